Context: an optimization exercise on an open-source flow, tuned for small area and a short achievable clock period. The choices shown serve that exercise and are no tape-out recipe. RTL that was checked went through simulation tests only; none was proved equivalent to the original. Order is by start time. A run may have started before the one above it ended, and the first run may already hold edits. Not every run is shown, and edits may drop behaviour that the tests do not exercise. For runs 7, 13 and 16, only the layout was checked, not whether the RTL still works. No activity file was given, so power comes from the tool's default toggle rates.

--- flow/config.mk ---
export PLATFORM = sky130hd
export DESIGN_NAME = unified_computing_system
export DESIGN_NICKNAME = unified_computing_system
export VERILOG_FILES = /design/flow/design.v
export SDC_FILE = /design/flow/constraint.sdc
export NUM_CORES = 4
export LEC_CHECK = 0
export CAP_MARGIN = 20
export CORE_MARGIN = 2
export CORE_UTILIZATION = 40
export SLEW_MARGIN = 20
--- flow/constraint.sdc ---
create_clock -name core_clock -period 26.0 [get_ports {clk}]
set_input_delay 5.2000 -clock core_clock [delete_from_list [all_inputs] [get_ports {clk}]]
set_output_delay 5.2000 -clock core_clock [all_outputs]
set_load 0.01 [all_outputs]
--- flow/design.v ---
module subtractor_16bits(
    input [15:0] a,
    input [15:0] b,
    input bin,
    output [15:0] diff,
    output bout
);
    assign {bout, diff} = a - b - bin;
endmodule
module adder_16bits(
    input [15:0] a,
    input [15:0] b,
    input cin,
    output [15:0] sum,
    output cout
);
    assign {cout, sum} = a + b + cin;
endmodule
module multiplier_16bits(
    input [15:0] a,
    input [15:0] b,
    output [31:0] product
);
    assign product = a * b;
endmodule
module divider_16bits(
    input [15:0] dividend,
    input [15:0] divisor,
    output [15:0] quotient,
    output [15:0] remainder
);
    assign quotient = dividend / divisor;
    assign remainder = dividend % divisor;
endmodule
module dff_16bit (
    input      [15:0] d,
    input             clk,
    input             rstn,
    input             en,
    output reg [15:0] q
);
    always @(posedge clk) begin
        if (!rstn)
            q <= 16'b0;
        else if (en)
            q <= d;
    end
endmodule
module unified_computing_system (
    input      [15:0] d_a,           
    input      [15:0] d_b,           
    input      [1:0]  op_code,       
    input             clk,
    input             rstn,
    input             en_a,           
    input             en_b,           
    input             en_result,      
    input             cin,            
    input             bin,            
    output reg [31:0] result,         
    output reg [15:0] remainder,      
    output reg        cout,           
    output reg        bout,           
    output reg        overflow_flag,  
    output reg        error_flag      
);
    wire [15:0] q_a;            
    wire [15:0] q_b;            
    wire [15:0] sum_result;
    wire        sum_cout;
    wire [15:0] diff_result;
    wire        diff_bout;
    wire [31:0] product_result;
    wire [15:0] quotient_result;
    wire [15:0] remainder_result;
    reg [31:0] temp_result;
    reg [15:0] temp_remainder;
    reg        temp_cout;
    reg        temp_bout;
    reg        temp_overflow;
    reg        temp_error;
    dff_16bit register_a_inst (
        .d   (d_a),
        .clk (clk),
        .rstn(rstn),
        .en  (en_a),
        .q   (q_a)
    );
    dff_16bit register_b_inst (
        .d   (d_b),
        .clk (clk),
        .rstn(rstn),
        .en  (en_b),
        .q   (q_b)
    );
    adder_16bits adder_inst (
        .a   (q_a),
        .b   (q_b),
        .cin (cin),
        .sum (sum_result),
        .cout(sum_cout)
    );
    subtractor_16bits subtractor_inst (
        .a    (q_a),
        .b    (q_b),
        .bin  (bin),
        .diff (diff_result),
        .bout (diff_bout)
    );
    multiplier_16bits multiplier_inst (
        .a      (q_a),
        .b      (q_b),
        .product(product_result)
    );
    divider_16bits divider_inst (
        .dividend (q_a),
        .divisor  (q_b),
        .quotient (quotient_result),
        .remainder(remainder_result)
    );
    always @(*) begin
        temp_result = 32'b0;
        temp_remainder = 16'b0;
        temp_cout = 1'b0;
        temp_bout = 1'b0;
        temp_overflow = 1'b0;
        temp_error = 1'b0;
        case(op_code)
            2'b00: begin  
                temp_result = {16'b0, sum_result};
                temp_cout = sum_cout;
                if ((q_a[15] == q_b[15]) && (sum_result[15] != q_a[15])) begin
                    temp_overflow = 1'b1;
                end
            end
            2'b01: begin  
                temp_result = {16'b0, diff_result};
                temp_bout = diff_bout;
                if ((q_a[15] != q_b[15]) && (diff_result[15] != q_a[15])) begin
                    temp_overflow = 1'b1;
                end
            end
            2'b10: begin  
                temp_result = product_result;
                if (product_result[31:16] != 16'b0 && 
                    product_result[31:16] != 16'hFFFF) begin
                    temp_overflow = 1'b1;
                end
            end
            2'b11: begin  
                if (q_b == 16'b0) begin  
                    temp_result = 32'b0;
                    temp_error = 1'b1;
                end else begin
                    temp_result = {16'b0, quotient_result};  
                    temp_remainder = remainder_result;
                end
            end
            default: begin
            end
        endcase
    end
    always @(posedge clk) begin
        if (!rstn) begin
            result <= 32'b0;
            remainder <= 16'b0;
            cout <= 1'b0;
            bout <= 1'b0;
            overflow_flag <= 1'b0;
            error_flag <= 1'b0;
        end
        else if (en_result) begin
            result <= temp_result;
            remainder <= temp_remainder;
            cout <= temp_cout;
            bout <= temp_bout;
            overflow_flag <= temp_overflow;
            error_flag <= temp_error;
        end
    end
endmodule
--- flow/run.sh ---
#!/bin/bash
# synth_recipe.tcl (not shown) runs the flow's synth.tcl, then flattens the netlist and writes it again
# the make line also repeats each setting of config.mk as NAME=value (left out here)
make -C /OpenROAD-flow-scripts/flow DESIGN_CONFIG=/design/flow/config.mk WORK_HOME=/design/flow/orfs CLKGATE_MAP_FILE= SYNTH_SCRIPT=/design/flow/synth_recipe.tcl finish
==> results of run 1 <==
==> state kept, by name, indices dropped and copies added, names as in the netlist <==
signal             cells
cout                   1
result                32
register_b_inst.q     16
bout                   1
remainder             16
overflow_flag          1
error_flag             1
register_a_inst.q     16
==> per-layer routing <==
metal	up-vias	share of wire	routed length [µm]	global-route usage
li1	9336	-	-	-
met1	10100	0.43	34100	0.392
met2	731	0.46	36100	0.482
met3	198	0.065	5100	0.0415
met4	0	0.047	3710	0.114
met5	-	0	0	0
==> layout make-up <==
cell class / count / area, µm²
tap: 672 / 841
clock inverter: 6 / 46.3
sequential: 84 / 1680
timing repair buffer: 366 / 3060
clock buffer: 10 / 239
fill: 4889 / 24900
inverter: 327 / 1230
multi-input combinational: 2060 / 18200
==> through the flow <==
step	setup TNS [ns]	area (µm²)	worst slack, ns	hold slack (ns)	instances
2_1_floorplan	0	20400	0.0291	0.484	2569
3_3_place_gp	-2.17	23200	-0.219	0.439	3425
3_5_place_dp	-10.97	23200	-0.730	0.443	3425
4_1_cts	0	23800	0.0241	0.462	3457
5_1_grt	-8.04	25300	-0.517	0.496	3525
6_report	0	25300	0.490	0.455	3525
==> timing repair <==
action                                  in CTS  in global routing
gates cloned                                 0                  3
endpoints found under the setup margin      17                 17
buffers inserted                            16                 66
pin swaps                                   18                111
resized for setup                           54                189
==> placed cells by master (no fill, tap or decap), types with 20 or more instances in the layout <==
cell type	count
nand2_1	280
a21oi_2	26
a21oi_1	89
o211ai_1	21
ha_4	20
o21a_1	63
inv_1	316
ha_1	267
fa_1	198
nand2b_1	20
nand3_1	34
clkdlybuf4s50_1	91
or3_1	21
nor3_1	66
dfxtp_1	83
o21ai_0	78
mux2i_1	39
xor2_1	42
nor2b_1	66
a21o_1	49
buf_4	255
nor2_1	217
xnor2_1	75
==> worst min path at each step <==
stage / start / end / depth (start not counted)
after global placement: remainder[15] / remainder[15] / 2
after global routing: remainder[1] / remainder[1] / 2
after floorplan: remainder[15] / remainder[15] / 2
final: remainder[1] / remainder[1] / 2
after detailed placement: remainder[1] / remainder[1] / 2
after CTS: remainder[1] / remainder[1] / 2
==> cell families (layout without fill, tap and decap cells) <==
family	count (synthesis)	in the layout	synth area share
AND/OR/NAND/NOR	812	812	0.185
buffers and inverters	425	709	0.0790
flip-flops	84	84	0.0828
adder cells (fa/ha/maj)	489	489	0.375
XOR/XNOR	118	118	0.0509
AO/OA/AOI/OAI	577	577	0.194
multiplexers	64	64	0.0332
==> worst max-delay path: cells and delay by family, from the launching register on <==
kind                     cells  cell delay, ns
multiplexers                 5            1.57
buffers and inverters       10            1.16
adder cells (fa/ha/maj)     15            3.54
AND/OR/NAND/NOR             25            5.62
AO/OA/AOI/OAI               72           13.17
flip-flops                   1            0.32
==> results_dict.tcl, run 1 <==
set metrics [dict create \
    rsz0062_at_grt "true" \
    ios 93 \
    worstPathArrival_ns 25.82 \
    antenna_found_initial 0 \
    critPathLaunch "register_b_inst.q[14]" \
    drive_gt1_frac 0.179 \
    routed_via_density 5.77 \
    synth_edf_count 0 \
    cts_tree "done" \
    synth_top_area_share 0.196 \
    cts_hold_buffers 0 \
    max_freq_mhz 39.2 \
    clock_path_buffers 2 \
    h-tree-depth 3 \
    synth.avg_cell_area_um2 7.90 \
    setup_viol 0 \
    place_congestion 1.01 \
    syn_nets 3099 \
    synth.area.top_cells "fa_1 20%, ha_1 18%, dfxtp_1 8.3%" \
    cp_max_fo 7 \
    crit_end "remainder[6]" \
    grt-ovfl-total 0 \
    rr_endpoint "remainder[6]" \
    critPathSlowestCell "or3b_4" \
    yosysTopAreaCell "fa_1" \
    areaGrowthSynthToFinish_pct 24.6 \
    core.rowCount 82 \
    async_reset_ff_frac 0 \
    r2r_start "register_b_inst.q[14]" \
    cts-root-buf "clkbuf_16" \
    reg2regPathDepth 127 \
    dieArea_mm2 0.0526 \
    grtUsageTotal 0.294 \
    clk_pin_slew_worst_paths_ns 0.08 \
    hold_viol 0 \
    synth_top_flop_cell "dfxtp_1" \
    synth-seq-cells 84 \
    routedWlPerCell_um 22.4 \
    core_area_mm2 0.0502 \
    critPathRequiredTime_ns 26.31 \
    clkLatencyLatePin_ns 0.42 \
    ys_warn_count 2 \
    fin_nets 3378 \
    min_path_type "reg2reg" \
    finalClockSkew_ns 0.0256 \
    seq_area_frac_synth 0.0828 \
    drtAntennaViolNets 0 \
    port_buffers 92 \
    start_util 0.405 \
    dieHeight_um 229 \
    route.detailed.drc 0 \
    endpoint_kind "flop" \
    fin_util 0.504 \
    drtIter0Drc 1690 \
    grt_pass1_vias 20000 \
    syn_area_mm2 0.0203 \
    grt_max_degree 69 \
    diodes 0 \
    slew_viol_final 0 \
    clock_sinks 84 \
    yosysMostFrequentCell "inv_1" \
    maxCapViolCount 0 \
    critPathMostFrequentCell "o21a_1" \
    outcome "no timing/DRC/antenna violations" \
    max_stage_delay_ns 0.42 \
    numCtsBuffers 9 \
    crit_type "reg2reg" \
    die_w_um 229 \
    tightest_slew_ns 1.15 \
    dp_hpwl_mm 60.3 \
    vias 20300 \
    finalCritPeriodShare 0.981 \
    start_kind "flop" \
    relSlewSlack 0.230 \
    dr.pass1.iters 8 \
    syn_inst 2569 \
    fin_crit_ns 25.51 \
    ys_top_cells_by_count "321 x inv_1, 290 x ha_1, 288 x nand2_1, 226 x nor2_1, 199 x fa_1" \
    r2r_slack_ns 0.49 \
    grt_pass1_wl_mm 118 \
    drt_wl_total_mm 79.0 \
    synth.distinct_cells 83 \
]
Power of run 1 is not shown: default switching activity piles up to over one toggle a cycle in this logic, so the estimate is an artifact.
## Run 2: large edit since run 1, in outline
flow/design.v: 181 -> 2330 lines; modules unchanged: 0
  unified_computing_system: edited, 133 -> 2330 lines, shown in part
  removed: subtractor_16bits, adder_16bits, multiplier_16bits, divider_16bits, dff_16bit
==> module unified_computing_system as of run 2, first 51 of 2330 lines <==
module unified_computing_system (
    input      [15:0] d_a, input [15:0] d_b, input [1:0] op_code,
    input clk, input rstn, input en_a, input en_b, input en_result,
    input cin, input bin,
    output reg [31:0] result, output reg [15:0] remainder,
    output reg cout, output reg bout, output reg overflow_flag, output reg error_flag);
  reg [15:0] qa, qb;
  always @(posedge clk) begin
    if (!rstn) begin qa <= 16'b0; qb <= 16'b0; end
    else begin if (en_a) qa <= d_a; if (en_b) qb <= d_b; end
  end
  wire sub = op_code[0];
  wire [15:0] bx = qb ^ {16{sub}};
  wire ci = sub ? ~bin : cin;
  wire [16:0] as_sum = {1'b0, qa} + {1'b0, bx} + {16'b0, ci};
  wire as_c = as_sum[16] ^ sub;
  wire as_ovf = (qa[15] == bx[15]) & (as_sum[15] != qa[15]);
  wire pp0_0 = qa[0] & qb[0];
  wire pp0_1 = qa[1] & qb[0];
  wire pp0_2 = qa[2] & qb[0];
  wire pp0_3 = qa[3] & qb[0];
  wire pp0_4 = qa[4] & qb[0];
  wire pp0_5 = qa[5] & qb[0];
  wire pp0_6 = qa[6] & qb[0];
  wire pp0_7 = qa[7] & qb[0];
  wire pp0_8 = qa[8] & qb[0];
  wire pp0_9 = qa[9] & qb[0];
  wire pp0_10 = qa[10] & qb[0];
  wire pp0_11 = qa[11] & qb[0];
  wire pp0_12 = qa[12] & qb[0];
  wire pp0_13 = qa[13] & qb[0];
  wire pp0_14 = qa[14] & qb[0];
  wire pp0_15 = qa[15] & qb[0];
  wire pp1_0 = qa[0] & qb[1];
  wire pp1_1 = qa[1] & qb[1];
  wire pp1_2 = qa[2] & qb[1];
  wire pp1_3 = qa[3] & qb[1];
  wire pp1_4 = qa[4] & qb[1];
  wire pp1_5 = qa[5] & qb[1];
  wire pp1_6 = qa[6] & qb[1];
  wire pp1_7 = qa[7] & qb[1];
  wire pp1_8 = qa[8] & qb[1];
  wire pp1_9 = qa[9] & qb[1];
  wire pp1_10 = qa[10] & qb[1];
  wire pp1_11 = qa[11] & qb[1];
  wire pp1_12 = qa[12] & qb[1];
  wire pp1_13 = qa[13] & qb[1];
  wire pp1_14 = qa[14] & qb[1];
  wire pp1_15 = qa[15] & qb[1];
  wire pp2_0 = qa[0] & qb[2];
  wire pp2_1 = qa[1] & qb[2];
==> results_dict.tcl, run 2 <==
set metrics [dict create \
    cts-root-buf "clkbuf_16" \
    die_w_um 237 \
    numCtsBuffers 9 \
    synth_compound_area_frac 0.167 \
    place_congestion 0.966 \
    setup_viol 0 \
    critPathTopFamily "compound AO/OA/AOI/OAI gates" \
    finalCritPeriodShare 0.866 \
    synth_top_area_share 0.287 \
    drive_gt1_frac 0.0460 \
    clkLatencyLatePin_ns 0.40 \
    relSlewSlack 0.231 \
    critPathMostFrequentCell "a21oi_1" \
    grtUsageTotal 0.288 \
    ctsResizeCount 0 \
    syn_inst 2559 \
    grt_max_degree 54 \
    dieHeight_um 237 \
    synth-seq-cells 84 \
    grt_pass1_vias 19900 \
    max_stage_delay_ns 0.85 \
    hold_viol 0 \
    route.detailed.drc 0 \
    start_util 0.404 \
    min_path_type "reg2reg" \
    ios 93 \
    fillers 5246 \
    grt-ovfl-total 0 \
    clock_path_buffers 2 \
    grt_most_used_layer "met2" \
    synth.distinct_cells 89 \
    ys_top_cells_by_count "329 x inv_1, 326 x nor2_1, 311 x fa_1, 262 x ha_1, 175 x nand2_1" \
    largest_register_ff_count 32 \
    maxCapViolCount 0 \
    routed_via_density 5.93 \
    synth_xor_area_frac 0.0509 \
    h-tree-depth 3 \
    yosysMostFrequentCell "inv_1" \
    postCtsSetupBuffers 0 \
    yosysTopAreaCell "fa_1" \
    clock_sinks 84 \
    core.rowCount 85 \
    final_cell_mix "326 x inv_1, 325 x nor2_1, 311 x fa_1" \
    grt_util_met2 0.449 \
    syn_area_mm2 0.0217 \
    drtIter0Drc 1853 \
    critPathRequiredTime_ns 26.28 \
    core_area_mm2 0.0537 \
    synthSimpleGateAreaFrac 0.149 \
    finalSetupTns_ns 0 \
    endpoint_kind "flop" \
    synth_edf_count 0 \
    crit_type "reg2reg" \
    clk_pin_slew_worst_paths_ns 0.08 \
    slew_viol_final 0 \
    top_register "result" \
    routedWlPerCell_um 24.2 \
    grtUsageMet1 0.401 \
    outcome "no timing/DRC/antenna violations" \
    start_kind "flop" \
    dr.pass1.iters 7 \
    final_common_cell "inv_1" \
    drtAntennaViolNets 0 \
    multi_input_area_mm2 0.0184 \
    critPathSlowestCell "a41o_1" \
    use_met3 0.0509 \
    fin_crit_ns 22.51 \
    seq_area_frac_synth 0.0775 \
    diodes 0 \
    synthAdderAreaFrac 0.438 \
    tightest_slew_ns 1.14 \
    synth.avg_cell_area_um2 8.48 \
    worstPathArrival_ns 22.79 \
    fin_nets 3241 \
    crit_buf_inv 8 \
    dieArea_mm2 0.0561 \
    syn_nets 3173 \
    areaGrowthSynthToFinish_pct 10.0 \
    synth_top_family_by_area "adder cells" \
    rsz0062_at_grt "false" \
    drt_wl_total_mm 80.5 \
    synthMuxAreaShare 0.0416 \
    finalClockSkew_ns 0.0174 \
    cp_max_fo 25 \
    max_freq_mhz 44.4 \
    grt_pass1_wl_mm 122 \
    vias 19700 \
    synth.area.top_cells "fa_1 29%, ha_1 15%, dfxtp_1 7.8%" \
    port_buffers 92 \
    dp_hpwl_mm 62.4 \
    synth_top_flop_cell "dfxtp_1" \
    cts_hold_buffers 0 \
    ys_warn_count 1 \
    regArea_mm2 0.00168 \
    async_reset_ff_frac 0 \
    cts_tree "done" \
    antenna_found_initial 1 \
]
[run 2: cell count changes in the layout (fill, tap and decap cells not counted), sizes merged, moves of 32 or more]
cell,previous run,this run
nor3,71,39
buf,274,60
nor2b,70,21
mux2i,43,75
fa,199,311
o21a,67,34
nor2,226,326
nand2,288,175
[run 2: area by class of cell]
cell class / instances / area share
multi-input cells: 2045 / 0.770
flip-flops and latches: 84 / 0.0706
repair buffers: 151 / 0.0573
inverters: 336 / 0.0529
well taps: 696 / 0.0365
clock buffers: 11 / 0.0102
clock inverters: 5 / 0.00252
[run 2: cells by family (layout without fill, tap and decap cells)]
group | count (synthesis) | in the layout
compound gates | 536 | 536
xor+xnor | 126 | 126
fa+ha+maj | 573 | 573
buf+inv | 430 | 503
flops | 84 | 84
mux | 87 | 87
simple gates | 723 | 723
[run 2: path summary, 6_finish.rpt]
path	startpoint	end	slack [ns]	cells after the start
max	qb[1]	remainder[14]	3.49	72
min	cout	cout	0.44	2
max reg2reg	qb[1]	remainder[14]	3.49	72
min reg2reg	cout	cout	0.44	2
[run 2: stage by stage]
step,std cells,instance area [µm²],hold WS [ns],setup WS [ns],utilization
floorplan,2559,21700,0.463,6.62,-
global placement,3311,23500,0.432,4.55,0.438
detailed placement,3311,23500,0.436,3.98,0.438
CTS,3327,23800,0.445,3.89,0.444
global route,3328,23900,0.481,1.88,0.444
finish,3328,23900,0.439,3.49,0.444
[run 2: worst reg2reg max path: cells and delay by family, from the launching register on]
kind,cells,cell delay [ns]
buffers and inverters,8,1.57
AND/OR/NAND/NOR,15,4.67
AO/OA/AOI/OAI,34,9.83
flip-flops,1,0.31
multiplexers,3,0.93
adder cells (fa/ha/maj),12,5.07
[run 2: layer usage]
metal	up-vias	share of wire
li1	8747	-
met1	9910	0.44
met2	928	0.44
met3	145	0.086
met4	2	0.039
met5	-	0.00016
Power of run 2 is left out for the same reason.
==> run 3: changes to the inputs <==
--- a/flow/config.mk
+++ b/flow/config.mk
@@ -7,5 +7,6 @@
 export LEC_CHECK = 0
 export CAP_MARGIN = 20
 export CORE_MARGIN = 2
-export CORE_UTILIZATION = 40
+export CORE_UTILIZATION = 60
+export SETUP_SLACK_MARGIN = 5
 export SLEW_MARGIN = 20
==> results_dict.tcl, run 3 <==
set metrics [dict create \
    critPathSlowestCell "or3_1" \
    crit_type "reg2reg" \
    grt_pass1_vias 19800 \
    final_cell_mix "325 x inv_1, 322 x nor2_1, 311 x fa_1" \
    drtIter0Drc 1842 \
    endpoint_kind "flop" \
    fin_crit_ns 19.95 \
    ys_top_cells_by_count "329 x inv_1, 326 x nor2_1, 311 x fa_1, 262 x ha_1, 175 x nand2_1" \
    grt_max_degree 54 \
    synth.avg_cell_area_um2 8.48 \
    hold_viol 0 \
    synth-seq-cells 84 \
    areaGrowthSynthToFinish_pct 10.0 \
    syn_inst 2559 \
    rr_endpoint "remainder[7]" \
    rsz0062_at_grt "false" \
    fin_ws_ns 6.05 \
    synth.area.top_cells "fa_1 29%, ha_1 15%, dfxtp_1 7.8%" \
    worstHoldPathCells 2 \
    port_buffers 92 \
    die_w_um 194 \
    yosysMostFrequentCell "inv_1" \
    cp_max_fo 25 \
    largest_register_ff_count 32 \
    clk_pin_slew_worst_paths_ns 0.09 \
    synth_top_flop_cell "dfxtp_1" \
    clock_path_buffers 2 \
    synth_edf_count 0 \
    maxCapViolCount 0 \
    start_util 0.610 \
    top_register "result" \
    core_area_mm2 0.0356 \
    syn_nets 3173 \
    vias 19900 \
    synth_top_area_share 0.287 \
    diodes 0 \
    r2r_slack_ns 6.05 \
    slew_viol_final 0 \
    drive_gt1_frac 0.0625 \
    cts-root-buf "clkbuf_16" \
    synth.distinct_cells 89 \
    ios 93 \
    drt_wl_total_mm 77.2 \
    max_stage_delay_ns 0.55 \
    yosysTopAreaCell "fa_1" \
    place_congestion 1.01 \
    fin_nets 3247 \
    min_path_type "reg2reg" \
    finalClockSkew_ns 0.0249 \
    clock_sinks 84 \
    grt-ovfl-total 0 \
    dp_hpwl_mm 59.5 \
    grtUsageTotal 0.410 \
    final_common_cell "inv_1" \
    finalCritPeriodShare 0.767 \
    place_ws_ns 4.47 \
    ys_warn_count 1 \
    tightest_slew_ns 1.00 \
    seq_area_frac_synth 0.0775 \
    dieHeight_um 194 \
    r2r_start "qb[7]" \
    core.rowCount 69 \
    drtAntennaViolNets 0 \
    start_kind "flop" \
    relSlewSlack 0.330 \
    max_freq_mhz 50.1 \
    hold_start "cout" \
    h-tree-depth 3 \
    outcome "no timing/DRC/antenna violations" \
    clkLatencyLatePin_ns 0.40 \
    setup_viol 0 \
    routedWlPerCell_um 24.9 \
    cts_hold_buffers 0 \
    cts_tree "done" \
    grt_pass1_wl_mm 118 \
    worstPathArrival_ns 20.22 \
    route.detailed.drc 0 \
    reg2regPathDepth 77 \
    numCtsBuffers 9 \
    syn_area_mm2 0.0217 \
    critPathRequiredTime_ns 26.27 \
    finalSetupTns_ns 0 \
    hold_end "cout" \
    dr.pass1.iters 8 \
    async_reset_ff_frac 0 \
    antenna_found_initial 2 \
    routed_via_density 6.42 \
    dieArea_mm2 0.0377 \
]
run 3: cell count changes in the layout (fill, tap and decap cells not counted), sizes merged:
| cell | previous run | this run |
|---|---|---|
| clkinvlp | 1 | 5 |
| clkbuf | 11 | 9 |
| clkinv | 11 | 8 |
| bufinv | 1 | 2 |
| buf | 60 | 66 |
run 3: logic make-up after synthesis:
family | synth area share
flip-flops | 0.0775
AND/OR/NAND/NOR | 0.149
buffers and inverters | 0.0758
multiplexers | 0.0416
XOR/XNOR | 0.0509
AO/OA/AOI/OAI | 0.167
adder cells (fa/ha/maj) | 0.438
run 3: metal layers:
metal / vias up / share of wire / track usage
met4: 2 / 0.051 / 0.177
met5: - / 0.00017 / 0
li1: 8747 / - / -
met3: 235 / 0.13 / 0.114
met1: 9654 / 0.41 / 0.572
met2: 1263 / 0.41 / 0.596
run 3: worst max-delay path by stage:
stage / from / endpoint / slack [ns] / cells after the start
finish: qb[7] / remainder[7] / 6.05 / 77
global route: qb[11] / remainder[7] / 5.02 / 76
CTS: qb[9] / remainder[4] / 5.07 / 80
detailed placement: qb[1] / remainder[14] / 4.47 / 74
global placement: qb[1] / remainder[4] / 4.86 / 72
floorplan: qb[1] / remainder[9] / 6.62 / 76
run 3: through the flow:
stage / cells / area (µm²) / utilization / hold slack [ns]
finish: 3099 / 23900 / 0.671 / 0.456
global route: 3099 / 23900 / 0.671 / 0.478
CTS: 3092 / 23600 / 0.664 / 0.461
detailed placement: 3076 / 23300 / 0.654 / 0.452
global placement: 3076 / 23200 / 0.654 / 0.432
floorplan: 2559 / 21700 / - / 0.463
run 3: repair_timing:
| action | in CTS | in global routing |
|---|---|---|
| setup endpoints to repair | 17 | 18 |
| gates resized for setup | 6 | 53 |
| pin swaps | 0 | 1 |
| hold endpoints to repair | 0 | 0 |
| gates cloned | 0 | 0 |
| buffers inserted | 0 | 6 |
run 3: worst max-delay path: cells and delay by family, from the launching register on:
kind	cells	cell delay, ns
flops	1	0.30
mux	6	2.20
compound gates	35	7.35
fa+ha+maj	11	4.07
simple gates	15	3.99
buf+inv	10	1.80
run 3: final cells by class:
| type | instances | area [µm²] |
|---|---|---|
| multi-input combinational | 2045 | 18600 |
| fill | 3060 | 11700 |
| sequential | 84 | 1690 |
| timing repair buffer | 157 | 1440 |
| inverter | 336 | 1280 |
| tap | 461 | 577 |
| clock buffer | 9 | 225 |
| clock inverter | 7 | 105 |
Power of run 3 is left out for the same reason.
==> run 4: changes to the inputs <==
--- a/flow/config.mk
+++ b/flow/config.mk
@@ -8,5 +8,4 @@
 export CAP_MARGIN = 20
 export CORE_MARGIN = 2
 export CORE_UTILIZATION = 60
-export SETUP_SLACK_MARGIN = 5
 export SLEW_MARGIN = 20
==> results_dict.tcl, run 4 <==
set metrics [dict create \
    seq_area_frac_synth 0.0775 \
    vias 19800 \
    die_w_um 194 \
    critPathRequiredTime_ns 26.27 \
    grt_max_degree 54 \
    clock_sinks 84 \
    r2r_start "qb[1]" \
    core_area_mm2 0.0356 \
    grt_pass1_vias 19800 \
    place_congestion 1.01 \
    crit_type "reg2reg" \
    hold_viol 0 \
    critPathMostFrequentCell "fa_1" \
    grt_pass1_wl_mm 118 \
    grt-ovfl-total 0 \
    routedWlPerCell_um 24.8 \
    worstPathArrival_ns 22.34 \
    max_freq_mhz 45.3 \
    critPathLaunch "qb[1]" \
    fillers 3079 \
    antenna_found_initial 1 \
    diodes 0 \
    ys_top_cells_by_count "329 x inv_1, 326 x nor2_1, 311 x fa_1, 262 x ha_1, 175 x nand2_1" \
    syn_nets 3173 \
    syn_inst 2559 \
    cp.depth 74 \
    synth.area.top_cells "fa_1 29%, ha_1 15%, dfxtp_1 7.8%" \
    top_register "result" \
    postCtsSetupBuffers 0 \
    critPathTopFamily "compound AO/OA/AOI/OAI gates" \
    numCtsBuffers 9 \
    endpoint_kind "flop" \
    start_util 0.610 \
    rsz0062_at_grt "false" \
    drtIter0Drc 1915 \
    h-tree-depth 3 \
    finalSetupTns_ns 0 \
    critPathSlowestCell "a211oi_2" \
    dieArea_mm2 0.0377 \
    clock_path_buffers 2 \
    slew_viol_final 0 \
    reg2regPathDepth 74 \
    finalCritPeriodShare 0.849 \
    dieHeight_um 194 \
    yosysMostFrequentCell "inv_1" \
    ys_warn_count 1 \
    fin_nets 3241 \
    fin_ws_ns 3.93 \
    drt_wl_total_mm 76.9 \
    core.rowCount 69 \
    port_buffers 92 \
    fin_crit_ns 22.07 \
    dp_hpwl_mm 59.5 \
    finalClockSkew_ns 0.0241 \
    cp_max_fo 25 \
    ctsResizeCount 0 \
    setup_viol 0 \
    synth_top_flop_cell "dfxtp_1" \
    relSlewSlack 0.236 \
    final_cell_mix "329 x inv_1, 326 x nor2_1, 311 x fa_1" \
    routed_via_density 6.42 \
    yosysTopAreaCell "fa_1" \
    multi_input_area_mm2 0.0184 \
    syn_area_mm2 0.0217 \
    dr.pass1.iters 6 \
    regArea_mm2 0.00168 \
    route.detailed.drc 0 \
    drive_gt1_frac 0.0464 \
    hold_start "cout" \
    drtAntennaViolNets 0 \
    place_ws_ns 4.47 \
    largest_register_ff_count 32 \
    worstHoldPathCells 2 \
    crit_buf_inv 10 \
    start_kind "flop" \
    ios 93 \
    async_reset_ff_frac 0 \
    areaGrowthSynthToFinish_pct 8.79 \
    final_common_cell "inv_1" \
    outcome "no timing/DRC/antenna violations" \
    cts_hold_buffers 0 \
    cts-root-buf "clkbuf_16" \
    synth_top_area_share 0.287 \
    max_stage_delay_ns 0.76 \
    synth.distinct_cells 89 \
    maxCapViolCount 0 \
    synth-seq-cells 84 \
    tightest_slew_ns 1.12 \
    min_path_type "reg2reg" \
    cts_tree "done" \
    synth.avg_cell_area_um2 8.48 \
    synth_edf_count 0 \
    clk_pin_slew_worst_paths_ns 0.07 \
    grtUsageTotal 0.410 \
    clkLatencyLatePin_ns 0.40 \
]
==> run 4: cell families after synthesis <==
logic type,share of synthesized area
multiplexers,0.0416
flip-flops,0.0775
AO/OA/AOI/OAI,0.167
buffers and inverters,0.0758
XOR/XNOR,0.0509
AND/OR/NAND/NOR,0.149
adder cells (fa/ha/maj),0.438
==> run 4: cell type report <==
| type | instances | area share |
|---|---|---|
| Tap cell | 461 | 0.0244 |
| Inverter | 336 | 0.0535 |
| Multi-Input combinational cell | 2045 | 0.779 |
| Timing Repair Buffer | 151 | 0.0579 |
| Clock inverter | 7 | 0.00445 |
| Clock buffer | 9 | 0.00954 |
| Sequential cell | 84 | 0.0714 |
==> run 4: path summary, 6_finish.rpt <==
path	slack [ns]	to
setup / recovery	3.93	remainder[4]
hold / removal	0.46	cout
setup reg to reg	3.93	remainder[4]
hold reg to reg	0.46	cout
==> run 4: worst reg2reg max path: cells and delay by family (launching register included) <==
kind	cells	cell delay (ns)
mux	3	1.00
buf+inv	10	2.04
simple gates	11	3.40
fa+ha+maj	12	4.86
flops	1	0.31
compound gates	38	10.37
==> run 4: per-layer routing <==
metal  part of all wire  track usage  routed length [µm]  up-vias
met3               0.13        0.114                9700      225
met2               0.41        0.597               31700     1212
met5                  0            0                   0        -
met4              0.050        0.176                3860        0
met1               0.41        0.573               31500     9658
li1                   -            -                   -     8749
==> run 4: per-stage QoR <==
| stage | area, µm² | util | cells | hold slack [ns] |
|---|---|---|---|---|
| 4_1_cts | 23600 | 0.663 | 3092 | 0.461 |
| 6_report | 23600 | 0.664 | 3093 | 0.457 |
| 3_5_place_dp | 23300 | 0.654 | 3076 | 0.452 |
| 2_1_floorplan | 21700 | - | 2559 | 0.463 |
| 5_1_grt | 23600 | 0.664 | 3093 | 0.478 |
| 3_3_place_gp | 23200 | 0.654 | 3076 | 0.432 |
Power of run 4 is left out for the same reason.
==> run 5: changes to the inputs <==
--- a/flow/design.v
+++ b/flow/design.v
@@ -828,37 +828,37 @@
   wire [1:0] s1_14_t;
   wire s1_14_co;
   wire s1_14_g0 = s1_14_x[0] & ~s1_14_y[0];
-  wire s1_14_p0 = ~(s1_14_x[0] ^ s1_14_y[0]);
+  wire s1_14_p0 = s1_14_x[0] | ~s1_14_y[0];
   wire s1_14_g1 = s1_14_x[1] & ~s1_14_y[1];
-  wire s1_14_p1 = ~(s1_14_x[1] ^ s1_14_y[1]);
+  wire s1_14_p1 = s1_14_x[1] | ~s1_14_y[1];
   wire pg481 = s1_14_g0 | s1_14_p0;
   wire g482 = s1_14_g1 | (s1_14_p1 & pg481);
   wire p483 = s1_14_p1 & s1_14_p0;
-  assign s1_14_t[0] = s1_14_p0 ^ 1;
-  assign s1_14_t[1] = s1_14_p1 ^ pg481;
+  assign s1_14_t[0] = s1_14_x[0] ^ (~s1_14_y[0] ^ 1);
+  assign s1_14_t[1] = s1_14_x[1] ^ (~s1_14_y[1] ^ pg481);
   assign s1_14_co = g482;
   wire [0:0] s2_14_x = r16[15:15];
   wire [0:0] s2_14_y = qb[0:0];
   wire [0:0] s2_14_t;
   wire s2_14_co;
   wire s2_14_g0 = s2_14_x[0] & ~s2_14_y[0];
-  wire s2_14_p0 = ~(s2_14_x[0] ^ s2_14_y[0]);
+  wire s2_14_p0 = s2_14_x[0] | ~s2_14_y[0];
   wire pg484 = s2_14_g0 | s2_14_p0;
-  assign s2_14_t[0] = s2_14_p0 ^ 1;
+  assign s2_14_t[0] = s2_14_x[0] ^ (~s2_14_y[0] ^ 1);
   assign s2_14_co = pg484;
   wire [1:0] s3_14_x = r16[15:14];
   wire [1:0] s3_14_y = b3[1:0];
   wire [1:0] s3_14_t;
   wire s3_14_co;
   wire s3_14_g0 = s3_14_x[0] & ~s3_14_y[0];
-  wire s3_14_p0 = ~(s3_14_x[0] ^ s3_14_y[0]);
+  wire s3_14_p0 = s3_14_x[0] | ~s3_14_y[0];
   wire s3_14_g1 = s3_14_x[1] & ~s3_14_y[1];
-  wire s3_14_p1 = ~(s3_14_x[1] ^ s3_14_y[1]);
+  wire s3_14_p1 = s3_14_x[1] | ~s3_14_y[1];
   wire pg485 = s3_14_g0 | s3_14_p0;
   wire g486 = s3_14_g1 | (s3_14_p1 & pg485);
   wire p487 = s3_14_p1 & s3_14_p0;
-  assign s3_14_t[0] = s3_14_p0 ^ 1;
-  assign s3_14_t[1] = s3_14_p1 ^ pg485;
+  assign s3_14_t[0] = s3_14_x[0] ^ (~s3_14_y[0] ^ 1);
+  assign s3_14_t[1] = s3_14_x[1] ^ (~s3_14_y[1] ^ pg485);
   assign s3_14_co = g486;
   wire c1_14 = ~(|qb[15:2]) & s1_14_co;
   wire c2_14 = ~(|qb[15:1]) & s2_14_co;
@@ -873,13 +873,13 @@
   wire [3:0] s1_12_t;
   wire s1_12_co;
   wire s1_12_g0 = s1_12_x[0] & ~s1_12_y[0];
-  wire s1_12_p0 = ~(s1_12_x[0] ^ s1_12_y[0]);
+  wire s1_12_p0 = s1_12_x[0] | ~s1_12_y[0];
   wire s1_12_g1 = s1_12_x[1] & ~s1_12_y[1];
-  wire s1_12_p1 = ~(s1_12_x[1] ^ s1_12_y[1]);
+  wire s1_12_p1 = s1_12_x[1] | ~s1_12_y[1];
   wire s1_12_g2 = s1_12_x[2] & ~s1_12_y[2];
-  wire s1_12_p2 = ~(s1_12_x[2] ^ s1_12_y[2]);
+  wire s1_12_p2 = s1_12_x[2] | ~s1_12_y[2];
   wire s1_12_g3 = s1_12_x[3] & ~s1_12_y[3];
-  wire s1_12_p3 = ~(s1_12_x[3] ^ s1_12_y[3]);
+  wire s1_12_p3 = s1_12_x[3] | ~s1_12_y[3];
   wire pg488 = s1_12_g0 | s1_12_p0;
   wire g489 = s1_12_g1 | (s1_12_p1 & pg488);
   wire p490 = s1_12_p1 & s1_12_p0;
@@ -889,42 +889,42 @@
   wire p494 = s1_12_p2 & p490;
   wire g495 = g491 | (p492 & g489);
   wire p496 = p492 & p490;
-  assign s1_12_t[0] = s1_12_p0 ^ 1;
-  assign s1_12_t[1] = s1_12_p1 ^ pg488;
-  assign s1_12_t[2] = s1_12_p2 ^ g489;
-  assign s1_12_t[3] = s1_12_p3 ^ g493;
+  assign s1_12_t[0] = s1_12_x[0] ^ (~s1_12_y[0] ^ 1);
+  assign s1_12_t[1] = s1_12_x[1] ^ (~s1_12_y[1] ^ pg488);
+  assign s1_12_t[2] = s1_12_x[2] ^ (~s1_12_y[2] ^ g489);
+  assign s1_12_t[3] = s1_12_x[3] ^ (~s1_12_y[3] ^ g493);
   assign s1_12_co = g495;
   wire [2:0] s2_12_x = r14[15:13];
   wire [2:0] s2_12_y = qb[2:0];
   wire [2:0] s2_12_t;
   wire s2_12_co;
   wire s2_12_g0 = s2_12_x[0] & ~s2_12_y[0];
-  wire s2_12_p0 = ~(s2_12_x[0] ^ s2_12_y[0]);
+  wire s2_12_p0 = s2_12_x[0] | ~s2_12_y[0];
   wire s2_12_g1 = s2_12_x[1] & ~s2_12_y[1];
-  wire s2_12_p1 = ~(s2_12_x[1] ^ s2_12_y[1]);
+  wire s2_12_p1 = s2_12_x[1] | ~s2_12_y[1];
   wire s2_12_g2 = s2_12_x[2] & ~s2_12_y[2];
-  wire s2_12_p2 = ~(s2_12_x[2] ^ s2_12_y[2]);
+  wire s2_12_p2 = s2_12_x[2] | ~s2_12_y[2];
   wire pg497 = s2_12_g0 | s2_12_p0;
   wire g498 = s2_12_g1 | (s2_12_p1 & pg497);
   wire p499 = s2_12_p1 & s2_12_p0;
   wire g500 = s2_12_g2 | (s2_12_p2 & g498);
   wire p501 = s2_12_p2 & p499;
-  assign s2_12_t[0] = s2_12_p0 ^ 1;
-  assign s2_12_t[1] = s2_12_p1 ^ pg497;
-  assign s2_12_t[2] = s2_12_p2 ^ g498;
+  assign s2_12_t[0] = s2_12_x[0] ^ (~s2_12_y[0] ^ 1);
+  assign s2_12_t[1] = s2_12_x[1] ^ (~s2_12_y[1] ^ pg497);
+  assign s2_12_t[2] = s2_12_x[2] ^ (~s2_12_y[2] ^ g498);
   assign s2_12_co = g500;
   wire [3:0] s3_12_x = r14[15:12];
   wire [3:0] s3_12_y = b3[3:0];
   wire [3:0] s3_12_t;
   wire s3_12_co;
   wire s3_12_g0 = s3_12_x[0] & ~s3_12_y[0];
-  wire s3_12_p0 = ~(s3_12_x[0] ^ s3_12_y[0]);
+  wire s3_12_p0 = s3_12_x[0] | ~s3_12_y[0];
   wire s3_12_g1 = s3_12_x[1] & ~s3_12_y[1];
-  wire s3_12_p1 = ~(s3_12_x[1] ^ s3_12_y[1]);
+  wire s3_12_p1 = s3_12_x[1] | ~s3_12_y[1];
   wire s3_12_g2 = s3_12_x[2] & ~s3_12_y[2];
-  wire s3_12_p2 = ~(s3_12_x[2] ^ s3_12_y[2]);
+  wire s3_12_p2 = s3_12_x[2] | ~s3_12_y[2];
   wire s3_12_g3 = s3_12_x[3] & ~s3_12_y[3];
-  wire s3_12_p3 = ~(s3_12_x[3] ^ s3_12_y[3]);
+  wire s3_12_p3 = s3_12_x[3] | ~s3_12_y[3];
   wire pg502 = s3_12_g0 | s3_12_p0;
   wire g503 = s3_12_g1 | (s3_12_p1 & pg502);
   wire p504 = s3_12_p1 & s3_12_p0;
@@ -934,10 +934,10 @@
   wire p508 = s3_12_p2 & p504;
   wire g509 = g505 | (p506 & g503);
   wire p510 = p506 & p504;
-  assign s3_12_t[0] = s3_12_p0 ^ 1;
-  assign s3_12_t[1] = s3_12_p1 ^ pg502;
-  assign s3_12_t[2] = s3_12_p2 ^ g503;
-  assign s3_12_t[3] = s3_12_p3 ^ g507;
+  assign s3_12_t[0] = s3_12_x[0] ^ (~s3_12_y[0] ^ 1);
+  assign s3_12_t[1] = s3_12_x[1] ^ (~s3_12_y[1] ^ pg502);
+  assign s3_12_t[2] = s3_12_x[2] ^ (~s3_12_y[2] ^ g503);
+  assign s3_12_t[3] = s3_12_x[3] ^ (~s3_12_y[3] ^ g507);
   assign s3_12_co = g509;
   wire c1_12 = ~(|qb[15:4]) & s1_12_co;
   wire c2_12 = ~(|qb[15:3]) & s2_12_co;
@@ -952,17 +952,17 @@
   wire [5:0] s1_10_t;
   wire s1_10_co;
   wire s1_10_g0 = s1_10_x[0] & ~s1_10_y[0];
-  wire s1_10_p0 = ~(s1_10_x[0] ^ s1_10_y[0]);
+  wire s1_10_p0 = s1_10_x[0] | ~s1_10_y[0];
   wire s1_10_g1 = s1_10_x[1] & ~s1_10_y[1];
-  wire s1_10_p1 = ~(s1_10_x[1] ^ s1_10_y[1]);
+  wire s1_10_p1 = s1_10_x[1] | ~s1_10_y[1];
   wire s1_10_g2 = s1_10_x[2] & ~s1_10_y[2];
-  wire s1_10_p2 = ~(s1_10_x[2] ^ s1_10_y[2]);
+  wire s1_10_p2 = s1_10_x[2] | ~s1_10_y[2];
   wire s1_10_g3 = s1_10_x[3] & ~s1_10_y[3];
-  wire s1_10_p3 = ~(s1_10_x[3] ^ s1_10_y[3]);
+  wire s1_10_p3 = s1_10_x[3] | ~s1_10_y[3];
   wire s1_10_g4 = s1_10_x[4] & ~s1_10_y[4];
-  wire s1_10_p4 = ~(s1_10_x[4] ^ s1_10_y[4]);
+  wire s1_10_p4 = s1_10_x[4] | ~s1_10_y[4];
   wire s1_10_g5 = s1_10_x[5] & ~s1_10_y[5];
-  wire s1_10_p5 = ~(s1_10_x[5] ^ s1_10_y[5]);
+  wire s1_10_p5 = s1_10_x[5] | ~s1_10_y[5];
   wire pg511 = s1_10_g0 | s1_10_p0;
   wire g512 = s1_10_g1 | (s1_10_p1 & pg511);
   wire p513 = s1_10_p1 & s1_10_p0;
@@ -978,27 +978,27 @@
   wire p523 = s1_10_p4 & p521;
   wire g524 = g516 | (p517 & g520);
   wire p525 = p517 & p521;
-  assign s1_10_t[0] = s1_10_p0 ^ 1;
-  assign s1_10_t[1] = s1_10_p1 ^ pg511;
-  assign s1_10_t[2] = s1_10_p2 ^ g512;
-  assign s1_10_t[3] = s1_10_p3 ^ g518;
-  assign s1_10_t[4] = s1_10_p4 ^ g520;
-  assign s1_10_t[5] = s1_10_p5 ^ g522;
+  assign s1_10_t[0] = s1_10_x[0] ^ (~s1_10_y[0] ^ 1);
+  assign s1_10_t[1] = s1_10_x[1] ^ (~s1_10_y[1] ^ pg511);
+  assign s1_10_t[2] = s1_10_x[2] ^ (~s1_10_y[2] ^ g512);
+  assign s1_10_t[3] = s1_10_x[3] ^ (~s1_10_y[3] ^ g518);
+  assign s1_10_t[4] = s1_10_x[4] ^ (~s1_10_y[4] ^ g520);
+  assign s1_10_t[5] = s1_10_x[5] ^ (~s1_10_y[5] ^ g522);
   assign s1_10_co = g524;
   wire [4:0] s2_10_x = r12[15:11];
   wire [4:0] s2_10_y = qb[4:0];
   wire [4:0] s2_10_t;
   wire s2_10_co;
   wire s2_10_g0 = s2_10_x[0] & ~s2_10_y[0];
-  wire s2_10_p0 = ~(s2_10_x[0] ^ s2_10_y[0]);
+  wire s2_10_p0 = s2_10_x[0] | ~s2_10_y[0];
   wire s2_10_g1 = s2_10_x[1] & ~s2_10_y[1];
-  wire s2_10_p1 = ~(s2_10_x[1] ^ s2_10_y[1]);
+  wire s2_10_p1 = s2_10_x[1] | ~s2_10_y[1];
   wire s2_10_g2 = s2_10_x[2] & ~s2_10_y[2];
-  wire s2_10_p2 = ~(s2_10_x[2] ^ s2_10_y[2]);
+  wire s2_10_p2 = s2_10_x[2] | ~s2_10_y[2];
   wire s2_10_g3 = s2_10_x[3] & ~s2_10_y[3];
-  wire s2_10_p3 = ~(s2_10_x[3] ^ s2_10_y[3]);
+  wire s2_10_p3 = s2_10_x[3] | ~s2_10_y[3];
   wire s2_10_g4 = s2_10_x[4] & ~s2_10_y[4];
-  wire s2_10_p4 = ~(s2_10_x[4] ^ s2_10_y[4]);
+  wire s2_10_p4 = s2_10_x[4] | ~s2_10_y[4];
   wire pg526 = s2_10_g0 | s2_10_p0;
   wire g527 = s2_10_g1 | (s2_10_p1 & pg526);
   wire p528 = s2_10_p1 & s2_10_p0;
@@ -1010,28 +1010,28 @@
   wire p534 = p530 & p528;
   wire g535 = s2_10_g4 | (s2_10_p4 & g533);
   wire p536 = s2_10_p4 & p534;
-  assign s2_10_t[0] = s2_10_p0 ^ 1;
-  assign s2_10_t[1] = s2_10_p1 ^ pg526;
-  assign s2_10_t[2] = s2_10_p2 ^ g527;
-  assign s2_10_t[3] = s2_10_p3 ^ g531;
-  assign s2_10_t[4] = s2_10_p4 ^ g533;
+  assign s2_10_t[0] = s2_10_x[0] ^ (~s2_10_y[0] ^ 1);
+  assign s2_10_t[1] = s2_10_x[1] ^ (~s2_10_y[1] ^ pg526);
+  assign s2_10_t[2] = s2_10_x[2] ^ (~s2_10_y[2] ^ g527);
+  assign s2_10_t[3] = s2_10_x[3] ^ (~s2_10_y[3] ^ g531);
+  assign s2_10_t[4] = s2_10_x[4] ^ (~s2_10_y[4] ^ g533);
   assign s2_10_co = g535;
   wire [5:0] s3_10_x = r12[15:10];
   wire [5:0] s3_10_y = b3[5:0];
   wire [5:0] s3_10_t;
   wire s3_10_co;
   wire s3_10_g0 = s3_10_x[0] & ~s3_10_y[0];
-  wire s3_10_p0 = ~(s3_10_x[0] ^ s3_10_y[0]);
+  wire s3_10_p0 = s3_10_x[0] | ~s3_10_y[0];
   wire s3_10_g1 = s3_10_x[1] & ~s3_10_y[1];
-  wire s3_10_p1 = ~(s3_10_x[1] ^ s3_10_y[1]);
+  wire s3_10_p1 = s3_10_x[1] | ~s3_10_y[1];
   wire s3_10_g2 = s3_10_x[2] & ~s3_10_y[2];
-  wire s3_10_p2 = ~(s3_10_x[2] ^ s3_10_y[2]);
+  wire s3_10_p2 = s3_10_x[2] | ~s3_10_y[2];
   wire s3_10_g3 = s3_10_x[3] & ~s3_10_y[3];
-  wire s3_10_p3 = ~(s3_10_x[3] ^ s3_10_y[3]);
+  wire s3_10_p3 = s3_10_x[3] | ~s3_10_y[3];
   wire s3_10_g4 = s3_10_x[4] & ~s3_10_y[4];
-  wire s3_10_p4 = ~(s3_10_x[4] ^ s3_10_y[4]);
+  wire s3_10_p4 = s3_10_x[4] | ~s3_10_y[4];
   wire s3_10_g5 = s3_10_x[5] & ~s3_10_y[5];
-  wire s3_10_p5 = ~(s3_10_x[5] ^ s3_10_y[5]);
+  wire s3_10_p5 = s3_10_x[5] | ~s3_10_y[5];
   wire pg537 = s3_10_g0 | s3_10_p0;
   wire g538 = s3_10_g1 | (s3_10_p1 & pg537);
   wire p539 = s3_10_p1 & s3_10_p0;
@@ -1047,12 +1047,12 @@
   wire p549 = s3_10_p4 & p547;
   wire g550 = g542 | (p543 & g546);
   wire p551 = p543 & p547;
-  assign s3_10_t[0] = s3_10_p0 ^ 1;
-  assign s3_10_t[1] = s3_10_p1 ^ pg537;
-  assign s3_10_t[2] = s3_10_p2 ^ g538;
-  assign s3_10_t[3] = s3_10_p3 ^ g544;
-  assign s3_10_t[4] = s3_10_p4 ^ g546;
-  assign s3_10_t[5] = s3_10_p5 ^ g548;
+  assign s3_10_t[0] = s3_10_x[0] ^ (~s3_10_y[0] ^ 1);
+  assign s3_10_t[1] = s3_10_x[1] ^ (~s3_10_y[1] ^ pg537);
+  assign s3_10_t[2] = s3_10_x[2] ^ (~s3_10_y[2] ^ g538);
+  assign s3_10_t[3] = s3_10_x[3] ^ (~s3_10_y[3] ^ g544);
+  assign s3_10_t[4] = s3_10_x[4] ^ (~s3_10_y[4] ^ g546);
+  assign s3_10_t[5] = s3_10_x[5] ^ (~s3_10_y[5] ^ g548);
   assign s3_10_co = g550;
   wire c1_10 = ~(|qb[15:6]) & s1_10_co;
   wire c2_10 = ~(|qb[15:5]) & s2_10_co;
@@ -1067,21 +1067,21 @@
   wire [7:0] s1_8_t;
   wire s1_8_co;
   wire s1_8_g0 = s1_8_x[0] & ~s1_8_y[0];
-  wire s1_8_p0 = ~(s1_8_x[0] ^ s1_8_y[0]);
+  wire s1_8_p0 = s1_8_x[0] | ~s1_8_y[0];
   wire s1_8_g1 = s1_8_x[1] & ~s1_8_y[1];
-  wire s1_8_p1 = ~(s1_8_x[1] ^ s1_8_y[1]);
+  wire s1_8_p1 = s1_8_x[1] | ~s1_8_y[1];
   wire s1_8_g2 = s1_8_x[2] & ~s1_8_y[2];
-  wire s1_8_p2 = ~(s1_8_x[2] ^ s1_8_y[2]);
+  wire s1_8_p2 = s1_8_x[2] | ~s1_8_y[2];
   wire s1_8_g3 = s1_8_x[3] & ~s1_8_y[3];
-  wire s1_8_p3 = ~(s1_8_x[3] ^ s1_8_y[3]);
+  wire s1_8_p3 = s1_8_x[3] | ~s1_8_y[3];
   wire s1_8_g4 = s1_8_x[4] & ~s1_8_y[4];
-  wire s1_8_p4 = ~(s1_8_x[4] ^ s1_8_y[4]);
+  wire s1_8_p4 = s1_8_x[4] | ~s1_8_y[4];
   wire s1_8_g5 = s1_8_x[5] & ~s1_8_y[5];
-  wire s1_8_p5 = ~(s1_8_x[5] ^ s1_8_y[5]);
+  wire s1_8_p5 = s1_8_x[5] | ~s1_8_y[5];
   wire s1_8_g6 = s1_8_x[6] & ~s1_8_y[6];
-  wire s1_8_p6 = ~(s1_8_x[6] ^ s1_8_y[6]);
+  wire s1_8_p6 = s1_8_x[6] | ~s1_8_y[6];
   wire s1_8_g7 = s1_8_x[7] & ~s1_8_y[7];
-  wire s1_8_p7 = ~(s1_8_x[7] ^ s1_8_y[7]);
+  wire s1_8_p7 = s1_8_x[7] | ~s1_8_y[7];
   wire pg552 = s1_8_g0 | s1_8_p0;
   wire g553 = s1_8_g1 | (s1_8_p1 & pg552);
   wire p554 = s1_8_p1 & s1_8_p0;
@@ -1107,33 +1107,33 @@
   wire p574 = p566 & p564;
   wire g575 = g567 | (p568 & g563);
   wire p576 = p568 & p564;
-  assign s1_8_t[0] = s1_8_p0 ^ 1;
-  assign s1_8_t[1] = s1_8_p1 ^ pg552;
-  assign s1_8_t[2] = s1_8_p2 ^ g553;
-  assign s1_8_t[3] = s1_8_p3 ^ g561;
-  assign s1_8_t[4] = s1_8_p4 ^ g563;
-  assign s1_8_t[5] = s1_8_p5 ^ g569;
-  assign s1_8_t[6] = s1_8_p6 ^ g571;
-  assign s1_8_t[7] = s1_8_p7 ^ g573;
+  assign s1_8_t[0] = s1_8_x[0] ^ (~s1_8_y[0] ^ 1);
+  assign s1_8_t[1] = s1_8_x[1] ^ (~s1_8_y[1] ^ pg552);
+  assign s1_8_t[2] = s1_8_x[2] ^ (~s1_8_y[2] ^ g553);
+  assign s1_8_t[3] = s1_8_x[3] ^ (~s1_8_y[3] ^ g561);
+  assign s1_8_t[4] = s1_8_x[4] ^ (~s1_8_y[4] ^ g563);
+  assign s1_8_t[5] = s1_8_x[5] ^ (~s1_8_y[5] ^ g569);
+  assign s1_8_t[6] = s1_8_x[6] ^ (~s1_8_y[6] ^ g571);
+  assign s1_8_t[7] = s1_8_x[7] ^ (~s1_8_y[7] ^ g573);
   assign s1_8_co = g575;
   wire [6:0] s2_8_x = r10[15:9];
   wire [6:0] s2_8_y = qb[6:0];
   wire [6:0] s2_8_t;
   wire s2_8_co;
   wire s2_8_g0 = s2_8_x[0] & ~s2_8_y[0];
-  wire s2_8_p0 = ~(s2_8_x[0] ^ s2_8_y[0]);
+  wire s2_8_p0 = s2_8_x[0] | ~s2_8_y[0];
   wire s2_8_g1 = s2_8_x[1] & ~s2_8_y[1];
-  wire s2_8_p1 = ~(s2_8_x[1] ^ s2_8_y[1]);
+  wire s2_8_p1 = s2_8_x[1] | ~s2_8_y[1];
   wire s2_8_g2 = s2_8_x[2] & ~s2_8_y[2];
-  wire s2_8_p2 = ~(s2_8_x[2] ^ s2_8_y[2]);
+  wire s2_8_p2 = s2_8_x[2] | ~s2_8_y[2];
   wire s2_8_g3 = s2_8_x[3] & ~s2_8_y[3];
-  wire s2_8_p3 = ~(s2_8_x[3] ^ s2_8_y[3]);
+  wire s2_8_p3 = s2_8_x[3] | ~s2_8_y[3];
   wire s2_8_g4 = s2_8_x[4] & ~s2_8_y[4];
-  wire s2_8_p4 = ~(s2_8_x[4] ^ s2_8_y[4]);
+  wire s2_8_p4 = s2_8_x[4] | ~s2_8_y[4];
   wire s2_8_g5 = s2_8_x[5] & ~s2_8_y[5];
-  wire s2_8_p5 = ~(s2_8_x[5] ^ s2_8_y[5]);
+  wire s2_8_p5 = s2_8_x[5] | ~s2_8_y[5];
   wire s2_8_g6 = s2_8_x[6] & ~s2_8_y[6];
-  wire s2_8_p6 = ~(s2_8_x[6] ^ s2_8_y[6]);
+  wire s2_8_p6 = s2_8_x[6] | ~s2_8_y[6];
   wire pg577 = s2_8_g0 | s2_8_p0;
   wire g578 = s2_8_g1 | (s2_8_p1 & pg577);
   wire p579 = s2_8_p1 & s2_8_p0;
@@ -1153,34 +1153,34 @@
   wire p593 = p583 & p587;
   wire g594 = g588 | (p589 & g586);
   wire p595 = p589 & p587;
-  assign s2_8_t[0] = s2_8_p0 ^ 1;
-  assign s2_8_t[1] = s2_8_p1 ^ pg577;
-  assign s2_8_t[2] = s2_8_p2 ^ g578;
-  assign s2_8_t[3] = s2_8_p3 ^ g584;
-  assign s2_8_t[4] = s2_8_p4 ^ g586;
-  assign s2_8_t[5] = s2_8_p5 ^ g590;
-  assign s2_8_t[6] = s2_8_p6 ^ g592;
+  assign s2_8_t[0] = s2_8_x[0] ^ (~s2_8_y[0] ^ 1);
+  assign s2_8_t[1] = s2_8_x[1] ^ (~s2_8_y[1] ^ pg577);
+  assign s2_8_t[2] = s2_8_x[2] ^ (~s2_8_y[2] ^ g578);
+  assign s2_8_t[3] = s2_8_x[3] ^ (~s2_8_y[3] ^ g584);
+  assign s2_8_t[4] = s2_8_x[4] ^ (~s2_8_y[4] ^ g586);
+  assign s2_8_t[5] = s2_8_x[5] ^ (~s2_8_y[5] ^ g590);
+  assign s2_8_t[6] = s2_8_x[6] ^ (~s2_8_y[6] ^ g592);
   assign s2_8_co = g594;
   wire [7:0] s3_8_x = r10[15:8];
   wire [7:0] s3_8_y = b3[7:0];
   wire [7:0] s3_8_t;
   wire s3_8_co;
   wire s3_8_g0 = s3_8_x[0] & ~s3_8_y[0];
-  wire s3_8_p0 = ~(s3_8_x[0] ^ s3_8_y[0]);
+  wire s3_8_p0 = s3_8_x[0] | ~s3_8_y[0];
   wire s3_8_g1 = s3_8_x[1] & ~s3_8_y[1];
-  wire s3_8_p1 = ~(s3_8_x[1] ^ s3_8_y[1]);
+  wire s3_8_p1 = s3_8_x[1] | ~s3_8_y[1];
   wire s3_8_g2 = s3_8_x[2] & ~s3_8_y[2];
-  wire s3_8_p2 = ~(s3_8_x[2] ^ s3_8_y[2]);
+  wire s3_8_p2 = s3_8_x[2] | ~s3_8_y[2];
   wire s3_8_g3 = s3_8_x[3] & ~s3_8_y[3];
-  wire s3_8_p3 = ~(s3_8_x[3] ^ s3_8_y[3]);
+  wire s3_8_p3 = s3_8_x[3] | ~s3_8_y[3];
   wire s3_8_g4 = s3_8_x[4] & ~s3_8_y[4];
-  wire s3_8_p4 = ~(s3_8_x[4] ^ s3_8_y[4]);
+  wire s3_8_p4 = s3_8_x[4] | ~s3_8_y[4];
   wire s3_8_g5 = s3_8_x[5] & ~s3_8_y[5];
-  wire s3_8_p5 = ~(s3_8_x[5] ^ s3_8_y[5]);
+  wire s3_8_p5 = s3_8_x[5] | ~s3_8_y[5];
   wire s3_8_g6 = s3_8_x[6] & ~s3_8_y[6];
-  wire s3_8_p6 = ~(s3_8_x[6] ^ s3_8_y[6]);
+  wire s3_8_p6 = s3_8_x[6] | ~s3_8_y[6];
   wire s3_8_g7 = s3_8_x[7] & ~s3_8_y[7];
-  wire s3_8_p7 = ~(s3_8_x[7] ^ s3_8_y[7]);
+  wire s3_8_p7 = s3_8_x[7] | ~s3_8_y[7];
   wire pg596 = s3_8_g0 | s3_8_p0;
   wire g597 = s3_8_g1 | (s3_8_p1 & pg596);
   wire p598 = s3_8_p1 & s3_8_p0;
@@ -1206,14 +1206,14 @@
   wire p618 = p610 & p608;
   wire g619 = g611 | (p612 & g607);
   wire p620 = p612 & p608;
-  assign s3_8_t[0] = s3_8_p0 ^ 1;
-  assign s3_8_t[1] = s3_8_p1 ^ pg596;
-  assign s3_8_t[2] = s3_8_p2 ^ g597;
-  assign s3_8_t[3] = s3_8_p3 ^ g605;
-  assign s3_8_t[4] = s3_8_p4 ^ g607;
-  assign s3_8_t[5] = s3_8_p5 ^ g613;
-  assign s3_8_t[6] = s3_8_p6 ^ g615;
-  assign s3_8_t[7] = s3_8_p7 ^ g617;
+  assign s3_8_t[0] = s3_8_x[0] ^ (~s3_8_y[0] ^ 1);
+  assign s3_8_t[1] = s3_8_x[1] ^ (~s3_8_y[1] ^ pg596);
+  assign s3_8_t[2] = s3_8_x[2] ^ (~s3_8_y[2] ^ g597);
+  assign s3_8_t[3] = s3_8_x[3] ^ (~s3_8_y[3] ^ g605);
+  assign s3_8_t[4] = s3_8_x[4] ^ (~s3_8_y[4] ^ g607);
+  assign s3_8_t[5] = s3_8_x[5] ^ (~s3_8_y[5] ^ g613);
+  assign s3_8_t[6] = s3_8_x[6] ^ (~s3_8_y[6] ^ g615);
+  assign s3_8_t[7] = s3_8_x[7] ^ (~s3_8_y[7] ^ g617);
   assign s3_8_co = g619;
   wire c1_8 = ~(|qb[15:8]) & s1_8_co;
   wire c2_8 = ~(|qb[15:7]) & s2_8_co;
@@ -1228,25 +1228,25 @@
   wire [9:0] s1_6_t;
   wire s1_6_co;
   wire s1_6_g0 = s1_6_x[0] & ~s1_6_y[0];
-  wire s1_6_p0 = ~(s1_6_x[0] ^ s1_6_y[0]);
+  wire s1_6_p0 = s1_6_x[0] | ~s1_6_y[0];
   wire s1_6_g1 = s1_6_x[1] & ~s1_6_y[1];
-  wire s1_6_p1 = ~(s1_6_x[1] ^ s1_6_y[1]);
+  wire s1_6_p1 = s1_6_x[1] | ~s1_6_y[1];
   wire s1_6_g2 = s1_6_x[2] & ~s1_6_y[2];
-  wire s1_6_p2 = ~(s1_6_x[2] ^ s1_6_y[2]);
+  wire s1_6_p2 = s1_6_x[2] | ~s1_6_y[2];
   wire s1_6_g3 = s1_6_x[3] & ~s1_6_y[3];
-  wire s1_6_p3 = ~(s1_6_x[3] ^ s1_6_y[3]);
+  wire s1_6_p3 = s1_6_x[3] | ~s1_6_y[3];
   wire s1_6_g4 = s1_6_x[4] & ~s1_6_y[4];
-  wire s1_6_p4 = ~(s1_6_x[4] ^ s1_6_y[4]);
+  wire s1_6_p4 = s1_6_x[4] | ~s1_6_y[4];
   wire s1_6_g5 = s1_6_x[5] & ~s1_6_y[5];
-  wire s1_6_p5 = ~(s1_6_x[5] ^ s1_6_y[5]);
+  wire s1_6_p5 = s1_6_x[5] | ~s1_6_y[5];
   wire s1_6_g6 = s1_6_x[6] & ~s1_6_y[6];
-  wire s1_6_p6 = ~(s1_6_x[6] ^ s1_6_y[6]);
+  wire s1_6_p6 = s1_6_x[6] | ~s1_6_y[6];
   wire s1_6_g7 = s1_6_x[7] & ~s1_6_y[7];
-  wire s1_6_p7 = ~(s1_6_x[7] ^ s1_6_y[7]);
+  wire s1_6_p7 = s1_6_x[7] | ~s1_6_y[7];
   wire s1_6_g8 = s1_6_x[8] & ~s1_6_y[8];
-  wire s1_6_p8 = ~(s1_6_x[8] ^ s1_6_y[8]);
+  wire s1_6_p8 = s1_6_x[8] | ~s1_6_y[8];
   wire s1_6_g9 = s1_6_x[9] & ~s1_6_y[9];
-  wire s1_6_p9 = ~(s1_6_x[9] ^ s1_6_y[9]);
+  wire s1_6_p9 = s1_6_x[9] | ~s1_6_y[9];
   wire pg621 = s1_6_g0 | s1_6_p0;
   wire g622 = s1_6_g1 | (s1_6_p1 & pg621);
   wire p623 = s1_6_p1 & s1_6_p0;
@@ -1278,39 +1278,39 @@
   wire p649 = s1_6_p8 & p647;
   wire g650 = g630 | (p631 & g646);
   wire p651 = p631 & p647;
-  assign s1_6_t[0] = s1_6_p0 ^ 1;
-  assign s1_6_t[1] = s1_6_p1 ^ pg621;
-  assign s1_6_t[2] = s1_6_p2 ^ g622;
-  assign s1_6_t[3] = s1_6_p3 ^ g632;
-  assign s1_6_t[4] = s1_6_p4 ^ g634;
-  assign s1_6_t[5] = s1_6_p5 ^ g640;
-  assign s1_6_t[6] = s1_6_p6 ^ g642;
-  assign s1_6_t[7] = s1_6_p7 ^ g644;
-  assign s1_6_t[8] = s1_6_p8 ^ g646;
-  assign s1_6_t[9] = s1_6_p9 ^ g648;
+  assign s1_6_t[0] = s1_6_x[0] ^ (~s1_6_y[0] ^ 1);
+  assign s1_6_t[1] = s1_6_x[1] ^ (~s1_6_y[1] ^ pg621);
+  assign s1_6_t[2] = s1_6_x[2] ^ (~s1_6_y[2] ^ g622);
+  assign s1_6_t[3] = s1_6_x[3] ^ (~s1_6_y[3] ^ g632);
+  assign s1_6_t[4] = s1_6_x[4] ^ (~s1_6_y[4] ^ g634);
+  assign s1_6_t[5] = s1_6_x[5] ^ (~s1_6_y[5] ^ g640);
+  assign s1_6_t[6] = s1_6_x[6] ^ (~s1_6_y[6] ^ g642);
+  assign s1_6_t[7] = s1_6_x[7] ^ (~s1_6_y[7] ^ g644);
+  assign s1_6_t[8] = s1_6_x[8] ^ (~s1_6_y[8] ^ g646);
+  assign s1_6_t[9] = s1_6_x[9] ^ (~s1_6_y[9] ^ g648);
   assign s1_6_co = g650;
   wire [8:0] s2_6_x = r8[15:7];
   wire [8:0] s2_6_y = qb[8:0];
   wire [8:0] s2_6_t;
   wire s2_6_co;
   wire s2_6_g0 = s2_6_x[0] & ~s2_6_y[0];
-  wire s2_6_p0 = ~(s2_6_x[0] ^ s2_6_y[0]);
+  wire s2_6_p0 = s2_6_x[0] | ~s2_6_y[0];
   wire s2_6_g1 = s2_6_x[1] & ~s2_6_y[1];
-  wire s2_6_p1 = ~(s2_6_x[1] ^ s2_6_y[1]);
+  wire s2_6_p1 = s2_6_x[1] | ~s2_6_y[1];
   wire s2_6_g2 = s2_6_x[2] & ~s2_6_y[2];
-  wire s2_6_p2 = ~(s2_6_x[2] ^ s2_6_y[2]);
+  wire s2_6_p2 = s2_6_x[2] | ~s2_6_y[2];
   wire s2_6_g3 = s2_6_x[3] & ~s2_6_y[3];
-  wire s2_6_p3 = ~(s2_6_x[3] ^ s2_6_y[3]);
+  wire s2_6_p3 = s2_6_x[3] | ~s2_6_y[3];
   wire s2_6_g4 = s2_6_x[4] & ~s2_6_y[4];
-  wire s2_6_p4 = ~(s2_6_x[4] ^ s2_6_y[4]);
+  wire s2_6_p4 = s2_6_x[4] | ~s2_6_y[4];
   wire s2_6_g5 = s2_6_x[5] & ~s2_6_y[5];
-  wire s2_6_p5 = ~(s2_6_x[5] ^ s2_6_y[5]);
+  wire s2_6_p5 = s2_6_x[5] | ~s2_6_y[5];
   wire s2_6_g6 = s2_6_x[6] & ~s2_6_y[6];
-  wire s2_6_p6 = ~(s2_6_x[6] ^ s2_6_y[6]);
+  wire s2_6_p6 = s2_6_x[6] | ~s2_6_y[6];
   wire s2_6_g7 = s2_6_x[7] & ~s2_6_y[7];
-  wire s2_6_p7 = ~(s2_6_x[7] ^ s2_6_y[7]);
+  wire s2_6_p7 = s2_6_x[7] | ~s2_6_y[7];
   wire s2_6_g8 = s2_6_x[8] & ~s2_6_y[8];
-  wire s2_6_p8 = ~(s2_6_x[8] ^ s2_6_y[8]);
+  wire s2_6_p8 = s2_6_x[8] | ~s2_6_y[8];
   wire pg652 = s2_6_g0 | s2_6_p0;
   wire g653 = s2_6_g1 | (s2_6_p1 & pg652);
   wire p654 = s2_6_p1 & s2_6_p0;
@@ -1338,40 +1338,40 @@
   wire p676 = p668 & p664;
   wire g677 = s2_6_g8 | (s2_6_p8 & g675);
   wire p678 = s2_6_p8 & p676;
-  assign s2_6_t[0] = s2_6_p0 ^ 1;
-  assign s2_6_t[1] = s2_6_p1 ^ pg652;
-  assign s2_6_t[2] = s2_6_p2 ^ g653;
-  assign s2_6_t[3] = s2_6_p3 ^ g661;
-  assign s2_6_t[4] = s2_6_p4 ^ g663;
-  assign s2_6_t[5] = s2_6_p5 ^ g669;
-  assign s2_6_t[6] = s2_6_p6 ^ g671;
-  assign s2_6_t[7] = s2_6_p7 ^ g673;
-  assign s2_6_t[8] = s2_6_p8 ^ g675;
+  assign s2_6_t[0] = s2_6_x[0] ^ (~s2_6_y[0] ^ 1);
+  assign s2_6_t[1] = s2_6_x[1] ^ (~s2_6_y[1] ^ pg652);
+  assign s2_6_t[2] = s2_6_x[2] ^ (~s2_6_y[2] ^ g653);
+  assign s2_6_t[3] = s2_6_x[3] ^ (~s2_6_y[3] ^ g661);
+  assign s2_6_t[4] = s2_6_x[4] ^ (~s2_6_y[4] ^ g663);
+  assign s2_6_t[5] = s2_6_x[5] ^ (~s2_6_y[5] ^ g669);
+  assign s2_6_t[6] = s2_6_x[6] ^ (~s2_6_y[6] ^ g671);
+  assign s2_6_t[7] = s2_6_x[7] ^ (~s2_6_y[7] ^ g673);
+  assign s2_6_t[8] = s2_6_x[8] ^ (~s2_6_y[8] ^ g675);
   assign s2_6_co = g677;
   wire [9:0] s3_6_x = r8[15:6];
   wire [9:0] s3_6_y = b3[9:0];
   wire [9:0] s3_6_t;
   wire s3_6_co;
   wire s3_6_g0 = s3_6_x[0] & ~s3_6_y[0];
-  wire s3_6_p0 = ~(s3_6_x[0] ^ s3_6_y[0]);
+  wire s3_6_p0 = s3_6_x[0] | ~s3_6_y[0];
   wire s3_6_g1 = s3_6_x[1] & ~s3_6_y[1];
-  wire s3_6_p1 = ~(s3_6_x[1] ^ s3_6_y[1]);
+  wire s3_6_p1 = s3_6_x[1] | ~s3_6_y[1];
   wire s3_6_g2 = s3_6_x[2] & ~s3_6_y[2];
-  wire s3_6_p2 = ~(s3_6_x[2] ^ s3_6_y[2]);
+  wire s3_6_p2 = s3_6_x[2] | ~s3_6_y[2];
   wire s3_6_g3 = s3_6_x[3] & ~s3_6_y[3];
-  wire s3_6_p3 = ~(s3_6_x[3] ^ s3_6_y[3]);
+  wire s3_6_p3 = s3_6_x[3] | ~s3_6_y[3];
   wire s3_6_g4 = s3_6_x[4] & ~s3_6_y[4];
-  wire s3_6_p4 = ~(s3_6_x[4] ^ s3_6_y[4]);
+  wire s3_6_p4 = s3_6_x[4] | ~s3_6_y[4];
   wire s3_6_g5 = s3_6_x[5] & ~s3_6_y[5];
-  wire s3_6_p5 = ~(s3_6_x[5] ^ s3_6_y[5]);
+  wire s3_6_p5 = s3_6_x[5] | ~s3_6_y[5];
   wire s3_6_g6 = s3_6_x[6] & ~s3_6_y[6];
-  wire s3_6_p6 = ~(s3_6_x[6] ^ s3_6_y[6]);
+  wire s3_6_p6 = s3_6_x[6] | ~s3_6_y[6];
   wire s3_6_g7 = s3_6_x[7] & ~s3_6_y[7];
-  wire s3_6_p7 = ~(s3_6_x[7] ^ s3_6_y[7]);
+  wire s3_6_p7 = s3_6_x[7] | ~s3_6_y[7];
   wire s3_6_g8 = s3_6_x[8] & ~s3_6_y[8];
-  wire s3_6_p8 = ~(s3_6_x[8] ^ s3_6_y[8]);
+  wire s3_6_p8 = s3_6_x[8] | ~s3_6_y[8];
   wire s3_6_g9 = s3_6_x[9] & ~s3_6_y[9];
-  wire s3_6_p9 = ~(s3_6_x[9] ^ s3_6_y[9]);
+  wire s3_6_p9 = s3_6_x[9] | ~s3_6_y[9];
   wire pg679 = s3_6_g0 | s3_6_p0;
   wire g680 = s3_6_g1 | (s3_6_p1 & pg679);
   wire p681 = s3_6_p1 & s3_6_p0;
@@ -1403,16 +1403,16 @@
   wire p707 = s3_6_p8 & p705;
   wire g708 = g688 | (p689 & g704);
   wire p709 = p689 & p705;
-  assign s3_6_t[0] = s3_6_p0 ^ 1;
-  assign s3_6_t[1] = s3_6_p1 ^ pg679;
-  assign s3_6_t[2] = s3_6_p2 ^ g680;
-  assign s3_6_t[3] = s3_6_p3 ^ g690;
-  assign s3_6_t[4] = s3_6_p4 ^ g692;
-  assign s3_6_t[5] = s3_6_p5 ^ g698;
-  assign s3_6_t[6] = s3_6_p6 ^ g700;
-  assign s3_6_t[7] = s3_6_p7 ^ g702;
-  assign s3_6_t[8] = s3_6_p8 ^ g704;
-  assign s3_6_t[9] = s3_6_p9 ^ g706;
+  assign s3_6_t[0] = s3_6_x[0] ^ (~s3_6_y[0] ^ 1);
+  assign s3_6_t[1] = s3_6_x[1] ^ (~s3_6_y[1] ^ pg679);
+  assign s3_6_t[2] = s3_6_x[2] ^ (~s3_6_y[2] ^ g680);
+  assign s3_6_t[3] = s3_6_x[3] ^ (~s3_6_y[3] ^ g690);
+  assign s3_6_t[4] = s3_6_x[4] ^ (~s3_6_y[4] ^ g692);
+  assign s3_6_t[5] = s3_6_x[5] ^ (~s3_6_y[5] ^ g698);
+  assign s3_6_t[6] = s3_6_x[6] ^ (~s3_6_y[6] ^ g700);
+  assign s3_6_t[7] = s3_6_x[7] ^ (~s3_6_y[7] ^ g702);
+  assign s3_6_t[8] = s3_6_x[8] ^ (~s3_6_y[8] ^ g704);
+  assign s3_6_t[9] = s3_6_x[9] ^ (~s3_6_y[9] ^ g706);
   assign s3_6_co = g708;
   wire c1_6 = ~(|qb[15:10]) & s1_6_co;
   wire c2_6 = ~(|qb[15:9]) & s2_6_co;
@@ -1427,29 +1427,29 @@
   wire [11:0] s1_4_t;
   wire s1_4_co;
   wire s1_4_g0 = s1_4_x[0] & ~s1_4_y[0];
-  wire s1_4_p0 = ~(s1_4_x[0] ^ s1_4_y[0]);
+  wire s1_4_p0 = s1_4_x[0] | ~s1_4_y[0];
   wire s1_4_g1 = s1_4_x[1] & ~s1_4_y[1];
-  wire s1_4_p1 = ~(s1_4_x[1] ^ s1_4_y[1]);
+  wire s1_4_p1 = s1_4_x[1] | ~s1_4_y[1];
   wire s1_4_g2 = s1_4_x[2] & ~s1_4_y[2];
-  wire s1_4_p2 = ~(s1_4_x[2] ^ s1_4_y[2]);
+  wire s1_4_p2 = s1_4_x[2] | ~s1_4_y[2];
   wire s1_4_g3 = s1_4_x[3] & ~s1_4_y[3];
-  wire s1_4_p3 = ~(s1_4_x[3] ^ s1_4_y[3]);
+  wire s1_4_p3 = s1_4_x[3] | ~s1_4_y[3];
   wire s1_4_g4 = s1_4_x[4] & ~s1_4_y[4];
-  wire s1_4_p4 = ~(s1_4_x[4] ^ s1_4_y[4]);
+  wire s1_4_p4 = s1_4_x[4] | ~s1_4_y[4];
   wire s1_4_g5 = s1_4_x[5] & ~s1_4_y[5];
-  wire s1_4_p5 = ~(s1_4_x[5] ^ s1_4_y[5]);
+  wire s1_4_p5 = s1_4_x[5] | ~s1_4_y[5];
   wire s1_4_g6 = s1_4_x[6] & ~s1_4_y[6];
-  wire s1_4_p6 = ~(s1_4_x[6] ^ s1_4_y[6]);
+  wire s1_4_p6 = s1_4_x[6] | ~s1_4_y[6];
   wire s1_4_g7 = s1_4_x[7] & ~s1_4_y[7];
-  wire s1_4_p7 = ~(s1_4_x[7] ^ s1_4_y[7]);
+  wire s1_4_p7 = s1_4_x[7] | ~s1_4_y[7];
   wire s1_4_g8 = s1_4_x[8] & ~s1_4_y[8];
-  wire s1_4_p8 = ~(s1_4_x[8] ^ s1_4_y[8]);
+  wire s1_4_p8 = s1_4_x[8] | ~s1_4_y[8];
   wire s1_4_g9 = s1_4_x[9] & ~s1_4_y[9];
-  wire s1_4_p9 = ~(s1_4_x[9] ^ s1_4_y[9]);
+  wire s1_4_p9 = s1_4_x[9] | ~s1_4_y[9];
   wire s1_4_g10 = s1_4_x[10] & ~s1_4_y[10];
-  wire s1_4_p10 = ~(s1_4_x[10] ^ s1_4_y[10]);
+  wire s1_4_p10 = s1_4_x[10] | ~s1_4_y[10];
   wire s1_4_g11 = s1_4_x[11] & ~s1_4_y[11];
-  wire s1_4_p11 = ~(s1_4_x[11] ^ s1_4_y[11]);
+  wire s1_4_p11 = s1_4_x[11] | ~s1_4_y[11];
   wire pg710 = s1_4_g0 | s1_4_p0;
   wire g711 = s1_4_g1 | (s1_4_p1 & pg710);
   wire p712 = s1_4_p1 & s1_4_p0;
@@ -1491,45 +1491,45 @@
   wire p748 = p732 & p742;
   wire g749 = g733 | (p734 & g741);
   wire p750 = p734 & p742;
-  assign s1_4_t[0] = s1_4_p0 ^ 1;
-  assign s1_4_t[1] = s1_4_p1 ^ pg710;
-  assign s1_4_t[2] = s1_4_p2 ^ g711;
-  assign s1_4_t[3] = s1_4_p3 ^ g723;
-  assign s1_4_t[4] = s1_4_p4 ^ g725;
-  assign s1_4_t[5] = s1_4_p5 ^ g735;
-  assign s1_4_t[6] = s1_4_p6 ^ g737;
-  assign s1_4_t[7] = s1_4_p7 ^ g739;
-  assign s1_4_t[8] = s1_4_p8 ^ g741;
-  assign s1_4_t[9] = s1_4_p9 ^ g743;
-  assign s1_4_t[10] = s1_4_p10 ^ g745;
-  assign s1_4_t[11] = s1_4_p11 ^ g747;
+  assign s1_4_t[0] = s1_4_x[0] ^ (~s1_4_y[0] ^ 1);
+  assign s1_4_t[1] = s1_4_x[1] ^ (~s1_4_y[1] ^ pg710);
+  assign s1_4_t[2] = s1_4_x[2] ^ (~s1_4_y[2] ^ g711);
+  assign s1_4_t[3] = s1_4_x[3] ^ (~s1_4_y[3] ^ g723);
+  assign s1_4_t[4] = s1_4_x[4] ^ (~s1_4_y[4] ^ g725);
+  assign s1_4_t[5] = s1_4_x[5] ^ (~s1_4_y[5] ^ g735);
+  assign s1_4_t[6] = s1_4_x[6] ^ (~s1_4_y[6] ^ g737);
+  assign s1_4_t[7] = s1_4_x[7] ^ (~s1_4_y[7] ^ g739);
+  assign s1_4_t[8] = s1_4_x[8] ^ (~s1_4_y[8] ^ g741);
+  assign s1_4_t[9] = s1_4_x[9] ^ (~s1_4_y[9] ^ g743);
+  assign s1_4_t[10] = s1_4_x[10] ^ (~s1_4_y[10] ^ g745);
+  assign s1_4_t[11] = s1_4_x[11] ^ (~s1_4_y[11] ^ g747);
   assign s1_4_co = g749;
   wire [10:0] s2_4_x = r6[15:5];
   wire [10:0] s2_4_y = qb[10:0];
   wire [10:0] s2_4_t;
   wire s2_4_co;
   wire s2_4_g0 = s2_4_x[0] & ~s2_4_y[0];
-  wire s2_4_p0 = ~(s2_4_x[0] ^ s2_4_y[0]);
+  wire s2_4_p0 = s2_4_x[0] | ~s2_4_y[0];
   wire s2_4_g1 = s2_4_x[1] & ~s2_4_y[1];
-  wire s2_4_p1 = ~(s2_4_x[1] ^ s2_4_y[1]);
+  wire s2_4_p1 = s2_4_x[1] | ~s2_4_y[1];
   wire s2_4_g2 = s2_4_x[2] & ~s2_4_y[2];
-  wire s2_4_p2 = ~(s2_4_x[2] ^ s2_4_y[2]);
+  wire s2_4_p2 = s2_4_x[2] | ~s2_4_y[2];
   wire s2_4_g3 = s2_4_x[3] & ~s2_4_y[3];
-  wire s2_4_p3 = ~(s2_4_x[3] ^ s2_4_y[3]);
+  wire s2_4_p3 = s2_4_x[3] | ~s2_4_y[3];
   wire s2_4_g4 = s2_4_x[4] & ~s2_4_y[4];
-  wire s2_4_p4 = ~(s2_4_x[4] ^ s2_4_y[4]);
+  wire s2_4_p4 = s2_4_x[4] | ~s2_4_y[4];
   wire s2_4_g5 = s2_4_x[5] & ~s2_4_y[5];
-  wire s2_4_p5 = ~(s2_4_x[5] ^ s2_4_y[5]);
+  wire s2_4_p5 = s2_4_x[5] | ~s2_4_y[5];
   wire s2_4_g6 = s2_4_x[6] & ~s2_4_y[6];
-  wire s2_4_p6 = ~(s2_4_x[6] ^ s2_4_y[6]);
+  wire s2_4_p6 = s2_4_x[6] | ~s2_4_y[6];
   wire s2_4_g7 = s2_4_x[7] & ~s2_4_y[7];
-  wire s2_4_p7 = ~(s2_4_x[7] ^ s2_4_y[7]);
+  wire s2_4_p7 = s2_4_x[7] | ~s2_4_y[7];
   wire s2_4_g8 = s2_4_x[8] & ~s2_4_y[8];
-  wire s2_4_p8 = ~(s2_4_x[8] ^ s2_4_y[8]);
+  wire s2_4_p8 = s2_4_x[8] | ~s2_4_y[8];
   wire s2_4_g9 = s2_4_x[9] & ~s2_4_y[9];
-  wire s2_4_p9 = ~(s2_4_x[9] ^ s2_4_y[9]);
+  wire s2_4_p9 = s2_4_x[9] | ~s2_4_y[9];
   wire s2_4_g10 = s2_4_x[10] & ~s2_4_y[10];
-  wire s2_4_p10 = ~(s2_4_x[10] ^ s2_4_y[10]);
+  wire s2_4_p10 = s2_4_x[10] | ~s2_4_y[10];
   wire pg751 = s2_4_g0 | s2_4_p0;
   wire g752 = s2_4_g1 | (s2_4_p1 & pg751);
   wire p753 = s2_4_p1 & s2_4_p0;
@@ -1565,46 +1565,46 @@
   wire p783 = p761 & p779;
   wire g784 = g770 | (p771 & g778);
   wire p785 = p771 & p779;
-  assign s2_4_t[0] = s2_4_p0 ^ 1;
-  assign s2_4_t[1] = s2_4_p1 ^ pg751;
-  assign s2_4_t[2] = s2_4_p2 ^ g752;
-  assign s2_4_t[3] = s2_4_p3 ^ g762;
-  assign s2_4_t[4] = s2_4_p4 ^ g764;
-  assign s2_4_t[5] = s2_4_p5 ^ g772;
-  assign s2_4_t[6] = s2_4_p6 ^ g774;
-  assign s2_4_t[7] = s2_4_p7 ^ g776;
-  assign s2_4_t[8] = s2_4_p8 ^ g778;
-  assign s2_4_t[9] = s2_4_p9 ^ g780;
-  assign s2_4_t[10] = s2_4_p10 ^ g782;
+  assign s2_4_t[0] = s2_4_x[0] ^ (~s2_4_y[0] ^ 1);
+  assign s2_4_t[1] = s2_4_x[1] ^ (~s2_4_y[1] ^ pg751);
+  assign s2_4_t[2] = s2_4_x[2] ^ (~s2_4_y[2] ^ g752);
+  assign s2_4_t[3] = s2_4_x[3] ^ (~s2_4_y[3] ^ g762);
+  assign s2_4_t[4] = s2_4_x[4] ^ (~s2_4_y[4] ^ g764);
+  assign s2_4_t[5] = s2_4_x[5] ^ (~s2_4_y[5] ^ g772);
+  assign s2_4_t[6] = s2_4_x[6] ^ (~s2_4_y[6] ^ g774);
+  assign s2_4_t[7] = s2_4_x[7] ^ (~s2_4_y[7] ^ g776);
+  assign s2_4_t[8] = s2_4_x[8] ^ (~s2_4_y[8] ^ g778);
+  assign s2_4_t[9] = s2_4_x[9] ^ (~s2_4_y[9] ^ g780);
+  assign s2_4_t[10] = s2_4_x[10] ^ (~s2_4_y[10] ^ g782);
   assign s2_4_co = g784;
   wire [11:0] s3_4_x = r6[15:4];
   wire [11:0] s3_4_y = b3[11:0];
   wire [11:0] s3_4_t;
   wire s3_4_co;
   wire s3_4_g0 = s3_4_x[0] & ~s3_4_y[0];
-  wire s3_4_p0 = ~(s3_4_x[0] ^ s3_4_y[0]);
+  wire s3_4_p0 = s3_4_x[0] | ~s3_4_y[0];
   wire s3_4_g1 = s3_4_x[1] & ~s3_4_y[1];
-  wire s3_4_p1 = ~(s3_4_x[1] ^ s3_4_y[1]);
+  wire s3_4_p1 = s3_4_x[1] | ~s3_4_y[1];
   wire s3_4_g2 = s3_4_x[2] & ~s3_4_y[2];
-  wire s3_4_p2 = ~(s3_4_x[2] ^ s3_4_y[2]);
+  wire s3_4_p2 = s3_4_x[2] | ~s3_4_y[2];
   wire s3_4_g3 = s3_4_x[3] & ~s3_4_y[3];
-  wire s3_4_p3 = ~(s3_4_x[3] ^ s3_4_y[3]);
+  wire s3_4_p3 = s3_4_x[3] | ~s3_4_y[3];
   wire s3_4_g4 = s3_4_x[4] & ~s3_4_y[4];
-  wire s3_4_p4 = ~(s3_4_x[4] ^ s3_4_y[4]);
+  wire s3_4_p4 = s3_4_x[4] | ~s3_4_y[4];
   wire s3_4_g5 = s3_4_x[5] & ~s3_4_y[5];
-  wire s3_4_p5 = ~(s3_4_x[5] ^ s3_4_y[5]);
+  wire s3_4_p5 = s3_4_x[5] | ~s3_4_y[5];
   wire s3_4_g6 = s3_4_x[6] & ~s3_4_y[6];
-  wire s3_4_p6 = ~(s3_4_x[6] ^ s3_4_y[6]);
+  wire s3_4_p6 = s3_4_x[6] | ~s3_4_y[6];
   wire s3_4_g7 = s3_4_x[7] & ~s3_4_y[7];
-  wire s3_4_p7 = ~(s3_4_x[7] ^ s3_4_y[7]);
+  wire s3_4_p7 = s3_4_x[7] | ~s3_4_y[7];
   wire s3_4_g8 = s3_4_x[8] & ~s3_4_y[8];
-  wire s3_4_p8 = ~(s3_4_x[8] ^ s3_4_y[8]);
+  wire s3_4_p8 = s3_4_x[8] | ~s3_4_y[8];
   wire s3_4_g9 = s3_4_x[9] & ~s3_4_y[9];
-  wire s3_4_p9 = ~(s3_4_x[9] ^ s3_4_y[9]);
+  wire s3_4_p9 = s3_4_x[9] | ~s3_4_y[9];
   wire s3_4_g10 = s3_4_x[10] & ~s3_4_y[10];
-  wire s3_4_p10 = ~(s3_4_x[10] ^ s3_4_y[10]);
+  wire s3_4_p10 = s3_4_x[10] | ~s3_4_y[10];
   wire s3_4_g11 = s3_4_x[11] & ~s3_4_y[11];
-  wire s3_4_p11 = ~(s3_4_x[11] ^ s3_4_y[11]);
+  wire s3_4_p11 = s3_4_x[11] | ~s3_4_y[11];
   wire pg786 = s3_4_g0 | s3_4_p0;
   wire g787 = s3_4_g1 | (s3_4_p1 & pg786);
   wire p788 = s3_4_p1 & s3_4_p0;
@@ -1646,18 +1646,18 @@
   wire p824 = p808 & p818;
   wire g825 = g809 | (p810 & g817);
   wire p826 = p810 & p818;
-  assign s3_4_t[0] = s3_4_p0 ^ 1;
-  assign s3_4_t[1] = s3_4_p1 ^ pg786;
-  assign s3_4_t[2] = s3_4_p2 ^ g787;
-  assign s3_4_t[3] = s3_4_p3 ^ g799;
-  assign s3_4_t[4] = s3_4_p4 ^ g801;
-  assign s3_4_t[5] = s3_4_p5 ^ g811;
-  assign s3_4_t[6] = s3_4_p6 ^ g813;
-  assign s3_4_t[7] = s3_4_p7 ^ g815;
-  assign s3_4_t[8] = s3_4_p8 ^ g817;
-  assign s3_4_t[9] = s3_4_p9 ^ g819;
-  assign s3_4_t[10] = s3_4_p10 ^ g821;
-  assign s3_4_t[11] = s3_4_p11 ^ g823;
+  assign s3_4_t[0] = s3_4_x[0] ^ (~s3_4_y[0] ^ 1);
+  assign s3_4_t[1] = s3_4_x[1] ^ (~s3_4_y[1] ^ pg786);
+  assign s3_4_t[2] = s3_4_x[2] ^ (~s3_4_y[2] ^ g787);
+  assign s3_4_t[3] = s3_4_x[3] ^ (~s3_4_y[3] ^ g799);
+  assign s3_4_t[4] = s3_4_x[4] ^ (~s3_4_y[4] ^ g801);
+  assign s3_4_t[5] = s3_4_x[5] ^ (~s3_4_y[5] ^ g811);
+  assign s3_4_t[6] = s3_4_x[6] ^ (~s3_4_y[6] ^ g813);
+  assign s3_4_t[7] = s3_4_x[7] ^ (~s3_4_y[7] ^ g815);
+  assign s3_4_t[8] = s3_4_x[8] ^ (~s3_4_y[8] ^ g817);
+  assign s3_4_t[9] = s3_4_x[9] ^ (~s3_4_y[9] ^ g819);
+  assign s3_4_t[10] = s3_4_x[10] ^ (~s3_4_y[10] ^ g821);
+  assign s3_4_t[11] = s3_4_x[11] ^ (~s3_4_y[11] ^ g823);
   assign s3_4_co = g825;
   wire c1_4 = ~(|qb[15:12]) & s1_4_co;
   wire c2_4 = ~(|qb[15:11]) & s2_4_co;
@@ -1672,33 +1672,33 @@
   wire [13:0] s1_2_t;
   wire s1_2_co;
   wire s1_2_g0 = s1_2_x[0] & ~s1_2_y[0];
-  wire s1_2_p0 = ~(s1_2_x[0] ^ s1_2_y[0]);
+  wire s1_2_p0 = s1_2_x[0] | ~s1_2_y[0];
   wire s1_2_g1 = s1_2_x[1] & ~s1_2_y[1];
-  wire s1_2_p1 = ~(s1_2_x[1] ^ s1_2_y[1]);
+  wire s1_2_p1 = s1_2_x[1] | ~s1_2_y[1];
   wire s1_2_g2 = s1_2_x[2] & ~s1_2_y[2];
-  wire s1_2_p2 = ~(s1_2_x[2] ^ s1_2_y[2]);
+  wire s1_2_p2 = s1_2_x[2] | ~s1_2_y[2];
   wire s1_2_g3 = s1_2_x[3] & ~s1_2_y[3];
-  wire s1_2_p3 = ~(s1_2_x[3] ^ s1_2_y[3]);
+  wire s1_2_p3 = s1_2_x[3] | ~s1_2_y[3];
   wire s1_2_g4 = s1_2_x[4] & ~s1_2_y[4];
-  wire s1_2_p4 = ~(s1_2_x[4] ^ s1_2_y[4]);
+  wire s1_2_p4 = s1_2_x[4] | ~s1_2_y[4];
   wire s1_2_g5 = s1_2_x[5] & ~s1_2_y[5];
-  wire s1_2_p5 = ~(s1_2_x[5] ^ s1_2_y[5]);
+  wire s1_2_p5 = s1_2_x[5] | ~s1_2_y[5];
   wire s1_2_g6 = s1_2_x[6] & ~s1_2_y[6];
-  wire s1_2_p6 = ~(s1_2_x[6] ^ s1_2_y[6]);
+  wire s1_2_p6 = s1_2_x[6] | ~s1_2_y[6];
   wire s1_2_g7 = s1_2_x[7] & ~s1_2_y[7];
-  wire s1_2_p7 = ~(s1_2_x[7] ^ s1_2_y[7]);
+  wire s1_2_p7 = s1_2_x[7] | ~s1_2_y[7];
   wire s1_2_g8 = s1_2_x[8] & ~s1_2_y[8];
-  wire s1_2_p8 = ~(s1_2_x[8] ^ s1_2_y[8]);
+  wire s1_2_p8 = s1_2_x[8] | ~s1_2_y[8];
   wire s1_2_g9 = s1_2_x[9] & ~s1_2_y[9];
-  wire s1_2_p9 = ~(s1_2_x[9] ^ s1_2_y[9]);
+  wire s1_2_p9 = s1_2_x[9] | ~s1_2_y[9];
   wire s1_2_g10 = s1_2_x[10] & ~s1_2_y[10];
-  wire s1_2_p10 = ~(s1_2_x[10] ^ s1_2_y[10]);
+  wire s1_2_p10 = s1_2_x[10] | ~s1_2_y[10];
   wire s1_2_g11 = s1_2_x[11] & ~s1_2_y[11];
-  wire s1_2_p11 = ~(s1_2_x[11] ^ s1_2_y[11]);
+  wire s1_2_p11 = s1_2_x[11] | ~s1_2_y[11];
   wire s1_2_g12 = s1_2_x[12] & ~s1_2_y[12];
-  wire s1_2_p12 = ~(s1_2_x[12] ^ s1_2_y[12]);
+  wire s1_2_p12 = s1_2_x[12] | ~s1_2_y[12];
   wire s1_2_g13 = s1_2_x[13] & ~s1_2_y[13];
-  wire s1_2_p13 = ~(s1_2_x[13] ^ s1_2_y[13]);
+  wire s1_2_p13 = s1_2_x[13] | ~s1_2_y[13];
   wire pg827 = s1_2_g0 | s1_2_p0;
   wire g828 = s1_2_g1 | (s1_2_p1 & pg827);
   wire p829 = s1_2_p1 & s1_2_p0;
@@ -1750,51 +1750,51 @@
   wire p875 = p863 & p861;
   wire g876 = g864 | (p865 & g860);
   wire p877 = p865 & p861;
-  assign s1_2_t[0] = s1_2_p0 ^ 1;
-  assign s1_2_t[1] = s1_2_p1 ^ pg827;
-  assign s1_2_t[2] = s1_2_p2 ^ g828;
-  assign s1_2_t[3] = s1_2_p3 ^ g842;
-  assign s1_2_t[4] = s1_2_p4 ^ g844;
-  assign s1_2_t[5] = s1_2_p5 ^ g854;
-  assign s1_2_t[6] = s1_2_p6 ^ g856;
-  assign s1_2_t[7] = s1_2_p7 ^ g858;
-  assign s1_2_t[8] = s1_2_p8 ^ g860;
-  assign s1_2_t[9] = s1_2_p9 ^ g866;
-  assign s1_2_t[10] = s1_2_p10 ^ g868;
-  assign s1_2_t[11] = s1_2_p11 ^ g870;
-  assign s1_2_t[12] = s1_2_p12 ^ g872;
-  assign s1_2_t[13] = s1_2_p13 ^ g874;
+  assign s1_2_t[0] = s1_2_x[0] ^ (~s1_2_y[0] ^ 1);
+  assign s1_2_t[1] = s1_2_x[1] ^ (~s1_2_y[1] ^ pg827);
+  assign s1_2_t[2] = s1_2_x[2] ^ (~s1_2_y[2] ^ g828);
+  assign s1_2_t[3] = s1_2_x[3] ^ (~s1_2_y[3] ^ g842);
+  assign s1_2_t[4] = s1_2_x[4] ^ (~s1_2_y[4] ^ g844);
+  assign s1_2_t[5] = s1_2_x[5] ^ (~s1_2_y[5] ^ g854);
+  assign s1_2_t[6] = s1_2_x[6] ^ (~s1_2_y[6] ^ g856);
+  assign s1_2_t[7] = s1_2_x[7] ^ (~s1_2_y[7] ^ g858);
+  assign s1_2_t[8] = s1_2_x[8] ^ (~s1_2_y[8] ^ g860);
+  assign s1_2_t[9] = s1_2_x[9] ^ (~s1_2_y[9] ^ g866);
+  assign s1_2_t[10] = s1_2_x[10] ^ (~s1_2_y[10] ^ g868);
+  assign s1_2_t[11] = s1_2_x[11] ^ (~s1_2_y[11] ^ g870);
+  assign s1_2_t[12] = s1_2_x[12] ^ (~s1_2_y[12] ^ g872);
+  assign s1_2_t[13] = s1_2_x[13] ^ (~s1_2_y[13] ^ g874);
   assign s1_2_co = g876;
   wire [12:0] s2_2_x = r4[15:3];
   wire [12:0] s2_2_y = qb[12:0];
   wire [12:0] s2_2_t;
   wire s2_2_co;
   wire s2_2_g0 = s2_2_x[0] & ~s2_2_y[0];
-  wire s2_2_p0 = ~(s2_2_x[0] ^ s2_2_y[0]);
+  wire s2_2_p0 = s2_2_x[0] | ~s2_2_y[0];
   wire s2_2_g1 = s2_2_x[1] & ~s2_2_y[1];
-  wire s2_2_p1 = ~(s2_2_x[1] ^ s2_2_y[1]);
+  wire s2_2_p1 = s2_2_x[1] | ~s2_2_y[1];
   wire s2_2_g2 = s2_2_x[2] & ~s2_2_y[2];
-  wire s2_2_p2 = ~(s2_2_x[2] ^ s2_2_y[2]);
+  wire s2_2_p2 = s2_2_x[2] | ~s2_2_y[2];
   wire s2_2_g3 = s2_2_x[3] & ~s2_2_y[3];
-  wire s2_2_p3 = ~(s2_2_x[3] ^ s2_2_y[3]);
+  wire s2_2_p3 = s2_2_x[3] | ~s2_2_y[3];
   wire s2_2_g4 = s2_2_x[4] & ~s2_2_y[4];
-  wire s2_2_p4 = ~(s2_2_x[4] ^ s2_2_y[4]);
+  wire s2_2_p4 = s2_2_x[4] | ~s2_2_y[4];
   wire s2_2_g5 = s2_2_x[5] & ~s2_2_y[5];
-  wire s2_2_p5 = ~(s2_2_x[5] ^ s2_2_y[5]);
+  wire s2_2_p5 = s2_2_x[5] | ~s2_2_y[5];
   wire s2_2_g6 = s2_2_x[6] & ~s2_2_y[6];
-  wire s2_2_p6 = ~(s2_2_x[6] ^ s2_2_y[6]);
+  wire s2_2_p6 = s2_2_x[6] | ~s2_2_y[6];
   wire s2_2_g7 = s2_2_x[7] & ~s2_2_y[7];
-  wire s2_2_p7 = ~(s2_2_x[7] ^ s2_2_y[7]);
+  wire s2_2_p7 = s2_2_x[7] | ~s2_2_y[7];
   wire s2_2_g8 = s2_2_x[8] & ~s2_2_y[8];
-  wire s2_2_p8 = ~(s2_2_x[8] ^ s2_2_y[8]);
+  wire s2_2_p8 = s2_2_x[8] | ~s2_2_y[8];
   wire s2_2_g9 = s2_2_x[9] & ~s2_2_y[9];
-  wire s2_2_p9 = ~(s2_2_x[9] ^ s2_2_y[9]);
+  wire s2_2_p9 = s2_2_x[9] | ~s2_2_y[9];
   wire s2_2_g10 = s2_2_x[10] & ~s2_2_y[10];
-  wire s2_2_p10 = ~(s2_2_x[10] ^ s2_2_y[10]);
+  wire s2_2_p10 = s2_2_x[10] | ~s2_2_y[10];
   wire s2_2_g11 = s2_2_x[11] & ~s2_2_y[11];
-  wire s2_2_p11 = ~(s2_2_x[11] ^ s2_2_y[11]);
+  wire s2_2_p11 = s2_2_x[11] | ~s2_2_y[11];
   wire s2_2_g12 = s2_2_x[12] & ~s2_2_y[12];
-  wire s2_2_p12 = ~(s2_2_x[12] ^ s2_2_y[12]);
+  wire s2_2_p12 = s2_2_x[12] | ~s2_2_y[12];
   wire pg878 = s2_2_g0 | s2_2_p0;
   wire g879 = s2_2_g1 | (s2_2_p1 & pg878);
   wire p880 = s2_2_p1 & s2_2_p0;
@@ -1840,52 +1840,52 @@
   wire p920 = p902 & p910;
   wire g921 = g911 | (p912 & g909);
   wire p922 = p912 & p910;
-  assign s2_2_t[0] = s2_2_p0 ^ 1;
-  assign s2_2_t[1] = s2_2_p1 ^ pg878;
-  assign s2_2_t[2] = s2_2_p2 ^ g879;
-  assign s2_2_t[3] = s2_2_p3 ^ g891;
-  assign s2_2_t[4] = s2_2_p4 ^ g893;
-  assign s2_2_t[5] = s2_2_p5 ^ g903;
-  assign s2_2_t[6] = s2_2_p6 ^ g905;
-  assign s2_2_t[7] = s2_2_p7 ^ g907;
-  assign s2_2_t[8] = s2_2_p8 ^ g909;
-  assign s2_2_t[9] = s2_2_p9 ^ g913;
-  assign s2_2_t[10] = s2_2_p10 ^ g915;
-  assign s2_2_t[11] = s2_2_p11 ^ g917;
-  assign s2_2_t[12] = s2_2_p12 ^ g919;
+  assign s2_2_t[0] = s2_2_x[0] ^ (~s2_2_y[0] ^ 1);
+  assign s2_2_t[1] = s2_2_x[1] ^ (~s2_2_y[1] ^ pg878);
+  assign s2_2_t[2] = s2_2_x[2] ^ (~s2_2_y[2] ^ g879);
+  assign s2_2_t[3] = s2_2_x[3] ^ (~s2_2_y[3] ^ g891);
+  assign s2_2_t[4] = s2_2_x[4] ^ (~s2_2_y[4] ^ g893);
+  assign s2_2_t[5] = s2_2_x[5] ^ (~s2_2_y[5] ^ g903);
+  assign s2_2_t[6] = s2_2_x[6] ^ (~s2_2_y[6] ^ g905);
+  assign s2_2_t[7] = s2_2_x[7] ^ (~s2_2_y[7] ^ g907);
+  assign s2_2_t[8] = s2_2_x[8] ^ (~s2_2_y[8] ^ g909);
+  assign s2_2_t[9] = s2_2_x[9] ^ (~s2_2_y[9] ^ g913);
+  assign s2_2_t[10] = s2_2_x[10] ^ (~s2_2_y[10] ^ g915);
+  assign s2_2_t[11] = s2_2_x[11] ^ (~s2_2_y[11] ^ g917);
+  assign s2_2_t[12] = s2_2_x[12] ^ (~s2_2_y[12] ^ g919);
   assign s2_2_co = g921;
   wire [13:0] s3_2_x = r4[15:2];
   wire [13:0] s3_2_y = b3[13:0];
   wire [13:0] s3_2_t;
   wire s3_2_co;
   wire s3_2_g0 = s3_2_x[0] & ~s3_2_y[0];
-  wire s3_2_p0 = ~(s3_2_x[0] ^ s3_2_y[0]);
+  wire s3_2_p0 = s3_2_x[0] | ~s3_2_y[0];
   wire s3_2_g1 = s3_2_x[1] & ~s3_2_y[1];
-  wire s3_2_p1 = ~(s3_2_x[1] ^ s3_2_y[1]);
+  wire s3_2_p1 = s3_2_x[1] | ~s3_2_y[1];
   wire s3_2_g2 = s3_2_x[2] & ~s3_2_y[2];
-  wire s3_2_p2 = ~(s3_2_x[2] ^ s3_2_y[2]);
+  wire s3_2_p2 = s3_2_x[2] | ~s3_2_y[2];
   wire s3_2_g3 = s3_2_x[3] & ~s3_2_y[3];
-  wire s3_2_p3 = ~(s3_2_x[3] ^ s3_2_y[3]);
+  wire s3_2_p3 = s3_2_x[3] | ~s3_2_y[3];
   wire s3_2_g4 = s3_2_x[4] & ~s3_2_y[4];
-  wire s3_2_p4 = ~(s3_2_x[4] ^ s3_2_y[4]);
+  wire s3_2_p4 = s3_2_x[4] | ~s3_2_y[4];
   wire s3_2_g5 = s3_2_x[5] & ~s3_2_y[5];
-  wire s3_2_p5 = ~(s3_2_x[5] ^ s3_2_y[5]);
+  wire s3_2_p5 = s3_2_x[5] | ~s3_2_y[5];
   wire s3_2_g6 = s3_2_x[6] & ~s3_2_y[6];
-  wire s3_2_p6 = ~(s3_2_x[6] ^ s3_2_y[6]);
+  wire s3_2_p6 = s3_2_x[6] | ~s3_2_y[6];
   wire s3_2_g7 = s3_2_x[7] & ~s3_2_y[7];
-  wire s3_2_p7 = ~(s3_2_x[7] ^ s3_2_y[7]);
+  wire s3_2_p7 = s3_2_x[7] | ~s3_2_y[7];
   wire s3_2_g8 = s3_2_x[8] & ~s3_2_y[8];
-  wire s3_2_p8 = ~(s3_2_x[8] ^ s3_2_y[8]);
+  wire s3_2_p8 = s3_2_x[8] | ~s3_2_y[8];
   wire s3_2_g9 = s3_2_x[9] & ~s3_2_y[9];
-  wire s3_2_p9 = ~(s3_2_x[9] ^ s3_2_y[9]);
+  wire s3_2_p9 = s3_2_x[9] | ~s3_2_y[9];
   wire s3_2_g10 = s3_2_x[10] & ~s3_2_y[10];
-  wire s3_2_p10 = ~(s3_2_x[10] ^ s3_2_y[10]);
+  wire s3_2_p10 = s3_2_x[10] | ~s3_2_y[10];
   wire s3_2_g11 = s3_2_x[11] & ~s3_2_y[11];
-  wire s3_2_p11 = ~(s3_2_x[11] ^ s3_2_y[11]);
+  wire s3_2_p11 = s3_2_x[11] | ~s3_2_y[11];
   wire s3_2_g12 = s3_2_x[12] & ~s3_2_y[12];
-  wire s3_2_p12 = ~(s3_2_x[12] ^ s3_2_y[12]);
+  wire s3_2_p12 = s3_2_x[12] | ~s3_2_y[12];
   wire s3_2_g13 = s3_2_x[13] & ~s3_2_y[13];
-  wire s3_2_p13 = ~(s3_2_x[13] ^ s3_2_y[13]);
+  wire s3_2_p13 = s3_2_x[13] | ~s3_2_y[13];
   wire pg923 = s3_2_g0 | s3_2_p0;
   wire g924 = s3_2_g1 | (s3_2_p1 & pg923);
   wire p925 = s3_2_p1 & s3_2_p0;
@@ -1937,20 +1937,20 @@
   wire p971 = p959 & p957;
   wire g972 = g960 | (p961 & g956);
   wire p973 = p961 & p957;
-  assign s3_2_t[0] = s3_2_p0 ^ 1;
-  assign s3_2_t[1] = s3_2_p1 ^ pg923;
-  assign s3_2_t[2] = s3_2_p2 ^ g924;
-  assign s3_2_t[3] = s3_2_p3 ^ g938;
-  assign s3_2_t[4] = s3_2_p4 ^ g940;
-  assign s3_2_t[5] = s3_2_p5 ^ g950;
-  assign s3_2_t[6] = s3_2_p6 ^ g952;
-  assign s3_2_t[7] = s3_2_p7 ^ g954;
-  assign s3_2_t[8] = s3_2_p8 ^ g956;
-  assign s3_2_t[9] = s3_2_p9 ^ g962;
-  assign s3_2_t[10] = s3_2_p10 ^ g964;
-  assign s3_2_t[11] = s3_2_p11 ^ g966;
-  assign s3_2_t[12] = s3_2_p12 ^ g968;
-  assign s3_2_t[13] = s3_2_p13 ^ g970;
+  assign s3_2_t[0] = s3_2_x[0] ^ (~s3_2_y[0] ^ 1);
+  assign s3_2_t[1] = s3_2_x[1] ^ (~s3_2_y[1] ^ pg923);
+  assign s3_2_t[2] = s3_2_x[2] ^ (~s3_2_y[2] ^ g924);
+  assign s3_2_t[3] = s3_2_x[3] ^ (~s3_2_y[3] ^ g938);
+  assign s3_2_t[4] = s3_2_x[4] ^ (~s3_2_y[4] ^ g940);
+  assign s3_2_t[5] = s3_2_x[5] ^ (~s3_2_y[5] ^ g950);
+  assign s3_2_t[6] = s3_2_x[6] ^ (~s3_2_y[6] ^ g952);
+  assign s3_2_t[7] = s3_2_x[7] ^ (~s3_2_y[7] ^ g954);
+  assign s3_2_t[8] = s3_2_x[8] ^ (~s3_2_y[8] ^ g956);
+  assign s3_2_t[9] = s3_2_x[9] ^ (~s3_2_y[9] ^ g962);
+  assign s3_2_t[10] = s3_2_x[10] ^ (~s3_2_y[10] ^ g964);
+  assign s3_2_t[11] = s3_2_x[11] ^ (~s3_2_y[11] ^ g966);
+  assign s3_2_t[12] = s3_2_x[12] ^ (~s3_2_y[12] ^ g968);
+  assign s3_2_t[13] = s3_2_x[13] ^ (~s3_2_y[13] ^ g970);
   assign s3_2_co = g972;
   wire c1_2 = ~(|qb[15:14]) & s1_2_co;
   wire c2_2 = ~(|qb[15:13]) & s2_2_co;
@@ -1965,37 +1965,37 @@
   wire [15:0] s1_0_t;
   wire s1_0_co;
   wire s1_0_g0 = s1_0_x[0] & ~s1_0_y[0];
-  wire s1_0_p0 = ~(s1_0_x[0] ^ s1_0_y[0]);
+  wire s1_0_p0 = s1_0_x[0] | ~s1_0_y[0];
   wire s1_0_g1 = s1_0_x[1] & ~s1_0_y[1];
-  wire s1_0_p1 = ~(s1_0_x[1] ^ s1_0_y[1]);
+  wire s1_0_p1 = s1_0_x[1] | ~s1_0_y[1];
   wire s1_0_g2 = s1_0_x[2] & ~s1_0_y[2];
-  wire s1_0_p2 = ~(s1_0_x[2] ^ s1_0_y[2]);
+  wire s1_0_p2 = s1_0_x[2] | ~s1_0_y[2];
   wire s1_0_g3 = s1_0_x[3] & ~s1_0_y[3];
-  wire s1_0_p3 = ~(s1_0_x[3] ^ s1_0_y[3]);
+  wire s1_0_p3 = s1_0_x[3] | ~s1_0_y[3];
   wire s1_0_g4 = s1_0_x[4] & ~s1_0_y[4];
-  wire s1_0_p4 = ~(s1_0_x[4] ^ s1_0_y[4]);
+  wire s1_0_p4 = s1_0_x[4] | ~s1_0_y[4];
   wire s1_0_g5 = s1_0_x[5] & ~s1_0_y[5];
-  wire s1_0_p5 = ~(s1_0_x[5] ^ s1_0_y[5]);
+  wire s1_0_p5 = s1_0_x[5] | ~s1_0_y[5];
   wire s1_0_g6 = s1_0_x[6] & ~s1_0_y[6];
-  wire s1_0_p6 = ~(s1_0_x[6] ^ s1_0_y[6]);
+  wire s1_0_p6 = s1_0_x[6] | ~s1_0_y[6];
   wire s1_0_g7 = s1_0_x[7] & ~s1_0_y[7];
-  wire s1_0_p7 = ~(s1_0_x[7] ^ s1_0_y[7]);
+  wire s1_0_p7 = s1_0_x[7] | ~s1_0_y[7];
   wire s1_0_g8 = s1_0_x[8] & ~s1_0_y[8];
-  wire s1_0_p8 = ~(s1_0_x[8] ^ s1_0_y[8]);
+  wire s1_0_p8 = s1_0_x[8] | ~s1_0_y[8];
   wire s1_0_g9 = s1_0_x[9] & ~s1_0_y[9];
-  wire s1_0_p9 = ~(s1_0_x[9] ^ s1_0_y[9]);
+  wire s1_0_p9 = s1_0_x[9] | ~s1_0_y[9];
   wire s1_0_g10 = s1_0_x[10] & ~s1_0_y[10];
-  wire s1_0_p10 = ~(s1_0_x[10] ^ s1_0_y[10]);
+  wire s1_0_p10 = s1_0_x[10] | ~s1_0_y[10];
   wire s1_0_g11 = s1_0_x[11] & ~s1_0_y[11];
-  wire s1_0_p11 = ~(s1_0_x[11] ^ s1_0_y[11]);
+  wire s1_0_p11 = s1_0_x[11] | ~s1_0_y[11];
   wire s1_0_g12 = s1_0_x[12] & ~s1_0_y[12];
-  wire s1_0_p12 = ~(s1_0_x[12] ^ s1_0_y[12]);
+  wire s1_0_p12 = s1_0_x[12] | ~s1_0_y[12];
   wire s1_0_g13 = s1_0_x[13] & ~s1_0_y[13];
-  wire s1_0_p13 = ~(s1_0_x[13] ^ s1_0_y[13]);
+  wire s1_0_p13 = s1_0_x[13] | ~s1_0_y[13];
   wire s1_0_g14 = s1_0_x[14] & ~s1_0_y[14];
-  wire s1_0_p14 = ~(s1_0_x[14] ^ s1_0_y[14]);
+  wire s1_0_p14 = s1_0_x[14] | ~s1_0_y[14];
   wire s1_0_g15 = s1_0_x[15] & ~s1_0_y[15];
-  wire s1_0_p15 = ~(s1_0_x[15] ^ s1_0_y[15]);
+  wire s1_0_p15 = s1_0_x[15] | ~s1_0_y[15];
   wire pg974 = s1_0_g0 | s1_0_p0;
   wire g975 = s1_0_g1 | (s1_0_p1 & pg974);
   wire p976 = s1_0_p1 & s1_0_p0;
@@ -2061,57 +2061,57 @@
   wire p1036 = p1020 & p1014;
   wire g1037 = g1021 | (p1022 & g1013);
   wire p1038 = p1022 & p1014;
-  assign s1_0_t[0] = s1_0_p0 ^ 1;
-  assign s1_0_t[1] = s1_0_p1 ^ pg974;
-  assign s1_0_t[2] = s1_0_p2 ^ g975;
-  assign s1_0_t[3] = s1_0_p3 ^ g991;
-  assign s1_0_t[4] = s1_0_p4 ^ g993;
-  assign s1_0_t[5] = s1_0_p5 ^ g1007;
-  assign s1_0_t[6] = s1_0_p6 ^ g1009;
-  assign s1_0_t[7] = s1_0_p7 ^ g1011;
-  assign s1_0_t[8] = s1_0_p8 ^ g1013;
-  assign s1_0_t[9] = s1_0_p9 ^ g1023;
-  assign s1_0_t[10] = s1_0_p10 ^ g1025;
-  assign s1_0_t[11] = s1_0_p11 ^ g1027;
-  assign s1_0_t[12] = s1_0_p12 ^ g1029;
-  assign s1_0_t[13] = s1_0_p13 ^ g1031;
-  assign s1_0_t[14] = s1_0_p14 ^ g1033;
-  assign s1_0_t[15] = s1_0_p15 ^ g1035;
+  assign s1_0_t[0] = s1_0_x[0] ^ (~s1_0_y[0] ^ 1);
+  assign s1_0_t[1] = s1_0_x[1] ^ (~s1_0_y[1] ^ pg974);
+  assign s1_0_t[2] = s1_0_x[2] ^ (~s1_0_y[2] ^ g975);
+  assign s1_0_t[3] = s1_0_x[3] ^ (~s1_0_y[3] ^ g991);
+  assign s1_0_t[4] = s1_0_x[4] ^ (~s1_0_y[4] ^ g993);
+  assign s1_0_t[5] = s1_0_x[5] ^ (~s1_0_y[5] ^ g1007);
+  assign s1_0_t[6] = s1_0_x[6] ^ (~s1_0_y[6] ^ g1009);
+  assign s1_0_t[7] = s1_0_x[7] ^ (~s1_0_y[7] ^ g1011);
+  assign s1_0_t[8] = s1_0_x[8] ^ (~s1_0_y[8] ^ g1013);
+  assign s1_0_t[9] = s1_0_x[9] ^ (~s1_0_y[9] ^ g1023);
+  assign s1_0_t[10] = s1_0_x[10] ^ (~s1_0_y[10] ^ g1025);
+  assign s1_0_t[11] = s1_0_x[11] ^ (~s1_0_y[11] ^ g1027);
+  assign s1_0_t[12] = s1_0_x[12] ^ (~s1_0_y[12] ^ g1029);
+  assign s1_0_t[13] = s1_0_x[13] ^ (~s1_0_y[13] ^ g1031);
+  assign s1_0_t[14] = s1_0_x[14] ^ (~s1_0_y[14] ^ g1033);
+  assign s1_0_t[15] = s1_0_x[15] ^ (~s1_0_y[15] ^ g1035);
   assign s1_0_co = g1037;
   wire [14:0] s2_0_x = r2[15:1];
   wire [14:0] s2_0_y = qb[14:0];
   wire [14:0] s2_0_t;
   wire s2_0_co;
   wire s2_0_g0 = s2_0_x[0] & ~s2_0_y[0];
-  wire s2_0_p0 = ~(s2_0_x[0] ^ s2_0_y[0]);
+  wire s2_0_p0 = s2_0_x[0] | ~s2_0_y[0];
   wire s2_0_g1 = s2_0_x[1] & ~s2_0_y[1];
-  wire s2_0_p1 = ~(s2_0_x[1] ^ s2_0_y[1]);
+  wire s2_0_p1 = s2_0_x[1] | ~s2_0_y[1];
   wire s2_0_g2 = s2_0_x[2] & ~s2_0_y[2];
-  wire s2_0_p2 = ~(s2_0_x[2] ^ s2_0_y[2]);
+  wire s2_0_p2 = s2_0_x[2] | ~s2_0_y[2];
   wire s2_0_g3 = s2_0_x[3] & ~s2_0_y[3];
-  wire s2_0_p3 = ~(s2_0_x[3] ^ s2_0_y[3]);
+  wire s2_0_p3 = s2_0_x[3] | ~s2_0_y[3];
   wire s2_0_g4 = s2_0_x[4] & ~s2_0_y[4];
-  wire s2_0_p4 = ~(s2_0_x[4] ^ s2_0_y[4]);
+  wire s2_0_p4 = s2_0_x[4] | ~s2_0_y[4];
   wire s2_0_g5 = s2_0_x[5] & ~s2_0_y[5];
-  wire s2_0_p5 = ~(s2_0_x[5] ^ s2_0_y[5]);
+  wire s2_0_p5 = s2_0_x[5] | ~s2_0_y[5];
   wire s2_0_g6 = s2_0_x[6] & ~s2_0_y[6];
-  wire s2_0_p6 = ~(s2_0_x[6] ^ s2_0_y[6]);
+  wire s2_0_p6 = s2_0_x[6] | ~s2_0_y[6];
   wire s2_0_g7 = s2_0_x[7] & ~s2_0_y[7];
-  wire s2_0_p7 = ~(s2_0_x[7] ^ s2_0_y[7]);
+  wire s2_0_p7 = s2_0_x[7] | ~s2_0_y[7];
   wire s2_0_g8 = s2_0_x[8] & ~s2_0_y[8];
-  wire s2_0_p8 = ~(s2_0_x[8] ^ s2_0_y[8]);
+  wire s2_0_p8 = s2_0_x[8] | ~s2_0_y[8];
   wire s2_0_g9 = s2_0_x[9] & ~s2_0_y[9];
-  wire s2_0_p9 = ~(s2_0_x[9] ^ s2_0_y[9]);
+  wire s2_0_p9 = s2_0_x[9] | ~s2_0_y[9];
   wire s2_0_g10 = s2_0_x[10] & ~s2_0_y[10];
-  wire s2_0_p10 = ~(s2_0_x[10] ^ s2_0_y[10]);
+  wire s2_0_p10 = s2_0_x[10] | ~s2_0_y[10];
   wire s2_0_g11 = s2_0_x[11] & ~s2_0_y[11];
-  wire s2_0_p11 = ~(s2_0_x[11] ^ s2_0_y[11]);
+  wire s2_0_p11 = s2_0_x[11] | ~s2_0_y[11];
   wire s2_0_g12 = s2_0_x[12] & ~s2_0_y[12];
-  wire s2_0_p12 = ~(s2_0_x[12] ^ s2_0_y[12]);
+  wire s2_0_p12 = s2_0_x[12] | ~s2_0_y[12];
   wire s2_0_g13 = s2_0_x[13] & ~s2_0_y[13];
-  wire s2_0_p13 = ~(s2_0_x[13] ^ s2_0_y[13]);
+  wire s2_0_p13 = s2_0_x[13] | ~s2_0_y[13];
   wire s2_0_g14 = s2_0_x[14] & ~s2_0_y[14];
-  wire s2_0_p14 = ~(s2_0_x[14] ^ s2_0_y[14]);
+  wire s2_0_p14 = s2_0_x[14] | ~s2_0_y[14];
   wire pg1039 = s2_0_g0 | s2_0_p0;
   wire g1040 = s2_0_g1 | (s2_0_p1 & pg1039);
   wire p1041 = s2_0_p1 & s2_0_p0;
@@ -2169,58 +2169,58 @@
   wire p1093 = p1079 & p1075;
   wire g1094 = g1080 | (p1081 & g1074);
   wire p1095 = p1081 & p1075;
-  assign s2_0_t[0] = s2_0_p0 ^ 1;
-  assign s2_0_t[1] = s2_0_p1 ^ pg1039;
-  assign s2_0_t[2] = s2_0_p2 ^ g1040;
-  assign s2_0_t[3] = s2_0_p3 ^ g1054;
-  assign s2_0_t[4] = s2_0_p4 ^ g1056;
-  assign s2_0_t[5] = s2_0_p5 ^ g1068;
-  assign s2_0_t[6] = s2_0_p6 ^ g1070;
-  assign s2_0_t[7] = s2_0_p7 ^ g1072;
-  assign s2_0_t[8] = s2_0_p8 ^ g1074;
-  assign s2_0_t[9] = s2_0_p9 ^ g1082;
-  assign s2_0_t[10] = s2_0_p10 ^ g1084;
-  assign s2_0_t[11] = s2_0_p11 ^ g1086;
-  assign s2_0_t[12] = s2_0_p12 ^ g1088;
-  assign s2_0_t[13] = s2_0_p13 ^ g1090;
-  assign s2_0_t[14] = s2_0_p14 ^ g1092;
+  assign s2_0_t[0] = s2_0_x[0] ^ (~s2_0_y[0] ^ 1);
+  assign s2_0_t[1] = s2_0_x[1] ^ (~s2_0_y[1] ^ pg1039);
+  assign s2_0_t[2] = s2_0_x[2] ^ (~s2_0_y[2] ^ g1040);
+  assign s2_0_t[3] = s2_0_x[3] ^ (~s2_0_y[3] ^ g1054);
+  assign s2_0_t[4] = s2_0_x[4] ^ (~s2_0_y[4] ^ g1056);
+  assign s2_0_t[5] = s2_0_x[5] ^ (~s2_0_y[5] ^ g1068);
+  assign s2_0_t[6] = s2_0_x[6] ^ (~s2_0_y[6] ^ g1070);
+  assign s2_0_t[7] = s2_0_x[7] ^ (~s2_0_y[7] ^ g1072);
+  assign s2_0_t[8] = s2_0_x[8] ^ (~s2_0_y[8] ^ g1074);
+  assign s2_0_t[9] = s2_0_x[9] ^ (~s2_0_y[9] ^ g1082);
+  assign s2_0_t[10] = s2_0_x[10] ^ (~s2_0_y[10] ^ g1084);
+  assign s2_0_t[11] = s2_0_x[11] ^ (~s2_0_y[11] ^ g1086);
+  assign s2_0_t[12] = s2_0_x[12] ^ (~s2_0_y[12] ^ g1088);
+  assign s2_0_t[13] = s2_0_x[13] ^ (~s2_0_y[13] ^ g1090);
+  assign s2_0_t[14] = s2_0_x[14] ^ (~s2_0_y[14] ^ g1092);
   assign s2_0_co = g1094;
   wire [15:0] s3_0_x = r2[15:0];
   wire [15:0] s3_0_y = b3[15:0];
   wire [15:0] s3_0_t;
   wire s3_0_co;
   wire s3_0_g0 = s3_0_x[0] & ~s3_0_y[0];
-  wire s3_0_p0 = ~(s3_0_x[0] ^ s3_0_y[0]);
+  wire s3_0_p0 = s3_0_x[0] | ~s3_0_y[0];
   wire s3_0_g1 = s3_0_x[1] & ~s3_0_y[1];
-  wire s3_0_p1 = ~(s3_0_x[1] ^ s3_0_y[1]);
+  wire s3_0_p1 = s3_0_x[1] | ~s3_0_y[1];
   wire s3_0_g2 = s3_0_x[2] & ~s3_0_y[2];
-  wire s3_0_p2 = ~(s3_0_x[2] ^ s3_0_y[2]);
+  wire s3_0_p2 = s3_0_x[2] | ~s3_0_y[2];
   wire s3_0_g3 = s3_0_x[3] & ~s3_0_y[3];
-  wire s3_0_p3 = ~(s3_0_x[3] ^ s3_0_y[3]);
+  wire s3_0_p3 = s3_0_x[3] | ~s3_0_y[3];
   wire s3_0_g4 = s3_0_x[4] & ~s3_0_y[4];
-  wire s3_0_p4 = ~(s3_0_x[4] ^ s3_0_y[4]);
+  wire s3_0_p4 = s3_0_x[4] | ~s3_0_y[4];
   wire s3_0_g5 = s3_0_x[5] & ~s3_0_y[5];
-  wire s3_0_p5 = ~(s3_0_x[5] ^ s3_0_y[5]);
+  wire s3_0_p5 = s3_0_x[5] | ~s3_0_y[5];
   wire s3_0_g6 = s3_0_x[6] & ~s3_0_y[6];
-  wire s3_0_p6 = ~(s3_0_x[6] ^ s3_0_y[6]);
+  wire s3_0_p6 = s3_0_x[6] | ~s3_0_y[6];
   wire s3_0_g7 = s3_0_x[7] & ~s3_0_y[7];
-  wire s3_0_p7 = ~(s3_0_x[7] ^ s3_0_y[7]);
+  wire s3_0_p7 = s3_0_x[7] | ~s3_0_y[7];
   wire s3_0_g8 = s3_0_x[8] & ~s3_0_y[8];
-  wire s3_0_p8 = ~(s3_0_x[8] ^ s3_0_y[8]);
+  wire s3_0_p8 = s3_0_x[8] | ~s3_0_y[8];
   wire s3_0_g9 = s3_0_x[9] & ~s3_0_y[9];
-  wire s3_0_p9 = ~(s3_0_x[9] ^ s3_0_y[9]);
+  wire s3_0_p9 = s3_0_x[9] | ~s3_0_y[9];
   wire s3_0_g10 = s3_0_x[10] & ~s3_0_y[10];
-  wire s3_0_p10 = ~(s3_0_x[10] ^ s3_0_y[10]);
+  wire s3_0_p10 = s3_0_x[10] | ~s3_0_y[10];
   wire s3_0_g11 = s3_0_x[11] & ~s3_0_y[11];
-  wire s3_0_p11 = ~(s3_0_x[11] ^ s3_0_y[11]);
+  wire s3_0_p11 = s3_0_x[11] | ~s3_0_y[11];
   wire s3_0_g12 = s3_0_x[12] & ~s3_0_y[12];
-  wire s3_0_p12 = ~(s3_0_x[12] ^ s3_0_y[12]);
+  wire s3_0_p12 = s3_0_x[12] | ~s3_0_y[12];
   wire s3_0_g13 = s3_0_x[13] & ~s3_0_y[13];
-  wire s3_0_p13 = ~(s3_0_x[13] ^ s3_0_y[13]);
+  wire s3_0_p13 = s3_0_x[13] | ~s3_0_y[13];
   wire s3_0_g14 = s3_0_x[14] & ~s3_0_y[14];
-  wire s3_0_p14 = ~(s3_0_x[14] ^ s3_0_y[14]);
+  wire s3_0_p14 = s3_0_x[14] | ~s3_0_y[14];
   wire s3_0_g15 = s3_0_x[15] & ~s3_0_y[15];
-  wire s3_0_p15 = ~(s3_0_x[15] ^ s3_0_y[15]);
+  wire s3_0_p15 = s3_0_x[15] | ~s3_0_y[15];
   wire pg1096 = s3_0_g0 | s3_0_p0;
   wire g1097 = s3_0_g1 | (s3_0_p1 & pg1096);
   wire p1098 = s3_0_p1 & s3_0_p0;
@@ -2286,22 +2286,22 @@
   wire p1158 = p1142 & p1136;
   wire g1159 = g1143 | (p1144 & g1135);
   wire p1160 = p1144 & p1136;
-  assign s3_0_t[0] = s3_0_p0 ^ 1;
-  assign s3_0_t[1] = s3_0_p1 ^ pg1096;
-  assign s3_0_t[2] = s3_0_p2 ^ g1097;
-  assign s3_0_t[3] = s3_0_p3 ^ g1113;
-  assign s3_0_t[4] = s3_0_p4 ^ g1115;
-  assign s3_0_t[5] = s3_0_p5 ^ g1129;
-  assign s3_0_t[6] = s3_0_p6 ^ g1131;
-  assign s3_0_t[7] = s3_0_p7 ^ g1133;
-  assign s3_0_t[8] = s3_0_p8 ^ g1135;
-  assign s3_0_t[9] = s3_0_p9 ^ g1145;
-  assign s3_0_t[10] = s3_0_p10 ^ g1147;
-  assign s3_0_t[11] = s3_0_p11 ^ g1149;
-  assign s3_0_t[12] = s3_0_p12 ^ g1151;
-  assign s3_0_t[13] = s3_0_p13 ^ g1153;
-  assign s3_0_t[14] = s3_0_p14 ^ g1155;
-  assign s3_0_t[15] = s3_0_p15 ^ g1157;
+  assign s3_0_t[0] = s3_0_x[0] ^ (~s3_0_y[0] ^ 1);
+  assign s3_0_t[1] = s3_0_x[1] ^ (~s3_0_y[1] ^ pg1096);
+  assign s3_0_t[2] = s3_0_x[2] ^ (~s3_0_y[2] ^ g1097);
+  assign s3_0_t[3] = s3_0_x[3] ^ (~s3_0_y[3] ^ g1113);
+  assign s3_0_t[4] = s3_0_x[4] ^ (~s3_0_y[4] ^ g1115);
+  assign s3_0_t[5] = s3_0_x[5] ^ (~s3_0_y[5] ^ g1129);
+  assign s3_0_t[6] = s3_0_x[6] ^ (~s3_0_y[6] ^ g1131);
+  assign s3_0_t[7] = s3_0_x[7] ^ (~s3_0_y[7] ^ g1133);
+  assign s3_0_t[8] = s3_0_x[8] ^ (~s3_0_y[8] ^ g1135);
+  assign s3_0_t[9] = s3_0_x[9] ^ (~s3_0_y[9] ^ g1145);
+  assign s3_0_t[10] = s3_0_x[10] ^ (~s3_0_y[10] ^ g1147);
+  assign s3_0_t[11] = s3_0_x[11] ^ (~s3_0_y[11] ^ g1149);
+  assign s3_0_t[12] = s3_0_x[12] ^ (~s3_0_y[12] ^ g1151);
+  assign s3_0_t[13] = s3_0_x[13] ^ (~s3_0_y[13] ^ g1153);
+  assign s3_0_t[14] = s3_0_x[14] ^ (~s3_0_y[14] ^ g1155);
+  assign s3_0_t[15] = s3_0_x[15] ^ (~s3_0_y[15] ^ g1157);
   assign s3_0_co = g1159;
   wire c1_0 = 1'b1 & s1_0_co;
   wire c2_0 = ~(|qb[15:15]) & s2_0_co;
==> flow/flow/run.sh (new file) <==
#!/bin/bash
# Standard ORFS layout, with a larger setup repair margin and minimum-size port buffers.
set -euo pipefail
bash standard.sh SETUP_SLACK_MARGIN=10 "BUFFER_PORTS_ARGS=-buffer_cell sky130_fd_sc_hd__buf_1" finish > standard_flow.log 2>&1
==> flow/standard.sh (new file) <==
#!/bin/bash
# synth_recipe.tcl (not shown) runs the flow's synth.tcl, then flattens the netlist and writes it again
# the make line also repeats each setting of config.mk as NAME=value (left out here)
make -C /OpenROAD-flow-scripts/flow DESIGN_CONFIG=/design/flow/config.mk WORK_HOME=/design/flow/orfs CLKGATE_MAP_FILE= SYNTH_SCRIPT=/design/flow/synth_recipe.tcl "${@:-finish}"
removed: flow/run.sh
==> results_dict.tcl, run 5 <==
set metrics [dict create \
    clkLatencyLatePin_ns 0.40 \
    die_w_um 201 \
    endpoint_kind "flop" \
    min_path_type "reg2reg" \
    drtAntennaViolNets 0 \
    critPathTopFamily "compound AO/OA/AOI/OAI gates" \
    clock_sinks 84 \
    grtUsageTotal 0.464 \
    syn_area_mm2 0.0233 \
    max_stage_delay_ns 0.60 \
    synth.distinct_cells 134 \
    drtIter0Drc 3230 \
    port_buffers 92 \
    yosysTopAreaCell "fa_1" \
    multi_input_area_mm2 0.0219 \
    cp_max_fo 11 \
    synth.avg_cell_area_um2 7.83 \
    fillers 2866 \
    cts-root-buf "clkbuf_16" \
    place_congestion 1.01 \
    grt_max_degree 62 \
    regArea_mm2 0.00172 \
    h-tree-depth 3 \
    start_util 0.605 \
    ios 93 \
    syn_nets 3347 \
    outcome "no timing/DRC/antenna violations" \
    critPathSlowestCell "or4_4" \
    core_area_mm2 0.0385 \
    clk_pin_slew_worst_paths_ns 0.08 \
    dp_hpwl_mm 65.4 \
    rsz0062_at_grt "false" \
    dr.pass1.iters 8 \
    start_kind "flop" \
    largest_register_ff_count 32 \
    worstPathArrival_ns 16.17 \
    synth_top_flop_cell "dfxtp_1" \
    async_reset_ff_frac 0 \
    synth_edf_count 0 \
    drt_wl_total_mm 101 \
    hold_viol 0 \
    synth_top_area_share 0.226 \
    seq_area_frac_synth 0.0723 \
    setup_viol 0 \
    dieArea_mm2 0.0404 \
    crit_buf_inv 4 \
    cts_tree "done" \
    numCtsBuffers 9 \
    fin_crit_ns 15.88 \
    tightest_slew_ns 1.18 \
    vias 25500 \
    dieHeight_um 201 \
    ys_top_cells_by_count "302 x nor2_1, 287 x inv_1, 263 x fa_1, 250 x nand2_1, 161 x xnor2_1" \
    critPathRequiredTime_ns 26.29 \
    core.rowCount 72 \
    ys_warn_count 1 \
    top_register "result" \
    cts_hold_buffers 0 \
    routed_via_density 6.90 \
    finalSetupTns_ns 0 \
    syn_inst 2971 \
    route.detailed.drc 0 \
    crit_type "reg2reg" \
    routedWlPerCell_um 27.3 \
    clock_path_buffers 2 \
    max_freq_mhz 63.0 \
    maxCapViolCount 0 \
    slew_viol_final 0 \
    relSlewSlack 0.209 \
    antenna_found_initial 3 \
    hold_slack_ns 0.451 \
    yosysMostFrequentCell "nor2_1" \
    synth.area.top_cells "fa_1 23%, dfxtp_1 7.2%, xnor2_1 6.1%" \
    final_cell_mix "290 x nor2_1, 274 x inv_1, 261 x fa_1" \
    grt_pass1_wl_mm 143 \
    fin_nets 3553 \
    finalClockSkew_ns 0.0137 \
    areaGrowthSynthToFinish_pct 24.4 \
    grt-ovfl-total 0 \
    grt_pass1_vias 24200 \
    synth-seq-cells 84 \
    drive_gt1_frac 0.232 \
    finalCritPeriodShare 0.611 \
    final_common_cell "nor2_1" \
]
## run 5: cell count changes after synthesis, sizes merged, moves of 59 or more
cell	before	now
ha	262	72
xnor2	65	166
and2	12	100
nand2	175	252
clkbuf	59	125
maj3	0	59
## run 5: final cells by class
| class | instances | area share |
|---|---|---|
| antenna | 2 | 0.000173 |
| sequential | 84 | 0.0595 |
| clock buffer | 9 | 0.00778 |
| timing repair buffer | 383 | 0.106 |
| tap | 518 | 0.0224 |
| inverter | 306 | 0.0419 |
| clock inverter | 7 | 0.00363 |
| timing repair inverter | 1 | 0.000303 |
| multi-input combinational | 2392 | 0.758 |
## run 5: metal layers
| metal | vias up | wire (µm) | GRT usage |
|---|---|---|---|
| met5 | - | 0 | 0 |
| met4 | 0 | 7900 | 0.296 |
| met3 | 574 | 14700 | 0.128 |
| li1 | 10800 | - | - |
| met2 | 1968 | 42900 | 0.702 |
| met1 | 12300 | 35700 | 0.587 |
## run 5: what timing repair did
action / CTS / global route
pin swaps: 44 / 128
endpoints found under the setup margin: 19 / 19
setup buffers: 74 / 153
resized for setup: 217 / 286
hold endpoints to repair: 0 / 0
cloned: 8 / 14
## run 5: final timing paths
check | startpoint | endpoint | slack (ns) | cells past startpoint
hold reg to reg | remainder[8] | remainder[8] | 0.45 | 2
setup / recovery | qb[12] | remainder[14] | 10.12 | 58
hold / removal | remainder[8] | remainder[8] | 0.45 | 2
setup reg to reg | qb[12] | remainder[14] | 10.12 | 58
## run 5: cells by family after synthesis
family,Yosys count,share of synthesized area
AOI/OAI and AO/OA,760,0.244
xor gates and xnor gates,198,0.0761
and+or+nand+nor,946,0.193
adders and majority gates,394,0.291
DFF,84,0.0723
buffers and inverters,503,0.0850
muxes,86,0.0376
## run 5: worst register-to-register path, delay by kind of cell (launching register included)
| family | cells | cell delay (ns) |
|---|---|---|
| AOI/OAI and AO/OA | 35 | 8.57 |
| adders and majority gates | 2 | 0.54 |
| buffers and inverters | 4 | 0.60 |
| DFF | 1 | 0.36 |
| muxes | 1 | 0.32 |
| and+or+nand+nor | 16 | 5.36 |
## run 5: metrics by stage
stage	instance area [µm²]	cells	worst slack, ns	util
5_1_grt	28900	3701	9.77	0.752
4_1_cts	26000	3533	9.96	0.677
3_5_place_dp	23900	3435	5.96	0.620
6_report	28900	3702	10.12	0.752
3_3_place_gp	23900	3435	6.45	0.620
2_1_floorplan	23300	2971	10.09	-
Power of run 5 is not shown: the default activity estimate is doubtful for this run.
==> run 6: changes to the inputs <==
==> flow/flow/run.sh (replaced) <==
#!/bin/bash
# Standard ORFS layout, with a larger setup repair margin and minimum-size port buffers.
set -euo pipefail
bash standard.sh SETUP_SLACK_MARGIN=14 "BUFFER_PORTS_ARGS=-buffer_cell sky130_fd_sc_hd__buf_1" finish > standard_flow.log 2>&1
==> results_dict.tcl, run 6 <==
set metrics [dict create \
    fin_util 0.786 \
    dieHeight_um 201 \
    seq_area_frac_synth 0.0723 \
    endpoint_kind "flop" \
    setup_viol 0 \
    routedWlPerCell_um 29.0 \
    syn_inst 2971 \
    hold_viol 0 \
    grt-ovfl-total 0 \
    core.rowCount 72 \
    drtIter0Drc 4022 \
    worstHoldPathCells 2 \
    async_reset_ff_frac 0 \
    drive_gt1_frac 0.293 \
    synth_top_flop_cell "dfxtp_1" \
    cts_tree "done" \
    finalCritPeriodShare 0.614 \
    worstPathArrival_ns 16.24 \
    numCtsBuffers 9 \
    fin_crit_ns 15.95 \
    max_freq_mhz 62.7 \
    yosysMostFrequentCell "nor2_1" \
    place_congestion 1.03 \
    synth-seq-cells 84 \
    h-tree-depth 3 \
    start_util 0.605 \
    ys_top_cells_by_count "302 x nor2_1, 287 x inv_1, 263 x fa_1, 250 x nand2_1, 161 x xnor2_1" \
    fillers 2609 \
    critPathMostFrequentCell "buf_4" \
    reg2regPathDepth 63 \
    synth.avg_cell_area_um2 7.83 \
    critPathRequiredTime_ns 26.28 \
    finalSetupTns_ns 0 \
    finalClockSkew_ns 0.0239 \
    crit_type "reg2reg" \
    cp_max_fo 49 \
    route.detailed.drc 0 \
    dr.pass1.iters 6 \
    synth.area.top_cells "fa_1 23%, dfxtp_1 7.2%, xnor2_1 6.1%" \
    largest_register_ff_count 32 \
    tightest_slew_ns 1.25 \
    cp.depth 63 \
    grtUsageTotal 0.512 \
    routed_via_density 7.23 \
    clk_pin_slew_worst_paths_ns 0.08 \
    dr_wl_met2_mm 45.9 \
    regArea_mm2 0.00173 \
    final_cell_mix "313 x buf_4, 283 x nor2_1, 270 x inv_1" \
    syn_nets 3347 \
    grt_max_degree 62 \
    antenna_found_initial 3 \
    m1WireLength_mm 36.3 \
    top_layer "met5" \
    yosysTopAreaCell "fa_1" \
    ys_warn_count 1 \
    min_path_type "reg2reg" \
    synth_top_area_share 0.226 \
    die_w_um 201 \
    clock_sinks 84 \
    grt_pass1_wl_mm 158 \
    syn_area_mm2 0.0233 \
    port_buffers 92 \
    maxCapViolCount 0 \
    vias 27300 \
    slew_viol_final 0 \
    areaGrowthSynthToFinish_pct 29.9 \
    max_stage_delay_ns 0.68 \
    dieArea_mm2 0.0404 \
    wl_met3_mm 16.7 \
    multi_input_area_mm2 0.0226 \
    final_common_cell "buf_4" \
    critPathSlowestCell "o211ai_1" \
    core_area_mm2 0.0385 \
    rsz0062_at_grt "true" \
    relSlewSlack 0.156 \
    dp_hpwl_mm 65.3 \
    critPathTopFamily "compound AO/OA/AOI/OAI gates" \
    ios 93 \
    fin_nets 3628 \
    drtAntennaViolNets 0 \
    crit_buf_inv 9 \
    clkLatencyLatePin_ns 0.42 \
    drt_wl_total_mm 110 \
    top_register "result" \
    grt_pass1_vias 27000 \
    start_kind "flop" \
    synth.distinct_cells 134 \
    synth_edf_count 0 \
    clock_path_buffers 2 \
    cts-root-buf "clkbuf_16" \
    outcome "no timing/DRC/antenna violations" \
]
-- run 6: final cells by class --
cell class / instances / area share
clock inverters: 7 / 0.00269
diodes: 4 / 0.000331
repair inverters: 4 / 0.00116
repair buffers: 457 / 0.119
clock buffers: 9 / 0.00745
multi-input cells: 2390 / 0.748
flip-flops and latches: 84 / 0.0574
inverters: 306 / 0.0427
well taps: 518 / 0.0214
-- run 6: worst paths after layout --
check | start | to | slack [ns]
setup / recovery | qb[2] | remainder[5] | 10.05
hold / removal | remainder[8] | remainder[8] | 0.46
setup reg to reg | qb[2] | remainder[5] | 10.05
hold reg to reg | remainder[8] | remainder[8] | 0.46
-- run 6: stage by stage --
step                area [µm²]  hold WS, ns  setup WS, ns  cells
floorplan                24100        0.467         11.40   2971
global placement         24300        0.434          7.00   3437
detailed placement       24300        0.440          6.17   3437
CTS                      28700        0.454         11.11   3694
global route             30200        0.481          9.89   3775
finish                   30200        0.456         10.05   3779
-- run 6: worst register-to-register path: cells and delay by family, from the launching register on --
family                     cells  cell delay [ns]
AOI/OAI and AO/OA             31             7.27
and+or+nand+nor               14             3.78
muxes                          4             0.96
xor gates and xnor gates       1             0.16
buffers and inverters          9             1.75
adders and majority gates      4             1.53
DFF                            1             0.38
-- run 6: cell families after synthesis --
family | Yosys count | synth area share
xor+xnor | 198 | 0.0761
simple gates | 946 | 0.193
flops | 84 | 0.0723
fa+ha+maj | 394 | 0.291
mux | 86 | 0.0376
compound gates | 760 | 0.244
buf+inv | 503 | 0.0850
-- run 6: routing by layer --
layer | track usage | vias to the layer above
li1 | - | 10900
met1 | 0.611 | 12900
met2 | 0.776 | 2587
met3 | 0.163 | 918
met4 | 0.380 | 6
met5 | 0 | -
-- run 6: repair_timing --
action / in CTS / in global routing
hold buffers: 0 / 0
gates cloned: 17 / 2
pin swaps: 155 / 161
setup buffers: 224 / 79
gates resized for setup: 409 / 188
endpoints found under the setup margin: 28 / 25
Power of run 6 is not shown: the default activity estimate is doubtful for this run.
==> run 7: changes to the inputs <==
--- a/flow/design.v
+++ b/flow/design.v
@@ -274,514 +274,514 @@
   wire hs1 = pp0_13 ^ pp1_12;
   wire hc2 = pp0_13 & pp1_12;
   wire fs3 = pp0_14 ^ pp1_13 ^ pp2_12;
-  wire fc4 = (pp0_14 & pp1_13) | (pp0_14 & pp2_12) | (pp1_13 & pp2_12);
+  wire fc4 = ~((~pp0_14 & ~pp1_13) | (~pp0_14 & ~pp2_12) | (~pp1_13 & ~pp2_12));
   wire hs5 = pp3_11 ^ pp4_10;
   wire hc6 = pp3_11 & pp4_10;
   wire fs7 = pp0_15 ^ pp1_14 ^ pp2_13;
-  wire fc8 = (pp0_15 & pp1_14) | (pp0_15 & pp2_13) | (pp1_14 & pp2_13);
+  wire fc8 = ~((~pp0_15 & ~pp1_14) | (~pp0_15 & ~pp2_13) | (~pp1_14 & ~pp2_13));
   wire fs9 = pp3_12 ^ pp4_11 ^ pp5_10;
-  wire fc10 = (pp3_12 & pp4_11) | (pp3_12 & pp5_10) | (pp4_11 & pp5_10);
+  wire fc10 = ~((~pp3_12 & ~pp4_11) | (~pp3_12 & ~pp5_10) | (~pp4_11 & ~pp5_10));
   wire hs11 = pp6_9 ^ pp7_8;
   wire hc12 = pp6_9 & pp7_8;
   wire fs13 = pp1_15 ^ pp2_14 ^ pp3_13;
-  wire fc14 = (pp1_15 & pp2_14) | (pp1_15 & pp3_13) | (pp2_14 & pp3_13);
+  wire fc14 = ~((~pp1_15 & ~pp2_14) | (~pp1_15 & ~pp3_13) | (~pp2_14 & ~pp3_13));
   wire fs15 = pp4_12 ^ pp5_11 ^ pp6_10;
-  wire fc16 = (pp4_12 & pp5_11) | (pp4_12 & pp6_10) | (pp5_11 & pp6_10);
+  wire fc16 = ~((~pp4_12 & ~pp5_11) | (~pp4_12 & ~pp6_10) | (~pp5_11 & ~pp6_10));
   wire hs17 = pp7_9 ^ pp8_8;
   wire hc18 = pp7_9 & pp8_8;
   wire fs19 = pp2_15 ^ pp3_14 ^ pp4_13;
-  wire fc20 = (pp2_15 & pp3_14) | (pp2_15 & pp4_13) | (pp3_14 & pp4_13);
+  wire fc20 = ~((~pp2_15 & ~pp3_14) | (~pp2_15 & ~pp4_13) | (~pp3_14 & ~pp4_13));
   wire fs21 = pp5_12 ^ pp6_11 ^ pp7_10;
-  wire fc22 = (pp5_12 & pp6_11) | (pp5_12 & pp7_10) | (pp6_11 & pp7_10);
+  wire fc22 = ~((~pp5_12 & ~pp6_11) | (~pp5_12 & ~pp7_10) | (~pp6_11 & ~pp7_10));
   wire fs23 = pp3_15 ^ pp4_14 ^ pp5_13;
-  wire fc24 = (pp3_15 & pp4_14) | (pp3_15 & pp5_13) | (pp4_14 & pp5_13);
+  wire fc24 = ~((~pp3_15 & ~pp4_14) | (~pp3_15 & ~pp5_13) | (~pp4_14 & ~pp5_13));
   wire hs25 = pp0_9 ^ pp1_8;
   wire hc26 = pp0_9 & pp1_8;
   wire fs27 = pp0_10 ^ pp1_9 ^ pp2_8;
-  wire fc28 = (pp0_10 & pp1_9) | (pp0_10 & pp2_8) | (pp1_9 & pp2_8);
+  wire fc28 = ~((~pp0_10 & ~pp1_9) | (~pp0_10 & ~pp2_8) | (~pp1_9 & ~pp2_8));
   wire hs29 = pp3_7 ^ pp4_6;
   wire hc30 = pp3_7 & pp4_6;
   wire fs31 = pp0_11 ^ pp1_10 ^ pp2_9;
-  wire fc32 = (pp0_11 & pp1_10) | (pp0_11 & pp2_9) | (pp1_10 & pp2_9);
+  wire fc32 = ~((~pp0_11 & ~pp1_10) | (~pp0_11 & ~pp2_9) | (~pp1_10 & ~pp2_9));
   wire fs33 = pp3_8 ^ pp4_7 ^ pp5_6;
-  wire fc34 = (pp3_8 & pp4_7) | (pp3_8 & pp5_6) | (pp4_7 & pp5_6);
+  wire fc34 = ~((~pp3_8 & ~pp4_7) | (~pp3_8 & ~pp5_6) | (~pp4_7 & ~pp5_6));
   wire hs35 = pp6_5 ^ pp7_4;
   wire hc36 = pp6_5 & pp7_4;
   wire fs37 = pp0_12 ^ pp1_11 ^ pp2_10;
-  wire fc38 = (pp0_12 & pp1_11) | (pp0_12 & pp2_10) | (pp1_11 & pp2_10);
+  wire fc38 = ~((~pp0_12 & ~pp1_11) | (~pp0_12 & ~pp2_10) | (~pp1_11 & ~pp2_10));
   wire fs39 = pp3_9 ^ pp4_8 ^ pp5_7;
-  wire fc40 = (pp3_9 & pp4_8) | (pp3_9 & pp5_7) | (pp4_8 & pp5_7);
+  wire fc40 = ~((~pp3_9 & ~pp4_8) | (~pp3_9 & ~pp5_7) | (~pp4_8 & ~pp5_7));
   wire fs41 = pp6_6 ^ pp7_5 ^ pp8_4;
-  wire fc42 = (pp6_6 & pp7_5) | (pp6_6 & pp8_4) | (pp7_5 & pp8_4);
+  wire fc42 = ~((~pp6_6 & ~pp7_5) | (~pp6_6 & ~pp8_4) | (~pp7_5 & ~pp8_4));
   wire hs43 = pp9_3 ^ pp10_2;
   wire hc44 = pp9_3 & pp10_2;
   wire fs45 = hs1 ^ pp2_11 ^ pp3_10;
-  wire fc46 = (hs1 & pp2_11) | (hs1 & pp3_10) | (pp2_11 & pp3_10);
+  wire fc46 = ~((~hs1 & ~pp2_11) | (~hs1 & ~pp3_10) | (~pp2_11 & ~pp3_10));
   wire fs47 = pp4_9 ^ pp5_8 ^ pp6_7;
-  wire fc48 = (pp4_9 & pp5_8) | (pp4_9 & pp6_7) | (pp5_8 & pp6_7);
+  wire fc48 = ~((~pp4_9 & ~pp5_8) | (~pp4_9 & ~pp6_7) | (~pp5_8 & ~pp6_7));
   wire fs49 = pp7_6 ^ pp8_5 ^ pp9_4;
-  wire fc50 = (pp7_6 & pp8_5) | (pp7_6 & pp9_4) | (pp8_5 & pp9_4);
+  wire fc50 = ~((~pp7_6 & ~pp8_5) | (~pp7_6 & ~pp9_4) | (~pp8_5 & ~pp9_4));
   wire fs51 = pp10_3 ^ pp11_2 ^ pp12_1;
-  wire fc52 = (pp10_3 & pp11_2) | (pp10_3 & pp12_1) | (pp11_2 & pp12_1);
+  wire fc52 = ~((~pp10_3 & ~pp11_2) | (~pp10_3 & ~pp12_1) | (~pp11_2 & ~pp12_1));
   wire fs53 = hc2 ^ fs3 ^ hs5;
-  wire fc54 = (hc2 & fs3) | (hc2 & hs5) | (fs3 & hs5);
+  wire fc54 = ~((~hc2 & ~fs3) | (~hc2 & ~hs5) | (~fs3 & ~hs5));
   wire fs55 = pp5_9 ^ pp6_8 ^ pp7_7;
-  wire fc56 = (pp5_9 & pp6_8) | (pp5_9 & pp7_7) | (pp6_8 & pp7_7);
+  wire fc56 = ~((~pp5_9 & ~pp6_8) | (~pp5_9 & ~pp7_7) | (~pp6_8 & ~pp7_7));
   wire fs57 = pp8_6 ^ pp9_5 ^ pp10_4;
-  wire fc58 = (pp8_6 & pp9_5) | (pp8_6 & pp10_4) | (pp9_5 & pp10_4);
+  wire fc58 = ~((~pp8_6 & ~pp9_5) | (~pp8_6 & ~pp10_4) | (~pp9_5 & ~pp10_4));
   wire fs59 = pp11_3 ^ pp12_2 ^ pp13_1;
-  wire fc60 = (pp11_3 & pp12_2) | (pp11_3 & pp13_1) | (pp12_2 & pp13_1);
+  wire fc60 = ~((~pp11_3 & ~pp12_2) | (~pp11_3 & ~pp13_1) | (~pp12_2 & ~pp13_1));
   wire fs61 = fc4 ^ hc6 ^ fs7;
-  wire fc62 = (fc4 & hc6) | (fc4 & fs7) | (hc6 & fs7);
+  wire fc62 = ~((~fc4 & ~hc6) | (~fc4 & ~fs7) | (~hc6 & ~fs7));
   wire fs63 = fs9 ^ hs11 ^ pp8_7;
-  wire fc64 = (fs9 & hs11) | (fs9 & pp8_7) | (hs11 & pp8_7);
+  wire fc64 = ~((~fs9 & ~hs11) | (~fs9 & ~pp8_7) | (~hs11 & ~pp8_7));
   wire fs65 = pp9_6 ^ pp10_5 ^ pp11_4;
-  wire fc66 = (pp9_6 & pp10_5) | (pp9_6 & pp11_4) | (pp10_5 & pp11_4);
+  wire fc66 = ~((~pp9_6 & ~pp10_5) | (~pp9_6 & ~pp11_4) | (~pp10_5 & ~pp11_4));
   wire fs67 = pp12_3 ^ pp13_2 ^ pp14_1;
-  wire fc68 = (pp12_3 & pp13_2) | (pp12_3 & pp14_1) | (pp13_2 & pp14_1);
+  wire fc68 = ~((~pp12_3 & ~pp13_2) | (~pp12_3 & ~pp14_1) | (~pp13_2 & ~pp14_1));
   wire fs69 = fc8 ^ fc10 ^ hc12;
-  wire fc70 = (fc8 & fc10) | (fc8 & hc12) | (fc10 & hc12);
+  wire fc70 = ~((~fc8 & ~fc10) | (~fc8 & ~hc12) | (~fc10 & ~hc12));
   wire fs71 = fs13 ^ fs15 ^ hs17;
-  wire fc72 = (fs13 & fs15) | (fs13 & hs17) | (fs15 & hs17);
+  wire fc72 = ~((~fs13 & ~fs15) | (~fs13 & ~hs17) | (~fs15 & ~hs17));
   wire fs73 = pp9_7 ^ pp10_6 ^ pp11_5;
-  wire fc74 = (pp9_7 & pp10_6) | (pp9_7 & pp11_5) | (pp10_6 & pp11_5);
+  wire fc74 = ~((~pp9_7 & ~pp10_6) | (~pp9_7 & ~pp11_5) | (~pp10_6 & ~pp11_5));
   wire fs75 = pp12_4 ^ pp13_3 ^ pp14_2;
-  wire fc76 = (pp12_4 & pp13_3) | (pp12_4 & pp14_2) | (pp13_3 & pp14_2);
+  wire fc76 = ~((~pp12_4 & ~pp13_3) | (~pp12_4 & ~pp14_2) | (~pp13_3 & ~pp14_2));
   wire fs77 = fc14 ^ fc16 ^ hc18;
-  wire fc78 = (fc14 & fc16) | (fc14 & hc18) | (fc16 & hc18);
+  wire fc78 = ~((~fc14 & ~fc16) | (~fc14 & ~hc18) | (~fc16 & ~hc18));
   wire fs79 = fs19 ^ fs21 ^ pp8_9;
-  wire fc80 = (fs19 & fs21) | (fs19 & pp8_9) | (fs21 & pp8_9);
+  wire fc80 = ~((~fs19 & ~fs21) | (~fs19 & ~pp8_9) | (~fs21 & ~pp8_9));
   wire fs81 = pp9_8 ^ pp10_7 ^ pp11_6;
-  wire fc82 = (pp9_8 & pp10_7) | (pp9_8 & pp11_6) | (pp10_7 & pp11_6);
+  wire fc82 = ~((~pp9_8 & ~pp10_7) | (~pp9_8 & ~pp11_6) | (~pp10_7 & ~pp11_6));
   wire fs83 = pp12_5 ^ pp13_4 ^ pp14_3;
-  wire fc84 = (pp12_5 & pp13_4) | (pp12_5 & pp14_3) | (pp13_4 & pp14_3);
+  wire fc84 = ~((~pp12_5 & ~pp13_4) | (~pp12_5 & ~pp14_3) | (~pp13_4 & ~pp14_3));
   wire fs85 = fc20 ^ fc22 ^ fs23;
-  wire fc86 = (fc20 & fc22) | (fc20 & fs23) | (fc22 & fs23);
+  wire fc86 = ~((~fc20 & ~fc22) | (~fc20 & ~fs23) | (~fc22 & ~fs23));
   wire fs87 = pp6_12 ^ pp7_11 ^ pp8_10;
-  wire fc88 = (pp6_12 & pp7_11) | (pp6_12 & pp8_10) | (pp7_11 & pp8_10);
+  wire fc88 = ~((~pp6_12 & ~pp7_11) | (~pp6_12 & ~pp8_10) | (~pp7_11 & ~pp8_10));
   wire fs89 = pp9_9 ^ pp10_8 ^ pp11_7;
-  wire fc90 = (pp9_9 & pp10_8) | (pp9_9 & pp11_7) | (pp10_8 & pp11_7);
+  wire fc90 = ~((~pp9_9 & ~pp10_8) | (~pp9_9 & ~pp11_7) | (~pp10_8 & ~pp11_7));
   wire fs91 = pp12_6 ^ pp13_5 ^ pp14_4;
-  wire fc92 = (pp12_6 & pp13_5) | (pp12_6 & pp14_4) | (pp13_5 & pp14_4);
+  wire fc92 = ~((~pp12_6 & ~pp13_5) | (~pp12_6 & ~pp14_4) | (~pp13_5 & ~pp14_4));
   wire fs93 = fc24 ^ pp4_15 ^ pp5_14;
-  wire fc94 = (fc24 & pp4_15) | (fc24 & pp5_14) | (pp4_15 & pp5_14);
+  wire fc94 = ~((~fc24 & ~pp4_15) | (~fc24 & ~pp5_14) | (~pp4_15 & ~pp5_14));
   wire fs95 = pp6_13 ^ pp7_12 ^ pp8_11;
-  wire fc96 = (pp6_13 & pp7_12) | (pp6_13 & pp8_11) | (pp7_12 & pp8_11);
+  wire fc96 = ~((~pp6_13 & ~pp7_12) | (~pp6_13 & ~pp8_11) | (~pp7_12 & ~pp8_11));
   wire fs97 = pp9_10 ^ pp10_9 ^ pp11_8;
-  wire fc98 = (pp9_10 & pp10_9) | (pp9_10 & pp11_8) | (pp10_9 & pp11_8);
+  wire fc98 = ~((~pp9_10 & ~pp10_9) | (~pp9_10 & ~pp11_8) | (~pp10_9 & ~pp11_8));
   wire fs99 = pp12_7 ^ pp13_6 ^ pp14_5;
-  wire fc100 = (pp12_7 & pp13_6) | (pp12_7 & pp14_5) | (pp13_6 & pp14_5);
+  wire fc100 = ~((~pp12_7 & ~pp13_6) | (~pp12_7 & ~pp14_5) | (~pp13_6 & ~pp14_5));
   wire fs101 = pp5_15 ^ pp6_14 ^ pp7_13;
-  wire fc102 = (pp5_15 & pp6_14) | (pp5_15 & pp7_13) | (pp6_14 & pp7_13);
+  wire fc102 = ~((~pp5_15 & ~pp6_14) | (~pp5_15 & ~pp7_13) | (~pp6_14 & ~pp7_13));
   wire fs103 = pp8_12 ^ pp9_11 ^ pp10_10;
-  wire fc104 = (pp8_12 & pp9_11) | (pp8_12 & pp10_10) | (pp9_11 & pp10_10);
+  wire fc104 = ~((~pp8_12 & ~pp9_11) | (~pp8_12 & ~pp10_10) | (~pp9_11 & ~pp10_10));
   wire fs105 = pp11_9 ^ pp12_8 ^ pp13_7;
-  wire fc106 = (pp11_9 & pp12_8) | (pp11_9 & pp13_7) | (pp12_8 & pp13_7);
+  wire fc106 = ~((~pp11_9 & ~pp12_8) | (~pp11_9 & ~pp13_7) | (~pp12_8 & ~pp13_7));
   wire fs107 = pp6_15 ^ pp7_14 ^ pp8_13;
-  wire fc108 = (pp6_15 & pp7_14) | (pp6_15 & pp8_13) | (pp7_14 & pp8_13);
+  wire fc108 = ~((~pp6_15 & ~pp7_14) | (~pp6_15 & ~pp8_13) | (~pp7_14 & ~pp8_13));
   wire fs109 = pp9_12 ^ pp10_11 ^ pp11_10;
-  wire fc110 = (pp9_12 & pp10_11) | (pp9_12 & pp11_10) | (pp10_11 & pp11_10);
+  wire fc110 = ~((~pp9_12 & ~pp10_11) | (~pp9_12 & ~pp11_10) | (~pp10_11 & ~pp11_10));
   wire fs111 = pp7_15 ^ pp8_14 ^ pp9_13;
-  wire fc112 = (pp7_15 & pp8_14) | (pp7_15 & pp9_13) | (pp8_14 & pp9_13);
+  wire fc112 = ~((~pp7_15 & ~pp8_14) | (~pp7_15 & ~pp9_13) | (~pp8_14 & ~pp9_13));
   wire hs113 = pp0_6 ^ pp1_5;
   wire hc114 = pp0_6 & pp1_5;
   wire fs115 = pp0_7 ^ pp1_6 ^ pp2_5;
-  wire fc116 = (pp0_7 & pp1_6) | (pp0_7 & pp2_5) | (pp1_6 & pp2_5);
+  wire fc116 = ~((~pp0_7 & ~pp1_6) | (~pp0_7 & ~pp2_5) | (~pp1_6 & ~pp2_5));
   wire hs117 = pp3_4 ^ pp4_3;
   wire hc118 = pp3_4 & pp4_3;
   wire fs119 = pp0_8 ^ pp1_7 ^ pp2_6;
-  wire fc120 = (pp0_8 & pp1_7) | (pp0_8 & pp2_6) | (pp1_7 & pp2_6);
+  wire fc120 = ~((~pp0_8 & ~pp1_7) | (~pp0_8 & ~pp2_6) | (~pp1_7 & ~pp2_6));
   wire fs121 = pp3_5 ^ pp4_4 ^ pp5_3;
-  wire fc122 = (pp3_5 & pp4_4) | (pp3_5 & pp5_3) | (pp4_4 & pp5_3);
+  wire fc122 = ~((~pp3_5 & ~pp4_4) | (~pp3_5 & ~pp5_3) | (~pp4_4 & ~pp5_3));
   wire hs123 = pp6_2 ^ pp7_1;
   wire hc124 = pp6_2 & pp7_1;
   wire fs125 = hs25 ^ pp2_7 ^ pp3_6;
-  wire fc126 = (hs25 & pp2_7) | (hs25 & pp3_6) | (pp2_7 & pp3_6);
+  wire fc126 = ~((~hs25 & ~pp2_7) | (~hs25 & ~pp3_6) | (~pp2_7 & ~pp3_6));
   wire fs127 = pp4_5 ^ pp5_4 ^ pp6_3;
-  wire fc128 = (pp4_5 & pp5_4) | (pp4_5 & pp6_3) | (pp5_4 & pp6_3);
+  wire fc128 = ~((~pp4_5 & ~pp5_4) | (~pp4_5 & ~pp6_3) | (~pp5_4 & ~pp6_3));
   wire fs129 = pp7_2 ^ pp8_1 ^ pp9_0;
-  wire fc130 = (pp7_2 & pp8_1) | (pp7_2 & pp9_0) | (pp8_1 & pp9_0);
+  wire fc130 = ~((~pp7_2 & ~pp8_1) | (~pp7_2 & ~pp9_0) | (~pp8_1 & ~pp9_0));
   wire fs131 = hc26 ^ fs27 ^ hs29;
-  wire fc132 = (hc26 & fs27) | (hc26 & hs29) | (fs27 & hs29);
+  wire fc132 = ~((~hc26 & ~fs27) | (~hc26 & ~hs29) | (~fs27 & ~hs29));
   wire fs133 = pp5_5 ^ pp6_4 ^ pp7_3;
-  wire fc134 = (pp5_5 & pp6_4) | (pp5_5 & pp7_3) | (pp6_4 & pp7_3);
+  wire fc134 = ~((~pp5_5 & ~pp6_4) | (~pp5_5 & ~pp7_3) | (~pp6_4 & ~pp7_3));
   wire fs135 = pp8_2 ^ pp9_1 ^ pp10_0;
-  wire fc136 = (pp8_2 & pp9_1) | (pp8_2 & pp10_0) | (pp9_1 & pp10_0);
+  wire fc136 = ~((~pp8_2 & ~pp9_1) | (~pp8_2 & ~pp10_0) | (~pp9_1 & ~pp10_0));
   wire fs137 = fc28 ^ hc30 ^ fs31;
-  wire fc138 = (fc28 & hc30) | (fc28 & fs31) | (hc30 & fs31);
+  wire fc138 = ~((~fc28 & ~hc30) | (~fc28 & ~fs31) | (~hc30 & ~fs31));
   wire fs139 = fs33 ^ hs35 ^ pp8_3;
-  wire fc140 = (fs33 & hs35) | (fs33 & pp8_3) | (hs35 & pp8_3);
+  wire fc140 = ~((~fs33 & ~hs35) | (~fs33 & ~pp8_3) | (~hs35 & ~pp8_3));
   wire fs141 = pp9_2 ^ pp10_1 ^ pp11_0;
-  wire fc142 = (pp9_2 & pp10_1) | (pp9_2 & pp11_0) | (pp10_1 & pp11_0);
+  wire fc142 = ~((~pp9_2 & ~pp10_1) | (~pp9_2 & ~pp11_0) | (~pp10_1 & ~pp11_0));
   wire fs143 = fc32 ^ fc34 ^ hc36;
-  wire fc144 = (fc32 & fc34) | (fc32 & hc36) | (fc34 & hc36);
+  wire fc144 = ~((~fc32 & ~fc34) | (~fc32 & ~hc36) | (~fc34 & ~hc36));
   wire fs145 = fs37 ^ fs39 ^ fs41;
-  wire fc146 = (fs37 & fs39) | (fs37 & fs41) | (fs39 & fs41);
+  wire fc146 = ~((~fs37 & ~fs39) | (~fs37 & ~fs41) | (~fs39 & ~fs41));
   wire fs147 = hs43 ^ pp11_1 ^ pp12_0;
-  wire fc148 = (hs43 & pp11_1) | (hs43 & pp12_0) | (pp11_1 & pp12_0);
+  wire fc148 = ~((~hs43 & ~pp11_1) | (~hs43 & ~pp12_0) | (~pp11_1 & ~pp12_0));
   wire fs149 = fc38 ^ fc40 ^ fc42;
-  wire fc150 = (fc38 & fc40) | (fc38 & fc42) | (fc40 & fc42);
+  wire fc150 = ~((~fc38 & ~fc40) | (~fc38 & ~fc42) | (~fc40 & ~fc42));
   wire fs151 = hc44 ^ fs45 ^ fs47;
-  wire fc152 = (hc44 & fs45) | (hc44 & fs47) | (fs45 & fs47);
+  wire fc152 = ~((~hc44 & ~fs45) | (~hc44 & ~fs47) | (~fs45 & ~fs47));
   wire fs153 = fs49 ^ fs51 ^ pp13_0;
-  wire fc154 = (fs49 & fs51) | (fs49 & pp13_0) | (fs51 & pp13_0);
+  wire fc154 = ~((~fs49 & ~fs51) | (~fs49 & ~pp13_0) | (~fs51 & ~pp13_0));
   wire fs155 = fc46 ^ fc48 ^ fc50;
-  wire fc156 = (fc46 & fc48) | (fc46 & fc50) | (fc48 & fc50);
+  wire fc156 = ~((~fc46 & ~fc48) | (~fc46 & ~fc50) | (~fc48 & ~fc50));
   wire fs157 = fc52 ^ fs53 ^ fs55;
-  wire fc158 = (fc52 & fs53) | (fc52 & fs55) | (fs53 & fs55);
+  wire fc158 = ~((~fc52 & ~fs53) | (~fc52 & ~fs55) | (~fs53 & ~fs55));
   wire fs159 = fs57 ^ fs59 ^ pp14_0;
-  wire fc160 = (fs57 & fs59) | (fs57 & pp14_0) | (fs59 & pp14_0);
+  wire fc160 = ~((~fs57 & ~fs59) | (~fs57 & ~pp14_0) | (~fs59 & ~pp14_0));
   wire fs161 = fc54 ^ fc56 ^ fc58;
-  wire fc162 = (fc54 & fc56) | (fc54 & fc58) | (fc56 & fc58);
+  wire fc162 = ~((~fc54 & ~fc56) | (~fc54 & ~fc58) | (~fc56 & ~fc58));
   wire fs163 = fc60 ^ fs61 ^ fs63;
-  wire fc164 = (fc60 & fs61) | (fc60 & fs63) | (fs61 & fs63);
+  wire fc164 = ~((~fc60 & ~fs61) | (~fc60 & ~fs63) | (~fs61 & ~fs63));
   wire fs165 = fs65 ^ fs67 ^ pp15_0;
-  wire fc166 = (fs65 & fs67) | (fs65 & pp15_0) | (fs67 & pp15_0);
+  wire fc166 = ~((~fs65 & ~fs67) | (~fs65 & ~pp15_0) | (~fs67 & ~pp15_0));
   wire fs167 = fc62 ^ fc64 ^ fc66;
-  wire fc168 = (fc62 & fc64) | (fc62 & fc66) | (fc64 & fc66);
+  wire fc168 = ~((~fc62 & ~fc64) | (~fc62 & ~fc66) | (~fc64 & ~fc66));
   wire fs169 = fc68 ^ fs69 ^ fs71;
-  wire fc170 = (fc68 & fs69) | (fc68 & fs71) | (fs69 & fs71);
+  wire fc170 = ~((~fc68 & ~fs69) | (~fc68 & ~fs71) | (~fs69 & ~fs71));
   wire fs171 = fs73 ^ fs75 ^ pp15_1;
-  wire fc172 = (fs73 & fs75) | (fs73 & pp15_1) | (fs75 & pp15_1);
+  wire fc172 = ~((~fs73 & ~fs75) | (~fs73 & ~pp15_1) | (~fs75 & ~pp15_1));
   wire fs173 = fc70 ^ fc72 ^ fc74;
-  wire fc174 = (fc70 & fc72) | (fc70 & fc74) | (fc72 & fc74);
+  wire fc174 = ~((~fc70 & ~fc72) | (~fc70 & ~fc74) | (~fc72 & ~fc74));
   wire fs175 = fc76 ^ fs77 ^ fs79;
-  wire fc176 = (fc76 & fs77) | (fc76 & fs79) | (fs77 & fs79);
+  wire fc176 = ~((~fc76 & ~fs77) | (~fc76 & ~fs79) | (~fs77 & ~fs79));
   wire fs177 = fs81 ^ fs83 ^ pp15_2;
-  wire fc178 = (fs81 & fs83) | (fs81 & pp15_2) | (fs83 & pp15_2);
+  wire fc178 = ~((~fs81 & ~fs83) | (~fs81 & ~pp15_2) | (~fs83 & ~pp15_2));
   wire fs179 = fc78 ^ fc80 ^ fc82;
-  wire fc180 = (fc78 & fc80) | (fc78 & fc82) | (fc80 & fc82);
+  wire fc180 = ~((~fc78 & ~fc80) | (~fc78 & ~fc82) | (~fc80 & ~fc82));
   wire fs181 = fc84 ^ fs85 ^ fs87;
-  wire fc182 = (fc84 & fs85) | (fc84 & fs87) | (fs85 & fs87);
+  wire fc182 = ~((~fc84 & ~fs85) | (~fc84 & ~fs87) | (~fs85 & ~fs87));
   wire fs183 = fs89 ^ fs91 ^ pp15_3;
-  wire fc184 = (fs89 & fs91) | (fs89 & pp15_3) | (fs91 & pp15_3);
+  wire fc184 = ~((~fs89 & ~fs91) | (~fs89 & ~pp15_3) | (~fs91 & ~pp15_3));
   wire fs185 = fc86 ^ fc88 ^ fc90;
-  wire fc186 = (fc86 & fc88) | (fc86 & fc90) | (fc88 & fc90);
+  wire fc186 = ~((~fc86 & ~fc88) | (~fc86 & ~fc90) | (~fc88 & ~fc90));
   wire fs187 = fc92 ^ fs93 ^ fs95;
-  wire fc188 = (fc92 & fs93) | (fc92 & fs95) | (fs93 & fs95);
+  wire fc188 = ~((~fc92 & ~fs93) | (~fc92 & ~fs95) | (~fs93 & ~fs95));
   wire fs189 = fs97 ^ fs99 ^ pp15_4;
-  wire fc190 = (fs97 & fs99) | (fs97 & pp15_4) | (fs99 & pp15_4);
+  wire fc190 = ~((~fs97 & ~fs99) | (~fs97 & ~pp15_4) | (~fs99 & ~pp15_4));
   wire fs191 = fc94 ^ fc96 ^ fc98;
-  wire fc192 = (fc94 & fc96) | (fc94 & fc98) | (fc96 & fc98);
+  wire fc192 = ~((~fc94 & ~fc96) | (~fc94 & ~fc98) | (~fc96 & ~fc98));
   wire fs193 = fc100 ^ fs101 ^ fs103;
-  wire fc194 = (fc100 & fs101) | (fc100 & fs103) | (fs101 & fs103);
+  wire fc194 = ~((~fc100 & ~fs101) | (~fc100 & ~fs103) | (~fs101 & ~fs103));
   wire fs195 = fs105 ^ pp14_6 ^ pp15_5;
-  wire fc196 = (fs105 & pp14_6) | (fs105 & pp15_5) | (pp14_6 & pp15_5);
+  wire fc196 = ~((~fs105 & ~pp14_6) | (~fs105 & ~pp15_5) | (~pp14_6 & ~pp15_5));
   wire fs197 = fc102 ^ fc104 ^ fc106;
-  wire fc198 = (fc102 & fc104) | (fc102 & fc106) | (fc104 & fc106);
+  wire fc198 = ~((~fc102 & ~fc104) | (~fc102 & ~fc106) | (~fc104 & ~fc106));
   wire fs199 = fs107 ^ fs109 ^ pp12_9;
-  wire fc200 = (fs107 & fs109) | (fs107 & pp12_9) | (fs109 & pp12_9);
+  wire fc200 = ~((~fs107 & ~fs109) | (~fs107 & ~pp12_9) | (~fs109 & ~pp12_9));
   wire fs201 = pp13_8 ^ pp14_7 ^ pp15_6;
-  wire fc202 = (pp13_8 & pp14_7) | (pp13_8 & pp15_6) | (pp14_7 & pp15_6);
+  wire fc202 = ~((~pp13_8 & ~pp14_7) | (~pp13_8 & ~pp15_6) | (~pp14_7 & ~pp15_6));
   wire fs203 = fc108 ^ fc110 ^ fs111;
-  wire fc204 = (fc108 & fc110) | (fc108 & fs111) | (fc110 & fs111);
+  wire fc204 = ~((~fc108 & ~fc110) | (~fc108 & ~fs111) | (~fc110 & ~fs111));
   wire fs205 = pp10_12 ^ pp11_11 ^ pp12_10;
-  wire fc206 = (pp10_12 & pp11_11) | (pp10_12 & pp12_10) | (pp11_11 & pp12_10);
+  wire fc206 = ~((~pp10_12 & ~pp11_11) | (~pp10_12 & ~pp12_10) | (~pp11_11 & ~pp12_10));
   wire fs207 = pp13_9 ^ pp14_8 ^ pp15_7;
-  wire fc208 = (pp13_9 & pp14_8) | (pp13_9 & pp15_7) | (pp14_8 & pp15_7);
+  wire fc208 = ~((~pp13_9 & ~pp14_8) | (~pp13_9 & ~pp15_7) | (~pp14_8 & ~pp15_7));
   wire fs209 = fc112 ^ pp8_15 ^ pp9_14;
-  wire fc210 = (fc112 & pp8_15) | (fc112 & pp9_14) | (pp8_15 & pp9_14);
+  wire fc210 = ~((~fc112 & ~pp8_15) | (~fc112 & ~pp9_14) | (~pp8_15 & ~pp9_14));
   wire fs211 = pp10_13 ^ pp11_12 ^ pp12_11;
-  wire fc212 = (pp10_13 & pp11_12) | (pp10_13 & pp12_11) | (pp11_12 & pp12_11);
+  wire fc212 = ~((~pp10_13 & ~pp11_12) | (~pp10_13 & ~pp12_11) | (~pp11_12 & ~pp12_11));
   wire fs213 = pp13_10 ^ pp14_9 ^ pp15_8;
-  wire fc214 = (pp13_10 & pp14_9) | (pp13_10 & pp15_8) | (pp14_9 & pp15_8);
+  wire fc214 = ~((~pp13_10 & ~pp14_9) | (~pp13_10 & ~pp15_8) | (~pp14_9 & ~pp15_8));
   wire fs215 = pp9_15 ^ pp10_14 ^ pp11_13;
-  wire fc216 = (pp9_15 & pp10_14) | (pp9_15 & pp11_13) | (pp10_14 & pp11_13);
+  wire fc216 = ~((~pp9_15 & ~pp10_14) | (~pp9_15 & ~pp11_13) | (~pp10_14 & ~pp11_13));
   wire fs217 = pp12_12 ^ pp13_11 ^ pp14_10;
-  wire fc218 = (pp12_12 & pp13_11) | (pp12_12 & pp14_10) | (pp13_11 & pp14_10);
+  wire fc218 = ~((~pp12_12 & ~pp13_11) | (~pp12_12 & ~pp14_10) | (~pp13_11 & ~pp14_10));
   wire fs219 = pp10_15 ^ pp11_14 ^ pp12_13;
-  wire fc220 = (pp10_15 & pp11_14) | (pp10_15 & pp12_13) | (pp11_14 & pp12_13);
+  wire fc220 = ~((~pp10_15 & ~pp11_14) | (~pp10_15 & ~pp12_13) | (~pp11_14 & ~pp12_13));
   wire hs221 = pp0_4 ^ pp1_3;
   wire hc222 = pp0_4 & pp1_3;
   wire fs223 = pp0_5 ^ pp1_4 ^ pp2_3;
-  wire fc224 = (pp0_5 & pp1_4) | (pp0_5 & pp2_3) | (pp1_4 & pp2_3);
+  wire fc224 = ~((~pp0_5 & ~pp1_4) | (~pp0_5 & ~pp2_3) | (~pp1_4 & ~pp2_3));
   wire hs225 = pp3_2 ^ pp4_1;
   wire hc226 = pp3_2 & pp4_1;
   wire fs227 = hs113 ^ pp2_4 ^ pp3_3;
-  wire fc228 = (hs113 & pp2_4) | (hs113 & pp3_3) | (pp2_4 & pp3_3);
+  wire fc228 = ~((~hs113 & ~pp2_4) | (~hs113 & ~pp3_3) | (~pp2_4 & ~pp3_3));
   wire fs229 = pp4_2 ^ pp5_1 ^ pp6_0;
-  wire fc230 = (pp4_2 & pp5_1) | (pp4_2 & pp6_0) | (pp5_1 & pp6_0);
+  wire fc230 = ~((~pp4_2 & ~pp5_1) | (~pp4_2 & ~pp6_0) | (~pp5_1 & ~pp6_0));
   wire fs231 = hc114 ^ fs115 ^ hs117;
-  wire fc232 = (hc114 & fs115) | (hc114 & hs117) | (fs115 & hs117);
+  wire fc232 = ~((~hc114 & ~fs115) | (~hc114 & ~hs117) | (~fs115 & ~hs117));
   wire fs233 = pp5_2 ^ pp6_1 ^ pp7_0;
-  wire fc234 = (pp5_2 & pp6_1) | (pp5_2 & pp7_0) | (pp6_1 & pp7_0);
+  wire fc234 = ~((~pp5_2 & ~pp6_1) | (~pp5_2 & ~pp7_0) | (~pp6_1 & ~pp7_0));
   wire fs235 = fc116 ^ hc118 ^ fs119;
-  wire fc236 = (fc116 & hc118) | (fc116 & fs119) | (hc118 & fs119);
+  wire fc236 = ~((~fc116 & ~hc118) | (~fc116 & ~fs119) | (~hc118 & ~fs119));
   wire fs237 = fs121 ^ hs123 ^ pp8_0;
-  wire fc238 = (fs121 & hs123) | (fs121 & pp8_0) | (hs123 & pp8_0);
+  wire fc238 = ~((~fs121 & ~hs123) | (~fs121 & ~pp8_0) | (~hs123 & ~pp8_0));
   wire fs239 = fc120 ^ fc122 ^ hc124;
-  wire fc240 = (fc120 & fc122) | (fc120 & hc124) | (fc122 & hc124);
+  wire fc240 = ~((~fc120 & ~fc122) | (~fc120 & ~hc124) | (~fc122 & ~hc124));
   wire fs241 = fs125 ^ fs127 ^ fs129;
-  wire fc242 = (fs125 & fs127) | (fs125 & fs129) | (fs127 & fs129);
+  wire fc242 = ~((~fs125 & ~fs127) | (~fs125 & ~fs129) | (~fs127 & ~fs129));
   wire fs243 = fc126 ^ fc128 ^ fc130;
-  wire fc244 = (fc126 & fc128) | (fc126 & fc130) | (fc128 & fc130);
+  wire fc244 = ~((~fc126 & ~fc128) | (~fc126 & ~fc130) | (~fc128 & ~fc130));
   wire fs245 = fs131 ^ fs133 ^ fs135;
-  wire fc246 = (fs131 & fs133) | (fs131 & fs135) | (fs133 & fs135);
+  wire fc246 = ~((~fs131 & ~fs133) | (~fs131 & ~fs135) | (~fs133 & ~fs135));
   wire fs247 = fc132 ^ fc134 ^ fc136;
-  wire fc248 = (fc132 & fc134) | (fc132 & fc136) | (fc134 & fc136);
+  wire fc248 = ~((~fc132 & ~fc134) | (~fc132 & ~fc136) | (~fc134 & ~fc136));
   wire fs249 = fs137 ^ fs139 ^ fs141;
-  wire fc250 = (fs137 & fs139) | (fs137 & fs141) | (fs139 & fs141);
+  wire fc250 = ~((~fs137 & ~fs139) | (~fs137 & ~fs141) | (~fs139 & ~fs141));
   wire fs251 = fc138 ^ fc140 ^ fc142;
-  wire fc252 = (fc138 & fc140) | (fc138 & fc142) | (fc140 & fc142);
+  wire fc252 = ~((~fc138 & ~fc140) | (~fc138 & ~fc142) | (~fc140 & ~fc142));
   wire fs253 = fs143 ^ fs145 ^ fs147;
-  wire fc254 = (fs143 & fs145) | (fs143 & fs147) | (fs145 & fs147);
+  wire fc254 = ~((~fs143 & ~fs145) | (~fs143 & ~fs147) | (~fs145 & ~fs147));
   wire fs255 = fc144 ^ fc146 ^ fc148;
-  wire fc256 = (fc144 & fc146) | (fc144 & fc148) | (fc146 & fc148);
+  wire fc256 = ~((~fc144 & ~fc146) | (~fc144 & ~fc148) | (~fc146 & ~fc148));
   wire fs257 = fs149 ^ fs151 ^ fs153;
-  wire fc258 = (fs149 & fs151) | (fs149 & fs153) | (fs151 & fs153);
+  wire fc258 = ~((~fs149 & ~fs151) | (~fs149 & ~fs153) | (~fs151 & ~fs153));
   wire fs259 = fc150 ^ fc152 ^ fc154;
-  wire fc260 = (fc150 & fc152) | (fc150 & fc154) | (fc152 & fc154);
+  wire fc260 = ~((~fc150 & ~fc152) | (~fc150 & ~fc154) | (~fc152 & ~fc154));
   wire fs261 = fs155 ^ fs157 ^ fs159;
-  wire fc262 = (fs155 & fs157) | (fs155 & fs159) | (fs157 & fs159);
+  wire fc262 = ~((~fs155 & ~fs157) | (~fs155 & ~fs159) | (~fs157 & ~fs159));
   wire fs263 = fc156 ^ fc158 ^ fc160;
-  wire fc264 = (fc156 & fc158) | (fc156 & fc160) | (fc158 & fc160);
+  wire fc264 = ~((~fc156 & ~fc158) | (~fc156 & ~fc160) | (~fc158 & ~fc160));
   wire fs265 = fs161 ^ fs163 ^ fs165;
-  wire fc266 = (fs161 & fs163) | (fs161 & fs165) | (fs163 & fs165);
+  wire fc266 = ~((~fs161 & ~fs163) | (~fs161 & ~fs165) | (~fs163 & ~fs165));
   wire fs267 = fc162 ^ fc164 ^ fc166;
-  wire fc268 = (fc162 & fc164) | (fc162 & fc166) | (fc164 & fc166);
+  wire fc268 = ~((~fc162 & ~fc164) | (~fc162 & ~fc166) | (~fc164 & ~fc166));
   wire fs269 = fs167 ^ fs169 ^ fs171;
-  wire fc270 = (fs167 & fs169) | (fs167 & fs171) | (fs169 & fs171);
+  wire fc270 = ~((~fs167 & ~fs169) | (~fs167 & ~fs171) | (~fs169 & ~fs171));
   wire fs271 = fc168 ^ fc170 ^ fc172;
-  wire fc272 = (fc168 & fc170) | (fc168 & fc172) | (fc170 & fc172);
+  wire fc272 = ~((~fc168 & ~fc170) | (~fc168 & ~fc172) | (~fc170 & ~fc172));
   wire fs273 = fs173 ^ fs175 ^ fs177;
-  wire fc274 = (fs173 & fs175) | (fs173 & fs177) | (fs175 & fs177);
+  wire fc274 = ~((~fs173 & ~fs175) | (~fs173 & ~fs177) | (~fs175 & ~fs177));
   wire fs275 = fc174 ^ fc176 ^ fc178;
-  wire fc276 = (fc174 & fc176) | (fc174 & fc178) | (fc176 & fc178);
+  wire fc276 = ~((~fc174 & ~fc176) | (~fc174 & ~fc178) | (~fc176 & ~fc178));
   wire fs277 = fs179 ^ fs181 ^ fs183;
-  wire fc278 = (fs179 & fs181) | (fs179 & fs183) | (fs181 & fs183);
+  wire fc278 = ~((~fs179 & ~fs181) | (~fs179 & ~fs183) | (~fs181 & ~fs183));
   wire fs279 = fc180 ^ fc182 ^ fc184;
-  wire fc280 = (fc180 & fc182) | (fc180 & fc184) | (fc182 & fc184);
+  wire fc280 = ~((~fc180 & ~fc182) | (~fc180 & ~fc184) | (~fc182 & ~fc184));
   wire fs281 = fs185 ^ fs187 ^ fs189;
-  wire fc282 = (fs185 & fs187) | (fs185 & fs189) | (fs187 & fs189);
+  wire fc282 = ~((~fs185 & ~fs187) | (~fs185 & ~fs189) | (~fs187 & ~fs189));
   wire fs283 = fc186 ^ fc188 ^ fc190;
-  wire fc284 = (fc186 & fc188) | (fc186 & fc190) | (fc188 & fc190);
+  wire fc284 = ~((~fc186 & ~fc188) | (~fc186 & ~fc190) | (~fc188 & ~fc190));
   wire fs285 = fs191 ^ fs193 ^ fs195;
-  wire fc286 = (fs191 & fs193) | (fs191 & fs195) | (fs193 & fs195);
+  wire fc286 = ~((~fs191 & ~fs193) | (~fs191 & ~fs195) | (~fs193 & ~fs195));
   wire fs287 = fc192 ^ fc194 ^ fc196;
-  wire fc288 = (fc192 & fc194) | (fc192 & fc196) | (fc194 & fc196);
+  wire fc288 = ~((~fc192 & ~fc194) | (~fc192 & ~fc196) | (~fc194 & ~fc196));
   wire fs289 = fs197 ^ fs199 ^ fs201;
-  wire fc290 = (fs197 & fs199) | (fs197 & fs201) | (fs199 & fs201);
+  wire fc290 = ~((~fs197 & ~fs199) | (~fs197 & ~fs201) | (~fs199 & ~fs201));
   wire fs291 = fc198 ^ fc200 ^ fc202;
-  wire fc292 = (fc198 & fc200) | (fc198 & fc202) | (fc200 & fc202);
+  wire fc292 = ~((~fc198 & ~fc200) | (~fc198 & ~fc202) | (~fc200 & ~fc202));
   wire fs293 = fs203 ^ fs205 ^ fs207;
-  wire fc294 = (fs203 & fs205) | (fs203 & fs207) | (fs205 & fs207);
+  wire fc294 = ~((~fs203 & ~fs205) | (~fs203 & ~fs207) | (~fs205 & ~fs207));
   wire fs295 = fc204 ^ fc206 ^ fc208;
-  wire fc296 = (fc204 & fc206) | (fc204 & fc208) | (fc206 & fc208);
+  wire fc296 = ~((~fc204 & ~fc206) | (~fc204 & ~fc208) | (~fc206 & ~fc208));
   wire fs297 = fs209 ^ fs211 ^ fs213;
-  wire fc298 = (fs209 & fs211) | (fs209 & fs213) | (fs211 & fs213);
+  wire fc298 = ~((~fs209 & ~fs211) | (~fs209 & ~fs213) | (~fs211 & ~fs213));
   wire fs299 = fc210 ^ fc212 ^ fc214;
-  wire fc300 = (fc210 & fc212) | (fc210 & fc214) | (fc212 & fc214);
+  wire fc300 = ~((~fc210 & ~fc212) | (~fc210 & ~fc214) | (~fc212 & ~fc214));
   wire fs301 = fs215 ^ fs217 ^ pp15_9;
-  wire fc302 = (fs215 & fs217) | (fs215 & pp15_9) | (fs217 & pp15_9);
+  wire fc302 = ~((~fs215 & ~fs217) | (~fs215 & ~pp15_9) | (~fs217 & ~pp15_9));
   wire fs303 = fc216 ^ fc218 ^ fs219;
-  wire fc304 = (fc216 & fc218) | (fc216 & fs219) | (fc218 & fs219);
+  wire fc304 = ~((~fc216 & ~fc218) | (~fc216 & ~fs219) | (~fc218 & ~fs219));
   wire fs305 = pp13_12 ^ pp14_11 ^ pp15_10;
-  wire fc306 = (pp13_12 & pp14_11) | (pp13_12 & pp15_10) | (pp14_11 & pp15_10);
+  wire fc306 = ~((~pp13_12 & ~pp14_11) | (~pp13_12 & ~pp15_10) | (~pp14_11 & ~pp15_10));
   wire fs307 = fc220 ^ pp11_15 ^ pp12_14;
-  wire fc308 = (fc220 & pp11_15) | (fc220 & pp12_14) | (pp11_15 & pp12_14);
+  wire fc308 = ~((~fc220 & ~pp11_15) | (~fc220 & ~pp12_14) | (~pp11_15 & ~pp12_14));
   wire fs309 = pp13_13 ^ pp14_12 ^ pp15_11;
-  wire fc310 = (pp13_13 & pp14_12) | (pp13_13 & pp15_11) | (pp14_12 & pp15_11);
+  wire fc310 = ~((~pp13_13 & ~pp14_12) | (~pp13_13 & ~pp15_11) | (~pp14_12 & ~pp15_11));
   wire fs311 = pp12_15 ^ pp13_14 ^ pp14_13;
-  wire fc312 = (pp12_15 & pp13_14) | (pp12_15 & pp14_13) | (pp13_14 & pp14_13);
+  wire fc312 = ~((~pp12_15 & ~pp13_14) | (~pp12_15 & ~pp14_13) | (~pp13_14 & ~pp14_13));
   wire hs313 = pp0_3 ^ pp1_2;
   wire hc314 = pp0_3 & pp1_2;
   wire fs315 = hs221 ^ pp2_2 ^ pp3_1;
-  wire fc316 = (hs221 & pp2_2) | (hs221 & pp3_1) | (pp2_2 & pp3_1);
+  wire fc316 = ~((~hs221 & ~pp2_2) | (~hs221 & ~pp3_1) | (~pp2_2 & ~pp3_1));
   wire fs317 = hc222 ^ fs223 ^ hs225;
-  wire fc318 = (hc222 & fs223) | (hc222 & hs225) | (fs223 & hs225);
+  wire fc318 = ~((~hc222 & ~fs223) | (~hc222 & ~hs225) | (~fs223 & ~hs225));
   wire fs319 = fc224 ^ hc226 ^ fs227;
-  wire fc320 = (fc224 & hc226) | (fc224 & fs227) | (hc226 & fs227);
+  wire fc320 = ~((~fc224 & ~hc226) | (~fc224 & ~fs227) | (~hc226 & ~fs227));
   wire fs321 = fc228 ^ fc230 ^ fs231;
-  wire fc322 = (fc228 & fc230) | (fc228 & fs231) | (fc230 & fs231);
+  wire fc322 = ~((~fc228 & ~fc230) | (~fc228 & ~fs231) | (~fc230 & ~fs231));
   wire fs323 = fc232 ^ fc234 ^ fs235;
-  wire fc324 = (fc232 & fc234) | (fc232 & fs235) | (fc234 & fs235);
+  wire fc324 = ~((~fc232 & ~fc234) | (~fc232 & ~fs235) | (~fc234 & ~fs235));
   wire fs325 = fc236 ^ fc238 ^ fs239;
-  wire fc326 = (fc236 & fc238) | (fc236 & fs239) | (fc238 & fs239);
+  wire fc326 = ~((~fc236 & ~fc238) | (~fc236 & ~fs239) | (~fc238 & ~fs239));
   wire fs327 = fc240 ^ fc242 ^ fs243;
-  wire fc328 = (fc240 & fc242) | (fc240 & fs243) | (fc242 & fs243);
+  wire fc328 = ~((~fc240 & ~fc242) | (~fc240 & ~fs243) | (~fc242 & ~fs243));
   wire fs329 = fc244 ^ fc246 ^ fs247;
-  wire fc330 = (fc244 & fc246) | (fc244 & fs247) | (fc246 & fs247);
+  wire fc330 = ~((~fc244 & ~fc246) | (~fc244 & ~fs247) | (~fc246 & ~fs247));
   wire fs331 = fc248 ^ fc250 ^ fs251;
-  wire fc332 = (fc248 & fc250) | (fc248 & fs251) | (fc250 & fs251);
+  wire fc332 = ~((~fc248 & ~fc250) | (~fc248 & ~fs251) | (~fc250 & ~fs251));
   wire fs333 = fc252 ^ fc254 ^ fs255;
-  wire fc334 = (fc252 & fc254) | (fc252 & fs255) | (fc254 & fs255);
+  wire fc334 = ~((~fc252 & ~fc254) | (~fc252 & ~fs255) | (~fc254 & ~fs255));
   wire fs335 = fc256 ^ fc258 ^ fs259;
-  wire fc336 = (fc256 & fc258) | (fc256 & fs259) | (fc258 & fs259);
+  wire fc336 = ~((~fc256 & ~fc258) | (~fc256 & ~fs259) | (~fc258 & ~fs259));
   wire fs337 = fc260 ^ fc262 ^ fs263;
-  wire fc338 = (fc260 & fc262) | (fc260 & fs263) | (fc262 & fs263);
+  wire fc338 = ~((~fc260 & ~fc262) | (~fc260 & ~fs263) | (~fc262 & ~fs263));
   wire fs339 = fc264 ^ fc266 ^ fs267;
-  wire fc340 = (fc264 & fc266) | (fc264 & fs267) | (fc266 & fs267);
+  wire fc340 = ~((~fc264 & ~fc266) | (~fc264 & ~fs267) | (~fc266 & ~fs267));
   wire fs341 = fc268 ^ fc270 ^ fs271;
-  wire fc342 = (fc268 & fc270) | (fc268 & fs271) | (fc270 & fs271);
+  wire fc342 = ~((~fc268 & ~fc270) | (~fc268 & ~fs271) | (~fc270 & ~fs271));
   wire fs343 = fc272 ^ fc274 ^ fs275;
-  wire fc344 = (fc272 & fc274) | (fc272 & fs275) | (fc274 & fs275);
+  wire fc344 = ~((~fc272 & ~fc274) | (~fc272 & ~fs275) | (~fc274 & ~fs275));
   wire fs345 = fc276 ^ fc278 ^ fs279;
-  wire fc346 = (fc276 & fc278) | (fc276 & fs279) | (fc278 & fs279);
+  wire fc346 = ~((~fc276 & ~fc278) | (~fc276 & ~fs279) | (~fc278 & ~fs279));
   wire fs347 = fc280 ^ fc282 ^ fs283;
-  wire fc348 = (fc280 & fc282) | (fc280 & fs283) | (fc282 & fs283);
+  wire fc348 = ~((~fc280 & ~fc282) | (~fc280 & ~fs283) | (~fc282 & ~fs283));
   wire fs349 = fc284 ^ fc286 ^ fs287;
-  wire fc350 = (fc284 & fc286) | (fc284 & fs287) | (fc286 & fs287);
+  wire fc350 = ~((~fc284 & ~fc286) | (~fc284 & ~fs287) | (~fc286 & ~fs287));
   wire fs351 = fc288 ^ fc290 ^ fs291;
-  wire fc352 = (fc288 & fc290) | (fc288 & fs291) | (fc290 & fs291);
+  wire fc352 = ~((~fc288 & ~fc290) | (~fc288 & ~fs291) | (~fc290 & ~fs291));
   wire fs353 = fc292 ^ fc294 ^ fs295;
-  wire fc354 = (fc292 & fc294) | (fc292 & fs295) | (fc294 & fs295);
+  wire fc354 = ~((~fc292 & ~fc294) | (~fc292 & ~fs295) | (~fc294 & ~fs295));
   wire fs355 = fc296 ^ fc298 ^ fs299;
-  wire fc356 = (fc296 & fc298) | (fc296 & fs299) | (fc298 & fs299);
+  wire fc356 = ~((~fc296 & ~fc298) | (~fc296 & ~fs299) | (~fc298 & ~fs299));
   wire fs357 = fc300 ^ fc302 ^ fs303;
-  wire fc358 = (fc300 & fc302) | (fc300 & fs303) | (fc302 & fs303);
+  wire fc358 = ~((~fc300 & ~fc302) | (~fc300 & ~fs303) | (~fc302 & ~fs303));
   wire fs359 = fc304 ^ fc306 ^ fs307;
-  wire fc360 = (fc304 & fc306) | (fc304 & fs307) | (fc306 & fs307);
+  wire fc360 = ~((~fc304 & ~fc306) | (~fc304 & ~fs307) | (~fc306 & ~fs307));
   wire fs361 = fc308 ^ fc310 ^ fs311;
-  wire fc362 = (fc308 & fc310) | (fc308 & fs311) | (fc310 & fs311);
+  wire fc362 = ~((~fc308 & ~fc310) | (~fc308 & ~fs311) | (~fc310 & ~fs311));
   wire fs363 = fc312 ^ pp13_15 ^ pp14_14;
-  wire fc364 = (fc312 & pp13_15) | (fc312 & pp14_14) | (pp13_15 & pp14_14);
+  wire fc364 = ~((~fc312 & ~pp13_15) | (~fc312 & ~pp14_14) | (~pp13_15 & ~pp14_14));
   wire hs365 = pp0_2 ^ pp1_1;
   wire hc366 = pp0_2 & pp1_1;
   wire fs367 = hs313 ^ pp2_1 ^ pp3_0;
-  wire fc368 = (hs313 & pp2_1) | (hs313 & pp3_0) | (pp2_1 & pp3_0);
+  wire fc368 = ~((~hs313 & ~pp2_1) | (~hs313 & ~pp3_0) | (~pp2_1 & ~pp3_0));
   wire fs369 = hc314 ^ fs315 ^ pp4_0;
-  wire fc370 = (hc314 & fs315) | (hc314 & pp4_0) | (fs315 & pp4_0);
+  wire fc370 = ~((~hc314 & ~fs315) | (~hc314 & ~pp4_0) | (~fs315 & ~pp4_0));
   wire fs371 = fc316 ^ fs317 ^ pp5_0;
-  wire fc372 = (fc316 & fs317) | (fc316 & pp5_0) | (fs317 & pp5_0);
+  wire fc372 = ~((~fc316 & ~fs317) | (~fc316 & ~pp5_0) | (~fs317 & ~pp5_0));
   wire fs373 = fc318 ^ fs319 ^ fs229;
-  wire fc374 = (fc318 & fs319) | (fc318 & fs229) | (fs319 & fs229);
+  wire fc374 = ~((~fc318 & ~fs319) | (~fc318 & ~fs229) | (~fs319 & ~fs229));
   wire fs375 = fc320 ^ fs321 ^ fs233;
-  wire fc376 = (fc320 & fs321) | (fc320 & fs233) | (fs321 & fs233);
+  wire fc376 = ~((~fc320 & ~fs321) | (~fc320 & ~fs233) | (~fs321 & ~fs233));
   wire fs377 = fc322 ^ fs323 ^ fs237;
-  wire fc378 = (fc322 & fs323) | (fc322 & fs237) | (fs323 & fs237);
+  wire fc378 = ~((~fc322 & ~fs323) | (~fc322 & ~fs237) | (~fs323 & ~fs237));
   wire fs379 = fc324 ^ fs325 ^ fs241;
-  wire fc380 = (fc324 & fs325) | (fc324 & fs241) | (fs325 & fs241);
+  wire fc380 = ~((~fc324 & ~fs325) | (~fc324 & ~fs241) | (~fs325 & ~fs241));
   wire fs381 = fc326 ^ fs327 ^ fs245;
-  wire fc382 = (fc326 & fs327) | (fc326 & fs245) | (fs327 & fs245);
+  wire fc382 = ~((~fc326 & ~fs327) | (~fc326 & ~fs245) | (~fs327 & ~fs245));
   wire fs383 = fc328 ^ fs329 ^ fs249;
-  wire fc384 = (fc328 & fs329) | (fc328 & fs249) | (fs329 & fs249);
+  wire fc384 = ~((~fc328 & ~fs329) | (~fc328 & ~fs249) | (~fs329 & ~fs249));
   wire fs385 = fc330 ^ fs331 ^ fs253;
-  wire fc386 = (fc330 & fs331) | (fc330 & fs253) | (fs331 & fs253);
+  wire fc386 = ~((~fc330 & ~fs331) | (~fc330 & ~fs253) | (~fs331 & ~fs253));
   wire fs387 = fc332 ^ fs333 ^ fs257;
-  wire fc388 = (fc332 & fs333) | (fc332 & fs257) | (fs333 & fs257);
+  wire fc388 = ~((~fc332 & ~fs333) | (~fc332 & ~fs257) | (~fs333 & ~fs257));
   wire fs389 = fc334 ^ fs335 ^ fs261;
-  wire fc390 = (fc334 & fs335) | (fc334 & fs261) | (fs335 & fs261);
+  wire fc390 = ~((~fc334 & ~fs335) | (~fc334 & ~fs261) | (~fs335 & ~fs261));
   wire fs391 = fc336 ^ fs337 ^ fs265;
-  wire fc392 = (fc336 & fs337) | (fc336 & fs265) | (fs337 & fs265);
+  wire fc392 = ~((~fc336 & ~fs337) | (~fc336 & ~fs265) | (~fs337 & ~fs265));
   wire fs393 = fc338 ^ fs339 ^ fs269;
-  wire fc394 = (fc338 & fs339) | (fc338 & fs269) | (fs339 & fs269);
+  wire fc394 = ~((~fc338 & ~fs339) | (~fc338 & ~fs269) | (~fs339 & ~fs269));
   wire fs395 = fc340 ^ fs341 ^ fs273;
-  wire fc396 = (fc340 & fs341) | (fc340 & fs273) | (fs341 & fs273);
+  wire fc396 = ~((~fc340 & ~fs341) | (~fc340 & ~fs273) | (~fs341 & ~fs273));
   wire fs397 = fc342 ^ fs343 ^ fs277;
-  wire fc398 = (fc342 & fs343) | (fc342 & fs277) | (fs343 & fs277);
+  wire fc398 = ~((~fc342 & ~fs343) | (~fc342 & ~fs277) | (~fs343 & ~fs277));
   wire fs399 = fc344 ^ fs345 ^ fs281;
-  wire fc400 = (fc344 & fs345) | (fc344 & fs281) | (fs345 & fs281);
+  wire fc400 = ~((~fc344 & ~fs345) | (~fc344 & ~fs281) | (~fs345 & ~fs281));
   wire fs401 = fc346 ^ fs347 ^ fs285;
-  wire fc402 = (fc346 & fs347) | (fc346 & fs285) | (fs347 & fs285);
+  wire fc402 = ~((~fc346 & ~fs347) | (~fc346 & ~fs285) | (~fs347 & ~fs285));
   wire fs403 = fc348 ^ fs349 ^ fs289;
-  wire fc404 = (fc348 & fs349) | (fc348 & fs289) | (fs349 & fs289);
+  wire fc404 = ~((~fc348 & ~fs349) | (~fc348 & ~fs289) | (~fs349 & ~fs289));
   wire fs405 = fc350 ^ fs351 ^ fs293;
-  wire fc406 = (fc350 & fs351) | (fc350 & fs293) | (fs351 & fs293);
+  wire fc406 = ~((~fc350 & ~fs351) | (~fc350 & ~fs293) | (~fs351 & ~fs293));
   wire fs407 = fc352 ^ fs353 ^ fs297;
-  wire fc408 = (fc352 & fs353) | (fc352 & fs297) | (fs353 & fs297);
+  wire fc408 = ~((~fc352 & ~fs353) | (~fc352 & ~fs297) | (~fs353 & ~fs297));
   wire fs409 = fc354 ^ fs355 ^ fs301;
-  wire fc410 = (fc354 & fs355) | (fc354 & fs301) | (fs355 & fs301);
+  wire fc410 = ~((~fc354 & ~fs355) | (~fc354 & ~fs301) | (~fs355 & ~fs301));
   wire fs411 = fc356 ^ fs357 ^ fs305;
-  wire fc412 = (fc356 & fs357) | (fc356 & fs305) | (fs357 & fs305);
+  wire fc412 = ~((~fc356 & ~fs357) | (~fc356 & ~fs305) | (~fs357 & ~fs305));
   wire fs413 = fc358 ^ fs359 ^ fs309;
-  wire fc414 = (fc358 & fs359) | (fc358 & fs309) | (fs359 & fs309);
+  wire fc414 = ~((~fc358 & ~fs359) | (~fc358 & ~fs309) | (~fs359 & ~fs309));
   wire fs415 = fc360 ^ fs361 ^ pp15_12;
-  wire fc416 = (fc360 & fs361) | (fc360 & pp15_12) | (fs361 & pp15_12);
+  wire fc416 = ~((~fc360 & ~fs361) | (~fc360 & ~pp15_12) | (~fs361 & ~pp15_12));
   wire fs417 = fc362 ^ fs363 ^ pp15_13;
-  wire fc418 = (fc362 & fs363) | (fc362 & pp15_13) | (fs363 & pp15_13);
+  wire fc418 = ~((~fc362 & ~fs363) | (~fc362 & ~pp15_13) | (~fs363 & ~pp15_13));
   wire fs419 = fc364 ^ pp14_15 ^ pp15_14;
-  wire fc420 = (fc364 & pp14_15) | (fc364 & pp15_14) | (pp14_15 & pp15_14);
+  wire fc420 = ~((~fc364 & ~pp14_15) | (~fc364 & ~pp15_14) | (~pp14_15 & ~pp15_14));
   wire [31:0] prod;
   assign prod[0] = pp0_0;
   wire hs421 = pp0_1 ^ pp1_0;
   wire hc422 = pp0_1 & pp1_0;
   assign prod[1] = hs421;
   wire fs423 = hs365 ^ pp2_0 ^ hc422;
-  wire fc424 = (hs365 & pp2_0) | (hs365 & hc422) | (pp2_0 & hc422);
+  wire fc424 = ~((~hs365 & ~pp2_0) | (~hs365 & ~hc422) | (~pp2_0 & ~hc422));
   assign prod[2] = fs423;
   wire fs425 = hc366 ^ fs367 ^ fc424;
-  wire fc426 = (hc366 & fs367) | (hc366 & fc424) | (fs367 & fc424);
+  wire fc426 = ~((~hc366 & ~fs367) | (~hc366 & ~fc424) | (~fs367 & ~fc424));
   assign prod[3] = fs425;
   wire fs427 = fc368 ^ fs369 ^ fc426;
-  wire fc428 = (fc368 & fs369) | (fc368 & fc426) | (fs369 & fc426);
+  wire fc428 = ~((~fc368 & ~fs369) | (~fc368 & ~fc426) | (~fs369 & ~fc426));
   assign prod[4] = fs427;
   wire fs429 = fc370 ^ fs371 ^ fc428;
-  wire fc430 = (fc370 & fs371) | (fc370 & fc428) | (fs371 & fc428);
+  wire fc430 = ~((~fc370 & ~fs371) | (~fc370 & ~fc428) | (~fs371 & ~fc428));
   assign prod[5] = fs429;
   wire fs431 = fc372 ^ fs373 ^ fc430;
-  wire fc432 = (fc372 & fs373) | (fc372 & fc430) | (fs373 & fc430);
+  wire fc432 = ~((~fc372 & ~fs373) | (~fc372 & ~fc430) | (~fs373 & ~fc430));
   assign prod[6] = fs431;
   wire fs433 = fc374 ^ fs375 ^ fc432;
-  wire fc434 = (fc374 & fs375) | (fc374 & fc432) | (fs375 & fc432);
+  wire fc434 = ~((~fc374 & ~fs375) | (~fc374 & ~fc432) | (~fs375 & ~fc432));
   assign prod[7] = fs433;
   wire fs435 = fc376 ^ fs377 ^ fc434;
-  wire fc436 = (fc376 & fs377) | (fc376 & fc434) | (fs377 & fc434);
+  wire fc436 = ~((~fc376 & ~fs377) | (~fc376 & ~fc434) | (~fs377 & ~fc434));
   assign prod[8] = fs435;
   wire fs437 = fc378 ^ fs379 ^ fc436;
-  wire fc438 = (fc378 & fs379) | (fc378 & fc436) | (fs379 & fc436);
+  wire fc438 = ~((~fc378 & ~fs379) | (~fc378 & ~fc436) | (~fs379 & ~fc436));
   assign prod[9] = fs437;
   wire fs439 = fc380 ^ fs381 ^ fc438;
-  wire fc440 = (fc380 & fs381) | (fc380 & fc438) | (fs381 & fc438);
+  wire fc440 = ~((~fc380 & ~fs381) | (~fc380 & ~fc438) | (~fs381 & ~fc438));
   assign prod[10] = fs439;
   wire fs441 = fc382 ^ fs383 ^ fc440;
-  wire fc442 = (fc382 & fs383) | (fc382 & fc440) | (fs383 & fc440);
+  wire fc442 = ~((~fc382 & ~fs383) | (~fc382 & ~fc440) | (~fs383 & ~fc440));
   assign prod[11] = fs441;
   wire fs443 = fc384 ^ fs385 ^ fc442;
-  wire fc444 = (fc384 & fs385) | (fc384 & fc442) | (fs385 & fc442);
+  wire fc444 = ~((~fc384 & ~fs385) | (~fc384 & ~fc442) | (~fs385 & ~fc442));
   assign prod[12] = fs443;
   wire fs445 = fc386 ^ fs387 ^ fc444;
-  wire fc446 = (fc386 & fs387) | (fc386 & fc444) | (fs387 & fc444);
+  wire fc446 = ~((~fc386 & ~fs387) | (~fc386 & ~fc444) | (~fs387 & ~fc444));
   assign prod[13] = fs445;
   wire fs447 = fc388 ^ fs389 ^ fc446;
-  wire fc448 = (fc388 & fs389) | (fc388 & fc446) | (fs389 & fc446);
+  wire fc448 = ~((~fc388 & ~fs389) | (~fc388 & ~fc446) | (~fs389 & ~fc446));
   assign prod[14] = fs447;
   wire fs449 = fc390 ^ fs391 ^ fc448;
-  wire fc450 = (fc390 & fs391) | (fc390 & fc448) | (fs391 & fc448);
+  wire fc450 = ~((~fc390 & ~fs391) | (~fc390 & ~fc448) | (~fs391 & ~fc448));
   assign prod[15] = fs449;
   wire fs451 = fc392 ^ fs393 ^ fc450;
-  wire fc452 = (fc392 & fs393) | (fc392 & fc450) | (fs393 & fc450);
+  wire fc452 = ~((~fc392 & ~fs393) | (~fc392 & ~fc450) | (~fs393 & ~fc450));
   assign prod[16] = fs451;
   wire fs453 = fc394 ^ fs395 ^ fc452;
-  wire fc454 = (fc394 & fs395) | (fc394 & fc452) | (fs395 & fc452);
+  wire fc454 = ~((~fc394 & ~fs395) | (~fc394 & ~fc452) | (~fs395 & ~fc452));
   assign prod[17] = fs453;
   wire fs455 = fc396 ^ fs397 ^ fc454;
-  wire fc456 = (fc396 & fs397) | (fc396 & fc454) | (fs397 & fc454);
+  wire fc456 = ~((~fc396 & ~fs397) | (~fc396 & ~fc454) | (~fs397 & ~fc454));
   assign prod[18] = fs455;
   wire fs457 = fc398 ^ fs399 ^ fc456;
-  wire fc458 = (fc398 & fs399) | (fc398 & fc456) | (fs399 & fc456);
+  wire fc458 = ~((~fc398 & ~fs399) | (~fc398 & ~fc456) | (~fs399 & ~fc456));
   assign prod[19] = fs457;
   wire fs459 = fc400 ^ fs401 ^ fc458;
-  wire fc460 = (fc400 & fs401) | (fc400 & fc458) | (fs401 & fc458);
+  wire fc460 = ~((~fc400 & ~fs401) | (~fc400 & ~fc458) | (~fs401 & ~fc458));
   assign prod[20] = fs459;
   wire fs461 = fc402 ^ fs403 ^ fc460;
-  wire fc462 = (fc402 & fs403) | (fc402 & fc460) | (fs403 & fc460);
+  wire fc462 = ~((~fc402 & ~fs403) | (~fc402 & ~fc460) | (~fs403 & ~fc460));
   assign prod[21] = fs461;
   wire fs463 = fc404 ^ fs405 ^ fc462;
-  wire fc464 = (fc404 & fs405) | (fc404 & fc462) | (fs405 & fc462);
+  wire fc464 = ~((~fc404 & ~fs405) | (~fc404 & ~fc462) | (~fs405 & ~fc462));
   assign prod[22] = fs463;
   wire fs465 = fc406 ^ fs407 ^ fc464;
-  wire fc466 = (fc406 & fs407) | (fc406 & fc464) | (fs407 & fc464);
+  wire fc466 = ~((~fc406 & ~fs407) | (~fc406 & ~fc464) | (~fs407 & ~fc464));
   assign prod[23] = fs465;
   wire fs467 = fc408 ^ fs409 ^ fc466;
-  wire fc468 = (fc408 & fs409) | (fc408 & fc466) | (fs409 & fc466);
+  wire fc468 = ~((~fc408 & ~fs409) | (~fc408 & ~fc466) | (~fs409 & ~fc466));
   assign prod[24] = fs467;
   wire fs469 = fc410 ^ fs411 ^ fc468;
-  wire fc470 = (fc410 & fs411) | (fc410 & fc468) | (fs411 & fc468);
+  wire fc470 = ~((~fc410 & ~fs411) | (~fc410 & ~fc468) | (~fs411 & ~fc468));
   assign prod[25] = fs469;
   wire fs471 = fc412 ^ fs413 ^ fc470;
-  wire fc472 = (fc412 & fs413) | (fc412 & fc470) | (fs413 & fc470);
+  wire fc472 = ~((~fc412 & ~fs413) | (~fc412 & ~fc470) | (~fs413 & ~fc470));
   assign prod[26] = fs471;
   wire fs473 = fc414 ^ fs415 ^ fc472;
-  wire fc474 = (fc414 & fs415) | (fc414 & fc472) | (fs415 & fc472);
+  wire fc474 = ~((~fc414 & ~fs415) | (~fc414 & ~fc472) | (~fs415 & ~fc472));
   assign prod[27] = fs473;
   wire fs475 = fc416 ^ fs417 ^ fc474;
-  wire fc476 = (fc416 & fs417) | (fc416 & fc474) | (fs417 & fc474);
+  wire fc476 = ~((~fc416 & ~fs417) | (~fc416 & ~fc474) | (~fs417 & ~fc474));
   assign prod[28] = fs475;
   wire fs477 = fc418 ^ fs419 ^ fc476;
-  wire fc478 = (fc418 & fs419) | (fc418 & fc476) | (fs419 & fc476);
+  wire fc478 = ~((~fc418 & ~fs419) | (~fc418 & ~fc476) | (~fs419 & ~fc476));
   assign prod[29] = fs477;
   wire fs479 = fc420 ^ pp15_15 ^ fc478;
-  wire fc480 = (fc420 & pp15_15) | (fc420 & fc478) | (pp15_15 & fc478);
+  wire fc480 = ~((~fc420 & ~pp15_15) | (~fc420 & ~fc478) | (~pp15_15 & ~fc478));
   assign prod[30] = fs479;
   assign prod[31] = fc480;
   wire mul_ovf = ~((&prod[31:16]) | ~(|prod[31:16]));
==> flow/flow/run.sh (replaced) <==
#!/bin/bash
# Standard ORFS layout, with a larger setup repair margin and minimum-size port buffers.
set -euo pipefail
bash standard.sh SETUP_SLACK_MARGIN=10 "BUFFER_PORTS_ARGS=-buffer_cell sky130_fd_sc_hd__buf_1" "SYNTH_ARGS=-noabc" finish > standard_flow.log 2>&1
==> results_dict.tcl, run 7 <==
set metrics [dict create \
    ys_warn_count 1 \
    routed_via_density 6.86 \
    antenna_found_initial 5 \
    critPathSlowestCell "or4_4" \
    fin_crit_ns 16.16 \
    drive_gt1_frac 0.240 \
    routedWlPerCell_um 26.3 \
    synth.area.top_cells "fa_1 22%, dfxtp_1 7.1%, inv_1 5.9%" \
    largest_register_ff_count 32 \
    rsz0062_at_grt "false" \
    dr.pass1.iters 8 \
    critPathMostFrequentCell "buf_4" \
    synth_top_area_share 0.224 \
    grt_pass1_vias 24300 \
    drtAntennaViolNets 0 \
    setup_viol 0 \
    diodes 0 \
    grt_pass1_wl_mm 141 \
    numCtsBuffers 9 \
    synth_edf_count 0 \
    outcome "no timing/DRC/antenna violations" \
    crit_type "reg2reg" \
    fin_nets 3599 \
    finalSetupTns_ns 0 \
    dieArea_mm2 0.0409 \
    rr_endpoint "remainder[10]" \
    max_freq_mhz 61.9 \
    hold_viol 0 \
    ios 93 \
    final_cell_area_mm2 0.0292 \
    max_stage_delay_ns 0.63 \
    synth_top_flop_cell "dfxtp_1" \
    final_cell_mix "361 x inv_1, 351 x nand2_1, 273 x buf_4" \
    yosysTopAreaCell "fa_1" \
    crit_end "remainder[10]" \
    h-tree-depth 3 \
    ys_top_cells_by_count "368 x inv_1, 362 x nand2_1, 264 x fa_1, 194 x nor2_1, 148 x xnor2_1" \
    place_ws_ns 6.38 \
    syn_inst 2990 \
    dp_hpwl_mm 65.8 \
    start_kind "flop" \
    clock_path_buffers 2 \
    yosysMostFrequentCell "inv_1" \
    areaGrowthSynthToFinish_pct 23.9 \
    slew_viol_final 0 \
    relSlewSlack 0.229 \
    fin_ws_ns 9.84 \
    placed_cell_area_mm2 0.0243 \
    syn_area_mm2 0.0236 \
    finalCritPeriodShare 0.622 \
    drtIter0Drc 3225 \
    clkLatencyLatePin_ns 0.40 \
    grt-ovfl-total 0 \
    clock_sinks 84 \
    core_area_mm2 0.0387 \
    synth-seq-cells 84 \
    synth.avg_cell_area_um2 7.88 \
    seq_area_frac_synth 0.0714 \
    critPathLaunch "qb[5]" \
    route.detailed.drc 0 \
    core.rowCount 72 \
    synth.distinct_cells 132 \
    reg2regPathDepth 64 \
    r2r_start "qb[5]" \
    maxCapViolCount 0 \
    r2r_slack_ns 9.84 \
    min_path_type "reg2reg" \
    cts-root-buf "clkbuf_16" \
    vias 25700 \
    async_reset_ff_frac 0 \
    fillers 2852 \
    die_w_um 202 \
    place_congestion 1.00 \
    hold_slack_ns 0.456 \
    tightest_slew_ns 1.15 \
    start_util 0.608 \
    grtUsageTotal 0.451 \
    drt_wl_total_mm 98.5 \
    cp_max_fo 13 \
    port_buffers 92 \
    syn_nets 3373 \
    finalClockSkew_ns 0.0242 \
    cts_hold_buffers 0 \
    endpoint_kind "flop" \
    cts_tree "done" \
    grt_max_degree 74 \
    worstPathArrival_ns 16.42 \
    top_register "result" \
    final_common_cell "inv_1" \
    critPathRequiredTime_ns 26.26 \
    clk_pin_slew_worst_paths_ns 0.08 \
    dieHeight_um 202 \
]
-- run 7: changes by cell type after synthesis, moves of 16 or more --
| cell | change |
|---|---|
| maj3_1 | +24 |
| nand2_1 | +112 |
| o21ai_0 | -18 |
| nor2b_1 | +45 |
| a21o_1 | -17 |
| nor2_1 | -108 |
| and2_1 | -69 |
| nand3_1 | -30 |
| inv_1 | +81 |
| a32oi_1 | +16 |
| a21oi_1 | -18 |
-- run 7: worst min path at each step --
stage,from,endpoint,slack [ns],cells past startpoint
final,remainder[9],remainder[9],0.46,2
after CTS,remainder[9],remainder[9],0.45,2
after floorplan,remainder[3],remainder[3],0.47,2
after detailed placement,remainder[9],remainder[9],0.44,2
after global routing,remainder[13],remainder[13],0.47,2
after global placement,remainder[13],remainder[13],0.43,2
-- run 7: kinds of logic (layout without fill, tap and decap cells) --
kind of cell	after synthesis	after routing	synth area share
muxes	98	98	0.0424
AOI/OAI and AO/OA	707	713	0.232
adders and majority gates	428	428	0.303
DFF	84	84	0.0714
xor gates and xnor gates	189	192	0.0725
and+or+nand+nor	907	908	0.184
buffers and inverters	577	798	0.0953
-- run 7: what timing repair did --
| action | CTS | global route |
|---|---|---|
| endpoints found under the setup margin | 20 | 18 |
| pin swaps | 46 | 145 |
| cloned | 6 | 8 |
| resized for setup | 181 | 296 |
| endpoints found under the hold margin | 0 | 0 |
| buffers inserted | 73 | 157 |
-- run 7: metal layers --
metal / vias up / wire length (µm) / track usage
met2: 1977 / 43200 / 0.702
met5: - / 27 / 0
li1: 10800 / - / -
met4: 4 / 7900 / 0.299
met1: 12300 / 34600 / 0.567
met3: 601 / 12700 / 0.0955
-- run 7: critical path: cells and delay by family, from the launching register on --
| kind | cells | cell delay [ns] |
|---|---|---|
| xor gates and xnor gates | 2 | 0.49 |
| buffers and inverters | 11 | 2.02 |
| and+or+nand+nor | 14 | 3.86 |
| AOI/OAI and AO/OA | 29 | 6.84 |
| adders and majority gates | 4 | 1.32 |
| muxes | 4 | 1.09 |
| DFF | 1 | 0.35 |
-- run 7: area by class of cell --
class | count | area [µm²] | area share
multi-input cells | 2339 | 22100 | 0.757
repair buffers | 395 | 2950 | 0.101
flip-flops and latches | 84 | 1690 | 0.0580
inverters | 387 | 1510 | 0.0516
well taps | 518 | 648 | 0.0222
clock buffers | 10 | 229 | 0.00784
clock inverters | 6 | 70.1 | 0.00240
-- run 7: metrics by stage --
step	cells	util
final	3739	0.754
after detailed placement	3479	0.627
after floorplan	2990	-
after global routing	3739	0.754
after global placement	3479	0.627
after CTS	3574	0.677
Power of run 7 is not shown: the default activity estimate is doubtful for this run.
==> run 8: changes to the inputs <==
==> flow/design.v: back to that of run 5 <==
==> flow/flow/run.sh (replaced) <==
#!/bin/bash
# Standard ORFS layout, with a larger setup repair margin and minimum-size port buffers.
set -euo pipefail
bash standard.sh SETUP_SLACK_MARGIN=14 "BUFFER_PORTS_ARGS=-buffer_cell sky130_fd_sc_hd__buf_1" "SYNTH_ARGS=-noabc" finish > standard_flow.log 2>&1
--- a/flow/config.mk
+++ b/flow/config.mk
@@ -5,6 +5,7 @@
 export SDC_FILE = /design/flow/constraint.sdc
 export NUM_CORES = 4
 export LEC_CHECK = 0
+export ABC_AREA = 1
 export CAP_MARGIN = 20
 export CORE_MARGIN = 2
 export CORE_UTILIZATION = 60
==> results_dict.tcl, run 8 <==
set metrics [dict create \
    grt_pass1_vias 25400 \
    synth.area.top_cells "fa_1 22%, nand2_1 20%, nand3_1 9.6%" \
    rsz0062_at_grt "true" \
    critPathSlowestCell "fa_1" \
    drive_gt1_frac 0.155 \
    synth_top_area_share 0.220 \
    critPathTopFamily "adder cells" \
    clkLatencyLatePin_ns 0.37 \
    r2r_slack_ns 13.79 \
    synth-seq-cells 84 \
    critPathMostFrequentCell "fa_2" \
    place_congestion 0.952 \
    clk_pin_slew_worst_paths_ns 0.07 \
    hold_end "result[31]" \
    setup_viol 0 \
    areaGrowthSynthToFinish_pct 12.5 \
    finalCritPeriodShare 0.470 \
    numCtsBuffers 9 \
    p_leak_uw 0.0157 \
    drt_wl_total_mm 91.7 \
    antenna_found_initial 0 \
    finalSetupTns_ns 0 \
    dieHeight_um 204 \
    seq_area_frac_synth 0.0701 \
    slew_viol_final 0 \
    maxCapViolCount 0 \
    fillers 3618 \
    fin_nets 4355 \
    cts-root-buf "clkbuf_16" \
    dieArea_mm2 0.0416 \
    largest_register_ff_count 32 \
    grt_pass1_wl_mm 137 \
    yosysTopAreaCell "fa_1" \
    synth.distinct_cells 60 \
    drtIter0Drc 2911 \
    cts_hold_buffers 0 \
    dp_hpwl_mm 63.7 \
    route.detailed.drc 0 \
    top_register "result" \
    worstPathArrival_ns 12.44 \
    hold_viol 0 \
    grt-ovfl-total 0 \
    hold_start "result[31]" \
    cp.depth 36 \
    p_per_area_mw_per_mm2 102 \
    grt_max_degree 54 \
    routedWlPerCell_um 20.4 \
    worstHoldPathCells 2 \
    cp_max_fo 41 \
    final_cell_mix "1,281 x nand2_1, 513 x inv_1, 449 x nand3_1" \
    tightest_slew_ns 1.09 \
    drtAntennaViolNets 0 \
    critPathRequiredTime_ns 26.23 \
    dp_cells 4335 \
    crit_type "reg2reg" \
    diodes 0 \
    port_buffers 92 \
    h-tree-depth 3 \
    ios 93 \
    r2r_start "qb[4]" \
    core_area_mm2 0.0396 \
    ys_top_cells_by_count "1,304 x nand2_1, 530 x inv_1, 462 x nand3_1, 264 x fa_1, 168 x nor2_1" \
    cts_tree "done" \
    max_stage_delay_ns 0.54 \
    synth_top_flop_cell "dfxtp_1" \
    syn_area_mm2 0.0240 \
    routed_via_density 5.98 \
    rr_endpoint "overflow_flag" \
    die_w_um 204 \
    syn_nets 4233 \
    grtUsageTotal 0.422 \
    clock_path_buffers 2 \
    crit_buf_inv 2 \
    vias 26900 \
    finalClockSkew_ns 0.0112 \
    start_util 0.605 \
    max_freq_mhz 81.9 \
    min_path_type "reg2reg" \
    fin_cells 4501 \
    synth.avg_cell_area_um2 6.23 \
    hold_slack_ns 0.468 \
    syn_inst 3850 \
    fin_crit_ns 12.21 \
    final_common_cell "nand2_1" \
    relSlewSlack 0.271 \
    reg2regPathDepth 36 \
    dr.pass1.iters 9 \
    core.rowCount 73 \
    ys_warn_count 1 \
    async_reset_ff_frac 0 \
    synth_edf_count 0 \
    yosysMostFrequentCell "nand2_1" \
    start_kind "flop" \
    irDropWorstVdd_uv 74.2 \
    endpoint_kind "flop" \
    outcome "no timing/DRC/antenna violations" \
    clock_sinks 84 \
]
==> run 8: per-stage QoR <==
step / area (µm²) / util / setup WS [ns] / total power [µW]
2_1_floorplan: 24100 / - / 13.82 / 1760
4_1_cts: 25300 / 0.638 / 13.82 / 2350
3_3_place_gp: 24500 / 0.617 / 12.79 / 2130
5_1_grt: 27000 / 0.681 / 13.60 / 2990
3_5_place_dp: 24500 / 0.617 / 12.64 / 2170
6_report: 27000 / 0.681 / 13.79 / 2760
==> run 8: layout make-up <==
cell class              instances  area (µm²)  area share
multi-input cells            3023       20000       0.743
inverters                     583        2260      0.0838
repair buffers                271        2010      0.0745
flip-flops and latches         84        1720      0.0637
well taps                     525         657      0.0243
clock buffers                  11         243     0.00899
clock inverters                 4        50.0     0.00185
==> run 8: kinds of logic (layout without fill, tap and decap cells) <==
group | after synthesis | after routing | share of synthesized area
XOR/XNOR | 92 | 92 | 0.0336
adder cells (fa/ha/maj) | 342 | 342 | 0.261
flip-flops | 84 | 84 | 0.0701
buffers and inverters | 755 | 869 | 0.130
AO/OA/AOI/OAI | 370 | 371 | 0.0916
AND/OR/NAND/NOR | 2207 | 2218 | 0.414
==> run 8: worst register-to-register path, delay by kind of cell, from the launching register on <==
family          cells  cell delay [ns]
compound gates      1             0.10
fa+ha+maj          29            10.61
buf+inv             2             0.40
flops               1             0.36
simple gates        4             0.59
==> run 8: how the worst max path moves through the flow <==
stage | start | end | slack, ns
floorplan | qb[1] | overflow_flag | 13.82
global placement | qb[0] | remainder[9] | 12.79
detailed placement | qb[0] | remainder[13] | 12.64
CTS | qb[0] | overflow_flag | 13.82
global route | qb[0] | overflow_flag | 13.60
finish | qb[4] | overflow_flag | 13.79
==> run 8: what timing repair did <==
action	4_1_cts	5_1_grt
setup buffers	33	103
cloned	1	14
gates resized for setup	59	145
pin swaps	10	49
setup endpoints to repair	22	20
==> run 8: power breakdown <==
group	internal, µW	switching, µW
clock	76.5	60.3
combinational	856	1610
sequential	143	15.8
==> run 8: layer usage <==
layer  up-vias  global-route usage  wire length [µm]
met1     12500               0.534             34000
met3       443              0.0706             10500
met4         0               0.250              6350
met2      1660               0.681             40900
met5         -                   0                 0
li1      12300                   -                 -
==> run 9: changes to the inputs <==
==> flow/flow/run.sh (replaced) <==
#!/bin/bash
# Standard ORFS layout, with a larger setup repair margin and minimum-size port buffers.
set -euo pipefail
bash standard.sh SETUP_SLACK_MARGIN=10 "BUFFER_PORTS_ARGS=-buffer_cell sky130_fd_sc_hd__buf_1" "SYNTH_ARGS=-noabc" finish > standard_flow.log 2>&1
==> results_dict.tcl, run 9 <==
set metrics [dict create \
    r2r_start "qa[4]" \
    synthMuxAreaShare 0 \
    cts-root-buf "clkbuf_16" \
    finalSetupTns_ns 0 \
    maxCapViolCount 0 \
    largest_register_ff_count 32 \
    syn_area_mm2 0.0240 \
    port_buffers 92 \
    final_common_cell "nand2_1" \
    ys_top_cells_by_count "1,304 x nand2_1, 530 x inv_1, 462 x nand3_1, 264 x fa_1, 168 x nor2_1" \
    hold_viol 0 \
    dp_hpwl_mm 63.7 \
    vias 25800 \
    max_stage_delay_ns 0.88 \
    grtUsageTotal 0.408 \
    irDropWorstVdd_uv 58.2 \
    syn_inst 3850 \
    fin_nets 4209 \
    drtIter0Drc 2805 \
    synth_compound_area_frac 0.0916 \
    start_kind "flop" \
    areaGrowthSynthToFinish_pct 3.03 \
    worstPathArrival_ns 14.32 \
    placed_cell_area_mm2 0.0244 \
    antenna_found_initial 1 \
    critPathRequiredTime_ns 26.25 \
    crit_type "reg2reg" \
    core_area_mm2 0.0396 \
    dieHeight_um 204 \
    p_leak_uw 0.0148 \
    final_cell_mix "1,304 x nand2_1, 530 x inv_1, 462 x nand3_1" \
    slew_viol_final 0 \
    syn_nets 4233 \
    fin_crit_ns 14.07 \
    ctsResizeCount 0 \
    relSlewSlack 0.260 \
    endpoint_kind "flop" \
    synth_edf_count 0 \
    async_reset_ff_frac 0 \
    drt_wl_total_mm 84.0 \
    clock_sinks 84 \
    clk_pin_slew_worst_paths_ns 0.07 \
    synth_top_area_share 0.220 \
    critPathMostFrequentCell "fa_1" \
    numCtsBuffers 9 \
    critPathLaunch "qa[4]" \
    synth.distinct_cells 60 \
    min_path_type "reg2reg" \
    drtAntennaViolNets 0 \
    hold_start "remainder[12]" \
    routedWlPerCell_um 19.3 \
    synth-seq-cells 84 \
    ys_warn_count 1 \
    clkLatencyLatePin_ns 0.40 \
    synth_top_family_by_area "simple AND/OR/NAND/NOR gates" \
    grt_pass1_vias 25000 \
    yosysTopAreaCell "fa_1" \
    route.detailed.drc 0 \
    die_w_um 204 \
    drive_gt1_frac 0.0916 \
    synth.avg_cell_area_um2 6.23 \
    routed_via_density 5.93 \
    tightest_slew_ns 1.10 \
    clock_path_buffers 2 \
    core.rowCount 73 \
    seq_area_frac_synth 0.0701 \
    synth_xor_area_frac 0.0336 \
    critPathSlowestCell "dfxtp_1" \
    synth.area.top_cells "fa_1 22%, nand2_1 20%, nand3_1 9.6%" \
    synthAdderAreaFrac 0.261 \
    finalClockSkew_ns 0.0287 \
    cp_max_fo 20 \
    top_register "result" \
    dieArea_mm2 0.0416 \
    synthSimpleGateAreaFrac 0.414 \
    p_per_area_mw_per_mm2 95.4 \
    grt_max_degree 54 \
    rsz0062_at_grt "false" \
    grt_pass1_wl_mm 133 \
    place_congestion 0.966 \
    setup_viol 0 \
    fillers 3805 \
    dr.pass1.iters 6 \
    finalCritPeriodShare 0.541 \
    power_uw 2360 \
    synth_top_flop_cell "dfxtp_1" \
    fin_cells 4357 \
    ios 93 \
    postCtsSetupBuffers 0 \
    start_util 0.605 \
    cts_tree "done" \
    dp_cells 4339 \
    outcome "no timing/DRC/antenna violations" \
    grt-ovfl-total 0 \
    yosysMostFrequentCell "nand2_1" \
    cts_hold_buffers 0 \
    max_freq_mhz 71.1 \
    h-tree-depth 3 \
    final_cell_area_mm2 0.0247 \
]
-- run 9: layout make-up --
| type | instances | area (µm²) | area share |
|---|---|---|---|
| flip-flops and latches | 84 | 1690 | 0.0684 |
| clock buffers | 11 | 243 | 0.00982 |
| well taps | 525 | 657 | 0.0266 |
| clock inverters | 5 | 36.3 | 0.00147 |
| diodes | 1 | 2.50 | 0.000101 |
| multi-input cells | 3011 | 19200 | 0.777 |
| inverters | 583 | 2190 | 0.0887 |
| repair buffers | 137 | 693 | 0.0280 |
-- run 9: logic make-up after synthesis --
kind of cell	Yosys count
flip-flops	84
AND/OR/NAND/NOR	2207
adder cells (fa/ha/maj)	342
AO/OA/AOI/OAI	370
buffers and inverters	755
XOR/XNOR	92
-- run 9: per-stage QoR --
step           setup WS [ns]  hold WS [ns]  utilization
2_1_floorplan          11.96         0.490            -
4_1_cts                11.95         0.464        0.623
3_3_place_gp           12.22         0.452        0.616
5_1_grt                10.78         0.480        0.623
6_report               11.93         0.465        0.624
3_5_place_dp           12.00         0.455        0.616
-- run 9: final timing paths --
kind | endpoint | cells after the start | slack [ns]
worst max-delay path | overflow_flag | 35 | 11.93
worst min-delay path | remainder[12] | 2 | 0.46
worst max register to register | overflow_flag | 35 | 11.93
worst min register to register | remainder[12] | 2 | 0.46
-- run 9: power by group --
part | total, µW | switching, µW | internal, µW
logic | 2070 | 1420 | 648
clock network | 132 | 64.4 | 67.6
registers | 158 | 15.9 | 143
total | 2360 | 1500 | 858
-- run 9: metal layers --
metal,global-route usage,vias to the layer above,wire length [µm]
met4,0.201,0,4330
met2,0.667,1403,38300
met1,0.523,12200,32900
li1,-,12000,-
met3,0.0706,279,8430
met5,0,-,0
-- run 9: worst max-delay path: cells and delay by family (launching register included) --
| kind | cells | cell delay (ns) |
|---|---|---|
| AOI/OAI and AO/OA | 1 | 0.08 |
| adders and majority gates | 31 | 12.42 |
| DFF | 1 | 0.88 |
| and+or+nand+nor | 3 | 0.52 |
==> run 10: changes to the inputs <==
==> flow/flow/run.sh (replaced) <==
#!/bin/bash
# Standard ORFS layout with: a custom ABC mapping script in synthesis (registers untouched),
# a larger setup repair margin, and minimum-size port buffers.
set -euo pipefail
W=$(pwd)
bash standard.sh "SYNTH_SCRIPT=$W/flow/synth_custom_abc.tcl" "CUSTOM_ABC_SCRIPT=$W/flow/abc_map.script" SYNTH_ARGS=-noabc SETUP_SLACK_MARGIN=10 "BUFFER_PORTS_ARGS=-buffer_cell sky130_fd_sc_hd__buf_1" finish > standard_flow.log 2>&1
==> flow/flow/abc_map.script (new file) <==
strash
dch
map -B 0.9
topo
dnsize -c
==> flow/flow/synth_custom_abc.tcl (new file) <==
# The standard synthesis script (synth_recipe.tcl), except that the final ABC
# technology mapping uses flow/abc_map.script instead of ORFS's ABC script.
proc synth {args} { yosys synth -nofsm -noshare {*}$args }
proc abc {args} {
  set i [lsearch -exact $args -script]
  if {$i >= 0} { lset args [expr {$i+1}] $::env(CUSTOM_ABC_SCRIPT) }
  yosys abc {*}$args
}
source $::env(SCRIPTS_DIR)/synth.tcl
# left out here: clear keep_hierarchy, flatten, clean up, hide names made inside functions, write 1_2_yosys.v
==> results_dict.tcl, run 10 <==
set metrics [dict create \
    core_area_mm2 0.0364 \
    grt_max_degree 54 \
    fin_nets 4237 \
    drtAntennaViolNets 0 \
    crit_type "reg2reg" \
    routedWlPerCell_um 19.7 \
    synth_edf_count 0 \
    yosysTopAreaCell "nand2_1" \
    antenna_found_initial 0 \
    tightest_slew_ns 0.935 \
    critPathRequiredTime_ns 26.31 \
    power_frac_seq 0.067 \
    slew_viol_final 0 \
    cp_max_fo 26 \
    p_clk_frac 0.065 \
    fillers 3346 \
    p_int_uw 839 \
    synth_top_family_by_area "simple AND/OR/NAND/NOR gates" \
    switchingPower_uw 1440 \
    finalClockSkew_ns 0.0195 \
    grt-ovfl-total 0 \
    rsz0062_at_grt "false" \
    synthSimpleGateAreaFrac 0.413 \
    largest_register_ff_count 32 \
    max_stage_delay_ns 0.57 \
    relSlewSlack 0.376 \
    finalSetupTns_ns 0 \
    drtIter0Drc 2477 \
    start_util 0.607 \
    h-tree-depth 3 \
    finalCritPeriodShare 0.568 \
    synth_top_area_share 0.242 \
    final_common_cell "nand2_1" \
    cts_tree "done" \
    dieArea_mm2 0.0384 \
    place_congestion 1.03 \
    synth-seq-cells 84 \
    setup_viol 0 \
    irDropWorstVdd_uv 61.9 \
    maxCapViolCount 0 \
    start_kind "flop" \
    numCtsBuffers 9 \
    min_path_type "reg2reg" \
    dp_cells 4305 \
    hold_viol 0 \
    reg2regPathDepth 87 \
    endpoint_kind "flop" \
    r2r_start "qb[10]" \
    final_cell_mix "1,412 x nand2_1, 572 x clkinv_1, 518 x nand3_1" \
    synth.avg_cell_area_um2 6.02 \
    ys_warn_count 1 \
    rr_endpoint "remainder[4]" \
    ios 93 \
    p_per_area_mw_per_mm2 94.5 \
    fin_cells 4328 \
    synthAdderAreaFrac 0.283 \
    async_reset_ff_frac 0 \
    syn_area_mm2 0.0221 \
    yosysMostFrequentCell "nand2_1" \
    core.rowCount 70 \
    critPathSlowestCell "clkinv_1" \
    grt_pass1_vias 25900 \
    critPathMostFrequentCell "nand2_1" \
    synth_compound_area_frac 0.0924 \
    dr.pass1.iters 8 \
    dp_hpwl_mm 63.9 \
    clk_pin_slew_worst_paths_ns 0.07 \
    p_leak_uw 0.0119 \
    synth.area.top_cells "nand2_1 24%, fa_1 24%, nand3_1 12%" \
    clkLatencyLatePin_ns 0.39 \
    seq_area_frac_synth 0.0760 \
    fin_crit_ns 14.76 \
    r2r_slack_ns 11.24 \
    clock_sinks 84 \
    synthMuxAreaShare 0 \
    worstPathArrival_ns 15.08 \
    crit_buf_inv 13 \
    cts_hold_buffers 0 \
    route.detailed.drc 0 \
    syn_nets 4061 \
    synth_top_flop_cell "dfxtp_1" \
    syn_inst 3678 \
    drt_wl_total_mm 85.4 \
    grt_pass1_wl_mm 134 \
    vias 26100 \
    top_register "result" \
    max_freq_mhz 67.7 \
    outcome "no timing/DRC/antenna violations" \
    p_sw_frac 0.632 \
    drive_gt1_frac 0.0368 \
    dieHeight_um 196 \
    pwr-share-comb 0.867 \
    die_w_um 196 \
    areaGrowthSynthToFinish_pct 8.88 \
    synth_xor_area_frac 0.0364 \
    hold_start "result[24]" \
    cts-root-buf "clkbuf_16" \
    routed_via_density 6.03 \
    critPathTopFamily "simple AND/OR/NAND/NOR gates" \
    hold_end "result[24]" \
    clock_path_buffers 2 \
    worstHoldPathCells 2 \
    synth.distinct_cells 33 \
    ys_top_cells_by_count "1,424 x nand2_1, 583 x clkinv_1, 520 x nand3_1, 264 x fa_1, 184 x nor2_1" \
    grtUsageTotal 0.448 \
    port_buffers 92 \
]
==> run 10: changes by cell type in the layout (fill, tap and decap cells not counted), moves of 43 or more <==
cell and change:
clkinv_1 +564, inv_1 -530, inv_2 -43, nand2_1 +108, nand2_2 -97, nand3_1 +56
nand3_2 -54
==> run 10: cell type report <==
type / count / area (µm²) / share of cell area
timing repair buffer: 165 / 903 / 0.0375
clock inverter: 6 / 76.3 / 0.00317
sequential: 84 / 1690 / 0.0702
inverter: 583 / 2220 / 0.0923
tap: 468 / 586 / 0.0243
multi-input combinational: 3011 / 18400 / 0.763
antenna: 1 / 2.50 / 0.000104
clock buffer: 10 / 239 / 0.00992
==> run 10: power groups by stage <==
stage | Sequential (µW) | Clock [µW] | Combinational, µW
final | 154 | 148 | 1980
after global routing | 155 | 152 | 2220
after CTS | 153 | 148 | 1890
after detailed placement | 156 | 0 | 1880
after global placement | 155 | 0 | 1830
after floorplan | 175 | 0 | 1390
==> run 10: layer usage <==
layer  vias up  wire [µm]  track usage
met3       492       9040       0.0873
met4         0       6830        0.320
li1      12000          -            -
met2      1659      38800        0.741
met5         -          0            0
met1     11900      30700        0.523
==> run 10: through the flow <==
step                      utilization  worst slack (ns)  hold WS, ns  total power, µW  cell area (µm²)
after floorplan                     -             11.75        0.490             1570            22100
after global placement          0.647              9.84        0.451             1990            23600
after detailed placement        0.647              9.15        0.457             2040            23600
after CTS                       0.656             10.06        0.470             2200            23900
after global routing            0.661              10.0        0.486             2520            24100
final                           0.661             11.24        0.470             2280            24100
==> run 10: how the worst max path moves through the flow <==
stage | startpoint | to | slack (ns) | depth (start not counted)
final | qb[10] | remainder[4] | 11.24 | 87
after global routing | qb[14] | remainder[13] | 10.0 | 93
after CTS | qb[15] | remainder[7] | 10.06 | 84
after detailed placement | qb[14] | remainder[13] | 9.15 | 85
after global placement | qb[3] | remainder[13] | 9.84 | 85
after floorplan | qb[2] | remainder[3] | 11.75 | 80
==> run 10: cell families after synthesis <==
kind of cell | Yosys count
AOI/OAI and AO/OA | 370
xor gates and xnor gates | 92
adders and majority gates | 342
buffers and inverters | 583
DFF | 84
and+or+nand+nor | 2207
==> run 10: repair_timing <==
action                     4_1_cts  5_1_grt
setup endpoints to repair       17       18
resized for setup                5       34
buffers inserted                 0        5
==> run 10: worst register-to-register path, delay by kind of cell, from the launching register on <==
| kind | cells | cell delay [ns] |
|---|---|---|
| fa+ha+maj | 1 | 0.49 |
| compound gates | 6 | 0.98 |
| simple gates | 67 | 10.04 |
| flops | 1 | 0.31 |
| buf+inv | 13 | 2.88 |
--- run 11: outline of the changes from run 10 ---
flow/design.v: 2330 -> 2510 lines; modules unchanged: 0
  unified_computing_system: edited, 2330 -> 2510 lines, shown in part
==> module unified_computing_system as of run 11, first 51 of 2510 lines <==
module unified_computing_system (
    input      [15:0] d_a, input [15:0] d_b, input [1:0] op_code,
    input clk, input rstn, input en_a, input en_b, input en_result,
    input cin, input bin,
    output reg [31:0] result, output reg [15:0] remainder,
    output reg cout, output reg bout, output reg overflow_flag, output reg error_flag);
  reg [15:0] qa, qb;
  always @(posedge clk) begin
    if (!rstn) begin qa <= 16'b0; qb <= 16'b0; end
    else begin if (en_a) qa <= d_a; if (en_b) qb <= d_b; end
  end
  wire sub = op_code[0];
  wire [15:0] bx = qb ^ {16{sub}};
  wire ci = sub ? ~bin : cin;
  wire [16:0] as_sum = {1'b0, qa} + {1'b0, bx} + {16'b0, ci};
  wire as_c = as_sum[16] ^ sub;
  wire as_ovf = (qa[15] == bx[15]) & (as_sum[15] != qa[15]);
  wire pp0_0 = qa[0] & qb[0];
  wire pp0_1 = qa[1] & qb[0];
  wire pp0_2 = qa[2] & qb[0];
  wire pp0_3 = qa[3] & qb[0];
  wire pp0_4 = qa[4] & qb[0];
  wire pp0_5 = qa[5] & qb[0];
  wire pp0_6 = qa[6] & qb[0];
  wire pp0_7 = qa[7] & qb[0];
  wire pp0_8 = qa[8] & qb[0];
  wire pp0_9 = qa[9] & qb[0];
  wire pp0_10 = qa[10] & qb[0];
  wire pp0_11 = qa[11] & qb[0];
  wire pp0_12 = qa[12] & qb[0];
  wire pp0_13 = qa[13] & qb[0];
  wire pp0_14 = qa[14] & qb[0];
  wire pp0_15 = qa[15] & qb[0];
  wire pp1_0 = qa[0] & qb[1];
  wire pp1_1 = qa[1] & qb[1];
  wire pp1_2 = qa[2] & qb[1];
  wire pp1_3 = qa[3] & qb[1];
  wire pp1_4 = qa[4] & qb[1];
  wire pp1_5 = qa[5] & qb[1];
  wire pp1_6 = qa[6] & qb[1];
  wire pp1_7 = qa[7] & qb[1];
  wire pp1_8 = qa[8] & qb[1];
  wire pp1_9 = qa[9] & qb[1];
  wire pp1_10 = qa[10] & qb[1];
  wire pp1_11 = qa[11] & qb[1];
  wire pp1_12 = qa[12] & qb[1];
  wire pp1_13 = qa[13] & qb[1];
  wire pp1_14 = qa[14] & qb[1];
  wire pp1_15 = qa[15] & qb[1];
  wire pp2_0 = qa[0] & qb[2];
  wire pp2_1 = qa[1] & qb[2];
removed: flow/flow/abc_map.script
removed: flow/flow/synth_custom_abc.tcl
==> flow/flow/run.sh (replaced) <==
#!/bin/bash
# Standard ORFS layout, with a larger setup repair margin and minimum-size port buffers.
set -euo pipefail
bash standard.sh SETUP_SLACK_MARGIN=18 "BUFFER_PORTS_ARGS=-buffer_cell sky130_fd_sc_hd__buf_1" "SYNTH_ARGS=-noabc" finish > standard_flow.log 2>&1
==> results_dict.tcl, run 11 <==
set metrics [dict create \
    synth_top_area_share 0.191 \
    placed_cell_area_mm2 0.0257 \
    cts_tree "done" \
    syn_nets 4413 \
    top_register "result" \
    route.detailed.drc 0 \
    core.rowCount 75 \
    port_buffers 92 \
    cp.depth 90 \
    numCtsBuffers 9 \
    max_stage_delay_ns 0.51 \
    fin_crit_ns 11.43 \
    pwr-share-comb 0.925 \
    cts-root-buf "clkbuf_16" \
    dieHeight_um 209 \
    power_frac_seq 0.039 \
    vias 31700 \
    maxCapViolCount 0 \
    relSlewSlack 0.284 \
    drtIter0Drc 4784 \
    synth.avg_cell_area_um2 6.30 \
    dp_cells 4503 \
    syn_area_mm2 0.0252 \
    crit_end "remainder[8]" \
    ys_warn_count 1 \
    drive_gt1_frac 0.342 \
    synth_edf_count 0 \
    crit_type "reg2reg" \
    synthMuxAreaShare 0 \
    hold_viol 0 \
    synth.area.top_cells "nand2_1 19%, fa_1 19%, inv_1 8.6%" \
    synth_xor_area_frac 0.0379 \
    crit_buf_inv 18 \
    clk_pin_slew_worst_paths_ns 0.11 \
    syn_inst 3998 \
    finalSetupTns_ns 0 \
    p_clk_frac 0.036 \
    antenna_found_initial 6 \
    min_path_type "reg2reg" \
    reg2regPathDepth 90 \
    final_cell_mix "1,027 x nand2_1, 542 x inv_1, 367 x buf_4" \
    clkLatencyLatePin_ns 0.43 \
    yosysTopAreaCell "nand2_1" \
    cp_max_fo 8 \
    grt-ovfl-total 0 \
    core_area_mm2 0.0417 \
    synth_top_flop_cell "dfxtp_1" \
    clock_sinks 84 \
    cts_hold_buffers 0 \
    dr.pass1.iters 11 \
    start_kind "flop" \
    synthSimpleGateAreaFrac 0.399 \
    rr_endpoint "remainder[8]" \
    h-tree-depth 3 \
    switchingPower_uw 2480 \
    die_w_um 209 \
    endpoint_kind "flop" \
    outcome "no timing/DRC/antenna violations" \
    yosysMostFrequentCell "nand2_1" \
    critPathLaunch "qb[14]" \
    p_sw_frac 0.603 \
    finalCritPeriodShare 0.440 \
    seq_area_frac_synth 0.0667 \
    critPathTopFamily "simple AND/OR/NAND/NOR gates" \
    final_common_cell "nand2_1" \
    routed_via_density 6.40 \
    critPathMostFrequentCell "nand2_4" \
    fin_util 0.815 \
    fin_nets 4831 \
    critPathSlowestCell "fa_2" \
    max_freq_mhz 87.5 \
    critPathRequiredTime_ns 26.24 \
    final_cell_area_mm2 0.0339 \
    finalClockSkew_ns 0.0434 \
    drt_wl_total_mm 116 \
    synth-seq-cells 84 \
    clock_path_buffers 2 \
    tightest_slew_ns 1.07 \
    p_per_area_mw_per_mm2 121 \
    synth_compound_area_frac 0.0947 \
    ys_top_cells_by_count "1,285 x nand2_1, 576 x inv_1, 385 x nand3_1, 240 x fa_1, 209 x nor2_1" \
    grt_pass1_wl_mm 157 \
    synth_top_family_by_area "simple AND/OR/NAND/NOR gates" \
    p_leak_uw 0.0187 \
    largest_register_ff_count 32 \
    synthAdderAreaFrac 0.257 \
    fin_cells 4962 \
    drtAntennaViolNets 0 \
    setup_viol 0 \
    areaGrowthSynthToFinish_pct 34.7 \
    start_util 0.605 \
    slew_viol_final 0 \
    p_int_uw 1630 \
    rsz0062_at_grt "true" \
    place_congestion 0.998 \
    grt_pass1_vias 29300 \
    irDropWorstVdd_uv 102 \
    async_reset_ff_frac 0 \
    grt_max_degree 52 \
    routedWlPerCell_um 23.3 \
    dieArea_mm2 0.0437 \
    synth.distinct_cells 64 \
    r2r_start "qb[14]" \
    grtUsageTotal 0.463 \
    worstPathArrival_ns 11.67 \
    dp_hpwl_mm 64.8 \
    ios 93 \
    r2r_slack_ns 14.57 \
]
==> run 11: cell types whose count changed in the layout (fill, tap and decap cells not counted), sizes merged, moves of 10 or more <==
cell    change
buf       +382
nand2      +35
nand3      -63
nor2       +45
fa         -24
clkinv    -561
o21ai      +13
a21oi      +18
xor2       +10
ha         +56
inv       +643
==> run 11: area by class of cell <==
class / instances / area (µm²)
clock inverters: 6 / 55.1
repair buffers: 551 / 4620
multi-input cells: 3109 / 23900
repair inverters: 1 / 11.3
well taps: 539 / 674
clock buffers: 10 / 229
flip-flops and latches: 84 / 1740
diodes: 2 / 5.00
fillers: 2652 / 7720
inverters: 660 / 2710
==> run 11: worst min-delay path by stage <==
stage                     slack (ns)           from  cells past startpoint       endpoint
after global placement          0.45     result[18]                      2     result[18]
final                           0.47  remainder[13]                      2  remainder[13]
after CTS                       0.46  remainder[14]                      2  remainder[14]
after floorplan                 0.49     result[19]                      2     result[19]
after detailed placement        0.45     result[18]                      2     result[18]
after global routing            0.47  remainder[13]                      2  remainder[13]
==> run 11: worst register-to-register path, delay by kind of cell, from the launching register on <==
kind | cells | cell delay (ns)
AO/OA/AOI/OAI | 5 | 0.67
flip-flops | 1 | 0.37
adder cells (fa/ha/maj) | 2 | 0.66
AND/OR/NAND/NOR | 65 | 7.41
buffers and inverters | 18 | 2.15
==> run 11: power groups by stage <==
stage / Clock [µW] / Combinational [µW] / Sequential (µW)
5_1_grt: 150 / 3950 / 160
6_report: 148 / 3810 / 160
3_3_place_gp: 0 / 2080 / 164
3_5_place_dp: 0 / 2130 / 165
2_1_floorplan: 0 / 1730 / 162
4_1_cts: 145 / 2970 / 158
==> run 11: stage by stage <==
stage	hold slack, ns	power, µW	setup slack [ns]
floorplan	0.490	1890	16.88
global placement	0.452	2240	13.37
detailed placement	0.455	2290	13.26
CTS	0.465	3270	15.59
global route	0.474	4260	14.23
finish	0.468	4110	14.57
==> run 11: cell families after synthesis <==
kind of cell,count (synthesis)
buf+inv,825
flops,84
fa+ha+maj,374
simple gates,2202
compound gates,404
xor+xnor,109
==> run 11: layer usage <==
metal | GRT usage | share of wire
met5 | 0 | 0.00037
met4 | 0.317 | 0.096
met3 | 0.108 | 0.15
met2 | 0.739 | 0.43
met1 | 0.554 | 0.33
==> run 11: what timing repair did <==
item,CTS,global route
cloned,26,2
buffers inserted,293,118
pin swaps,268,270
gates resized for setup,520,493
setup endpoints to repair,34,37
==> run 12: changes to the inputs <==
==> flow/flow/run.sh (replaced) <==
#!/bin/bash
# Standard ORFS layout, with a larger setup repair margin and minimum-size port buffers.
set -euo pipefail
bash standard.sh SETUP_SLACK_MARGIN=16 "BUFFER_PORTS_ARGS=-buffer_cell sky130_fd_sc_hd__buf_1" "SYNTH_ARGS=-noabc" finish > standard_flow.log 2>&1
--- a/flow/config.mk
+++ b/flow/config.mk
@@ -8,5 +8,5 @@
 export ABC_AREA = 1
 export CAP_MARGIN = 20
 export CORE_MARGIN = 2
-export CORE_UTILIZATION = 60
+export CORE_UTILIZATION = 70
 export SLEW_MARGIN = 20
==> results_dict.tcl, run 12 <==
set metrics [dict create \
    die_w_um 194 \
    port_buffers 92 \
    placed_cell_area_mm2 0.0253 \
    clock_path_buffers 2 \
    synth_top_flop_cell "dfxtp_1" \
    first-error "[ERROR GRT-0232] Routing congestion too high. Check the congestion heatmap in the GUI." \
    grt_max_degree 52 \
    async_reset_ff_frac 0 \
    synth_top_area_share 0.191 \
    synth.distinct_cells 64 \
    place_congestion 1.00 \
    syn_inst 3998 \
    synth_top_family_by_area "simple AND/OR/NAND/NOR gates" \
    synth_compound_area_frac 0.0947 \
    ys_warn_count 1 \
    ys_top_cells_by_count "1,285 x nand2_1, 576 x inv_1, 385 x nand3_1, 240 x fa_1, 209 x nor2_1" \
    synth.avg_cell_area_um2 6.30 \
    dp_hpwl_mm 64.7 \
    synth.area.top_cells "nand2_1 19%, fa_1 19%, inv_1 8.6%" \
    dp_cells 4429 \
    core.rowCount 69 \
    grt-ovfl-total 1024 \
    dieHeight_um 194 \
    synth-seq-cells 84 \
    syn_nets 4413 \
    worst_path_end_type "register input" \
    cts_hold_buffers 0 \
    synth_xor_area_frac 0.0379 \
    stop_stage "global routing (5_1_grt)" \
    synth_edf_count 0 \
    yosysTopAreaCell "nand2_1" \
    grtUsageTotal 0.912 \
    ios 93 \
    syn_area_mm2 0.0252 \
    cts-root-buf "clkbuf_16" \
    numCtsBuffers 9 \
    synthAdderAreaFrac 0.257 \
    seq_area_frac_synth 0.0667 \
    synthSimpleGateAreaFrac 0.399 \
    clock_sinks 84 \
    synthMuxAreaShare 0 \
    crit_endpoint "remainder[8]$_SDFFE_PN0P_/D" \
    h-tree-depth 3 \
    start_util 0.710 \
    yosysMostFrequentCell "nand2_1" \
    outcome "stopped before the end" \
]
==> run 12: cell counts after synthesis <==
Identical to the previous run, type by type.
==> run 12: stage by stage <==
step                      hold WS [ns]  setup WS (ns)
after CTS                        0.471          15.74
after detailed placement         0.459          13.11
after global placement           0.450          13.44
after floorplan                  0.490          16.10
==> run 12: how the worst max path moves through the flow <==
stage,from,endpoint,slack [ns],cells after the start
3_5_place_dp,qb[0],remainder[10],13.11,81
4_1_cts,qb[14],remainder[13],15.74,86
3_3_place_gp,qb[0],remainder[0],13.44,84
2_1_floorplan,qb[4],remainder[9],16.10,86
==> run 12: per-layer routing <==
layer  overflow  global-route usage
met1         68               0.888
met2        613                1.05
met3         70               0.808
met4        255               0.915
met5         18               0.610
==> run 12: logic make-up after synthesis <==
group,count (synthesis)
buf+inv,825
simple gates,2202
xor+xnor,109
fa+ha+maj,374
flops,84
compound gates,404
==> run 12: timing repair <==
action,CTS
setup buffers,218
endpoints found under the setup margin,20
endpoints found under the hold margin,0
pin swaps,169
gates cloned,29
gates resized for setup,480
## Run 13: large edit since run 12, in outline
flow/design.v: 2510 -> 2761 lines; modules unchanged: 0
  unified_computing_system: edited, 2510 -> 2761 lines, shown in part
==> module unified_computing_system as of run 13, first 51 of 2761 lines <==
module unified_computing_system (
    input      [15:0] d_a, input [15:0] d_b, input [1:0] op_code,
    input clk, input rstn, input en_a, input en_b, input en_result,
    input cin, input bin,
    output reg [31:0] result, output reg [15:0] remainder,
    output reg cout, output reg bout, output reg overflow_flag, output reg error_flag);
  reg [15:0] qa, qb;
  always @(posedge clk) begin
    if (!rstn) begin qa <= 16'b0; qb <= 16'b0; end
    else begin if (en_a) qa <= d_a; if (en_b) qb <= d_b; end
  end
  wire sub = op_code[0];
  wire [15:0] bx = qb ^ {16{sub}};
  wire ci = sub ? ~bin : cin;
  wire [16:0] as_sum = {1'b0, qa} + {1'b0, bx} + {16'b0, ci};
  wire as_c = as_sum[16] ^ sub;
  wire as_ovf = (qa[15] == bx[15]) & (as_sum[15] != qa[15]);
  wire pp0_0 = qa[0] & qb[0];
  wire pp0_1 = qa[1] & qb[0];
  wire pp0_2 = qa[2] & qb[0];
  wire pp0_3 = qa[3] & qb[0];
  wire pp0_4 = qa[4] & qb[0];
  wire pp0_5 = qa[5] & qb[0];
  wire pp0_6 = qa[6] & qb[0];
  wire pp0_7 = qa[7] & qb[0];
  wire pp0_8 = qa[8] & qb[0];
  wire pp0_9 = qa[9] & qb[0];
  wire pp0_10 = qa[10] & qb[0];
  wire pp0_11 = qa[11] & qb[0];
  wire pp0_12 = qa[12] & qb[0];
  wire pp0_13 = qa[13] & qb[0];
  wire pp0_14 = qa[14] & qb[0];
  wire pp0_15 = qa[15] & qb[0];
  wire pp1_0 = qa[0] & qb[1];
  wire pp1_1 = qa[1] & qb[1];
  wire pp1_2 = qa[2] & qb[1];
  wire pp1_3 = qa[3] & qb[1];
  wire pp1_4 = qa[4] & qb[1];
  wire pp1_5 = qa[5] & qb[1];
  wire pp1_6 = qa[6] & qb[1];
  wire pp1_7 = qa[7] & qb[1];
  wire pp1_8 = qa[8] & qb[1];
  wire pp1_9 = qa[9] & qb[1];
  wire pp1_10 = qa[10] & qb[1];
  wire pp1_11 = qa[11] & qb[1];
  wire pp1_12 = qa[12] & qb[1];
  wire pp1_13 = qa[13] & qb[1];
  wire pp1_14 = qa[14] & qb[1];
  wire pp1_15 = qa[15] & qb[1];
  wire pp2_0 = qa[0] & qb[2];
  wire pp2_1 = qa[1] & qb[2];
--- a/flow/config.mk
+++ b/flow/config.mk
@@ -8,5 +8,5 @@
 export ABC_AREA = 1
 export CAP_MARGIN = 20
 export CORE_MARGIN = 2
-export CORE_UTILIZATION = 70
+export CORE_UTILIZATION = 60
 export SLEW_MARGIN = 20
==> results_dict.tcl, run 13 <==
set metrics [dict create \
    synth_top_family_by_area "simple AND/OR/NAND/NOR gates" \
    maxCapViolCount 1 \
    syn_inst 4195 \
    synthAdderAreaFrac 0.258 \
    port_buffers 92 \
    grt_pass1_vias 27400 \
    slew_viol_final 1 \
    cts-root-buf "clkbuf_16" \
    fin_crit_ns 10.49 \
    endpoint_kind "flop" \
    routed_via_density 6.05 \
    worstPathArrival_ns 10.80 \
    critPathRequiredTime_ns 26.31 \
    drive_gt1_frac 0.285 \
    dieArea_mm2 0.0456 \
    final_common_cell "nand2_1" \
    dr.pass1.iters 10 \
    h-tree-depth 3 \
    synth-seq-cells 84 \
    drtAntennaViolNets 0 \
    core_area_mm2 0.0432 \
    finalSetupTns_ns 0 \
    clock_path_buffers 2 \
    grt_pass1_wl_mm 153 \
    max_stage_delay_ns 0.61 \
    yosysMostFrequentCell "nand2_1" \
    routedWlPerCell_um 21.4 \
    critPathMostFrequentCell "nand2_2" \
    numCtsBuffers 9 \
    syn_area_mm2 0.0263 \
    dieHeight_um 214 \
    crit_type "reg2reg" \
    drt_wl_total_mm 110 \
    vias 31300 \
    synth_edf_count 0 \
    start_util 0.610 \
    synth.area.top_cells "nand2_1 19%, fa_1 19%, inv_1 8.8%" \
    synth.avg_cell_area_um2 6.28 \
    synthMuxAreaShare 0 \
    dp_hpwl_mm 68.0 \
    critPathTopFamily "simple AND/OR/NAND/NOR gates" \
    grtUsageTotal 0.442 \
    core.rowCount 76 \
    die_w_um 214 \
    drtIter0Drc 3755 \
    start_kind "flop" \
    finalClockSkew_ns 0.0188 \
    clk_pin_slew_worst_paths_ns 0.09 \
    grt_max_degree 52 \
    synth_top_area_share 0.192 \
    final_cell_mix "1,134 x nand2_1, 592 x inv_1, 337 x buf_4" \
    rsz0062_at_grt "true" \
    largest_register_ff_count 32 \
    setup_viol 0 \
    synth_top_flop_cell "dfxtp_1" \
    clock_sinks 84 \
    critPathSlowestCell "fa_2" \
    place_congestion 0.986 \
    crit_buf_inv 17 \
    ys_warn_count 1 \
    clkLatencyLatePin_ns 0.42 \
    ios 93 \
    finalCritPeriodShare 0.403 \
    ys_top_cells_by_count "1,349 x nand2_1, 620 x inv_1, 443 x nand3_1, 247 x fa_1, 223 x nor2_1" \
    synth_xor_area_frac 0.0392 \
    top_register "result" \
    areaGrowthSynthToFinish_pct 28.7 \
    antenna_found_initial 2 \
    synth.distinct_cells 72 \
    so_faults "max-capacitance violations, max-slew violations" \
    route.detailed.drc 0 \
    synth_compound_area_frac 0.0983 \
    async_reset_ff_frac 0 \
    max_freq_mhz 95.3 \
    syn_nets 4631 \
    cp_max_fo 13 \
    hold_viol 0 \
    fin_nets 5007 \
    relSlewSlack -0.00303 \
    min_path_type "reg2reg" \
    synthSimpleGateAreaFrac 0.398 \
    grt-ovfl-total 0 \
    yosysTopAreaCell "nand2_1" \
    outcome "finished with violations" \
    seq_area_frac_synth 0.0639 \
    cts_tree "done" \
    tightest_slew_ns 1.49 \
]
-- run 13: cell count changes after synthesis, moves of 12 or more --
cell	previous run	this run
nand2_1	1285	1349
nand3_1	385	443
inv_1	576	620
inv_2	68	38
ha_1	134	148
nor2_1	209	223
buf_4	23	10
nand3_2	68	55
nand2_2	130	118
-- run 13: area by class of cell --
class,instances,area [µm²]
multi-input combinational,3282,24100
fill,3148,9280
timing repair buffer,512,4240
inverter,681,2760
sequential,84,1730
tap,585,732
clock buffer,10,239
clock inverter,6,100
timing repair inverter,1,11.3
antenna,1,2.50
-- run 13: cell families (layout without fill, tap and decap cells) --
logic type / Yosys count / after routing
fa+ha+maj: 396 / 396
simple gates: 2318 / 2336
xor+xnor: 118 / 118
compound gates: 431 / 432
buf+inv: 848 / 1210
flops: 84 / 84
other cells: 0 / 1
-- run 13: path summary, 6_finish.rpt --
| path | from | to | slack, ns | cells after the start |
|---|---|---|---|---|
| max | qb[1] | remainder[6] | 15.51 | 78 |
| max reg2reg | qb[1] | remainder[6] | 15.51 | 78 |
| min | result[20] | result[20] | 0.46 | 2 |
| min reg2reg | result[20] | result[20] | 0.46 | 2 |
-- run 13: stage by stage --
stage               hold WS, ns  std cells  setup WS [ns]  cell area (µm²)   util
floorplan                 0.490       4195          16.25            26300      -
global placement          0.454       4760          13.21            26700  0.618
detailed placement        0.455       4760          13.21            26700  0.618
CTS                       0.466       4973          15.97            30000  0.694
global route              0.481       5161          15.03            33900  0.785
finish                    0.464       5162          15.51            33900  0.785
-- run 13: layer usage --
layer | global-route usage | wire length, µm | up-vias
li1 | - | - | 13900
met1 | 0.566 | 39500 | 14200
met2 | 0.693 | 46700 | 2422
met3 | 0.0994 | 14900 | 771
met4 | 0.238 | 9230 | 4
met5 | 0 | 26 | -
-- run 13: worst min-delay path: cells and delay by family, from the launching register on --
family	cells	cell delay [ns]
compound gates	1	0.06
flops	1	0.31
simple gates	1	0.06
-- run 13: timing repair --
action                                  4_1_cts  5_1_grt
gates resized for setup                     299      608
pin swaps                                   117      293
cloned                                       21        8
endpoints found under the setup margin       20       20
hold buffers                                  0        0
setup buffers                               176      179
Power of run 13 is not shown: default switching activity piles up to over one toggle a cycle in this logic, so the estimate is an artifact.
==> run 14: changes to the inputs <==
==> flow/design.v: back to that of run 11 <==
==> flow/flow/run.sh (replaced) <==
#!/bin/bash
# Standard ORFS layout, with a larger setup repair margin and minimum-size port buffers.
set -euo pipefail
bash standard.sh SETUP_SLACK_MARGIN=14 "BUFFER_PORTS_ARGS=-buffer_cell sky130_fd_sc_hd__buf_1" "SYNTH_ARGS=-noabc" finish > standard_flow.log 2>&1
==> results_dict.tcl, run 14 <==
set metrics [dict create \
    fin_crit_ns 11.37 \
    drive_gt1_frac 0.145 \
    ys_warn_count 1 \
    hold_viol 0 \
    yosysTopAreaCell "nand2_1" \
    clkLatencyLatePin_ns 0.40 \
    h-tree-depth 3 \
    grt_max_degree 52 \
    seq_area_frac_synth 0.0667 \
    use_met3 0.0754 \
    vias 26900 \
    die_w_um 209 \
    start_kind "flop" \
    outcome "no timing/DRC/antenna violations" \
    final_common_cell "nand2_1" \
    syn_nets 4413 \
    critPathMostFrequentCell "nand2_1" \
    setup_viol 0 \
    grt_util_met2 0.678 \
    dieArea_mm2 0.0437 \
    power_uw 2670 \
    async_reset_ff_frac 0 \
    grt_pass1_wl_mm 138 \
    routedWlPerCell_um 19.8 \
    rsz0062_at_grt "true" \
    fin_nets 4490 \
    top_register "result" \
    place_congestion 1.00 \
    cts-root-buf "clkbuf_16" \
    core.rowCount 75 \
    dp_hpwl_mm 65.7 \
    p_per_area_mw_per_mm2 98.3 \
    p_leak_uw 0.0160 \
    port_buffers 92 \
    numCtsBuffers 9 \
    finalClockSkew_ns 0.0230 \
    worstPathArrival_ns 11.70 \
    drtIter0Drc 2638 \
    synth_top_area_share 0.191 \
    synth.avg_cell_area_um2 6.30 \
    clk_pin_slew_worst_paths_ns 0.09 \
    synth.distinct_cells 64 \
    grt_pass1_vias 25600 \
    endpoint_kind "flop" \
    routed_via_density 5.83 \
    syn_inst 3998 \
    clock_sinks 84 \
    dieHeight_um 209 \
    irDropWorstVdd_uv 105 \
    critPathSlowestCell "fa_1" \
    largest_register_ff_count 32 \
    critPathRequiredTime_ns 26.33 \
    slew_viol_final 0 \
    grt_most_used_layer "met2" \
    max_stage_delay_ns 0.43 \
    antenna_found_initial 2 \
    maxCapViolCount 0 \
    finalSetupTns_ns 0 \
    start_util 0.605 \
    synth_top_flop_cell "dfxtp_1" \
    drtAntennaViolNets 0 \
    grtUsageTotal 0.405 \
    areaGrowthSynthToFinish_pct 7.95 \
    yosysMostFrequentCell "nand2_1" \
    min_path_type "reg2reg" \
    clock_path_buffers 2 \
    dr.pass1.iters 8 \
    relSlewSlack 0.262 \
    cts_tree "done" \
    grtUsageMet1 0.505 \
    ios 93 \
    cts_hold_buffers 0 \
    crit_type "reg2reg" \
    core_area_mm2 0.0417 \
    final_cell_mix "1,274 x nand2_1, 564 x inv_1, 377 x nand3_1" \
    grt-ovfl-total 0 \
    tightest_slew_ns 1.11 \
    synth_edf_count 0 \
    synth-seq-cells 84 \
    max_freq_mhz 87.9 \
    finalCritPeriodShare 0.437 \
    synth.area.top_cells "nand2_1 19%, fa_1 19%, inv_1 8.6%" \
    route.detailed.drc 0 \
    drt_wl_total_mm 91.6 \
    syn_area_mm2 0.0252 \
    cp_max_fo 18 \
    ys_top_cells_by_count "1,285 x nand2_1, 576 x inv_1, 385 x nand3_1, 240 x fa_1, 209 x nor2_1" \
]
run 14: worst max-delay path: cells and delay by family, from the launching register on:
| family | cells | cell delay, ns |
|---|---|---|
| buffers and inverters | 12 | 1.43 |
| AO/OA/AOI/OAI | 6 | 0.97 |
| AND/OR/NAND/NOR | 60 | 7.18 |
| XOR/XNOR | 2 | 0.32 |
| flip-flops | 1 | 0.37 |
| adder cells (fa/ha/maj) | 3 | 0.97 |
run 14: through the flow:
step / area [µm²] / worst slack, ns / instances / hold slack [ns] / util
finish: 27200 / 14.63 / 4620 / 0.467 / 0.653
global route: 27200 / 13.93 / 4620 / 0.483 / 0.653
global placement: 25400 / 12.81 / 4510 / 0.451 / 0.610
CTS: 26000 / 14.03 / 4541 / 0.467 / 0.624
floorplan: 25200 / 16.10 / 3998 / 0.490 / -
detailed placement: 25400 / 12.57 / 4510 / 0.454 / 0.610
run 14: power by group:
group	internal, µW	switching [µW]
logic	798	1570
clock network	76.1	74.4
registers	143	15.8
run 14: logic make-up after synthesis:
kind of cell               synth area share
DFF                                  0.0667
adders and majority gates             0.257
buffers and inverters                 0.145
xor gates and xnor gates             0.0379
AOI/OAI and AO/OA                    0.0947
and+or+nand+nor                       0.399
run 14: worst paths after layout:
check,startpoint,end,slack (ns),cells past startpoint
max reg2reg,qb[14],remainder[0],14.63,83
min,result[22],result[22],0.47,2
min reg2reg,result[22],result[22],0.47,2
max,qb[14],remainder[0],14.63,83
run 14: area by class of cell:
| cell class | count | area (µm²) |
|---|---|---|
| repair buffers | 221 | 1580 |
| inverters | 660 | 2550 |
| multi-input cells | 3099 | 20400 |
| well taps | 539 | 674 |
| clock buffers | 9 | 225 |
| fillers | 3917 | 14500 |
| diodes | 1 | 2.50 |
| flip-flops and latches | 84 | 1700 |
| clock inverters | 7 | 81.3 |
run 14: layer usage:
layer | wire, µm | vias up
met1 | 35500 | 12600
li1 | - | 12500
met5 | 15 | -
met3 | 9430 | 303
met4 | 4680 | 2
met2 | 41900 | 1483
run 14: timing repair:
item	in CTS	in global routing
pin swaps	3	37
resized for setup	32	113
buffers inserted	14	63
cloned	1	14
endpoints found under the setup margin	18	18
==> run 15: changes to the inputs <==
--- a/flow/config.mk
+++ b/flow/config.mk
@@ -8,5 +8,5 @@
 export ABC_AREA = 1
 export CAP_MARGIN = 20
 export CORE_MARGIN = 2
-export CORE_UTILIZATION = 60
+export CORE_UTILIZATION = 70
 export SLEW_MARGIN = 20
==> results_dict.tcl, run 15 <==
set metrics [dict create \
    outcome "no timing/DRC/antenna violations" \
    slew_viol_final 0 \
    hold_viol 0 \
    endpoint_kind "flop" \
    antenna_found_initial 3 \
    grtUsageTotal 0.458 \
    worstPathArrival_ns 12.01 \
    ys_top_cells_by_count "1,285 x nand2_1, 576 x inv_1, 385 x nand3_1, 240 x fa_1, 209 x nor2_1" \
    grt_pass1_wl_mm 137 \
    power_uw 2750 \
    critPathTopFamily "simple AND/OR/NAND/NOR gates" \
    max_stage_delay_ns 0.99 \
    min_path_type "reg2reg" \
    drtIter0Drc 3836 \
    grt_max_degree 52 \
    die_w_um 194 \
    synth.distinct_cells 64 \
    routed_via_density 6.20 \
    ys_warn_count 1 \
    vias 28300 \
    syn_nets 4413 \
    dp_hpwl_mm 64.7 \
    critPathRequiredTime_ns 26.34 \
    finalSetupTns_ns 0 \
    critPathSlowestCell "fa_1" \
    h-tree-depth 3 \
    fin_crit_ns 11.68 \
    routedWlPerCell_um 20.0 \
    fin_nets 4511 \
    dieArea_mm2 0.0375 \
    core.rowCount 69 \
    grt-ovfl-total 0 \
    drt_wl_total_mm 91.4 \
    cts_tree "done" \
    final_cell_mix "1,266 x nand2_1, 563 x inv_1, 370 x nand3_1" \
    drtAntennaViolNets 0 \
    final_common_cell "nand2_1" \
    cts-root-buf "clkbuf_16" \
    synth_top_area_share 0.191 \
    top_register "result" \
    tightest_slew_ns 1.28 \
    irDropWorstVdd_uv 118 \
    place_congestion 1.00 \
    cp_max_fo 34 \
    core_area_mm2 0.0355 \
    synth.area.top_cells "nand2_1 19%, fa_1 19%, inv_1 8.6%" \
    setup_viol 0 \
    seq_area_frac_synth 0.0667 \
    syn_area_mm2 0.0252 \
    p_leak_uw 0.0160 \
    finalClockSkew_ns 0.0243 \
    syn_inst 3998 \
    max_freq_mhz 85.6 \
    route.detailed.drc 0 \
    clock_path_buffers 2 \
    yosysMostFrequentCell "nand2_1" \
    synth-seq-cells 84 \
    synth_edf_count 0 \
    synth_top_flop_cell "dfxtp_1" \
    start_kind "flop" \
    p_per_area_mw_per_mm2 101 \
    crit_buf_inv 9 \
    critPathMostFrequentCell "nand2_1" \
    areaGrowthSynthToFinish_pct 8.44 \
    crit_type "reg2reg" \
    dr.pass1.iters 8 \
    clk_pin_slew_worst_paths_ns 0.10 \
    start_util 0.710 \
    clkLatencyLatePin_ns 0.39 \
    largest_register_ff_count 32 \
    synth.avg_cell_area_um2 6.30 \
    rsz0062_at_grt "false" \
    clock_sinks 84 \
    relSlewSlack 0.147 \
    maxCapViolCount 0 \
    finalCritPeriodShare 0.449 \
    drive_gt1_frac 0.152 \
    port_buffers 92 \
    ios 93 \
    yosysTopAreaCell "nand2_1" \
    grt_pass1_vias 26900 \
    dieHeight_um 194 \
    async_reset_ff_frac 0 \
    numCtsBuffers 9 \
]
## run 15: cell counts after synthesis
Identical to the previous run, type by type.
## run 15: cells by family (layout without fill, tap and decap cells)
group,Yosys count,in the layout,synth area share
and+or+nand+nor,2202,2213,0.399
xor gates and xnor gates,109,109,0.0379
DFF,84,84,0.0667
adders and majority gates,374,374,0.257
buffers and inverters,825,917,0.145
AOI/OAI and AO/OA,404,404,0.0947
other,0,3,0
## run 15: final timing paths
kind	slack [ns]	endpoint	start	cells past startpoint
setup / recovery	14.32	remainder[8]	qb[1]	71
hold / removal	0.47	result[25]	result[25]	2
setup reg to reg	14.32	remainder[8]	qb[1]	71
hold reg to reg	0.47	result[25]	result[25]	2
## run 15: report_power, final
group	switching, µW	total (µW)	leakage [µW]	internal (µW)
Clock	75.6	143	0.000138	67.6
Sequential	17.6	160	0.000694	143
Combinational	1620	2450	0.0152	828
## run 15: cell type report
type                       count  area (µm²)
timing repair buffer         241        1700
antenna                        3        7.51
fill                        2737        8160
tap                          461         577
clock inverter                 7        68.8
clock buffer                   9         225
sequential                    84        1700
multi-input combinational   3100       20500
inverter                     660        2550
## run 15: repair_timing
action	CTS	global route
cloned	1	12
setup endpoints to repair	18	18
setup buffers	17	86
resized for setup	21	150
hold buffers	0	0
pin swaps	3	38
## run 15: through the flow
| stage | setup slack, ns | cells | area (µm²) | hold WS, ns | util |
|---|---|---|---|---|---|
| floorplan | 16.10 | 3998 | 25200 | 0.490 | - |
| global placement | 13.44 | 4429 | 25300 | 0.450 | 0.713 |
| detailed placement | 13.11 | 4429 | 25300 | 0.459 | 0.713 |
| CTS | 14.06 | 4463 | 25800 | 0.471 | 0.727 |
| global route | 13.77 | 4564 | 27300 | 0.491 | 0.770 |
| finish | 14.32 | 4565 | 27300 | 0.469 | 0.770 |
## run 15: worst min-delay path: cells and delay by family, from the launching register on
family           cells  cell delay, ns
flip-flops           1            0.31
AO/OA/AOI/OAI        1            0.06
AND/OR/NAND/NOR      1            0.06
## run 15: layer usage
layer	GRT usage	routed length [µm]
met3	0.0858	11900
met2	0.743	40200
met5	0	0
met4	0.308	7730
met1	0.554	31600
## Run 16: large edit since run 15, in outline
flow/design.v: 2510 -> 2428 lines; modules unchanged: 0
  unified_computing_system: edited, 2510 -> 2428 lines, shown in part
==> module unified_computing_system, changes in run 16, first 45 of 1721 lines <==
@@ -1065,15 +1065,15 @@
   wire p670 = s1_12_p1 & s1_12_p0;
   wire g671 = s1_12_g3 | (s1_12_p3 & s1_12_g2);
   wire p672 = s1_12_p3 & s1_12_p2;
-  wire g673 = s1_12_g2 | (s1_12_p2 & g669);
-  wire p674 = s1_12_p2 & p670;
-  wire g675 = g671 | (p672 & g669);
-  wire p676 = p672 & p670;
+  wire g673 = g671 | (p672 & g669);
+  wire p674 = p672 & p670;
+  wire g675 = s1_12_g2 | (s1_12_p2 & g669);
+  wire p676 = s1_12_p2 & p670;
   assign s1_12_t[0] = s1_12_x[0] ^ (~s1_12_y[0] ^ 1);
   assign s1_12_t[1] = s1_12_x[1] ^ (~s1_12_y[1] ^ pg668);
   assign s1_12_t[2] = s1_12_x[2] ^ (~s1_12_y[2] ^ g669);
-  assign s1_12_t[3] = s1_12_x[3] ^ (~s1_12_y[3] ^ g673);
-  assign s1_12_co = g675;
+  assign s1_12_t[3] = s1_12_x[3] ^ (~s1_12_y[3] ^ g675);
+  assign s1_12_co = g673;
   wire [2:0] s2_12_x = r14[15:13];
   wire [2:0] s2_12_y = qb[2:0];
   wire [2:0] s2_12_t;
@@ -1110,15 +1110,15 @@
   wire p684 = s3_12_p1 & s3_12_p0;
   wire g685 = s3_12_g3 | (s3_12_p3 & s3_12_g2);
   wire p686 = s3_12_p3 & s3_12_p2;
-  wire g687 = s3_12_g2 | (s3_12_p2 & g683);
-  wire p688 = s3_12_p2 & p684;
-  wire g689 = g685 | (p686 & g683);
-  wire p690 = p686 & p684;
+  wire g687 = g685 | (p686 & g683);
+  wire p688 = p686 & p684;
+  wire g689 = s3_12_g2 | (s3_12_p2 & g683);
+  wire p690 = s3_12_p2 & p684;
   assign s3_12_t[0] = s3_12_x[0] ^ (~s3_12_y[0] ^ 1);
   assign s3_12_t[1] = s3_12_x[1] ^ (~s3_12_y[1] ^ pg682);
   assign s3_12_t[2] = s3_12_x[2] ^ (~s3_12_y[2] ^ g683);
-  assign s3_12_t[3] = s3_12_x[3] ^ (~s3_12_y[3] ^ g687);
-  assign s3_12_co = g689;
+  assign s3_12_t[3] = s3_12_x[3] ^ (~s3_12_y[3] ^ g689);
+  assign s3_12_co = g687;
   wire c1_12 = ~(|qb[15:4]) & s1_12_co;
   wire c2_12 = ~(|qb[15:3]) & s2_12_co;
   wire c3_12 = (qb <= 16'd5) & s3_12_co;
@@ -1150,21 +1150,21 @@
--- a/flow/config.mk
+++ b/flow/config.mk
@@ -8,5 +8,5 @@
 export ABC_AREA = 1
 export CAP_MARGIN = 20
 export CORE_MARGIN = 2
-export CORE_UTILIZATION = 70
+export CORE_UTILIZATION = 60
 export SLEW_MARGIN = 20
==> results_dict.tcl, run 16 <==
set metrics [dict create \
    outcome "no timing/DRC/antenna violations" \
    fin_util 0.658 \
    grt_pass1_wl_mm 135 \
    ys_top_cells_by_count "1,113 x nand2_1, 524 x inv_1, 325 x nand3_1, 251 x fa_1, 169 x nor2_1" \
    p_int_uw 1080 \
    placed_cell_area_mm2 0.0260 \
    maxCapViolCount 0 \
    cp_max_fo 17 \
    grt_util_met2 0.646 \
    yosysTopAreaCell "fa_1" \
    final_cell_mix "1,097 x nand2_1, 511 x inv_1, 316 x nand3_1" \
    yosysMostFrequentCell "nand2_1" \
    crit_type "reg2reg" \
    drt_wl_total_mm 89.4 \
    synth_top_flop_cell "dfxtp_1" \
    min_path_type "reg2reg" \
    place_congestion 0.974 \
    use_met3 0.0586 \
    port_buffers 92 \
    irDropWorstVdd_uv 94.5 \
    grt_max_degree 50 \
    critPathMostFrequentCell "nand2_1" \
    drtIter0Drc 2424 \
    seq_area_frac_synth 0.0650 \
    grt_most_used_layer "met2" \
    dieArea_mm2 0.0448 \
    synth.area.top_cells "fa_1 19%, nand2_1 16%, inv_1 7.6%" \
    drive_gt1_frac 0.209 \
    finalSetupTns_ns 0 \
    ios 93 \
    place_ws_ns 13.40 \
    fin_crit_ns 11.35 \
    r2r_slack_ns 14.65 \
    fin_ws_ns 14.65 \
    hold_viol 0 \
    critPathTopFamily "simple AND/OR/NAND/NOR gates" \
    dr.pass1.iters 6 \
    setup_viol 0 \
    endpoint_kind "flop" \
    drtAntennaViolNets 0 \
    start_kind "flop" \
    cts_hold_buffers 0 \
    grt_pass1_vias 24700 \
    clk_pin_slew_worst_paths_ns 0.07 \
    syn_area_mm2 0.0259 \
    critPathLaunch "qb[6]" \
    p_per_area_mw_per_mm2 98.5 \
    die_w_um 212 \
    final_common_cell "nand2_1" \
    power_frac_seq 0.057 \
    p_sw_frac 0.612 \
    max_freq_mhz 88.1 \
    crit_buf_inv 14 \
    cts_tree "done" \
    critPathRequiredTime_ns 26.31 \
    switchingPower_uw 1700 \
    critPathSlowestCell "fa_1" \
    async_reset_ff_frac 0 \
    synth_edf_count 0 \
    synth.avg_cell_area_um2 6.78 \
    syn_nets 4240 \
    grtUsageTotal 0.392 \
    hold_start "result[21]" \
    vias 25700 \
    core_area_mm2 0.0428 \
    cts-root-buf "clkbuf_16" \
    hold_slack_ns 0.461 \
    max_stage_delay_ns 0.40 \
    clock_sinks 84 \
    finalCritPeriodShare 0.436 \
    diodes 0 \
    dieHeight_um 212 \
    syn_inst 3814 \
    r2r_start "qb[6]" \
    routed_via_density 5.73 \
    dp_hpwl_mm 64.5 \
    rsz0062_at_grt "false" \
    ys_warn_count 1 \
    p_clk_frac 0.050 \
    core.rowCount 76 \
    clock_path_buffers 2 \
    largest_register_ff_count 32 \
    numCtsBuffers 9 \
    antenna_found_initial 1 \
    worstPathArrival_ns 11.65 \
    tightest_slew_ns 1.34 \
    synth.distinct_cells 68 \
    clkLatencyLatePin_ns 0.38 \
    start_util 0.604 \
    synth_top_area_share 0.194 \
    fin_nets 4362 \
    pwr-share-comb 0.893 \
    synth-seq-cells 84 \
    route.detailed.drc 0 \
    final_cell_area_mm2 0.0281 \
    finalClockSkew_ns 0.0161 \
    grtUsageMet1 0.488 \
    areaGrowthSynthToFinish_pct 8.83 \
    routedWlPerCell_um 19.9 \
    p_leak_uw 0.0160 \
    slew_viol_final 0 \
    h-tree-depth 3 \
    top_register "result" \
    relSlewSlack 0.0997 \
    grt-ovfl-total 0 \
]
-- run 16: cell families after synthesis --
| kind of cell | Yosys count | share of synthesized area |
|---|---|---|
| AND/OR/NAND/NOR | 2064 | 0.400 |
| buffers and inverters | 782 | 0.145 |
| adder cells (fa/ha/maj) | 386 | 0.260 |
| AO/OA/AOI/OAI | 382 | 0.0913 |
| XOR/XNOR | 116 | 0.0393 |
| flip-flops | 84 | 0.0650 |
-- run 16: worst paths after layout --
path,endpoint,cells after the start
worst min register to register,result[21],2
worst max register to register,remainder[15],87
worst max-delay path,remainder[15],87
worst min-delay path,result[21],2
-- run 16: worst register-to-register path: cells and delay by family (launching register included) --
kind	cells	cell delay, ns
buffers and inverters	14	1.71
AND/OR/NAND/NOR	57	5.56
adder cells (fa/ha/maj)	6	2.11
flip-flops	1	0.33
XOR/XNOR	4	0.63
AO/OA/AOI/OAI	6	0.95
-- run 16: routing by layer --
metal / wire [µm] / vias to the layer above / share of wire
li1: - / 12100 / -
met1: 34500 / 12000 / 0.39
met5: 13 / - / 0.00015
met3: 8510 / 323 / 0.095
met4: 5860 / 2 / 0.066
met2: 40400 / 1314 / 0.45
-- run 16: cell type report --
cell class / instances / area (µm²)
Clock buffer: 11 / 243
Clock inverter: 5 / 60.1
Fill cell: 3898 / 14700
Inverter: 620 / 2490
Multi-Input combinational cell: 2954 / 21000
Sequential cell: 84 / 1710
Tap cell: 546 / 683
Timing Repair Buffer: 267 / 1990
-- run 16: through the flow --
stage	total power, µW	std cells
2_1_floorplan	1970	3814
6_report	2770	4487
3_5_place_dp	2350	4345
3_3_place_gp	2300	4345
4_1_cts	2500	4369
5_1_grt	3030	4487
-- run 16: repair_timing --
action	CTS	global route
pin swaps	0	48
setup endpoints to repair	18	18
cloned	0	12
setup buffers	8	105
resized for setup	22	151
-- run 16: power groups by stage --
stage                     logic (µW)  registers (µW)  clock network [µW]
after floorplan                 1810             163                   0
after global placement          2140             159                   0
after detailed placement        2190             160                   0
after CTS                       2200             157                 142
after global routing            2720             159                 149
final                           2470             158                 140

[what the ideal ports hide]
In the flow no input, the clock included, has a driving cell. The finished layouts below were timed again as built, in two steps. Step 1 assumes that a clkbuf_16 drives the clock port and a buf_2 every other input. Step 2 also shifts input and output timing later by t, the mid clock arrival at the registers, as if the neighbouring blocks saw the same clock. Three values: no drivers, after step 1, after step 2; two values: the first two.
run | t, ns | setup slack, ns | cell pins on the clock port's net
run 1 | 0.454 | 0.490 / 0.490 / 0.490 | 1
run 2 | 0.451 | 3.495 / 3.495 / 3.495 | 1
run 3 | 0.425 | 6.050 / 6.050 / 6.050 | 1
run 4 | 0.428 | 3.933 / 3.933 / 3.933 | 1
run 5 | 0.448 | 10.121 / 10.121 / 10.121 | 1
run 6 | 0.471 | 10.049 / 10.049 / 10.049 | 1
run 7 | 0.452 | 9.841 / 9.841 / 9.841 | 1
run 8 | 0.415 | 13.790 / 13.790 / 13.790 | 1
run 9 | 0.433 | 11.926 / 11.926 / 11.926 | 1
run 10 | 0.441 | 11.239 / 11.239 / 11.239 | 1
run 11 | 0.464 | 14.572 / 14.572 / 14.572 | 1
run 13 | 0.466 | 15.512 / 15.512 / 15.512 | 1
run 14 | 0.451 | 14.628 / 14.628 / 14.628 | 1
run 15 | 0.438 | 14.324 / 14.324 / 14.324 | 1
run 16 | 0.427 | 14.653 / 14.653 / 14.653 | 1
